What follows belongs to an exercise in optimizing a design on an open flow for small area and a short achievable clock period; a production flow would make more cautious choices. The RTL was checked by simulation tests, not by an equivalence proof against the original design. The runs stand in the order in which they began. Some may have run side by side, so a run need not build on the results above it, and the first need not be the original design. Some runs may be left out. An edit can pass the tests and still lose a function that they never use. Power is estimated from default activity; no workload was simulated.

**flow/run.sh**
```bash
#!/bin/bash
# synth_recipe.tcl (not shown) runs the flow's synth.tcl, then flattens the netlist and writes it again
# the make line also repeats each setting of config.mk as NAME=value (left out here)
make -C /OpenROAD-flow-scripts/flow DESIGN_CONFIG=/design/flow/config.mk WORK_HOME=/design/flow/orfs CLKGATE_MAP_FILE= SYNTH_SCRIPT=/design/flow/synth_recipe.tcl finish
```
**flow/config.mk**
```make
export PLATFORM = sky130hd
export DESIGN_NAME = slifo_v2
export DESIGN_NICKNAME = slifo_v2
export VERILOG_FILES = /design/flow/design.v
export SDC_FILE = /design/flow/constraint.sdc
export NUM_CORES = 4
export LEC_CHECK = 0
export CAP_MARGIN = 20
export CORE_MARGIN = 2
export CORE_UTILIZATION = 40
export SLEW_MARGIN = 20
```
**flow/constraint.sdc**
```tcl
create_clock -name core_clock -period 3.7 [get_ports {clk}]
set_input_delay 0.7400 -clock core_clock [delete_from_list [all_inputs] [get_ports {clk}]]
set_output_delay 0.7400 -clock core_clock [all_outputs]
set_load 0.01 [all_outputs]
```
**flow/design.v**
```verilog
module slifo_v2 (clk, rst_n, wr, rd,
                    lifo_empty,
                    lifo_full,
                    low_th,
                    high_th,
                    lifo_low_th,
                    lifo_high_th,
                    lifo_ov,
                    lifo_ud,
                    lifo_valid,
                    data_in, data_out);
parameter DATA_WIDTH    = 32;
parameter POINTER_WIDTH = 5;
parameter DATA_NUM      = 2**POINTER_WIDTH;
input clk;
  input [POINTER_WIDTH:0] low_th;
  input [POINTER_WIDTH:0] high_th;
input rst_n;
input wr;
input rd;
input [DATA_WIDTH-1:0] data_in;
output  reg [DATA_WIDTH-1:0] data_out;
  output wire lifo_low_th;
  output wire lifo_high_th;
  output reg lifo_ov;
  output reg lifo_ud;
  output  lifo_empty;
  output  lifo_full;
  output reg lifo_valid;
reg [POINTER_WIDTH:0] pointer;
wire [POINTER_WIDTH:0] next_pointer, add_value;
reg [DATA_WIDTH-1:0] mem_array[DATA_NUM-1:0];
wire lifo_re, lifo_we, lifo_en;
  assign lifo_we = wr & ~lifo_full & ~rd;
  assign lifo_re = rd & ~lifo_empty & ~wr;
assign lifo_en = lifo_re ^ lifo_we;
assign add_value[POINTER_WIDTH:0] = lifo_re? {{POINTER_WIDTH{1'b1}}, 1'b0}: {POINTER_WIDTH{1'b0}};
assign next_pointer[POINTER_WIDTH:0] = 
        pointer[POINTER_WIDTH:0] +
        add_value[POINTER_WIDTH:0] + 1'b1;
always @ (posedge clk) begin
  if (~rst_n)
    pointer[POINTER_WIDTH:0] <= {(POINTER_WIDTH+1){1'b0}};
  else if (lifo_en)
    pointer[POINTER_WIDTH:0] <= next_pointer[POINTER_WIDTH:0];
end
assign lifo_full = pointer[POINTER_WIDTH];
assign lifo_empty= ~|pointer[POINTER_WIDTH:0];
always @ (posedge clk) begin
  if (lifo_we)
    mem_array[pointer[POINTER_WIDTH-1:0]] <=
    data_in[DATA_WIDTH-1:0];
end
  wire forward_dt = wr & rd;
  wire [DATA_WIDTH-1:0] pre_data_out = forward_dt?
  data_in[DATA_WIDTH-1:0]: mem_array[next_pointer[POINTER_WIDTH-1:0]];
  always @ (posedge clk) begin
    data_out[DATA_WIDTH-1:0] <= pre_data_out[DATA_WIDTH-1:0];
  end
    wire [POINTER_WIDTH:0] low_level = low_th[POINTER_WIDTH:0];
  assign lifo_low_th = (pointer[POINTER_WIDTH:0] < low_level[POINTER_WIDTH:0]);
    wire [POINTER_WIDTH:0] high_level = high_th[POINTER_WIDTH:0];
  assign lifo_high_th = (pointer[POINTER_WIDTH:0] >= high_level[POINTER_WIDTH:0]);
    wire set_ov = wr & lifo_full & ~rd;
  always @ (posedge clk) begin
    if (~rst_n) lifo_ov <= 1'b0;
    else if (rd) lifo_ov <= 1'b0;
    else if (set_ov) lifo_ov <= 1'b1;
  end
    wire set_ud = rd & lifo_empty & ~wr;
  always @ (posedge clk) begin
    if (~rst_n) lifo_ud <= 1'b0;
    else if (wr) lifo_ud <= 1'b0;
    else if (set_ud) lifo_ud <= 1'b1;
  end
    always @ (posedge clk) begin
      lifo_valid <= lifo_re | forward_dt;
    end
endmodule
```
==> run summary, run 1 <==
Outcome - finished clean
Area after DPL - 0.0455 sq mm
Sequential cell area - 0.0316 sq mm
Distinct cells, synth - 39
Worst reg2reg path startpoint - pointer[2]
Syn avg cell area - 19.8 sq um
First-pass GRT wire length - 152000 microns
Die Height - 325 microns
Antenna Nets Post-Route - 0
Gate power share - 28.4%
CP endpoint kind - output port
Initial DRT Pass Iterations - 7
Routed WL per cell - 27.5 microns
Clock latency (worst-skew pair) - 690 ps
Syn Inst Count - 2074
Largest stage delay, worst path - 550 ps
Setup Viol. Count Final - 0
Startpoint Class - input port
Placed cells - 3580
Routed vias/inst - 5.60
TritonCTS clock tree - built
Data arrival, critical path - 2880 ps
Multi-input logic area - 0.00918 sq mm
Core area - 0.102 sq mm
Initial antenna violation count - 4
Slew @ Worst Pin - 1050 ps
Largest fanout on the critical path - 1
Hold Startpoint - lifo_ov
Final non-filler cell area - 0.0489 sq mm
Final Max Slew Viols - 0
Tmin final - 3620 ps
Die X - 325 microns
WP data required - 2960 ps
Switch Pwr - 0.00983 W
Num Clock Sinks - 1065
Detailed placement HPWL - 58200 microns
Die area - 0.105 sq mm
Routability cong. - 0.778
Synth area leader - edfxtp_1
Max Freq - 276 MHz
Num CTS Buffers - 105
Leak pwr - 15.7 nW
Reg clk slew, reported paths - 60 ps
Top post-synthesis cells by area - edfxtp_1 75%, mux4_2 14%, nand2_1 3.0%, dfxtp_1 2.0%, o211ai_1 1.2%
TNS Setup - 0 ps
Final hold vios - 0
Clk pwr share - 30.9%
Initial DRC count - 2128
Post-synthesis sequential area ratio - 76.8%
Largest net degree at the start of global routing - 109
Fin util - 48.0%
Drc violations - 0
EDFF count, synth - 1024
Via count - 21200
Post-synth top flop - edfxtp_1
Maxcap violations - 0
Yosys reg bits - 1065
Layout fillers - 8380
P_int - 0.0241 W
Post-layout nets - 2390
Post-Route Skew - 26.2 ps
Post-synth top area share - 74.8%
Post-synth ARST share - 0%
Number of global-route vias before repair - 21700
Hold buffers post-CTS - 0
H-Tree Depth - 3
Clock Path Buffers - 3
Slew HR - 29.5%
Worst path cell trace - clkdlybuf4s50_1 -> inv_1 -> ha_1 -> a21o_1 -> a21o_1 -> a21o_1 -> a21o_1 -> a21oi_1 -> clkdlybuf4s50_1
Final Cycle Share - 97.8%
CP Class - input port to output port
# IOs - 87
Layout cells sized above 1 - 26.6%
Flop pwr share - 40.8%
Mapped Area - 0.0411 sq mm
Most common cell type on the critical path - a21o_1
Initial cell density of the core - 40.4%
Cell Pwr Density - 694 mW/mm^2
WL final - 104000 microns
Switching share of power - 29.0%
Area growth syn-to-layout - 19.0%
GRT overflow - 0
Peak supply drop - 0.000566 V
Critical path's slowest cell - clkdlybuf4s50_1
Total track usage - 19.8%
Yosys warning count - 1
IO Port Bufs - 86
Hold WS - 527 ps
Worst setup startpoint - low_th[1]
Row count - 117
Non-filler instance count after layout - 3784
HP Class - flip-flop to flip-flop
CTS root buf - clkbuf_16
kinds of logic after synthesis:
logic type / synth area share, %
DFF: 76.8
and+or+nand+nor: 4.84
muxes: 14.1
buffers and inverters: 1.63
AOI/OAI and AO/OA: 2.00
adders and majority gates: 0.505
xor gates and xnor gates: 0.128
flip-flops by register name, summed over array words and instances (netlist names):
signal / cells
data_out: 32
lifo_ov: 1
lifo_ud: 1
lifo_valid: 1
mem_array: 1024
pointer: 6
critical path, delay by kind of cell:
| kind | cells | cell delay (ps) |
|---|---|---|
| buffers and inverters | 3 | 1040 |
| AOI/OAI and AO/OA | 5 | 810 |
| adders and majority gates | 1 | 280 |
layout make-up:
type | instances | share of cell area [%]
Tap cell | 1368 | 3.50
Multi-Input combinational cell | 879 | 18.8
Sequential cell | 1065 | 64.5
Clock buffer | 139 | 5.86
Inverter | 13 | 0.105
Antenna cell | 1 | 0.00511
Clock inverter | 57 | 1.08
Timing Repair Buffer | 262 | 6.15
layout by cell type (no fill, tap or decap), types with 8 or more instances in the layout:
cell             synthesis  final
edfxtp_1              1024   1024
nand2_1                325    324
mux4_2                 256    256
clkbuf_16                0    107
buf_4                   12    106
clkdlybuf4s50_1          0     73
nand3_1                 68     68
buf_12                   0     65
o211ai_1                64     64
dfxtp_1                 41     40
nor2_1                  69     38
a31oi_1                 32     32
nor2_4                   0     31
clkbuf_1                41     25
clkinv_1                 0     19
clkinv_2                 0     17
ha_1                    15     15
inv_1                   12     12
buf_2                   30     12
a21o_1                  10     10
bufinv_16                0      8
cell usage after synthesis (2+ instances only):
master,instances
buf_6,13
xor2_1,2
dfxtp_1,41
nor2_1,69
nand2_1,325
o211ai_1,64
xnor2_1,4
mux4_2,256
a21oi_1,5
inv_1,12
ha_1,15
mux2i_1,4
clkbuf_1,41
nand3b_1,3
nor3b_1,2
buf_2,30
nand3_1,68
a21o_1,10
edfxtp_1,1024
nor2b_1,3
buf_4,12
nand2b_1,3
buf_1,21
a31oi_1,32
power groups by stage:
stage / registers, W / clock network (W) / logic, W
floorplan: 0.0140 / 0 / 0.00561
detailed placement: 0.0141 / 0 / 0.00958
finish: 0.0138 / 0.0105 / 0.00962
global placement: 0.0141 / 0 / 0.00954
CTS: 0.0138 / 0.0107 / 0.00969
global route: 0.0138 / 0.0112 / 0.0104
worst paths after layout:
check	endpoint	slack, ps	depth (start not counted)
setup / recovery	lifo_low_th	80	9
hold / removal	lifo_ov	530	2
setup reg to reg	data_out[16]	90	13
hold reg to reg	lifo_ov	530	2
stage by stage:
step | total power (W) | setup WS, ps
2_1_floorplan | 0.0196 | 249
3_3_place_gp | 0.0236 | -262
3_5_place_dp | 0.0237 | -224
4_1_cts | 0.0342 | 36.1
5_1_grt | 0.0354 | -5.77
6_report | 0.0339 | 80.8
layer usage:
layer  global-route usage, %  part of all wire (%)  up-vias
li1                        -                     -     8870
met1                    28.4                    43    11300
met2                    31.6                    47      839
met3                    3.74                   7.6      149
met4                    4.79                   2.2        4
met5                       0                 0.026        -
timing repair:
item	4_1_cts	5_1_grt
gates resized for setup	1	4
cloned	1	0
endpoints found under the setup margin	2	7
buffers inserted	2	4
pin swaps	0	1
==> run 2: changes to the inputs <==
==> flow/design.v (replaced) <==
module slifo_v2 (clk, rst_n, wr, rd, lifo_empty, lifo_full, low_th, high_th,
                 lifo_low_th, lifo_high_th, lifo_ov, lifo_ud, lifo_valid,
                 data_in, data_out);
  input         clk;
  input         rst_n;
  input         wr;
  input         rd;
  input  [5:0]  low_th;
  input  [5:0]  high_th;
  input  [31:0] data_in;
  output reg [31:0] data_out;
  output        lifo_empty;
  output        lifo_full;
  output        lifo_low_th;
  output        lifo_high_th;
  output reg    lifo_ov;
  output reg    lifo_ud;
  output reg    lifo_valid;
  reg  [5:0]  cnt;      
  reg  [4:0]  top;      
  reg  [31:0] mem [0:31];
  assign lifo_empty = (cnt == 6'd0);
  assign lifo_full  = cnt[5];
  wire push = wr & ~rd & ~cnt[5];
  wire pop  = rd & ~wr & ~lifo_empty;
  wire fwd  = wr & rd;
  always @(posedge clk) begin
    if (~rst_n) begin
      cnt <= 6'd0;
      top <= 5'd31;
    end else if (push) begin
      cnt <= cnt + 6'd1;
      top <= top + 5'd1;
    end else if (pop) begin
      cnt <= cnt - 6'd1;
      top <= top - 5'd1;
    end
  end
  wire [31:0] sel;
  genvar g;
  generate
    for (g = 0; g < 32; g = g + 1) begin : g_word
      assign sel[g] = (top == g);
      always @(posedge clk)
        if (push & sel[(g + 31) % 32])
          mem[g] <= data_in;
    end
  endgenerate
  reg [31:0] rdata;
  integer k;
  always @(*) begin
    rdata = 32'd0;
    for (k = 0; k < 32; k = k + 1)
      rdata = rdata | (mem[k] & {32{sel[k]}});
  end
  always @(posedge clk) begin
    data_out   <= fwd ? data_in : rdata;
    lifo_valid <= pop | fwd;
  end
  always @(posedge clk) begin
    if (~rst_n)                 lifo_ov <= 1'b0;
    else if (rd)                lifo_ov <= 1'b0;
    else if (wr & lifo_full)    lifo_ov <= 1'b1;
  end
  always @(posedge clk) begin
    if (~rst_n)                 lifo_ud <= 1'b0;
    else if (wr)                lifo_ud <= 1'b0;
    else if (rd & lifo_empty)   lifo_ud <= 1'b1;
  end
  assign lifo_low_th  = (cnt <  low_th);
  assign lifo_high_th = (cnt >= high_th);
endmodule
--- a/flow/config.mk
+++ b/flow/config.mk
@@ -7,5 +7,6 @@
 export LEC_CHECK = 0
 export CAP_MARGIN = 20
 export CORE_MARGIN = 2
-export CORE_UTILIZATION = 40
+export CORE_UTILIZATION = 60
+export SETUP_SLACK_MARGIN = 1.4
 export SLEW_MARGIN = 20
==> run 2 against run 1 <==
Effect of this change: die area is 34% lower; hold slack worse by 11 ps; flip-flop and latch count is 5 higher; largest cell class unchanged; setup slack better by 860 ps.
==> run summary, run 2 <==
Mapped Area - 0.0404 sq mm (was 0.0411 sq mm)
Drc violations - 0 (unchanged)
Final non-filler cell area - 0.0520 sq mm (was 0.0489 sq mm)
CP endpoint kind - output port (unchanged)
CTS root buf - clkbuf_16 (unchanged)
Fin util - 77.7% (was 48.0%)
Switch Pwr - 0.00936 W (was 0.00983 W)
IO Port Bufs - 86 (unchanged)
Die area - 0.0694 sq mm (was 0.105 sq mm)
Die X - 264 microns (was 325 microns)
Via count - 28700 (was 21200)
Syn avg cell area - 17.6 sq um (was 19.8 sq um)
Critical path's slowest cell - dfxtp_4 (was clkdlybuf4s50_1)
Clk pwr share - 33.0% (was 30.9%)
Distinct cells, synth - 76 (was 39)
Number of flip-flops in the largest register - 1024 (unchanged)
Initial DRC count - 5779 (was 2128)
# IOs - 87 (unchanged)
CP Class - flip-flop to output port (was input port to output port)
Largest stage delay, worst path - 350 ps (was 550 ps)
Setup Viol. Count Final - 0 (unchanged)
Data arrival, critical path - 2020 ps (was 2880 ps)
Yosys warning count - 2 (was 1)
Final hold vios - 0 (unchanged)
Hold buffers post-CTS - 0 (unchanged)
Largest fanout on the critical path - 2 (was 1)
Initial DRT Pass Iterations - 7 (unchanged)
EDFF count, synth - 1024 (unchanged)
TritonCTS clock tree - built (unchanged)
Clock latency (worst-skew pair) - 690 ps (about the same)
TNS Setup - 0 ps (unchanged)
First-pass GRT wire length - 212000 microns (was 152000 microns)
H-Tree Depth - 3 (unchanged)
Slew @ Worst Pin - 1140 ps (was 1050 ps)
Die Height - 264 microns (was 325 microns)
Leak pwr - 17.7 nW (was 15.7 nW)
Final Cycle Share - 74.6% (was 97.8%)
Max Freq - 363 MHz (was 276 MHz)
Commonest non-fill, non-tap cell in the layout - edfxtp_1 (unchanged)
Routability cong. - 0.889 (was 0.778)
Total track usage - 45.1% (was 19.8%)
Yosys reg bits - 1070 (was 1065)
Reg clk slew, reported paths - 60 ps (about the same)
Startpoint Class - flip-flop (was input port)
Maxcap violations - 0 (unchanged)
Post-synth top area share - 76.1% (was 74.8%)
Num Clock Sinks - 1070 (was 1065)
Initial antenna violation count - 10 (was 4)
Peak supply drop - 0.000551 V (was 0.000566 V)
Slew HR - 24.0% (was 29.5%)
Detailed placement HPWL - 87800 microns (was 58200 microns)
Routed WL per cell - 43.8 microns (was 27.5 microns)
Outcome - finished clean (unchanged)
Non-filler instance count after layout - 3757 (was 3784)
Initial cell density of the core - 60.4% (was 40.4%)
Core area - 0.0669 sq mm (was 0.102 sq mm)
Layout cells sized above 1 - 33.1% (was 26.6%)
Syn Inst Count - 2297 (was 2074)
Clock Path Buffers - 3 (unchanged)
Switching share of power - 29.1% (was 29.0%)
Unrepaired setup endpoints after global routing - true
Post-synth ARST share - 0% (unchanged)
Top-count cell post-synth - edfxtp_1 (unchanged)
Top post-synthesis cells by count - 1024 x edfxtp_1, 252 x a22oi_1, 87 x nand2_1, 75 x clkbuf_1, 60 x mux2_2 (was 1024 x edfxtp_1, 325 x nand2_1, 256 x mux4_2, 69 x nor2_1, 68 x nand3_1)
Synth area leader - edfxtp_1 (unchanged)
Gate power share - 23.5% (was 28.4%)
Most frequent cells in the layout - 1024 x edfxtp_1, 240 x buf_4, 204 x a22oi_1 (was 1024 x edfxtp_1, 324 x nand2_1, 256 x mux4_2)
WL final - 164000 microns (was 104000 microns)
Final Max Slew Viols - 0 (unchanged)
Area after DPL - 0.0438 sq mm (was 0.0455 sq mm)
Post-Route Skew - 21.2 ps (was 26.2 ps)
Most common cell type on the critical path - a21o_1 (unchanged)
Overall Power - 0.0321 W (was 0.0339 W)
Post-layout nets - 2858 (was 2390)
Num CTS Buffers - 104 (was 105)
Tmin final - 2760 ps (was 3620 ps)
Routed vias/inst - 7.64 (was 5.60)
Top post-synthesis cells by area - edfxtp_1 76%, a22oi_1 4.7%, dfxtp_1 2.3%, mux2_2 1.7%, mux2i_1 1.0% (was edfxtp_1 75%, mux4_2 14%, nand2_1 3.0%, dfxtp_1 2.0%, o211ai_1 1.2%)
WP data required - 2960 ps (about the same)
Post-synthesis sequential area ratio - 78.4% (was 76.8%)
GRT overflow - 0 (unchanged)
Placed cells - 3304 (was 3580)
Cell Pwr Density - 617 mW/mm^2 (was 694 mW/mm^2)
Worst path cell trace - inv_2 -> ha_4 -> nand2b_4 -> a21o_1 -> a21o_1 -> a21oi_1 -> o21ai_1 -> buf_2 (was clkdlybuf4s50_1 -> inv_1 -> ha_1 -> a21o_1 -> a21o_1 -> a21o_1 -> a21o_1 -> a21oi_1 -> clkdlybuf4s50_1)
Antenna Nets Post-Route - 0 (unchanged)
Row count - 95 (was 117)
P_int - 0.0228 W (was 0.0241 W)
Flop pwr share - 43.5% (was 40.8%)
HP Class - input port to flip-flop (was flip-flop to flip-flop)
Post-synth top flop - edfxtp_1 (unchanged)
Layout fillers - 3667 (was 8380)
Largest net degree at the start of global routing - 36 (was 109)
Area growth syn-to-layout - 28.7% (was 19.0%)
Number of global-route vias before repair - 25800 (was 21700)
-- run 2: changes by cell type in the layout (fill, tap and decap cells not counted), moves of 39 or more --
| cell | delta |
|---|---|
| buf_4 | +134 |
| o211ai_1 | -55 |
| buf_6 | +61 |
| mux2_2 | +60 |
| nand3_1 | -39 |
| mux4_2 | -254 |
| nand2_1 | -248 |
| a22oi_2 | +49 |
| a22oi_1 | +204 |
-- run 2: power groups by stage --
stage | clock (W) | sequential, W | combinational, W
3_5_place_dp | 0 | 0.0143 | 0.00511
2_1_floorplan | 0 | 0.0142 | 0.00254
6_report | 0.0106 | 0.0140 | 0.00754
5_1_grt | 0.0110 | 0.0140 | 0.00754
3_3_place_gp | 0 | 0.0143 | 0.00505
4_1_cts | 0.0105 | 0.0140 | 0.00635
-- run 2: final cells by class --
| type | count | area (sq um) | area share, % |
|---|---|---|---|
| antenna | 5 | 12.5 | 0.0241 |
| clock buffer | 133 | 2790 | 5.37 |
| clock inverter | 65 | 581 | 1.12 |
| inverter | 21 | 91.3 | 0.176 |
| multi-input combinational | 1061 | 9640 | 18.5 |
| sequential | 1070 | 31700 | 61.0 |
| tap | 873 | 1090 | 2.10 |
| timing repair buffer | 529 | 6100 | 11.7 |
-- run 2: metal layers --
layer | part of all wire (%) | global-route usage (%) | wire length (microns) | vias up
met5 | 0.036 | 0 | 60 | -
met4 | 7.9 | 24.8 | 13000 | 6
met3 | 18 | 15.4 | 29300 | 809
met2 | 42 | 65.2 | 68900 | 3049
met1 | 32 | 60.7 | 53200 | 14300
li1 | - | - | - | 10600
-- run 2: repair_timing --
action,CTS,global route
resized for setup,294,232
cloned,8,19
setup endpoints to repair,1038,600
pin swaps,76,123
buffers inserted,145,78
-- run 2: critical path: cells and delay by family (launching register included) --
family,cells,cell delay [ps]
AO/OA/AOI/OAI,4,480
flip-flops,1,350
adder cells (fa/ha/maj),1,220
buffers and inverters,2,180
AND/OR/NAND/NOR,1,130
-- run 2: path summary, 6_finish.rpt --
kind | end | slack [ps] | start | depth (start not counted)
max | lifo_high_th | 940 | cnt[0] | 8
min | lifo_ud | 520 | wr | 2
max reg2reg | data_out[2] | 1120 | top[2] | 6
min reg2reg | lifo_ov | 520 | lifo_ov | 2
-- run 2: stage by stage --
step	setup slack (ps)	hold slack [ps]
4_1_cts	922	520
3_3_place_gp	277	503
6_report	942	516
3_5_place_dp	297	517
5_1_grt	872	558
2_1_floorplan	892	486
-- run 2: logic make-up after synthesis --
| kind of cell | synth area share [%] |
|---|---|
| fa+ha+maj | 0.731 |
| mux | 2.91 |
| flops | 78.4 |
| simple gates | 4.78 |
| xor+xnor | 0.152 |
| buf+inv | 2.00 |
| compound gates | 11.1 |
==> run 3: changes to the inputs <==
--- a/flow/config.mk
+++ b/flow/config.mk
@@ -5,6 +5,7 @@
 export SDC_FILE = /design/flow/constraint.sdc
 export NUM_CORES = 4
 export LEC_CHECK = 0
+export ABC_CLOCK_PERIOD_IN_PS = 2200
 export CAP_MARGIN = 20
 export CORE_MARGIN = 2
 export CORE_UTILIZATION = 60
==> run 3 against run 2 <==
Effect of this change: still clean; hold slack stayed put; global-route usage did not move; critical path depth stayed put; maximum frequency stayed put; first-iteration DRC count unchanged; synthesized cell count unchanged; register-to-register slack barely moved; largest power group unchanged.
==> run summary, run 3 <==
First-pass GRT wire length - 212000 microns (unchanged)
WP data required - 2960 ps (about the same)
Sequential cell area - 0.0317 sq mm (unchanged)
Num Clock Sinks - 1070 (unchanged)
Clock Path Buffers - 3 (unchanged)
Yosys warning count - 2 (unchanged)
Top post-synthesis cells by area - edfxtp_1 76%, a22oi_1 4.7%, dfxtp_1 2.3%, mux2_2 1.7%, mux2i_1 1.0% (unchanged)
Syn Inst Count - 2297 (unchanged)
Post-synth ARST share - 0% (unchanged)
Routed vias/inst - 7.64 (unchanged)
Layout fillers - 3667 (unchanged)
Hold WS - 516 ps (unchanged)
Final Cycle Share - 74.6% (unchanged)
Setup Viol. Count Final - 0 (unchanged)
CP endpoint kind - output port (unchanged)
GRT overflow - 0 (unchanged)
# IOs - 87 (unchanged)
Largest fanout on the critical path - 2 (unchanged)
Initial DRC count - 5779 (unchanged)
CTS root buf - clkbuf_16 (unchanged)
Combinational family with the most area after synthesis - compound AO/OA/AOI/OAI gates (unchanged)
Post-layout nets - 2858 (unchanged)
Cell Pwr Density - 617 mW/mm^2 (unchanged)
Total track usage - 45.1% (unchanged)
Distinct cells, synth - 76 (unchanged)
Post-synthesis mux area share - 2.91% (unchanged)
Overall Power - 0.0321 W (unchanged)
Top post-synthesis cells by count - 1024 x edfxtp_1, 252 x a22oi_1, 87 x nand2_1, 75 x clkbuf_1, 60 x mux2_2 (unchanged)
Synth area leader - edfxtp_1 (unchanged)
Max Freq - 363 MHz (unchanged)
Hold Startpoint - wr (unchanged)
Post-Route Skew - 21.2 ps (unchanged)
Row count - 95 (unchanged)
Final Max Slew Viols - 0 (unchanged)
Slew @ Worst Pin - 1140 ps (unchanged)
Routability cong. - 0.889 (unchanged)
Yosys reg bits - 1070 (unchanged)
Metal2 WL - 68900 microns (unchanged)
Outcome - finished clean (unchanged)
Die area - 0.0694 sq mm (unchanged)
Num CTS Buffers - 104 (unchanged)
Post-synthesis sequential area ratio - 78.4% (unchanged)
Initial DRT Pass Iterations - 7 (unchanged)
DR top layer - met5 (unchanged)
Post-synth top area share - 76.1% (unchanged)
Number of global-route vias before repair - 25800 (unchanged)
Peak supply drop - 0.000551 V (unchanged)
Multi-input logic area - 0.00964 sq mm (unchanged)
Worst setup startpoint - cnt[0] (unchanged)
DR WL met3 - 29300 microns (unchanged)
Top-count cell post-synth - edfxtp_1 (unchanged)
Hold buffers post-CTS - 0 (unchanged)
Worst reg2reg path startpoint - top[2] (unchanged)
TNS Setup - 0 ps (unchanged)
Synth Area in Simple Gates - 4.78% (unchanged)
CP Class - flip-flop to output port (unchanged)
Drc violations - 0 (unchanged)
Die Height - 264 microns (unchanged)
HP Class - input port to flip-flop (unchanged)
Tmin final - 2760 ps (unchanged)
Post-synth top flop - edfxtp_1 (unchanged)
Data arrival, critical path - 2020 ps (about the same)
Reg clk slew, reported paths - 60 ps (about the same)
H-Tree Depth - 3 (unchanged)
Number of flip-flops in the largest register - 1024 (unchanged)
Clock latency (worst-skew pair) - 690 ps (about the same)
EDFF count, synth - 1024 (unchanged)
Initial cell density of the core - 60.4% (unchanged)
Die X - 264 microns (unchanged)
Syn avg cell area - 17.6 sq um (unchanged)
Detailed placement HPWL - 87800 microns (unchanged)
Area growth syn-to-layout - 28.7% (unchanged)
Leak pwr - 17.7 nW (unchanged)
IO Port Bufs - 86 (unchanged)
Maxcap violations - 0 (unchanged)
Flop-to-flop setup slack - 1120 ps (about the same)
TritonCTS clock tree - built (unchanged)
WL final - 164000 microns (unchanged)
Slew HR - 24.0% (unchanged)
Post-Synth Adder-Cell Area - 0.731% (unchanged)
Core area - 0.0669 sq mm (unchanged)
Unrepaired setup endpoints after global routing - true (unchanged)
Layout cells sized above 1 - 33.1% (unchanged)
Startpoint Class - flip-flop (unchanged)
Final hold vios - 0 (unchanged)
Synth Area in XOR/XNOR - 0.152% (unchanged)
Compound-Gate Fraction of Synth Area - 11.1% (unchanged)
Final non-filler cell area - 0.0520 sq mm (unchanged)
Mapped Area - 0.0404 sq mm (unchanged)
Antenna Nets Post-Route - 0 (unchanged)
Largest net degree at the start of global routing - 36 (unchanged)
M1 WL - 53200 microns (unchanged)
Initial antenna violation count - 10 (unchanged)
Area after DPL - 0.0438 sq mm (unchanged)
Via count - 28700 (unchanged)
Routed WL per cell - 43.8 microns (unchanged)
Most frequent cells in the layout - 1024 x edfxtp_1, 240 x buf_4, 204 x a22oi_1 (unchanged)
Commonest non-fill, non-tap cell in the layout - edfxtp_1 (unchanged)
run 3: path summary, 6_finish.rpt:
path,endpoint,depth (start not counted)
worst min register to register,lifo_ov,2
worst min-delay path,lifo_ud,2
worst max-delay path,lifo_high_th,8
worst max register to register,data_out[2],6
run 3: logic make-up after synthesis:
family | count (synthesis)
compound gates | 582
xor+xnor | 7
fa+ha+maj | 23
buf+inv | 168
flops | 1070
mux | 106
simple gates | 341
run 3: timing repair:
| action | CTS | global route |
|---|---|---|
| gates cloned | 8 | 19 |
| setup endpoints to repair | 1038 | 600 |
| buffers inserted | 145 | 78 |
| pin swaps | 76 | 123 |
| resized for setup | 294 | 232 |
run 3: power breakdown:
| group | internal (W) | total (W) | leakage [nW] | switching (W) |
|---|---|---|---|---|
| Sequential | 0.0137 | 0.0140 | 9.60 | 0.000279 |
| Clock | 0.00597 | 0.0106 | 1.65 | 0.00462 |
| Combinational | 0.00309 | 0.00754 | 6.42 | 0.00446 |
run 3: worst max-delay path, stage by stage (launching register included):
cell	delay, ps
dfxtp_4	350
inv_2	40
ha_4	220
nand2b_4	130
a21o_1	150
a21o_1	140
a21oi_1	120
o21ai_1	70
buf_2	140
run 3: layer usage:
layer	GRT usage (%)	vias to the layer above
met5	0	-
met4	24.8	6
met3	15.4	809
met2	65.2	3049
met1	60.7	14300
li1	-	10600
run 3: stage by stage:
step	worst slack, ps	instances	util, %
after floorplan	892	2297	-
after global placement	277	3304	65.5
after detailed placement	297	3304	65.5
after CTS	922	3655	74.4
after global routing	872	3752	77.7
final	942	3757	77.7
run 3: layout make-up:
class / count / share of cell area (%)
sequential: 1070 / 61.0
multi-input combinational: 1061 / 18.5
timing repair buffer: 529 / 11.7
clock buffer: 133 / 5.37
tap: 873 / 2.10
clock inverter: 65 / 1.12
inverter: 21 / 0.176
antenna: 5 / 0.0241
==> run 4: changes to the inputs <==
--- a/flow/design.v
+++ b/flow/design.v
@@ -9,7 +9,7 @@
   input  [5:0]  high_th;
   input  [31:0] data_in;
   output reg [31:0] data_out;
-  output        lifo_empty;
+  output reg    lifo_empty;
   output        lifo_full;
   output        lifo_low_th;
   output        lifo_high_th;
@@ -17,30 +17,37 @@
   output reg    lifo_ud;
   output reg    lifo_valid;
   reg  [5:0]  cnt;      
-  reg  [4:0]  top;      
+  reg  [3:0]  tlo;      
+  reg  [7:0]  thi;      
   reg  [31:0] mem [0:31];
-  assign lifo_empty = (cnt == 6'd0);
-  assign lifo_full  = cnt[5];
+  assign lifo_full = cnt[5];
   wire push = wr & ~rd & ~cnt[5];
   wire pop  = rd & ~wr & ~lifo_empty;
   wire fwd  = wr & rd;
+  wire [5:0] cnt_nx = push ? cnt + 6'd1 : pop ? cnt - 6'd1 : cnt;
   always @(posedge clk) begin
     if (~rst_n) begin
-      cnt <= 6'd0;
-      top <= 5'd31;
-    end else if (push) begin
-      cnt <= cnt + 6'd1;
-      top <= top + 5'd1;
-    end else if (pop) begin
-      cnt <= cnt - 6'd1;
-      top <= top - 5'd1;
+      cnt        <= 6'd0;
+      lifo_empty <= 1'b1;
+      tlo        <= 4'b1000;
+      thi        <= 8'b1000_0000;
+    end else begin
+      cnt        <= cnt_nx;
+      lifo_empty <= (cnt_nx == 6'd0);
+      if (push) begin
+        tlo <= {tlo[2:0], tlo[3]};
+        if (tlo[3]) thi <= {thi[6:0], thi[7]};
+      end else if (pop) begin
+        tlo <= {tlo[0], tlo[3:1]};
+        if (tlo[0]) thi <= {thi[0], thi[7:1]};
+      end
     end
   end
   wire [31:0] sel;
   genvar g;
   generate
     for (g = 0; g < 32; g = g + 1) begin : g_word
-      assign sel[g] = (top == g);
+      assign sel[g] = tlo[g % 4] & thi[g / 4];
       always @(posedge clk)
         if (push & sel[(g + 31) % 32])
           mem[g] <= data_in;
@@ -67,6 +74,20 @@
     else if (wr)                lifo_ud <= 1'b0;
     else if (rd & lifo_empty)   lifo_ud <= 1'b1;
   end
-  assign lifo_low_th  = (cnt <  low_th);
-  assign lifo_high_th = (cnt >= high_th);
+  function lt6;
+    input [5:0] c;
+    input [5:0] x;
+    reg [5:0] gt, eq;
+    reg gh, eh, gl;
+    begin
+      gt = x & ~c;
+      eq = ~(x ^ c);
+      gh = gt[5] | (eq[5] & gt[4]) | (eq[5] & eq[4] & gt[3]);
+      eh = eq[5] & eq[4] & eq[3];
+      gl = gt[2] | (eq[2] & gt[1]) | (eq[2] & eq[1] & gt[0]);
+      lt6 = gh | (eh & gl);
+    end
+  endfunction
+  assign lifo_low_th  = lt6(cnt, low_th);
+  assign lifo_high_th = ~lt6(cnt, high_th);
 endmodule
--- a/flow/config.mk
+++ b/flow/config.mk
@@ -5,9 +5,8 @@
 export SDC_FILE = /design/flow/constraint.sdc
 export NUM_CORES = 4
 export LEC_CHECK = 0
-export ABC_CLOCK_PERIOD_IN_PS = 2200
 export CAP_MARGIN = 20
 export CORE_MARGIN = 2
-export CORE_UTILIZATION = 60
+export CORE_UTILIZATION = 55
 export SETUP_SLACK_MARGIN = 1.4
 export SLEW_MARGIN = 20
==> run 4 against run 3 <==
Effect of this change: area after synthesis shrank 1.8%; hold slack lost 80 ps; die area grew 7.1%; first-iteration DRC count shrank 28%; clock skew grew 11 ps; clock power grew 4%; core utilization shrank 12 points; total power shrank 16%; critical endpoint unchanged.
==> run summary, run 4 <==
Die Height - 273 microns (was 264 microns)
CP Class - flip-flop to output port (unchanged)
Num Clock Sinks - 1078 (was 1070)
Routed vias/inst - 7.17 (was 7.64)
Post-Route Skew - 32.3 ps (was 21.2 ps)
Most frequent cells in the layout - 1024 x edfxtp_1, 319 x a22oi_1, 111 x clkbuf_16 (was 1024 x edfxtp_1, 240 x buf_4, 204 x a22oi_1)
Num CTS Buffers - 106 (was 104)
Routability cong. - 0.856 (was 0.889)
Max Freq - 349 MHz (was 363 MHz)
Syn avg cell area - 17.2 sq um (was 17.6 sq um)
Top post-synthesis cells by count - 1024 x edfxtp_1, 321 x a22oi_1, 107 x a21oi_1, 103 x clkbuf_1, 63 x nor2_1 (was 1024 x edfxtp_1, 252 x a22oi_1, 87 x nand2_1, 75 x clkbuf_1, 60 x mux2_2)
TritonCTS clock tree - built (unchanged)
GRT met2 Usage - 55.6% (was 65.2%)
Final hold vios - 0 (unchanged)
Largest net degree at the start of global routing - 73 (was 36)
Worst setup startpoint - cnt[1] (was cnt[0])
Top-count cell post-synth - edfxtp_1 (unchanged)
Unrepaired setup endpoints after global routing - true (unchanged)
Hold Startpoint - wr (unchanged)
Hold EP - lifo_ud (unchanged)
Area growth syn-to-layout - 17.8% (was 28.7%)
Peak supply drop - 0.000431 V (was 0.000551 V)
Detailed placement HPWL - 68800 microns (was 87800 microns)
Routed WL per cell - 38.3 microns (was 43.8 microns)
# IOs - 87 (unchanged)
Met1 usage in global routing - 50.9% (was 60.7%)
WL final - 135000 microns (was 164000 microns)
Initial cell density of the core - 55.5% (was 60.4%)
Antenna Nets Post-Route - 0 (unchanged)
Post-layout nets - 2544 (was 2858)
H-Tree Depth - 3 (unchanged)
Die X - 273 microns (was 264 microns)
Via count - 25300 (was 28700)
Met3 Usage GRT - 8.80% (was 15.4%)
First-pass GRT wire length - 187000 microns (was 212000 microns)
Reg2reg end - mem[3][16] (was data_out[2])
Layout cells sized above 1 - 15.6% (was 33.1%)
Initial DRT Pass Iterations - 9 (was 7)
Yosys reg bits - 1078 (was 1070)
Slew @ Worst Pin - 1110 ps (was 1140 ps)
Slew HR - 25.7% (was 24.0%)
Non-filler instance count after layout - 3528 (was 3757)
Initial DRC count - 4138 (was 5779)
Hold buffers post-CTS - 0 (unchanged)
CTS root buf - clkbuf_16 (unchanged)
Drc violations - 0 (unchanged)
Post-synthesis sequential area ratio - 80.2% (was 78.4%)
Syn Inst Count - 2309 (was 2297)
Die area - 0.0744 sq mm (was 0.0694 sq mm)
HP Class - input port to flip-flop (unchanged)
Row count - 98 (was 95)
Yosys warning count - 2 (unchanged)
EDFF count, synth - 1024 (unchanged)
Worst reg2reg path depth - 4 (was 6)
Final Cycle Share - 77.4% (was 74.6%)
Most Used Layer, Global Route - met2 (unchanged)
Mapped Area - 0.0397 sq mm (was 0.0404 sq mm)
Worst reg2reg path startpoint - tlo[2] (was top[2])
Clock latency (worst-skew pair) - 680 ps (was 690 ps)
Tmin final - 2860 ps (was 2760 ps)
Hold depth - 2 (unchanged)
Number of global-route vias before repair - 24300 (was 25800)
Placed cells - 3303 (was 3304)
TNS Setup - 0 ps (unchanged)
Cell Pwr Density - 576 mW/mm^2 (was 617 mW/mm^2)
CP endpoint kind - output port (unchanged)
Largest stage delay, worst path - 370 ps (was 350 ps)
Clock Path Buffers - 3 (unchanged)
Largest fanout on the critical path - 3 (was 2)
Distinct cells, synth - 62 (was 76)
Reg clk slew, reported paths - 70 ps (was 60 ps)
IO Port Bufs - 86 (unchanged)
Core area - 0.0715 sq mm (was 0.0669 sq mm)
WP data required - 2960 ps (about the same)
Data arrival, critical path - 2120 ps (was 2020 ps)
Synth area leader - edfxtp_1 (unchanged)
Commonest non-fill, non-tap cell in the layout - edfxtp_1 (unchanged)
Setup Viol. Count Final - 0 (unchanged)
Final Max Slew Viols - 0 (unchanged)
Worst path cell trace - inv_6 -> ha_4 -> and3b_1 -> o21a_1 -> o21ai_2 -> a21oi_2 -> nor2_1 -> buf_2 (was inv_2 -> ha_4 -> nand2b_4 -> a21o_1 -> a21o_1 -> a21oi_1 -> o21ai_1 -> buf_2)
Post-synth ARST share - 0% (unchanged)
Flop-to-flop setup slack - 1310 ps (was 1120 ps)
Post-synth top flop - edfxtp_1 (unchanged)
Outcome - finished clean (unchanged)
Initial antenna violation count - 5 (was 10)
GRT overflow - 0 (unchanged)
Post-synth top area share - 77.4% (was 76.1%)
Top post-synthesis cells by area - edfxtp_1 77%, a22oi_1 6.1%, dfxtp_1 2.7%, a222oi_1 1.5%, a21oi_1 1.3% (was edfxtp_1 76%, a22oi_1 4.7%, dfxtp_1 2.3%, mux2_2 1.7%, mux2i_1 1.0%)
Number of flip-flops in the largest register - 1024 (unchanged)
Maxcap violations - 0 (unchanged)
Critical path's slowest cell - dfxtp_4 (unchanged)
Total track usage - 35.9% (was 45.1%)
Startpoint Class - flip-flop (unchanged)
Leak pwr - 15.0 nW (was 17.7 nW)
run 4: cell count changes in the layout (fill, tap and decap cells not counted), moves of 53 or more:
cell      delta
buf_4      -138
a22oi_1    +115
a21oi_1     +80
mux2_2      -60
a222oi_1    +53
buf_6       -53
run 4: cell families after synthesis:
kind of cell	synth area share (%)
and+or+nand+nor	3.44
AOI/OAI and AO/OA	13.9
buffers and inverters	2.00
adders and majority gates	0.378
DFF	80.2
xor gates and xnor gates	0.0882
run 4: power by group:
part | total, W | switching (W) | internal (W)
logic | 0.00228 | 0.00151 | 0.000765
registers | 0.0137 | 0.000186 | 0.0135
clock network | 0.0110 | 0.00460 | 0.00637
run 4: worst max-delay path, delay by kind of cell, from the launching register on:
family / cells / cell delay (ps)
flops: 1 / 370
buf+inv: 2 / 180
compound gates: 3 / 440
simple gates: 2 / 240
fa+ha+maj: 1 / 220
run 4: layout make-up:
cell class	instances	area, sq um
flip-flops and latches	1078	31900
fillers	4854	24700
multi-input cells	1032	7420
clock buffers	145	2960
repair buffers	246	2660
well taps	950	1190
clock inverters	55	569
inverters	20	93.8
diodes	2	5.00
run 4: what timing repair did:
item,in CTS,in global routing
pin swaps,10,6
gates cloned,1,3
resized for setup,58,20
endpoints found under the setup margin,785,227
setup buffers,13,6
run 4: metrics by stage:
step	hold WS (ps)	instance area (sq um)	total power, W	util (%)	setup slack (ps)
detailed placement	540	42800	0.0161	59.8	233
floorplan	531	40000	0.0149	-	880
global route	446	46800	0.0275	65.4	781
CTS	514	46600	0.0269	65.2	821
global placement	504	42800	0.0161	59.8	237
finish	436	46800	0.0270	65.5	836
run 4: worst max-delay path by stage:
stage	endpoint	slack [ps]
2_1_floorplan	mem[14][0]	880
3_3_place_gp	lifo_high_th	240
3_5_place_dp	lifo_high_th	230
4_1_cts	lifo_high_th	820
5_1_grt	lifo_low_th	780
6_report	lifo_high_th	840
run 4: layer usage:
metal	vias to the layer above	wire length, microns
met5	-	12
met4	2	4330
met3	257	18600
met2	2031	62900
met1	13000	49300
li1	10000	-
==> run 5: changes to the inputs <==
--- a/flow/design.v
+++ b/flow/design.v
@@ -53,13 +53,17 @@
           mem[g] <= data_in;
     end
   endgenerate
-  reg [31:0] rdata;
-  integer k;
-  always @(*) begin
-    rdata = 32'd0;
-    for (k = 0; k < 32; k = k + 1)
-      rdata = rdata | (mem[k] & {32{sel[k]}});
-  end
+  wire [31:0] grp [0:10];
+  generate
+    for (g = 0; g < 10; g = g + 1) begin : g_grp
+      slifo_aoi3 u_aoi (.a(mem[3*g]), .b(mem[3*g+1]), .c(mem[3*g+2]),
+                        .sa(sel[3*g]), .sb(sel[3*g+1]), .sc(sel[3*g+2]), .y(grp[g]));
+    end
+  endgenerate
+  slifo_aoi3 u_aoi_last (.a(mem[30]), .b(mem[31]), .c(32'd0),
+                         .sa(sel[30]), .sb(sel[31]), .sc(1'b0), .y(grp[10]));
+  wire [31:0] rdata = ~(grp[0] & grp[1] & grp[2] & grp[3] & grp[4] & grp[5] &
+                        grp[6] & grp[7] & grp[8] & grp[9] & grp[10]);
   always @(posedge clk) begin
     data_out   <= fwd ? data_in : rdata;
     lifo_valid <= pop | fwd;
@@ -74,20 +78,25 @@
     else if (wr)                lifo_ud <= 1'b0;
     else if (rd & lifo_empty)   lifo_ud <= 1'b1;
   end
-  function lt6;
-    input [5:0] c;
-    input [5:0] x;
-    reg [5:0] gt, eq;
-    reg gh, eh, gl;
-    begin
-      gt = x & ~c;
-      eq = ~(x ^ c);
-      gh = gt[5] | (eq[5] & gt[4]) | (eq[5] & eq[4] & gt[3]);
-      eh = eq[5] & eq[4] & eq[3];
-      gl = gt[2] | (eq[2] & gt[1]) | (eq[2] & eq[1] & gt[0]);
-      lt6 = gh | (eh & gl);
-    end
-  endfunction
-  assign lifo_low_th  = lt6(cnt, low_th);
-  assign lifo_high_th = ~lt6(cnt, high_th);
+  slifo_lt u_lt_low  (.c(cnt), .x(low_th),  .lt(lifo_low_th));
+  wire hi_lt;
+  slifo_lt u_lt_high (.c(cnt), .x(high_th), .lt(hi_lt));
+  assign lifo_high_th = ~hi_lt;
 endmodule
+module slifo_aoi3 (a, b, c, sa, sb, sc, y);
+  input  [31:0] a, b, c;
+  input         sa, sb, sc;
+  output [31:0] y;
+  assign y = ~((a & {32{sa}}) | (b & {32{sb}}) | (c & {32{sc}}));
+endmodule
+module slifo_lt (c, x, lt);
+  input  [5:0] c;
+  input  [5:0] x;
+  output       lt;
+  wire [5:0] g = x & ~c;
+  wire [5:0] p = x | ~c;
+  wire gh = g[5] | (p[5] & g[4]) | (p[5] & p[4] & g[3]);
+  wire ph = p[5] & p[4] & p[3];
+  wire gl = g[2] | (p[2] & g[1]) | (p[2] & p[1] & g[0]);
+  assign lt = gh | (ph & gl);
+endmodule
--- a/flow/config.mk
+++ b/flow/config.mk
@@ -10,3 +10,4 @@
 export CORE_UTILIZATION = 55
 export SETUP_SLACK_MARGIN = 1.4
 export SLEW_MARGIN = 20
+export SYNTH_HIERARCHICAL = 1
==> run 5 against run 4 <==
Effect of this change: largest power group unchanged; setup slack gained 54 ps; flip-flop and latch count stayed put; hold slack better by 80 ps; synthesized cell count down 16%; critical path type unchanged; critical path depth decreased by 1; global-route usage down 10 points; combinational power shrank 34%; core utilization decreased by 1.2 points; via count shrank 16%; first-iteration DRC count fell by 6.8%; non-clock buffer count shrank 57.
==> run summary, run 5 <==
WP data required - 2960 ps (about the same)
Hold WS - 516 ps (was 436 ps)
Top post-synthesis cells by area - edfxtp_1 80%, a222oi_1 9.1%, dfxtp_1 2.8%, buf_6 2.0%, nand4_1 1.1% (was edfxtp_1 77%, a22oi_1 6.1%, dfxtp_1 2.7%, a222oi_1 1.5%, a21oi_1 1.3%)
Post-Route Skew - 30.0 ps (was 32.3 ps)
Initial DRT Pass Iterations - 8 (was 9)
Num CTS Buffers - 105 (was 106)
Syn Inst Count - 1944 (was 2309)
Sequential cell area - 0.0319 sq mm (about the same)
# IOs - 87 (unchanged)
Max Freq - 356 MHz (was 349 MHz)
Via count - 21400 (was 25300)
GRT met2 Usage - 41.1% (was 55.6%)
Yosys reg bits - 1078 (unchanged)
Drc violations - 0 (unchanged)
Worst reg2reg path depth - 7 (was 4)
H-Tree Depth - 3 (unchanged)
Worst path cell trace - buf_6 -> nor3b_4 -> a2111oi_4 -> o221ai_2 -> maj3_2 -> inv_2 -> buf_6 (was inv_6 -> ha_4 -> and3b_1 -> o21a_1 -> o21ai_2 -> a21oi_2 -> nor2_1 -> buf_2)
Initial antenna violation count - 0 (was 5)
Post-synth top flop - edfxtp_1 (unchanged)
Leak pwr - 14.2 nW (was 15.0 nW)
Slew @ Worst Pin - 705 ps (was 1110 ps)
EDFF count, synth - 1024 (unchanged)
Routed WL per cell - 30.9 microns (was 38.3 microns)
Number of global-route vias before repair - 20400 (was 24300)
CP endpoint kind - output port (unchanged)
Gate power share - 5.8% (was 8.4%)
Switching share of power - 21.3% (was 23.3%)
Detailed placement HPWL - 53000 microns (was 68800 microns)
Num Clock Sinks - 1078 (unchanged)
Syn avg cell area - 19.9 sq um (was 17.2 sq um)
Met1 usage in global routing - 36.6% (was 50.9%)
Reg clk slew, reported paths - 60 ps (was 70 ps)
Post-synth top area share - 79.6% (was 77.4%)
Tmin final - 2810 ps (was 2860 ps)
Area growth syn-to-layout - 16.0% (was 17.8%)
Placed cells - 2961 (was 3303)
Routed vias/inst - 6.68 (was 7.17)
Switch Pwr - 0.00552 W (was 0.00629 W)
Setup Viol. Count Final - 0 (unchanged)
CTS root buf - clkbuf_16 (unchanged)
Post-layout nets - 2221 (was 2544)
CP Class - flip-flop to output port (unchanged)
Die X - 269 microns (was 273 microns)
Maxcap violations - 0 (unchanged)
Final Max Slew Viols - 0 (unchanged)
Distinct cells, synth - 45 (was 62)
Total track usage - 25.8% (was 35.9%)
Yosys warning count - 9 (was 2)
Antenna Nets Post-Route - 0 (unchanged)
Core area - 0.0698 sq mm (was 0.0715 sq mm)
Most Used Layer, Global Route - met2 (unchanged)
TritonCTS clock tree - built (unchanged)
Clock latency (worst-skew pair) - 670 ps (was 680 ps)
HP Class - flip-flop to flip-flop (was input port to flip-flop)
Post-synth ARST share - 0% (unchanged)
Critical path's slowest cell - dfxtp_4 (unchanged)
Largest stage delay, worst path - 370 ps (about the same)
Number of flip-flops in the largest register - 1024 (unchanged)
Overall Power - 0.0259 W (was 0.0270 W)
Final Cycle Share - 75.9% (was 77.4%)
Unrepaired setup endpoints after global routing - true (unchanged)
Routability cong. - 0.817 (was 0.856)
Final hold vios - 0 (unchanged)
Flop pwr share - 52.7% (was 50.9%)
Most frequent cells in the layout - 1024 x edfxtp_1, 352 x a222oi_1, 109 x clkbuf_16 (was 1024 x edfxtp_1, 319 x a22oi_1, 111 x clkbuf_16)
Multi-input logic area - 0.00651 sq mm (was 0.00742 sq mm)
Non-filler instance count after layout - 3200 (was 3528)
Row count - 97 (was 98)
Hold depth - 2 (unchanged)
Largest net degree at the start of global routing - 52 (was 73)
First-pass GRT wire length - 135000 microns (was 187000 microns)
Outcome - finished clean (unchanged)
Commonest non-fill, non-tap cell in the layout - edfxtp_1 (unchanged)
Die area - 0.0724 sq mm (was 0.0744 sq mm)
Mapped Area - 0.0386 sq mm (was 0.0397 sq mm)
GRT overflow - 0 (unchanged)
P_int - 0.0204 W (was 0.0207 W)
Flop-to-flop setup slack - 1310 ps (about the same)
Largest fanout on the critical path - 4 (was 3)
Met3 Usage GRT - 4.26% (was 8.80%)
Top-count cell post-synth - edfxtp_1 (unchanged)
Startpoint Class - flip-flop (unchanged)
Cell Pwr Density - 579 mW/mm^2 (was 576 mW/mm^2)
Die Height - 269 microns (was 273 microns)
Initial cell density of the core - 55.4% (was 55.5%)
TNS Setup - 0 ps (unchanged)
Hold buffers post-CTS - 0 (unchanged)
N_diodes - 0 (was 2)
Layout cells sized above 1 - 17.6% (was 15.6%)
Top post-synthesis cells by count - 1024 x edfxtp_1, 352 x a222oi_1, 70 x nand4_1, 67 x buf_6, 54 x dfxtp_1 (was 1024 x edfxtp_1, 321 x a22oi_1, 107 x a21oi_1, 103 x clkbuf_1, 63 x nor2_1)
Peak supply drop - 0.000392 V (was 0.000431 V)
IO Port Bufs - 86 (unchanged)
Clk pwr share - 41.5% (was 40.6%)
Post-synthesis sequential area ratio - 82.4% (was 80.2%)
WL final - 98900 microns (was 135000 microns)
Initial DRC count - 3856 (was 4138)
Layout fillers - 4780 (was 4854)
Data arrival, critical path - 2070 ps (was 2120 ps)
Clock Path Buffers - 3 (unchanged)
Synth area leader - edfxtp_1 (unchanged)
Most common cell type on the critical path - buf_6
Slew HR - 53.0% (was 25.7%)
==> run 5: changes by cell type in the layout (fill, tap and decap cells not counted), moves of 48 or more <==
cell,change
nand4_1,+54
a21oi_1,-74
a22oi_1,-316
a222oi_1,+291
and3_4,+48
a22o_1,-58
==> run 5: area by class of cell <==
type / count / area share [%]
Sequential cell: 1078 / 71.1
Multi-Input combinational cell: 784 / 14.5
Tap cell: 940 / 2.62
Inverter: 13 / 0.109
Clock inverter: 63 / 1.44
Clock buffer: 133 / 6.37
Timing Repair Buffer: 189 / 3.86
==> run 5: worst paths after layout <==
kind                                      to  startpoint
worst max register to register  data_out[10]      thi[2]
worst min register to register       lifo_ud     lifo_ud
worst min-delay path                 lifo_ud     lifo_ud
worst max-delay path            lifo_high_th      cnt[0]
==> run 5: cell families (layout without fill, tap and decap cells) <==
logic type / after synthesis / count (layout) / share of synthesized area (%)
buffers and inverters: 145 / 398 / 2.83
XOR/XNOR: 1 / 1 / 0.0227
AO/OA/AOI/OAI: 425 / 425 / 10.4
adder cells (fa/ha/maj): 4 / 4 / 0.123
AND/OR/NAND/NOR: 290 / 317 / 4.21
flip-flops: 1078 / 1078 / 82.4
other: 1 / 37 / 0.00971
==> run 5: timing repair <==
action	in CTS	in global routing
setup buffers	3	13
cloned	0	27
resized for setup	81	65
pin swaps	31	67
endpoints found under the setup margin	48	630
==> run 5: modules after synthesis (local to each module, per instance) <==
module	flip-flops and latches	copies in the design
slifo_v2	1078	1
slifo_lt	0	2
slifo_aoi3	0	11
==> run 5: metrics by stage <==
| stage | instance area (sq um) | util, % | setup WS [ps] |
|---|---|---|---|
| after floorplan | 38900 | - | 1230 |
| after global placement | 40700 | 58.3 | 161 |
| after detailed placement | 40700 | 58.3 | 206 |
| after CTS | 44300 | 63.5 | 749 |
| after global routing | 44800 | 64.2 | 797 |
| final | 44800 | 64.2 | 891 |
==> run 5: power by group through the flow <==
stage	logic [W]	clock network (W)	registers [W]
floorplan	0.000673	0	0.0139
global placement	0.00140	0	0.0139
detailed placement	0.00142	0	0.0139
CTS	0.00144	0.0109	0.0137
global route	0.00160	0.0114	0.0137
finish	0.00150	0.0108	0.0137
==> run 5: worst max-delay path, delay by kind of cell (launching register included) <==
| kind | cells | cell delay, ps |
|---|---|---|
| DFF | 1 | 370 |
| and+or+nand+nor | 1 | 40 |
| AOI/OAI and AO/OA | 2 | 410 |
| buffers and inverters | 3 | 260 |
| adders and majority gates | 1 | 330 |
==> run 5: layer usage <==
layer | share of wire [%] | vias up
li1 | - | 9120
met1 | 39 | 10900
met2 | 47 | 1224
met3 | 10 | 150
met5 | 0 | -
met4 | 3.1 | 0
==> run 6: changes to the inputs <==
--- a/flow/config.mk
+++ b/flow/config.mk
@@ -8,6 +8,9 @@
 export CAP_MARGIN = 20
 export CORE_MARGIN = 2
 export CORE_UTILIZATION = 55
+export CTS_BUF_LIST = sky130_fd_sc_hd__clkbuf_8
+export CTS_CLUSTER_DIAMETER = 50
+export CTS_CLUSTER_SIZE = 12
 export SETUP_SLACK_MARGIN = 1.4
 export SLEW_MARGIN = 20
 export SYNTH_HIERARCHICAL = 1
==> run 6 against run 5 <==
Effect of this change: non-clock buffer count decreased by 9; clock-buffer cell count is 18 lower; flip-flop and latch count unchanged; maximum frequency down 4.7%; clock power decreased by 33%.
==> run summary, run 6 <==
HP Class - flip-flop to flip-flop (unchanged)
Post-layout nets - 2188 (was 2221)
Routed vias/inst - 6.59 (was 6.68)
Largest fanout on the critical path - 2 (was 4)
Final hold vios - 0 (unchanged)
Via count - 20800 (was 21400)
First-pass GRT wire length - 135000 microns (about the same)
Outcome - finished clean (unchanged)
Largest stage delay, worst path - 430 ps (was 370 ps)
Slew HR - 27.3% (was 53.0%)
Total track usage - 25.8% (about the same)
Antenna Nets Post-Route - 0 (unchanged)
Unrepaired setup endpoints after global routing - true (unchanged)
Drc violations - 0 (unchanged)
Synth area leader - edfxtp_1 (unchanged)
Maxcap violations - 0 (unchanged)
Die Height - 269 microns (unchanged)
CP endpoint kind - output port (unchanged)
Max Freq - 339 MHz (was 356 MHz)
Non-filler instance count after layout - 3154 (was 3200)
Area growth syn-to-layout - 11.3% (was 16.0%)
Row count - 97 (unchanged)
TritonCTS clock tree - built (unchanged)
Worst path cell trace - clkdlybuf4s50_1 -> nor2b_4 -> a2111oi_4 -> o221ai_1 -> maj3_2 -> buf_6 (was buf_6 -> nor3b_4 -> a2111oi_4 -> o221ai_2 -> maj3_2 -> inv_2 -> buf_6)
Post-synthesis sequential area ratio - 82.4% (unchanged)
Fin util - 61.6% (was 64.2%)
Num CTS Buffers - 108 (was 105)
Syn Inst Count - 1944 (unchanged)
Post-synth top area share - 79.6% (unchanged)
Post-synth top flop - edfxtp_1 (unchanged)
Top-count cell post-synth - edfxtp_1 (unchanged)
Initial antenna violation count - 1 (was 0)
WL final - 93000 microns (was 98900 microns)
Layout fillers - 4994 (was 4780)
TNS Setup - 0 ps (unchanged)
Cell Pwr Density - 519 mW/mm^2 (was 579 mW/mm^2)
Yosys reg bits - 1078 (unchanged)
H-Tree Depth - 3 (unchanged)
Commonest non-fill, non-tap cell in the layout - edfxtp_1 (unchanged)
Tmin final - 2950 ps (was 2810 ps)
Routability cong. - 0.817 (unchanged)
Detailed placement HPWL - 53000 microns (unchanged)
Reg clk slew, reported paths - 80 ps (was 60 ps)
Die area - 0.0724 sq mm (unchanged)
CP Class - input port to output port (was flip-flop to output port)
Syn avg cell area - 19.9 sq um (unchanged)
Hold WS - 518 ps (was 516 ps)
Clock Path Buffers - 3 (unchanged)
Post-synth ARST share - 0% (unchanged)
Number of flip-flops in the largest register - 1024 (unchanged)
Clock latency (worst-skew pair) - 740 ps (was 670 ps)
Final Max Slew Viols - 0 (unchanged)
GRT overflow - 0 (unchanged)
Final Cycle Share - 79.7% (was 75.9%)
Startpoint Class - input port (was flip-flop)
Core area - 0.0698 sq mm (unchanged)
Critical path's slowest cell - clkdlybuf4s50_1 (was dfxtp_4)
Top post-synthesis cells by area - edfxtp_1 80%, a222oi_1 9.1%, dfxtp_1 2.8%, buf_6 2.0%, nand4_1 1.1% (unchanged)
Yosys warning count - 9 (unchanged)
Initial cell density of the core - 55.4% (unchanged)
Initial DRC count - 3484 (was 3856)
Routed WL per cell - 29.5 microns (was 30.9 microns)
Post-placement setup slack - 206 ps (unchanged)
Die X - 269 microns (unchanged)
Hold buffers post-CTS - 0 (unchanged)
Slew @ Worst Pin - 1090 ps (was 705 ps)
Initial DRT Pass Iterations - 13 (was 8)
Distinct cells, synth - 45 (unchanged)
Top post-synthesis cells by count - 1024 x edfxtp_1, 352 x a222oi_1, 70 x nand4_1, 67 x buf_6, 54 x dfxtp_1 (unchanged)
Largest net degree at the start of global routing - 52 (unchanged)
# IOs - 87 (unchanged)
Num Clock Sinks - 1078 (unchanged)
Data arrival, critical path - 2210 ps (was 2070 ps)
EDFF count, synth - 1024 (unchanged)
Most frequent cells in the layout - 1024 x edfxtp_1, 352 x a222oi_1, 115 x clkbuf_8 (was 1024 x edfxtp_1, 352 x a222oi_1, 109 x clkbuf_16)
Peak supply drop - 0.000367 V (was 0.000392 V)
Placed cells - 2961 (unchanged)
WP data required - 2960 ps (about the same)
CTS root buf - clkbuf_8 (was clkbuf_16)
Mapped Area - 0.0386 sq mm (unchanged)
Final setup margin - 752 ps (was 891 ps)
Layout cells sized above 1 - 15.6% (was 17.6%)
Post-Route Skew - 34.1 ps (was 30.0 ps)
Leak pwr - 13.6 nW (was 14.2 nW)
IO Port Bufs - 86 (unchanged)
Setup Viol. Count Final - 0 (unchanged)
Number of global-route vias before repair - 20400 (about the same)
==> run 6: final cells by class <==
type                            instances  area [sq um]  share of cell area (%)
Sequential cell                      1078         31900                    74.1
Multi-Input combinational cell        757          6210                    14.5
Timing Repair Buffer                  180          1630                    3.80
Clock buffer                          115          1580                    3.68
Tap cell                              940          1180                    2.73
Clock inverter                         70           477                    1.11
Inverter                               13          48.8                   0.113
Antenna cell                            1          2.50                 0.00582
==> run 6: metal layers <==
metal / track usage (%) / vias to the layer above / part of all wire, %
met4: 8.27 / 0 / 2.7
met2: 41.5 / 1019 / 48
met5: 0 / - / 0
met1: 36.9 / 10700 / 40
li1: - / 8982 / -
met3: 3.78 / 118 / 8.9
==> run 6: kinds of logic (layout without fill, tap and decap cells) <==
kind of cell,count (synthesis),in the layout,share of synthesized area (%)
compound gates,425,425,10.4
xor+xnor,1,1,0.0227
fa+ha+maj,4,4,0.123
buf+inv,145,378,2.83
flops,1078,1078,82.4
other cells,1,38,0.00971
simple gates,290,290,4.21
==> run 6: timing repair <==
action	in CTS	in global routing
pin swaps	31	40
setup endpoints to repair	71	26
gates resized for setup	110	34
setup buffers	3	4
==> run 6: path summary, 6_finish.rpt <==
path | from | end | slack [ps] | cells past startpoint
worst min-delay path | lifo_ud | lifo_ud | 520 | 2
worst min register to register | lifo_ud | lifo_ud | 520 | 2
worst max register to register | thi[2] | data_out[10] | 1380 | 7
worst max-delay path | low_th[2] | lifo_low_th | 750 | 6
==> run 6: through the flow <==
step                power (W)  cell area, sq um
detailed placement     0.0153             40700
global placement       0.0153             40700
CTS                    0.0224             42900
floorplan              0.0146             38900
finish                 0.0223             43000
global route           0.0230             43000
==> run 6: Yosys stat by module, one instance, submodules excluded <==
module / cells / area [sq um]
slifo_aoi3: 41 / 403
slifo_lt: 14 / 93.8
slifo_v2: 1465 / 34000
==> run 6: power breakdown <==
group          total, W  leakage [nW]  internal [W]  switching (W)
clock network   0.00722          1.18       0.00329        0.00393
logic           0.00144          2.70      0.000493       0.000947
registers        0.0136          9.68        0.0135       0.000112
total            0.0223          13.6        0.0173        0.00499
==> run 6: critical path: cells and delay by family <==
kind	cells	cell delay [ps]
adders and majority gates	1	320
buffers and inverters	2	550
and+or+nand+nor	1	140
AOI/OAI and AO/OA	2	450
==> run 7: changes to the inputs <==
--- a/flow/design.v
+++ b/flow/design.v
@@ -17,6 +17,7 @@
   output reg    lifo_ud;
   output reg    lifo_valid;
   reg  [5:0]  cnt;      
+  reg  [5:0]  ncnt;     
   reg  [3:0]  tlo;      
   reg  [7:0]  thi;      
   reg  [31:0] mem [0:31];
@@ -28,11 +29,13 @@
   always @(posedge clk) begin
     if (~rst_n) begin
       cnt        <= 6'd0;
+      ncnt       <= 6'h3f;
       lifo_empty <= 1'b1;
       tlo        <= 4'b1000;
       thi        <= 8'b1000_0000;
     end else begin
       cnt        <= cnt_nx;
+      ncnt       <= ~cnt_nx;
       lifo_empty <= (cnt_nx == 6'd0);
       if (push) begin
         tlo <= {tlo[2:0], tlo[3]};
@@ -78,10 +81,8 @@
     else if (wr)                lifo_ud <= 1'b0;
     else if (rd & lifo_empty)   lifo_ud <= 1'b1;
   end
-  slifo_lt u_lt_low  (.c(cnt), .x(low_th),  .lt(lifo_low_th));
-  wire hi_lt;
-  slifo_lt u_lt_high (.c(cnt), .x(high_th), .lt(hi_lt));
-  assign lifo_high_th = ~hi_lt;
+  slifo_ge u_ge_low  (.c(cnt), .nx(~low_th), .nge(lifo_low_th));
+  slifo_gt u_gt_high (.nc(ncnt), .x(high_th), .ngt(lifo_high_th));
 endmodule
 module slifo_aoi3 (a, b, c, sa, sb, sc, y);
   input  [31:0] a, b, c;
@@ -89,14 +90,61 @@
   output [31:0] y;
   assign y = ~((a & {32{sa}}) | (b & {32{sb}}) | (c & {32{sc}}));
 endmodule
-module slifo_lt (c, x, lt);
-  input  [5:0] c;
-  input  [5:0] x;
-  output       lt;
-  wire [5:0] g = x & ~c;
-  wire [5:0] p = x | ~c;
-  wire gh = g[5] | (p[5] & g[4]) | (p[5] & p[4] & g[3]);
-  wire ph = p[5] & p[4] & p[3];
-  wire gl = g[2] | (p[2] & g[1]) | (p[2] & p[1] & g[0]);
-  assign lt = gh | (ph & gl);
+module slifo_ge (c, nx, nge);
+  input  [5:0] c, nx;
+  output       nge;
+  wire [5:0] ng, np;    
+  genvar i;
+  generate
+    for (i = 0; i < 6; i = i + 1) begin : g_bit
+      slifo_nand2 u_g (.a(c[i]), .b(nx[i]), .y(ng[i]));
+      slifo_nor2  u_p (.a(c[i]), .b(nx[i]), .y(np[i]));
+    end
+  endgenerate
+  wire g10, g32, g54, p54, p5432;
+  slifo_oai21  u_g10 (.a1(np[1]), .a2(np[0]), .b(ng[1]), .y(g10));
+  slifo_oai21  u_g32 (.a1(np[3]), .a2(ng[2]), .b(ng[3]), .y(g32));
+  slifo_oai21  u_g54 (.a1(np[5]), .a2(ng[4]), .b(ng[5]), .y(g54));
+  slifo_nor2   u_p54 (.a(np[5]), .b(np[4]), .y(p54));
+  slifo_nor4   u_p52 (.a(np[5]), .b(np[4]), .c(np[3]), .d(np[2]), .y(p5432));
+  slifo_a221oi u_out (.a1(p54), .a2(g32), .b1(p5432), .b2(g10), .c(g54), .y(nge));
 endmodule
+module slifo_gt (nc, x, ngt);
+  input  [5:0] nc, x;
+  output       ngt;
+  wire [5:0] ng, np;
+  genvar i;
+  generate
+    for (i = 0; i < 6; i = i + 1) begin : g_bit
+      slifo_nand2 u_g (.a(x[i]), .b(nc[i]), .y(ng[i]));
+      slifo_nor2  u_p (.a(x[i]), .b(nc[i]), .y(np[i]));
+    end
+  endgenerate
+  wire g10, g32, g54, p54, p5432;
+  slifo_oai21  u_g10 (.a1(np[1]), .a2(ng[0]), .b(ng[1]), .y(g10));
+  slifo_oai21  u_g32 (.a1(np[3]), .a2(ng[2]), .b(ng[3]), .y(g32));
+  slifo_oai21  u_g54 (.a1(np[5]), .a2(ng[4]), .b(ng[5]), .y(g54));
+  slifo_nor2   u_p54 (.a(np[5]), .b(np[4]), .y(p54));
+  slifo_nor4   u_p52 (.a(np[5]), .b(np[4]), .c(np[3]), .d(np[2]), .y(p5432));
+  slifo_a221oi u_out (.a1(p54), .a2(g32), .b1(p5432), .b2(g10), .c(g54), .y(ngt));
+endmodule
+module slifo_nand2 (a, b, y);
+  input a, b; output y;
+  assign y = ~(a & b);
+endmodule
+module slifo_nor2 (a, b, y);
+  input a, b; output y;
+  assign y = ~(a | b);
+endmodule
+module slifo_nor4 (a, b, c, d, y);
+  input a, b, c, d; output y;
+  assign y = ~(a | b | c | d);
+endmodule
+module slifo_oai21 (a1, a2, b, y);
+  input a1, a2, b; output y;
+  assign y = ~((a1 | a2) & b);
+endmodule
+module slifo_a221oi (a1, a2, b1, b2, c, y);
+  input a1, a2, b1, b2, c; output y;
+  assign y = ~((a1 & a2) | (b1 & b2) | c);
+endmodule
--- a/flow/config.mk
+++ b/flow/config.mk
@@ -8,9 +8,6 @@
 export CAP_MARGIN = 20
 export CORE_MARGIN = 2
 export CORE_UTILIZATION = 55
-export CTS_BUF_LIST = sky130_fd_sc_hd__clkbuf_8
-export CTS_CLUSTER_DIAMETER = 50
-export CTS_CLUSTER_SIZE = 12
 export SETUP_SLACK_MARGIN = 1.4
 export SLEW_MARGIN = 20
 export SYNTH_HIERARCHICAL = 1
==> run 7 against run 6 <==
Effect of this change: core utilization rose by 2.4 points; largest power group unchanged; non-clock buffer count rose by 47; die area rose by 0.27%; routed wire length rose by 3.0%; clock power rose by 45%; clock skew fell by 18 ps; maximum frequency rose by 23%; total power rose by 15%; via count rose by 2.5%; setup slack improved by 560 ps; flip-flop and latch count rose by 6.
==> run summary, run 7 <==
Outcome - finished clean (unchanged)
Maxcap violations - 0 (unchanged)
Drc violations - 0 (unchanged)
Yosys warning count - 9 (unchanged)
Post-synth top flop - edfxtp_1 (unchanged)
Hold buffers post-CTS - 0 (unchanged)
Post-Route Skew - 16.2 ps (was 34.1 ps)
H-Tree Depth - 3 (unchanged)
Largest fanout on the critical path - 2 (unchanged)
Cell Pwr Density - 575 mW/mm^2 (was 519 mW/mm^2)
Commonest non-fill, non-tap cell in the layout - edfxtp_1 (unchanged)
Final hold vios - 0 (unchanged)
Final Max Slew Viols - 0 (unchanged)
Initial DRC count - 3671 (was 3484)
Clock Path Buffers - 3 (unchanged)
Total track usage - 25.9% (was 25.8%)
HP Class - flip-flop to flip-flop (unchanged)
Post-synth top area share - 79.4% (was 79.6%)
Synth area leader - edfxtp_1 (unchanged)
Routed WL per cell - 29.7 microns (was 29.5 microns)
# IOs - 87 (unchanged)
Hold WS - 520 ps (was 518 ps)
Die X - 269 microns (about the same)
Syn avg cell area - 19.9 sq um (about the same)
Hold depth - 2 (unchanged)
TNS Setup - 0 ps (unchanged)
Top post-synthesis cells by count - 1024 x edfxtp_1, 352 x a222oi_1, 68 x buf_6, 67 x nand4_1, 60 x dfxtp_1 (was 1024 x edfxtp_1, 352 x a222oi_1, 70 x nand4_1, 67 x buf_6, 54 x dfxtp_1)
Post-synthesis sequential area ratio - 82.5% (was 82.4%)
Via count - 21300 (was 20800)
Setup Viol. Count Final - 0 (unchanged)
Final Cycle Share - 64.6% (was 79.7%)
Routability cong. - 0.841 (was 0.817)
Die area - 0.0726 sq mm (was 0.0724 sq mm)
First-pass GRT wire length - 139000 microns (was 135000 microns)
Slew HR - 37.8% (was 27.3%)
Unrepaired setup endpoints after global routing - true (unchanged)
EDFF count, synth - 1024 (unchanged)
Area growth syn-to-layout - 15.6% (was 11.3%)
Tmin final - 2390 ps (was 2950 ps)
Num CTS Buffers - 104 (was 108)
Routed vias/inst - 6.61 (was 6.59)
Fin util - 64.1% (was 61.6%)
Max Freq - 419 MHz (was 339 MHz)
CP endpoint kind - output port (unchanged)
Data arrival, critical path - 1650 ps (was 2210 ps)
Row count - 97 (unchanged)
Placed cells - 3014 (was 2961)
WP data required - 2960 ps (about the same)
Most frequent cells in the layout - 1024 x edfxtp_1, 352 x a222oi_1, 118 x buf_4 (was 1024 x edfxtp_1, 352 x a222oi_1, 115 x clkbuf_8)
Initial DRT Pass Iterations - 13 (unchanged)
Mapped Area - 0.0387 sq mm (was 0.0386 sq mm)
TritonCTS clock tree - built (unchanged)
Leak pwr - 14.5 nW (was 13.6 nW)
Layout cells sized above 1 - 17.5% (was 15.6%)
GRT overflow - 0 (unchanged)
Number of flip-flops in the largest register - 1024 (unchanged)
Non-filler instance count after layout - 3223 (was 3154)
Initial cell density of the core - 55.4% (about the same)
IO Port Bufs - 86 (unchanged)
Detailed placement HPWL - 56900 microns (was 53000 microns)
Num Clock Sinks - 1084 (was 1078)
Distinct cells, synth - 40 (was 45)
Top post-synthesis cells by area - edfxtp_1 79%, a222oi_1 9.1%, dfxtp_1 3.1%, buf_6 2.0%, nand4_1 1.1% (was edfxtp_1 80%, a222oi_1 9.1%, dfxtp_1 2.8%, buf_6 2.0%, nand4_1 1.1%)
Largest net degree at the start of global routing - 52 (unchanged)
Startpoint Class - input port (unchanged)
Peak supply drop - 0.000388 V (was 0.000367 V)
Syn Inst Count - 1950 (was 1944)
Worst reg2reg path depth - 6 (was 7)
Post-layout nets - 2242 (was 2188)
Slew @ Worst Pin - 930 ps (was 1090 ps)
Core area - 0.0699 sq mm (was 0.0698 sq mm)
CP Class - input port to output port (unchanged)
Die Height - 269 microns (about the same)
Initial antenna violation count - 0 (was 1)
WL final - 95800 microns (was 93000 microns)
Antenna Nets Post-Route - 0 (unchanged)
Post-synth ARST share - 0% (unchanged)
Top-count cell post-synth - edfxtp_1 (unchanged)
CTS root buf - clkbuf_16 (was clkbuf_8)
Reg clk slew, reported paths - 60 ps (was 80 ps)
Clock latency (worst-skew pair) - 650 ps (was 740 ps)
Number of global-route vias before repair - 20600 (was 20400)
Yosys reg bits - 1084 (was 1078)
[run 7: changes by cell type after synthesis, moves of 4 or more]
cell,before,now
o221ai_1,4,0
dfxtp_1,54,60
and3_1,38,33
mux2i_1,0,11
a211oi_1,0,7
nor2_1,39,53
a311oi_1,7,0
[run 7: per-layer routing]
layer / part of all wire [%] / GRT usage (%)
met1: 39 / 36.8
met2: 49 / 42.1
met3: 9.0 / 3.52
met4: 3.0 / 8.79
met5: 0 / 0
[run 7: cell families after synthesis]
family	synth area share [%]
and+or+nand+nor	4.01
buffers and inverters	2.85
xor gates and xnor gates	0.113
adders and majority gates	0.0646
DFF	82.5
other	0.00968
AOI/OAI and AO/OA	10.2
muxes	0.313
[run 7: final timing paths]
check | from | endpoint | slack [ps]
min | lifo_ov | lifo_ov | 520
max | low_th[3] | lifo_low_th | 1310
min reg2reg | lifo_ov | lifo_ov | 520
max reg2reg | thi[2] | data_out[26] | 1420
[run 7: cell type report]
cell class              count  area, sq um
diodes                      1         2.50
clock buffers             131         2890
clock inverters            65          508
fillers                  4875        25100
inverters                  15         56.3
multi-input cells         760         6060
flip-flops and latches   1084        32000
well taps                 940         1180
repair buffers            227         2100
[run 7: worst max-delay path: stages]
cell and delay, ps:
dlygate4sd2_1 240, inv_2 80, nor2_4 50, nor4_2 290, a221oi_2 90, buf_2 150
[run 7: stage by stage]
step	power (W)	area, sq um	worst slack (ps)
after floorplan	0.0147	38900	1240
after global placement	0.0155	41100	570
after detailed placement	0.0155	41100	547
after CTS	0.0259	44600	1270
after global routing	0.0265	44800	1260
final	0.0257	44800	1310
[run 7: what timing repair did]
item / 4_1_cts / 5_1_grt
resized for setup: 107 / 32
endpoints found under the setup margin: 200 / 75
pin swaps: 37 / 19
setup buffers: 1 / 8
gates cloned: 3 / 0
[run 7: Yosys stat by module (local to each module, per instance), a selection]
module | times used | cells inside
slifo_a221oi | 2 | 1
slifo_aoi3 | 11 | 41
slifo_nand2 | 11 | 1
slifo_nor2 | 13 | 1
slifo_nor4 | 2 | 1
slifo_oai21 | 6 | 1
slifo_v2 | 1 | 1465
[run 7: report_power, final]
group	switching (W)	leakage, nW	internal [W]	total [W]
combinational	0.000997	3.08	0.000548	0.00154
sequential	0.000123	9.73	0.0136	0.0137
clock	0.00439	1.68	0.00607	0.0105
==> run 8: changes to the inputs <==
--- a/flow/config.mk
+++ b/flow/config.mk
@@ -8,6 +8,9 @@
 export CAP_MARGIN = 20
 export CORE_MARGIN = 2
 export CORE_UTILIZATION = 55
+export CTS_BUF_LIST = sky130_fd_sc_hd__clkbuf_8
+export CTS_CLUSTER_DIAMETER = 50
+export CTS_CLUSTER_SIZE = 12
 export SETUP_SLACK_MARGIN = 1.4
 export SLEW_MARGIN = 20
 export SYNTH_HIERARCHICAL = 1
==> run 8 against run 7 <==
Effect of this change: still clean on timing, DRC and antenna; synthesized cell count is the same; core utilization shrank 2.2 points; sequential power is essentially flat; global-route usage shrank 0.30 points; non-clock buffer count shrank 3; setup slack lost 43 ps; cell count shrank 0.25%; cell area shrank 3.4%; first-iteration DRC count shrank 2.7%; register-to-register slack is essentially flat; clock power shrank 35%; largest power group unchanged.
==> run summary, run 8 <==
Mapped Area - 0.0387 sq mm (unchanged)
Distinct cells, synth - 40 (unchanged)
Drc violations - 0 (unchanged)
Yosys warning count - 9 (unchanged)
Leak pwr - 14.0 nW (was 14.5 nW)
IO Port Bufs - 86 (unchanged)
Top post-synthesis cells by count - 1024 x edfxtp_1, 352 x a222oi_1, 68 x buf_6, 67 x nand4_1, 60 x dfxtp_1 (unchanged)
Area after DPL - 0.0411 sq mm (unchanged)
Clock Path Buffers - 3 (unchanged)
Post-Synth Adder-Cell Area - 0.0646% (unchanged)
Switch Pwr - 0.00503 W (was 0.00551 W)
Cell Pwr Density - 509 mW/mm^2 (was 575 mW/mm^2)
Unrepaired setup endpoints after global routing - true (unchanged)
Number of flip-flops in the largest register - 1024 (unchanged)
Clock latency (worst-skew pair) - 710 ps (was 650 ps)
Die X - 269 microns (unchanged)
TritonCTS clock tree - built (unchanged)
Clk pwr share - 30.9% (was 40.6%)
Overall Power - 0.0220 W (was 0.0257 W)
Commonest non-fill, non-tap cell in the layout - edfxtp_1 (unchanged)
Tmin final - 2430 ps (was 2390 ps)
First-pass GRT wire length - 137000 microns (was 139000 microns)
Top post-synthesis cells by area - edfxtp_1 79%, a222oi_1 9.1%, dfxtp_1 3.1%, buf_6 2.0%, nand4_1 1.1% (unchanged)
Flop pwr share - 62.3% (was 53.4%)
Initial cell density of the core - 55.4% (unchanged)
Initial DRC count - 3571 (was 3671)
Maxcap violations - 0 (unchanged)
Largest stage delay, worst path - 400 ps (was 290 ps)
Gate power share - 6.8% (was 6.0%)
Final Cycle Share - 65.7% (was 64.6%)
Final Max Slew Viols - 0 (unchanged)
Post-synthesis mux area share - 0.313% (unchanged)
Antenna Nets Post-Route - 0 (unchanged)
Data arrival, critical path - 1690 ps (was 1650 ps)
Yosys reg bits - 1084 (unchanged)
Outcome - finished clean (unchanged)
Synth area leader - edfxtp_1 (unchanged)
Max Freq - 411 MHz (was 419 MHz)
Final hold vios - 0 (unchanged)
GRT overflow - 0 (unchanged)
Fin util - 61.9% (was 64.1%)
Peak supply drop - 0.000327 V (was 0.000388 V)
Post-Route Skew - 22.0 ps (was 16.2 ps)
Syn Inst Count - 1950 (unchanged)
Most frequent cells in the layout - 1024 x edfxtp_1, 352 x a222oi_1, 116 x clkbuf_8 (was 1024 x edfxtp_1, 352 x a222oi_1, 118 x buf_4)
Switching share of power - 22.8% (was 21.4%)
CTS root buf - clkbuf_8 (was clkbuf_16)
Initial antenna violation count - 2 (was 0)
Post-synth top flop - edfxtp_1 (unchanged)
Row count - 97 (unchanged)
Synth Area in Simple Gates - 4.01% (unchanged)
Compound-Gate Fraction of Synth Area - 10.2% (unchanged)
CP endpoint kind - output port (unchanged)
Routability cong. - 0.841 (unchanged)
Largest fanout on the critical path - 5 (was 2)
Post-synthesis sequential area ratio - 82.5% (unchanged)
Die Height - 269 microns (unchanged)
Total track usage - 25.7% (was 25.9%)
Num CTS Buffers - 107 (was 104)
P_int - 0.0170 W (was 0.0202 W)
Startpoint Class - flip-flop (was input port)
Routed WL per cell - 29.5 microns (was 29.7 microns)
Critical path's slowest cell - dfxtp_4 (was nor4_2)
# IOs - 87 (unchanged)
Area growth syn-to-layout - 11.6% (was 15.6%)
Layout cells sized above 1 - 16.5% (was 17.5%)
Post-synth top area share - 79.4% (unchanged)
Number of global-route vias before repair - 20500 (was 20600)
HP Class - flip-flop to flip-flop (unchanged)
Detailed placement HPWL - 56900 microns (unchanged)
Syn avg cell area - 19.9 sq um (unchanged)
Reg clk slew, reported paths - 70 ps (was 60 ps)
Hold buffers post-CTS - 0 (unchanged)
Initial DRT Pass Iterations - 10 (was 13)
Post-synth ARST share - 0% (unchanged)
EDFF count, synth - 1024 (unchanged)
Final non-filler cell area - 0.0432 sq mm (was 0.0448 sq mm)
Core area - 0.0699 sq mm (unchanged)
CP Class - flip-flop to output port (was input port to output port)
Num Clock Sinks - 1084 (unchanged)
H-Tree Depth - 3 (unchanged)
Hold WS - 520 ps (about the same)
Worst path cell trace - nor2_4 -> nor4_2 -> a221oi_2 -> buf_2 (was dlygate4sd2_1 -> inv_2 -> nor2_4 -> nor4_2 -> a221oi_2 -> buf_2)
WL final - 95000 microns (was 95800 microns)
Setup Viol. Count Final - 0 (unchanged)
Die area - 0.0726 sq mm (unchanged)
Synth Area in XOR/XNOR - 0.113% (unchanged)
Largest net degree at the start of global routing - 49 (was 52)
Via count - 21200 (was 21300)
Combinational family with the most area after synthesis - compound AO/OA/AOI/OAI gates (unchanged)
Routed vias/inst - 6.59 (was 6.61)
WP data required - 2960 ps (about the same)
Slew @ Worst Pin - 933 ps (was 930 ps)
Top-count cell post-synth - edfxtp_1 (unchanged)
Post-layout nets - 2240 (was 2242)
Slew HR - 37.6% (was 37.8%)
TNS Setup - 0 ps (unchanged)
-- run 8: cell count changes in the layout (fill, tap and decap cells not counted), moves of 16 or more --
cell / previous run / this run
clkinv_1: 30 / 5
clkbuf_16: 110 / 0
dlygate4sd2_1: 23 / 47
clkinv_2: 21 / 5
clkbuf_8: 7 / 116
inv_1: 11 / 69
clkdlybuf4s50_1: 54 / 34
-- run 8: worst paths after layout --
check | from | to | slack (ps) | cells past startpoint
setup / recovery | cnt[4] | lifo_low_th | 1270 | 4
hold / removal | lifo_ud | lifo_ud | 520 | 2
setup reg to reg | thi[6] | data_out[19] | 1420 | 6
hold reg to reg | lifo_ud | lifo_ud | 520 | 2
-- run 8: final cells by class --
cell class | count | area (sq um)
Antenna cell | 2 | 5.00
Sequential cell | 1084 | 32000
Clock inverter | 77 | 337
Timing Repair Buffer | 224 | 2050
Fill cell | 5070 | 26700
Clock buffer | 115 | 1580
Inverter | 15 | 56.3
Tap cell | 940 | 1180
Multi-Input combinational cell | 758 | 6040
-- run 8: cells by family (layout without fill, tap and decap cells) --
family	after synthesis	after routing
buffers and inverters	145	431
other	1	39
AO/OA/AOI/OAI	417	417
XOR/XNOR	5	5
adder cells (fa/ha/maj)	2	2
flip-flops	1084	1084
AND/OR/NAND/NOR	284	285
multiplexers	12	12
-- run 8: worst max-delay path: cells and delay by family, from the launching register on --
kind | cells | cell delay [ps]
buffers and inverters | 1 | 150
AND/OR/NAND/NOR | 2 | 350
flip-flops | 1 | 400
AO/OA/AOI/OAI | 1 | 90
-- run 8: per-stage QoR --
| step | setup slack (ps) | std cells |
|---|---|---|
| after floorplan | 1240 | 1986 |
| after global placement | 570 | 3014 |
| after detailed placement | 547 | 3014 |
| after CTS | 1180 | 3207 |
| after global routing | 1180 | 3215 |
| final | 1270 | 3215 |
-- run 8: what timing repair did --
action / 4_1_cts / 5_1_grt
resized for setup: 128 / 34
endpoints found under the setup margin: 71 / 192
pin swaps: 37 / 22
buffers inserted: 1 / 5
cloned: 0 / 1
-- run 8: routing by layer --
| layer | share of wire, % | track usage (%) |
|---|---|---|
| met2 | 49 | 41.8 |
| met3 | 8.3 | 3.77 |
| met1 | 39 | 36.0 |
| met5 | 0 | 0 |
| met4 | 3.2 | 8.57 |
-- run 8: power groups by stage --
stage	registers, W	logic [W]	clock network (W)
floorplan	0.0140	0.000704	0
global placement	0.0140	0.00149	0
finish	0.0137	0.00151	0.00680
CTS	0.0137	0.00148	0.00694
detailed placement	0.0140	0.00151	0
global route	0.0137	0.00160	0.00741
-- run 8: Yosys stat by module (local to each module, per instance), excerpt --
module        cells  times used  area (sq um)  flops+latches
slifo_v2       1465           1         34100           1084
slifo_aoi3       41          11           403              0
slifo_a221oi      1           2          15.0              0
slifo_nor4        1           2          12.5              0
slifo_oai21       1           6          5.00              0
slifo_nand2       1          11          3.75              0
slifo_nor2        1          13          3.75              0
==> run 9: changes to the inputs <==
==> flow/design.v (replaced) <==
module slifo_v2 (clk, rst_n, wr, rd, lifo_empty, lifo_full, low_th, high_th,
                 lifo_low_th, lifo_high_th, lifo_ov, lifo_ud, lifo_valid,
                 data_in, data_out);
  input         clk;
  input         rst_n;
  input         wr;
  input         rd;
  input  [5:0]  low_th;
  input  [5:0]  high_th;
  input  [31:0] data_in;
  output reg [31:0] data_out;
  output reg    lifo_empty;
  output        lifo_full;
  output        lifo_low_th;
  output        lifo_high_th;
  output reg    lifo_ov;
  output reg    lifo_ud;
  output reg    lifo_valid;
  reg  [5:0]  cnt;      
  reg  [5:0]  ncnt;     
  reg  [31:0] sel;      
  reg  [31:0] mem [0:31];
  assign lifo_full = cnt[5];
  wire push = wr & ~rd & ~cnt[5];
  wire pop  = rd & ~wr & ~lifo_empty;
  wire fwd  = wr & rd;
  wire [5:0] cnt_nx = push ? cnt + 6'd1 : pop ? cnt - 6'd1 : cnt;
  always @(posedge clk) begin
    if (~rst_n) begin
      cnt        <= 6'd0;
      ncnt       <= 6'h3f;
      lifo_empty <= 1'b1;
      sel        <= 32'h8000_0000;
    end else begin
      cnt        <= cnt_nx;
      ncnt       <= ~cnt_nx;
      lifo_empty <= (cnt_nx == 6'd0);
      if (push)
        sel <= {sel[30:0], sel[31]};
      else if (pop)
        sel <= {sel[0], sel[31:1]};
    end
  end
  genvar g;
  generate
    for (g = 0; g < 32; g = g + 1) begin : g_word
      always @(posedge clk)
        if (push & sel[(g + 31) % 32])
          mem[g] <= data_in;
    end
  endgenerate
  wire [31:0] grp [0:10];
  generate
    for (g = 0; g < 10; g = g + 1) begin : g_grp
      slifo_aoi3 u_aoi (.a(mem[3*g]), .b(mem[3*g+1]), .c(mem[3*g+2]),
                        .sa(sel[3*g]), .sb(sel[3*g+1]), .sc(sel[3*g+2]), .y(grp[g]));
    end
  endgenerate
  slifo_aoi2 u_aoi_last (.a(mem[30]), .b(mem[31]),
                         .sa(sel[30]), .sb(sel[31]), .y(grp[10]));
  wire [31:0] rdata = ~(grp[0] & grp[1] & grp[2] & grp[3] & grp[4] & grp[5] &
                        grp[6] & grp[7] & grp[8] & grp[9] & grp[10]);
  always @(posedge clk) begin
    data_out   <= fwd ? data_in : rdata;
    lifo_valid <= pop | fwd;
  end
  always @(posedge clk) begin
    if (~rst_n)                 lifo_ov <= 1'b0;
    else if (rd)                lifo_ov <= 1'b0;
    else if (wr & lifo_full)    lifo_ov <= 1'b1;
  end
  always @(posedge clk) begin
    if (~rst_n)                 lifo_ud <= 1'b0;
    else if (wr)                lifo_ud <= 1'b0;
    else if (rd & lifo_empty)   lifo_ud <= 1'b1;
  end
  slifo_cla6 #(.CIN(0)) u_low  (.pa(cnt),  .pb(~low_th), .co(lifo_low_th));
  slifo_cla6 #(.CIN(1)) u_high (.pa(ncnt), .pb(high_th), .co(lifo_high_th));
endmodule
module slifo_aoi3 (a, b, c, sa, sb, sc, y);
  input  [31:0] a, b, c;
  input         sa, sb, sc;
  output [31:0] y;
  assign y = ~((a & {32{sa}}) | (b & {32{sb}}) | (c & {32{sc}}));
endmodule
module slifo_aoi2 (a, b, sa, sb, y);
  input  [31:0] a, b;
  input         sa, sb;
  output [31:0] y;
  assign y = ~((a & {32{sa}}) | (b & {32{sb}}));
endmodule
module slifo_cla6 (pa, pb, co);
  parameter CIN = 0;
  input  [5:0] pa, pb;
  output       co;
  wire [5:0] g, p;
  genvar i;
  generate
    for (i = 0; i < 6; i = i + 1) begin : g_bit
      slifo_nor2  u_g (.a(pa[i]), .b(pb[i]), .y(g[i]));
      slifo_nand2 u_p (.a(pa[i]), .b(pb[i]), .y(p[i]));
    end
  endgenerate
  wire c1 = CIN ? p[0] : g[0];
  wire ng10, ng32, ng54, np54, np5432;
  slifo_aoi21 u_g10 (.a1(p[1]), .a2(c1),   .b(g[1]), .y(ng10));
  slifo_aoi21 u_g32 (.a1(p[3]), .a2(g[2]), .b(g[3]), .y(ng32));
  slifo_aoi21 u_g54 (.a1(p[5]), .a2(g[4]), .b(g[5]), .y(ng54));
  slifo_nand2 u_p54 (.a(p[5]), .b(p[4]), .y(np54));
  slifo_nand4 u_p52 (.a(p[5]), .b(p[4]), .c(p[3]), .d(p[2]), .y(np5432));
  slifo_o221ai u_co (.a1(np54), .a2(ng32), .b1(np5432), .b2(ng10), .c(ng54), .y(co));
endmodule
module slifo_nand2 (a, b, y);
  input a, b; output y;
  assign y = ~(a & b);
endmodule
module slifo_nor2 (a, b, y);
  input a, b; output y;
  assign y = ~(a | b);
endmodule
module slifo_nand4 (a, b, c, d, y);
  input a, b, c, d; output y;
  assign y = ~(a & b & c & d);
endmodule
module slifo_aoi21 (a1, a2, b, y);
  input a1, a2, b; output y;
  assign y = ~((a1 & a2) | b);
endmodule
module slifo_o221ai (a1, a2, b1, b2, c, y);
  input a1, a2, b1, b2, c; output y;
  assign y = ~((a1 | a2) & (b1 | b2) & c);
endmodule
--- a/flow/config.mk
+++ b/flow/config.mk
@@ -8,9 +8,8 @@
 export CAP_MARGIN = 20
 export CORE_MARGIN = 2
 export CORE_UTILIZATION = 55
-export CTS_BUF_LIST = sky130_fd_sc_hd__clkbuf_8
-export CTS_CLUSTER_DIAMETER = 50
-export CTS_CLUSTER_SIZE = 12
-export SETUP_SLACK_MARGIN = 1.4
+export CTS_CLUSTER_DIAMETER = 100
+export CTS_CLUSTER_SIZE = 26
+export SETUP_SLACK_MARGIN = 1.5
 export SLEW_MARGIN = 20
 export SYNTH_HIERARCHICAL = 1
==> run 9 against run 8 <==
Effect of this change: critical endpoint is now data_out[7]; core utilization decreased by 1.2 points; area after synthesis increased by 0.59%; via count increased by 1.9%; sequential share of layout area increased by 2.3 points.
==> run summary, run 9 <==
Initial antenna violation count - 3 (was 2)
WL final - 111000 microns (was 95000 microns)
Number of flip-flops in the largest register - 1024 (unchanged)
Maxcap violations - 0 (unchanged)
First-pass GRT wire length - 152000 microns (was 137000 microns)
Unrepaired setup endpoints after global routing - true (unchanged)
Startpoint Class - flip-flop (unchanged)
Synth area leader - edfxtp_1 (unchanged)
Initial DRC count - 4581 (was 3571)
Cell Pwr Density - 491 mW/mm^2 (was 509 mW/mm^2)
CP Class - flip-flop to flip-flop (was flip-flop to output port)
TNS Setup - 0 ps (unchanged)
WP data required - 4220 ps (was 2960 ps)
Slew @ Worst Pin - 1230 ps (was 933 ps)
Commonest non-fill, non-tap cell in the layout - edfxtp_1 (unchanged)
Compound-Gate Fraction of Synth Area - 10.5% (was 10.2%)
Via count - 21600 (was 21200)
Most Used Layer, Global Route - met1 (was met2)
Final Cycle Share - 68.7% (was 65.7%)
Number of global-route vias before repair - 19800 (was 20500)
IO Port Bufs - 86 (unchanged)
Slew HR - 17.8% (was 37.6%)
Post-synth top area share - 78.9% (was 79.4%)
Max Freq - 394 MHz (was 411 MHz)
Post-synthesis mux area share - 0.0835% (was 0.313%)
Setup Viol. Count Final - 0 (unchanged)
Distinct cells, synth - 43 (was 40)
Area growth syn-to-layout - 9.19% (was 11.6%)
Post-synth ARST share - 0% (unchanged)
# IOs - 87 (unchanged)
Top-count cell post-synth - edfxtp_1 (unchanged)
TritonCTS clock tree - built (unchanged)
Row count - 97 (unchanged)
Die Height - 270 microns (was 269 microns)
Leak pwr - 13.3 nW (was 14.0 nW)
Peak supply drop - 0.000418 V (was 0.000327 V)
Mapped Area - 0.0390 sq mm (was 0.0387 sq mm)
H-Tree Depth - 2 (was 3)
Met3 Usage GRT - 5.91% (was 3.77%)
Post-synthesis sequential area ratio - 83.0% (was 82.5%)
Clock latency (worst-skew pair) - 630 ps (was 710 ps)
Combinational family with the most area after synthesis - compound AO/OA/AOI/OAI gates (unchanged)
CP endpoint kind - flip-flop (was output port)
HP Class - flip-flop to flip-flop (unchanged)
Top post-synthesis cells by area - edfxtp_1 79%, a222oi_1 8.2%, dfxtp_1 4.1%, buf_6 1.8%, nand4_1 1.2% (was edfxtp_1 79%, a222oi_1 9.1%, dfxtp_1 3.1%, buf_6 2.0%, nand4_1 1.1%)
Die area - 0.0730 sq mm (was 0.0726 sq mm)
Clock Path Buffers - 3 (unchanged)
Initial cell density of the core - 55.6% (was 55.4%)
Antenna Nets Post-Route - 0 (unchanged)
GRT overflow - 0 (unchanged)
Core area - 0.0701 sq mm (was 0.0699 sq mm)
Initial DRT Pass Iterations - 13 (was 10)
Post-synth top flop - edfxtp_1 (unchanged)
Most frequent cells in the layout - 1024 x edfxtp_1, 320 x a222oi_1, 74 x nand4_1 (was 1024 x edfxtp_1, 352 x a222oi_1, 116 x clkbuf_8)
Layout fillers - 5133 (was 5070)
CTS root buf - clkbuf_16 (was clkbuf_8)
Yosys warning count - 9 (unchanged)
Post-Route Skew - 23.3 ps (was 22.0 ps)
Detailed placement HPWL - 63100 microns (was 56900 microns)
EDFF count, synth - 1024 (unchanged)
Die X - 270 microns (was 269 microns)
Post-layout nets - 2112 (was 2240)
Final hold vios - 0 (unchanged)
Data arrival, critical path - 3060 ps (was 1690 ps)
Synth Area in XOR/XNOR - 0.112% (was 0.113%)
Num CTS Buffers - 48 (was 107)
Largest net degree at the start of global routing - 40 (was 49)
Total track usage - 29.7% (was 25.7%)
Routability cong. - 0.856 (was 0.841)
Area after DPL - 0.0402 sq mm (was 0.0411 sq mm)
N_diodes - 0 (was 2)
Num Clock Sinks - 1104 (was 1084)
Met1 usage in global routing - 46.1% (was 36.0%)
GRT met2 Usage - 43.4% (was 41.8%)
Final non-filler cell area - 0.0426 sq mm (was 0.0432 sq mm)
Outcome - finished clean (unchanged)
Reg clk slew, reported paths - 100 ps (was 70 ps)
Largest fanout on the critical path - 8 (was 5)
Syn avg cell area - 20.0 sq um (was 19.9 sq um)
Post-Synth Adder-Cell Area - 0.0642% (was 0.0646%)
Syn Inst Count - 1952 (was 1950)
Drc violations - 0 (unchanged)
Routed vias/inst - 7.10 (was 6.59)
Routed WL per cell - 36.4 microns (was 29.5 microns)
Tmin final - 2540 ps (was 2430 ps)
Layout cells sized above 1 - 14.9% (was 16.5%)
Final Max Slew Viols - 0 (unchanged)
Yosys reg bits - 1104 (was 1084)
Top post-synthesis cells by count - 1024 x edfxtp_1, 320 x a222oi_1, 80 x dfxtp_1, 74 x nand4_1, 72 x nor2_1 (was 1024 x edfxtp_1, 352 x a222oi_1, 68 x buf_6, 67 x nand4_1, 60 x dfxtp_1)
Synth Area in Simple Gates - 3.65% (was 4.01%)
## run 9: cell count changes after synthesis, sizes merged, moves of 7 or more
cell    delta
a211oi     -7
a221oi    +29
a222oi    -32
a22oi     +30
and3      -33
buf        -7
dfxtp     +20
mux2i     -10
nand4      +7
nor2      +19
## run 9: layout make-up
| cell class | instances | area [sq um] | area share, % |
|---|---|---|---|
| inverter | 14 | 52.6 | 0.123 |
| sequential | 1104 | 32500 | 76.3 |
| timing repair buffer | 178 | 1540 | 3.61 |
| clock buffer | 86 | 1380 | 3.23 |
| clock inverter | 1 | 16.3 | 0.0382 |
| tap | 940 | 1180 | 2.76 |
| multi-input combinational | 716 | 5930 | 13.9 |
## run 9: what timing repair did
item / CTS / global route
buffers inserted: 33 / 35
hold buffers: 0 / 0
cloned: 1 / 1
endpoints found under the setup margin: 1029 / 30
resized for setup: 143 / 30
hold endpoints to repair: 0 / 0
pin swaps: 112 / 70
## run 9: final timing paths
check                             start           to  slack (ps)  cells after the start
worst min register to register  lifo_ud      lifo_ud         520                      2
worst max-delay path             sel[9]  data_out[7]        1160                      6
worst min-delay path            lifo_ud      lifo_ud         520                      2
worst max register to register   sel[9]  data_out[7]        1160                      6
## run 9: logic make-up after synthesis
| kind of cell | after synthesis |
|---|---|
| xor gates and xnor gates | 5 |
| buffers and inverters | 132 |
| AOI/OAI and AO/OA | 438 |
| DFF | 1104 |
| adders and majority gates | 2 |
| and+or+nand+nor | 268 |
| muxes | 3 |
## run 9: power by group
part | leakage [nW] | internal (W) | switching (W) | total (W)
logic | 2.71 | 0.000234 | 0.000653 | 0.000887
registers | 9.89 | 0.0137 | 0.0000807 | 0.0138
clock network | 0.660 | 0.00256 | 0.00366 | 0.00622
total | 13.3 | 0.0165 | 0.00440 | 0.0209
## run 9: Yosys stat by module (local to each module, per instance), a selection
module | area [sq um] | flip-flops and latches | times used | cells inside
slifo_nand4 | 6.26 | 0 | 2 | 1
slifo_nand2 | 3.75 | 0 | 13 | 1
slifo_aoi3 | 403 | 0 | 10 | 41
slifo_aoi2 | 289 | 0 | 1 | 38
slifo_v2 | 34500 | 1104 | 1 | 1470
slifo_aoi21 | 8.76 | 0 | 6 | 1
slifo_o221ai | 15.0 | 0 | 2 | 1
slifo_nor2 | 3.75 | 0 | 11 | 1
## run 9: worst max-delay path, stage by stage, from the launching register on
cell and delay [ps]:
dfxtp_4 400, buf_6 140, buf_4 120, a222oi_1 910, nand4_1 460, nor3_2 290
a21oi_1 100
## run 9: per-layer routing
| metal | part of all wire, % | routed length (microns) |
|---|---|---|
| met4 | 2.9 | 3200 |
| met1 | 41 | 45000 |
| met2 | 45 | 49200 |
| met5 | 0 | 0 |
| met3 | 12 | 13200 |
## run 9: metrics by stage
stage               hold WS [ps]  setup WS [ps]  power (W)  instances  util, %
finish                       521           1160     0.0209       3039     60.7
global route                 535           1150     0.0214       3039     60.7
CTS                          522           1330     0.0209       3003     60.1
detailed placement           510            702     0.0149       2882     57.4
global placement             503            755     0.0149       2882     57.4
floorplan                    525           1490     0.0143       1952        -
==> run 10: changes to the inputs <==
--- a/flow/config.mk
+++ b/flow/config.mk
@@ -10,6 +10,6 @@
 export CORE_UTILIZATION = 55
 export CTS_CLUSTER_DIAMETER = 100
 export CTS_CLUSTER_SIZE = 26
-export SETUP_SLACK_MARGIN = 1.5
+export SETUP_SLACK_MARGIN = 1.2
 export SLEW_MARGIN = 20
 export SYNTH_HIERARCHICAL = 1
==> run 10 against run 9 <==
Effect of this change: still clean; global-route usage decreased by 0.96 points; critical path depth unchanged; core utilization decreased by 0.055 points; combinational power decreased by 12%; area after synthesis unchanged; register-to-register slack improved by 160 ps; sequential power about the same; flip-flop and latch count unchanged; clock power decreased by 0.8%; critical path type is now input port to output port.
==> run summary, run 10 <==
Outcome - finished clean (unchanged)
Num CTS Buffers - 48 (unchanged)
Slew HR - 23.6% (was 17.8%)
Slew @ Worst Pin - 1150 ps (was 1230 ps)
H-Tree Depth - 2 (unchanged)
Largest fanout on the critical path - 2 (was 8)
Antenna Nets Post-Route - 0 (unchanged)
CP Class - input port to output port (was flip-flop to flip-flop)
Max Freq - 400 MHz (was 394 MHz)
Unrepaired setup endpoints after global routing - true (unchanged)
Initial antenna violation count - 0 (was 3)
Post-layout nets - 2129 (was 2112)
Cell Pwr Density - 488 mW/mm^2 (was 491 mW/mm^2)
Die X - 270 microns (unchanged)
Fin util - 60.6% (was 60.7%)
Post-synth top flop - edfxtp_1 (unchanged)
Setup Viol. Count Final - 0 (unchanged)
Routability cong. - 0.815 (was 0.856)
TritonCTS clock tree - built (unchanged)
Leak pwr - 13.2 nW (was 13.3 nW)
GRT overflow - 0 (unchanged)
# IOs - 87 (unchanged)
Tmin final - 2500 ps (was 2540 ps)
Post-Route Skew - 24.1 ps (was 23.3 ps)
WL final - 106000 microns (was 111000 microns)
Final setup margin - 1200 ps (was 1160 ps)
Mapped Area - 0.0390 sq mm (unchanged)
Syn avg cell area - 20.0 sq um (unchanged)
Post-synth ARST share - 0% (unchanged)
Distinct cells, synth - 43 (unchanged)
Num Clock Sinks - 1104 (unchanged)
Number of global-route vias before repair - 20900 (was 19800)
Synth area leader - edfxtp_1 (unchanged)
Non-filler instance count after layout - 3061 (was 3039)
IO Port Bufs - 86 (unchanged)
Number of flip-flops in the largest register - 1024 (unchanged)
Initial DRT Pass Iterations - 9 (was 13)
Top post-synthesis cells by count - 1024 x edfxtp_1, 320 x a222oi_1, 80 x dfxtp_1, 74 x nand4_1, 72 x nor2_1 (unchanged)
Area growth syn-to-layout - 9.10% (was 9.19%)
Layout cells sized above 1 - 12.6% (was 14.9%)
Core area - 0.0701 sq mm (unchanged)
Row count - 97 (unchanged)
Hold buffers post-CTS - 0 (unchanged)
Top post-synthesis cells by area - edfxtp_1 79%, a222oi_1 8.2%, dfxtp_1 4.1%, buf_6 1.8%, nand4_1 1.2% (unchanged)
Largest net degree at the start of global routing - 36 (was 40)
Total track usage - 28.7% (was 29.7%)
Final Max Slew Viols - 0 (unchanged)
Yosys warning count - 9 (unchanged)
HP Class - flip-flop to flip-flop (unchanged)
TNS Setup - 0 ps (unchanged)
Via count - 21500 (was 21600)
Clock latency (worst-skew pair) - 640 ps (was 630 ps)
Detailed placement HPWL - 60600 microns (was 63100 microns)
Top-count cell post-synth - edfxtp_1 (unchanged)
Syn Inst Count - 1952 (unchanged)
WP data required - 2960 ps (was 4220 ps)
Initial DRC count - 4273 (was 4581)
Post-CTS Setup Inserts - 0 (was 33)
Placed cells - 2969 (was 2882)
Final Cycle Share - 67.6% (was 68.7%)
First-pass GRT wire length - 151000 microns (was 152000 microns)
CP endpoint kind - output port (was flip-flop)
EDFF count, synth - 1024 (unchanged)
Routed WL per cell - 34.5 microns (was 36.4 microns)
Die area - 0.0730 sq mm (unchanged)
Data arrival, critical path - 1760 ps (was 3060 ps)
Peak supply drop - 0.000375 V (was 0.000418 V)
Post-synth top area share - 78.9% (unchanged)
CTS root buf - clkbuf_16 (unchanged)
Die Height - 270 microns (unchanged)
Startpoint Class - input port (was flip-flop)
Yosys reg bits - 1104 (unchanged)
Post-synthesis sequential area ratio - 83.0% (unchanged)
Post-placement setup slack - 684 ps (was 702 ps)
Reg clk slew, reported paths - 100 ps (about the same)
Final hold vios - 0 (unchanged)
Drc violations - 0 (unchanged)
Maxcap violations - 0 (unchanged)
Clock Path Buffers - 3 (unchanged)
Most frequent cells in the layout - 1024 x edfxtp_1, 320 x a222oi_1, 94 x buf_4 (was 1024 x edfxtp_1, 320 x a222oi_1, 74 x nand4_1)
Initial cell density of the core - 55.6% (unchanged)
Routed vias/inst - 7.02 (was 7.10)
Commonest non-fill, non-tap cell in the layout - edfxtp_1 (unchanged)
[run 10: cell counts after synthesis]
No cell type changed its count.
[run 10: worst paths after layout]
| kind | from | endpoint | slack (ps) | cells past startpoint |
|---|---|---|---|---|
| worst min register to register | lifo_ud | lifo_ud | 520 | 2 |
| worst max register to register | sel[15] | data_out[15] | 1320 | 5 |
| worst min-delay path | lifo_ud | lifo_ud | 520 | 2 |
| worst max-delay path | low_th[3] | lifo_low_th | 1200 | 6 |
[run 10: timing repair]
action / CTS / global route
setup endpoints to repair: 3 / 3
pin swaps: 2 / 3
resized for setup: 11 / 13
[run 10: kinds of logic after synthesis]
kind of cell | after synthesis | share of synthesized area [%]
simple gates | 268 | 3.65
compound gates | 438 | 10.5
fa+ha+maj | 2 | 0.0642
buf+inv | 132 | 2.60
xor+xnor | 5 | 0.112
mux | 3 | 0.0835
flops | 1104 | 83.0
[run 10: worst max-delay path: stages]
cell,delay [ps]
clkdlybuf4s50_1,450
inv_1,70
nand2_2,80
nand4_1,120
o221ai_2,140
buf_2,160
[run 10: area by class of cell]
type / instances / area, sq um
repair buffers: 195 / 1800
clock inverters: 4 / 36.3
flip-flops and latches: 1104 / 32400
well taps: 940 / 1180
clock buffers: 86 / 1370
fillers: 5138 / 27600
diodes: 2 / 5.00
inverters: 14 / 52.6
multi-input cells: 716 / 5670
[run 10: routing by layer]
layer / wire (microns) / global-route usage (%) / part of all wire, %
met4: 2740 / 7.55 / 2.6
met2: 49100 / 45.0 / 47
met3: 10700 / 4.19 / 10
met5: 0 / 0 / 0
met1: 42900 / 42.9 / 41
[run 10: through the flow]
stage	hold WS, ps	total power, W	area, sq um
2_1_floorplan	525	0.0143	39000
3_3_place_gp	500	0.0148	41100
3_5_place_dp	508	0.0149	41100
4_1_cts	524	0.0209	42500
5_1_grt	546	0.0213	42500
6_report	522	0.0207	42500
[run 10: per-module statistics from Yosys, one instance, submodules excluded, a selection]
module | flip-flops and latches | times used | cells inside | cell area, sq um
slifo_aoi21 | 0 | 6 | 1 | 8.76
slifo_nand2 | 0 | 13 | 1 | 3.75
slifo_aoi3 | 0 | 10 | 41 | 403
slifo_nor2 | 0 | 11 | 1 | 3.75
slifo_nand4 | 0 | 2 | 1 | 6.26
slifo_o221ai | 0 | 2 | 1 | 15.0
slifo_aoi2 | 0 | 1 | 38 | 289
slifo_v2 | 1104 | 1 | 1470 | 34500
[run 10: report_power, final]
| part | total, W | switching [W] | leakage [nW] | internal [W] |
|---|---|---|---|---|
| clock network | 0.00617 | 0.00362 | 0.663 | 0.00255 |
| logic | 0.000779 | 0.000501 | 2.63 | 0.000278 |
| registers | 0.0138 | 0.0000916 | 9.89 | 0.0137 |
==> run 11: changes to the inputs <==
--- a/flow/design.v
+++ b/flow/design.v
@@ -18,6 +18,7 @@
   output reg    lifo_valid;
   reg  [5:0]  cnt;      
   reg  [5:0]  ncnt;     
+  reg  [5:0]  cntp1;    
   reg  [31:0] sel;      
   reg  [31:0] mem [0:31];
   assign lifo_full = cnt[5];
@@ -29,11 +30,13 @@
     if (~rst_n) begin
       cnt        <= 6'd0;
       ncnt       <= 6'h3f;
+      cntp1      <= 6'd1;
       lifo_empty <= 1'b1;
       sel        <= 32'h8000_0000;
     end else begin
       cnt        <= cnt_nx;
       ncnt       <= ~cnt_nx;
+      cntp1      <= cnt_nx + 6'd1;
       lifo_empty <= (cnt_nx == 6'd0);
       if (push)
         sel <= {sel[30:0], sel[31]};
@@ -74,7 +77,7 @@
     else if (wr)                lifo_ud <= 1'b0;
     else if (rd & lifo_empty)   lifo_ud <= 1'b1;
   end
-  slifo_cla6 #(.CIN(0)) u_low  (.pa(cnt),  .pb(~low_th), .co(lifo_low_th));
+  slifo_cla6 #(.CIN(1)) u_low  (.pa(~low_th), .pb(cntp1), .co(lifo_low_th));
   slifo_cla6 #(.CIN(1)) u_high (.pa(ncnt), .pb(high_th), .co(lifo_high_th));
 endmodule
 module slifo_aoi3 (a, b, c, sa, sb, sc, y);
--- a/flow/config.mk
+++ b/flow/config.mk
@@ -7,9 +7,10 @@
 export LEC_CHECK = 0
 export CAP_MARGIN = 20
 export CORE_MARGIN = 2
-export CORE_UTILIZATION = 55
+export CORE_UTILIZATION = 65
 export CTS_CLUSTER_DIAMETER = 100
 export CTS_CLUSTER_SIZE = 26
-export SETUP_SLACK_MARGIN = 1.2
+export PLACE_DENSITY = 0.78
+export SETUP_SLACK_MARGIN = 1.5
 export SLEW_MARGIN = 20
 export SYNTH_HIERARCHICAL = 1
==> run 11 against run 10 <==
Effect of this change: setup slack improved by 160 ps; hold slack got worse by 38 ps; via count up 3.3%; non-clock buffer count is 35 lower; combinational power rose by 18%; routed wire length down 3.1%; register-to-register slack better by 30 ps; still clean; clock skew down 0.73 ps; highest routed layer is now met5; clock-buffer cell count fell by 2.
==> run summary, run 11 <==
P_int - 0.0166 W (was 0.0165 W)
Post-placement setup slack - 560 ps (was 684 ps)
Syn Inst Count - 1965 (was 1952)
Layout cells sized above 1 - 15.2% (was 12.6%)
N_diodes - 0 (was 2)
Post-synthesis sequential area ratio - 82.9% (was 83.0%)
Num CTS Buffers - 48 (unchanged)
Max Freq - 426 MHz (was 400 MHz)
Distinct cells, synth - 44 (was 43)
HP Class - input port to flip-flop (was flip-flop to flip-flop)
Data arrival, critical path - 2820 ps (was 1760 ps)
Post-synth top area share - 78.6% (was 78.9%)
Layout fillers - 3395 (was 5138)
Leak pwr - 13.4 nW (was 13.2 nW)
TNS Setup - 0 ps (unchanged)
Unrepaired setup endpoints after global routing - true (unchanged)
Final Max Slew Viols - 0 (unchanged)
Top post-synthesis cells by area - edfxtp_1 79%, a222oi_1 8.2%, dfxtp_1 4.3%, buf_6 1.8%, nand4_1 1.2% (was edfxtp_1 79%, a222oi_1 8.2%, dfxtp_1 4.1%, buf_6 1.8%, nand4_1 1.2%)
Slew HR - 33.5% (was 23.6%)
Most frequent cells in the layout - 1024 x edfxtp_1, 320 x a222oi_1, 75 x nand4_1 (was 1024 x edfxtp_1, 320 x a222oi_1, 94 x buf_4)
Top post-synthesis cells by count - 1024 x edfxtp_1, 320 x a222oi_1, 85 x dfxtp_1, 75 x nand4_1, 69 x nor2_1 (was 1024 x edfxtp_1, 320 x a222oi_1, 80 x dfxtp_1, 74 x nand4_1, 72 x nor2_1)
Mapped Area - 0.0391 sq mm (was 0.0390 sq mm)
CP Class - flip-flop to flip-flop (was input port to output port)
H-Tree Depth - 2 (unchanged)
Yosys reg bits - 1109 (was 1104)
Initial DRC count - 5568 (was 4273)
Post-synth ARST share - 0% (unchanged)
Routability cong. - 0.927 (was 0.815)
Syn avg cell area - 19.9 sq um (was 20.0 sq um)
Detailed placement HPWL - 58100 microns (was 60600 microns)
Routed vias/inst - 7.65 (was 7.02)
Largest stage delay, worst path - 730 ps (was 450 ps)
Final setup margin - 1350 ps (was 1200 ps)
Post-layout nets - 2144 (was 2129)
TritonCTS clock tree - built (unchanged)
Core area - 0.0592 sq mm (was 0.0701 sq mm)
First-pass GRT wire length - 144000 microns (was 151000 microns)
Reg clk slew, reported paths - 100 ps (about the same)
# IOs - 87 (unchanged)
Final hold vios - 0 (unchanged)
Die area - 0.0622 sq mm (was 0.0730 sq mm)
Post-synth top flop - edfxtp_1 (unchanged)
Hold WS - 484 ps (was 522 ps)
Startpoint Class - flip-flop (was input port)
Switching share of power - 20.7% (was 20.3%)
Flop pwr share - 66.2% (was 66.5%)
WP data required - 4170 ps (was 2960 ps)
Placed cells - 2739 (was 2969)
Outcome - finished clean (unchanged)
Clock Path Buffers - 3 (unchanged)
Clk pwr share - 29.4% (was 29.7%)
Commonest non-fill, non-tap cell in the layout - edfxtp_1 (unchanged)
Initial DRT Pass Iterations - 11 (was 9)
Setup Viol. Count Final - 0 (unchanged)
Top-count cell post-synth - edfxtp_1 (unchanged)
Routed WL per cell - 35.2 microns (was 34.5 microns)
EDFF count, synth - 1024 (unchanged)
CTS root buf - clkbuf_16 (unchanged)
Area growth syn-to-layout - 9.17% (was 9.10%)
Cell Pwr Density - 489 mW/mm^2 (was 488 mW/mm^2)
GRT overflow - 0 (unchanged)
Initial antenna violation count - 4 (was 0)
Drc violations - 0 (unchanged)
Row count - 89 (was 97)
Die X - 249 microns (was 270 microns)
Tmin final - 2350 ps (was 2500 ps)
WL final - 102000 microns (was 106000 microns)
Antenna Nets Post-Route - 0 (unchanged)
Largest net degree at the start of global routing - 43 (was 36)
IO Port Bufs - 86 (unchanged)
Via count - 22200 (was 21500)
Clock latency (worst-skew pair) - 650 ps (was 640 ps)
Fin util - 72.1% (was 60.6%)
Initial cell density of the core - 66.0% (was 55.6%)
Number of flip-flops in the largest register - 1024 (unchanged)
Num Clock Sinks - 1109 (was 1104)
Number of global-route vias before repair - 20500 (was 20900)
Maxcap violations - 0 (unchanged)
Slew @ Worst Pin - 997 ps (was 1150 ps)
Die Height - 249 microns (was 270 microns)
Synth area leader - edfxtp_1 (unchanged)
Gate power share - 4.4% (was 3.8%)
Largest fanout on the critical path - 19 (was 2)
Non-filler instance count after layout - 2902 (was 3061)
Critical path's slowest cell - a222oi_1 (was clkdlybuf4s50_1)
Total track usage - 32.4% (was 28.7%)
Hold buffers post-CTS - 0 (unchanged)
Peak supply drop - 0.000413 V (was 0.000375 V)
Final Cycle Share - 63.4% (was 67.6%)
CP endpoint kind - flip-flop (was output port)
Worst path cell trace - buf_6 -> a222oi_1 -> nand4_1 -> o32a_1 (was clkdlybuf4s50_1 -> inv_1 -> nand2_2 -> nand4_1 -> o221ai_2 -> buf_2)
Switch Pwr - 0.00433 W (was 0.00421 W)
Yosys warning count - 9 (unchanged)
Post-Route Skew - 23.4 ps (was 24.1 ps)
-- run 11: changes by cell type in the layout (fill, tap and decap cells not counted), moves of 14 or more --
| cell | previous run | this run |
|---|---|---|
| and2_2 | 32 | 16 |
| dfxtp_4 | 3 | 22 |
| dlygate4sd2_1 | 0 | 40 |
| buf_2 | 13 | 28 |
| nor3_1 | 30 | 16 |
| and2_4 | 0 | 51 |
| clkdlybuf4s50_1 | 72 | 7 |
| buf_4 | 94 | 40 |
-- run 11: routing by layer --
metal | global-route usage (%) | up-vias | part of all wire [%]
li1 | - | 8885 | -
met1 | 48.4 | 11100 | 35
met2 | 49.5 | 2030 | 46
met3 | 6.77 | 197 | 16
met4 | 8.76 | 6 | 3.2
met5 | 0 | - | 0.043
-- run 11: cell families after synthesis --
| logic type | Yosys count | synth area share [%] |
|---|---|---|
| DFF | 1109 | 82.9 |
| AOI/OAI and AO/OA | 438 | 10.5 |
| and+or+nand+nor | 272 | 3.66 |
| buffers and inverters | 136 | 2.63 |
| xor gates and xnor gates | 6 | 0.173 |
| adders and majority gates | 4 | 0.128 |
-- run 11: final timing paths --
kind         cells after the start  slack [ps]    start            to
max                              4        1350  sel[27]  data_out[12]
min                              2         480       rd       lifo_ov
max reg2reg                      4        1350  sel[27]  data_out[12]
min reg2reg                      2         520  lifo_ov       lifo_ov
-- run 11: power by group through the flow --
stage	logic [W]	registers [W]	clock network [W]
global route	0.000957	0.0138	0.00652
global placement	0.000848	0.0141	0
CTS	0.000878	0.0138	0.00612
detailed placement	0.000875	0.0141	0
floorplan	0.000310	0.0141	0
finish	0.000920	0.0138	0.00613
-- run 11: area by class of cell --
| type | count | area [sq um] | area share (%) |
|---|---|---|---|
| clock buffer | 84 | 1360 | 3.18 |
| clock inverter | 3 | 28.8 | 0.0674 |
| inverter | 18 | 67.6 | 0.158 |
| multi-input combinational | 755 | 6180 | 14.5 |
| sequential | 1109 | 32600 | 76.2 |
| tap | 773 | 967 | 2.26 |
| timing repair buffer | 160 | 1550 | 3.63 |
-- run 11: metrics by stage --
stage	power [W]	instance area (sq um)
final	0.0209	42700
after global routing	0.0213	42700
after CTS	0.0208	42400
after detailed placement	0.0150	40200
after global placement	0.0150	40200
after floorplan	0.0144	39200
-- run 11: repair_timing --
item,in CTS,in global routing
setup buffers,29,11
gates resized for setup,135,62
hold endpoints to repair,0,0
setup endpoints to repair,1132,28
pin swaps,50,52
gates cloned,35,1
-- run 11: critical path: cells and delay by family, from the launching register on --
family | cells | cell delay [ps]
AO/OA/AOI/OAI | 2 | 1260
flip-flops | 1 | 380
AND/OR/NAND/NOR | 1 | 370
buffers and inverters | 1 | 170
-- run 11: per-module statistics from Yosys (local to each module, per instance), a selection --
module | cells inside | copies in the design | cell area (sq um)
slifo_aoi21 | 1 | 6 | 8.76
slifo_aoi3 | 41 | 10 | 403
slifo_v2 | 1483 | 1 | 34600
slifo_nand2 | 1 | 14 | 3.75
slifo_nor2 | 1 | 10 | 3.75
slifo_nand4 | 1 | 2 | 6.26
slifo_o221ai | 1 | 2 | 15.0
slifo_aoi2 | 38 | 1 | 289
==> run 12: changes to the inputs <==
--- a/flow/design.v
+++ b/flow/design.v
@@ -22,10 +22,13 @@
   reg  [31:0] sel;      
   reg  [31:0] mem [0:31];
   assign lifo_full = cnt[5];
-  wire push = wr & ~rd & ~cnt[5];
+  wire pw   = wr & ~rd;               
+  wire push = pw & ~cnt[5];
   wire pop  = rd & ~wr & ~lifo_empty;
   wire fwd  = wr & rd;
-  wire [5:0] cnt_nx = push ? cnt + 6'd1 : pop ? cnt - 6'd1 : cnt;
+  wire [5:0] cnt_inc = cnt + 6'd1;
+  wire [5:0] cnt_dec = cnt - 6'd1;
+  wire [5:0] cnt_inc2 = cnt + 6'd2;
   always @(posedge clk) begin
     if (~rst_n) begin
       cnt        <= 6'd0;
@@ -33,22 +36,31 @@
       cntp1      <= 6'd1;
       lifo_empty <= 1'b1;
       sel        <= 32'h8000_0000;
-    end else begin
-      cnt        <= cnt_nx;
-      ncnt       <= ~cnt_nx;
-      cntp1      <= cnt_nx + 6'd1;
-      lifo_empty <= (cnt_nx == 6'd0);
-      if (push)
-        sel <= {sel[30:0], sel[31]};
-      else if (pop)
-        sel <= {sel[0], sel[31:1]};
+    end else if (push) begin
+      cnt        <= cnt_inc;
+      ncnt       <= ~cnt_inc;
+      cntp1      <= cnt_inc2;
+      lifo_empty <= 1'b0;
+      sel        <= {sel[30:0], sel[31]};
+    end else if (pop) begin
+      cnt        <= cnt_dec;
+      ncnt       <= ~cnt_dec;
+      cntp1      <= cnt;
+      lifo_empty <= (cnt == 6'd1);
+      sel        <= {sel[0], sel[31:1]};
     end
   end
   genvar g;
   generate
     for (g = 0; g < 32; g = g + 1) begin : g_word
+      wire we;
+      if (g == 0) begin : g_w0
+        assign we = pw & sel[31] & ~cnt[5];
+      end else begin : g_wn
+        assign we = pw & sel[g - 1];
+      end
       always @(posedge clk)
-        if (push & sel[(g + 31) % 32])
+        if (we)
           mem[g] <= data_in;
     end
   endgenerate
==> run 12 against run 11 <==
Effect of this change: largest cell class unchanged; register-to-register slack gained 150 ps; critical endpoint is now lifo_low_th; combinational power grew 100%; highest routed layer unchanged; still clean on timing, DRC and antenna; cell count increased by 2.7%; area after synthesis increased by 0.61%; critical path type is now flip-flop to output port.
==> run summary, run 12 <==
Outcome - finished clean (unchanged)
Mapped Area - 0.0394 sq mm (was 0.0391 sq mm)
Antenna Nets Post-Route - 0 (unchanged)
Routed vias/inst - 7.50 (was 7.65)
EDFF count, synth - 1024 (unchanged)
H-Tree Depth - 2 (unchanged)
WP data required - 2960 ps (was 4170 ps)
Drc violations - 0 (unchanged)
Initial DRT Pass Iterations - 11 (unchanged)
TNS Setup - 0 ps (unchanged)
Top-count cell post-synth - edfxtp_1 (unchanged)
Tmin final - 2290 ps (was 2350 ps)
Initial cell density of the core - 65.5% (was 66.0%)
Clock latency (worst-skew pair) - 630 ps (was 650 ps)
Synth area leader - edfxtp_1 (unchanged)
Metal2 WL - 46900 microns (was 47100 microns)
M1 WL - 34400 microns (was 35500 microns)
Number of global-route vias before repair - 21700 (was 20500)
Final non-filler cell area - 0.0428 sq mm (was 0.0427 sq mm)
Post-synthesis sequential area ratio - 82.4% (was 82.9%)
HP Class - flip-flop to flip-flop (was input port to flip-flop)
Routed WL per cell - 33.5 microns (was 35.2 microns)
Initial antenna violation count - 1 (was 4)
N_diodes - 0 (unchanged)
Post-synth top flop - edfxtp_1 (unchanged)
Startpoint Class - flip-flop (unchanged)
Core area - 0.0601 sq mm (was 0.0592 sq mm)
Worst setup startpoint - cntp1[5] (was sel[27])
Worst reg2reg path startpoint - sel[6] (was sel[27])
Slew @ Worst Pin - 1120 ps (was 997 ps)
Largest net degree at the start of global routing - 37 (was 43)
Total track usage - 31.8% (was 32.4%)
Num CTS Buffers - 48 (unchanged)
Final Max Slew Viols - 0 (unchanged)
Post-layout nets - 2213 (was 2144)
Distinct cells, synth - 48 (was 44)
Yosys warning count - 9 (unchanged)
Hold buffers post-CTS - 0 (unchanged)
First-pass GRT wire length - 145000 microns (was 144000 microns)
CP Class - flip-flop to output port (was flip-flop to flip-flop)
Number of flip-flops in the largest register - 1024 (unchanged)
CTS root buf - clkbuf_16 (unchanged)
# IOs - 87 (unchanged)
Commonest non-fill, non-tap cell in the layout - edfxtp_1 (unchanged)
Top post-synthesis cells by area - edfxtp_1 78%, a222oi_1 8.2%, dfxtp_1 4.3%, buf_6 1.8%, nand4_1 1.1% (was edfxtp_1 79%, a222oi_1 8.2%, dfxtp_1 4.3%, buf_6 1.8%, nand4_1 1.2%)
Post-placement setup slack - 552 ps (was 560 ps)
Sequential cell area - 0.0325 sq mm (was 0.0326 sq mm)
Post-Route Skew - 20.0 ps (was 23.4 ps)
IO Port Bufs - 86 (unchanged)
Via count - 22400 (was 22200)
Layout fillers - 3580 (was 3395)
Post-synth top area share - 78.1% (was 78.6%)
Detailed placement HPWL - 60600 microns (was 58100 microns)
Final Cycle Share - 61.8% (was 63.4%)
Fin util - 71.2% (was 72.1%)
Area growth syn-to-layout - 8.76% (was 9.17%)
Routability cong. - 0.851 (was 0.927)
Final hold vios - 0 (unchanged)
Data arrival, critical path - 1550 ps (was 2820 ps)
CP endpoint kind - output port (was flip-flop)
Syn Inst Count - 2027 (was 1965)
Initial DRC count - 5020 (was 5568)
Leak pwr - 13.4 nW (about the same)
WL final - 99800 microns (was 102000 microns)
Top post-synthesis cells by count - 1024 x edfxtp_1, 321 x a222oi_1, 85 x dfxtp_1, 79 x nor2_1, 71 x nand4_1 (was 1024 x edfxtp_1, 320 x a222oi_1, 85 x dfxtp_1, 75 x nand4_1, 69 x nor2_1)
DR top layer - met5 (unchanged)
Syn avg cell area - 19.4 sq um (was 19.9 sq um)
Setup Viol. Count Final - 0 (unchanged)
TritonCTS clock tree - built (unchanged)
Maxcap violations - 0 (unchanged)
Die X - 250 microns (was 249 microns)
Multi-input logic area - 0.00597 sq mm (was 0.00618 sq mm)
Reg clk slew, reported paths - 100 ps (about the same)
Slew HR - 25.0% (was 33.5%)
Clock Path Buffers - 3 (unchanged)
Num Clock Sinks - 1109 (unchanged)
DR WL met3 - 14200 microns (was 16300 microns)
Layout cells sized above 1 - 12.6% (was 15.2%)
Final setup margin - 1410 ps (was 1350 ps)
Largest fanout on the critical path - 3 (was 19)
Max Freq - 437 MHz (was 426 MHz)
Unrepaired setup endpoints after global routing - true (unchanged)
Peak supply drop - 0.000429 V (was 0.000413 V)
Row count - 90 (was 89)
Hold WS - 485 ps (was 484 ps)
GRT overflow - 0 (unchanged)
Die area - 0.0625 sq mm (was 0.0622 sq mm)
Cell Pwr Density - 517 mW/mm^2 (was 489 mW/mm^2)
Hold Startpoint - ncnt[3] (was rd)
Post-synth ARST share - 0% (unchanged)
Most frequent cells in the layout - 1024 x edfxtp_1, 321 x a222oi_1, 90 x buf_4 (was 1024 x edfxtp_1, 320 x a222oi_1, 75 x nand4_1)
Die Height - 250 microns (was 249 microns)
Yosys reg bits - 1109 (unchanged)
Area after DPL - 0.0414 sq mm (was 0.0402 sq mm)
-- run 12: changes by cell type after synthesis, moves of 3 or more --
cell / change
nor3_1: +29
a221oi_1: -27
o22ai_1: +27
a21oi_1: +10
nor2_1: +10
inv_1: -8
buf_2: +6
nand3_1: +6
a21o_1: +4
a22oi_1: +4
nand4_1: -4
buf_1: +3
o32a_1: -3
-- run 12: critical path, stage by stage, from the launching register on --
cell and delay, ps:
dfxtp_1 420, nand2_2 100, a21oi_2 160, o221ai_2 100
buf_2 150
-- run 12: logic make-up after synthesis --
| family | after synthesis | synth area share (%) |
|---|---|---|
| buffers and inverters | 137 | 2.67 |
| xor gates and xnor gates | 1 | 0.0223 |
| adders and majority gates | 6 | 0.191 |
| and+or+nand+nor | 310 | 4.00 |
| DFF | 1109 | 82.4 |
| muxes | 1 | 0.0254 |
| AOI/OAI and AO/OA | 463 | 10.6 |
-- run 12: path summary, 6_finish.rpt --
| path | to | cells after the start | slack [ps] |
|---|---|---|---|
| worst min register to register | ncnt[3] | 1 | 490 |
| worst max register to register | data_out[12] | 6 | 1500 |
| worst max-delay path | lifo_low_th | 4 | 1410 |
| worst min-delay path | ncnt[3] | 1 | 490 |
-- run 12: modules after synthesis, one instance, submodules excluded, excerpt --
| module | flip-flops and latches | copies in the design | cells inside |
|---|---|---|---|
| slifo_nand4 | 0 | 2 | 1 |
| slifo_aoi21 | 0 | 6 | 1 |
| slifo_o221ai | 0 | 2 | 1 |
| slifo_v2 | 1109 | 1 | 1545 |
| slifo_aoi3 | 0 | 10 | 41 |
| slifo_nor2 | 0 | 10 | 1 |
| slifo_aoi2 | 0 | 1 | 38 |
| slifo_nand2 | 0 | 14 | 1 |
-- run 12: what timing repair did --
item | CTS | global route
setup endpoints to repair | 729 | 826
resized for setup | 119 | 15
pin swaps | 18 | 10
hold endpoints to repair | 0 | 0
setup buffers | 3 | 0
-- run 12: where the power goes --
group / switching [W] / internal, W / total, W / leakage (nW)
Combinational: 0.00124 / 0.000596 / 0.00184 / 2.78
Clock: 0.00353 / 0.00254 / 0.00607 / 0.655
Sequential: 0.000245 / 0.0140 / 0.0142 / 9.97
-- run 12: through the flow --
step                      total power, W  cells
final                             0.0222   2979
after global routing              0.0227   2979
after CTS                         0.0221   2979
after detailed placement          0.0163   2888
after global placement            0.0163   2888
after floorplan                   0.0154   2027
-- run 12: cell type report --
| cell class | instances | share of cell area (%) |
|---|---|---|
| Sequential cell | 1109 | 75.9 |
| Multi-Input combinational cell | 781 | 14.0 |
| Timing Repair Buffer | 209 | 4.55 |
| Clock buffer | 87 | 3.20 |
| Tap cell | 782 | 2.29 |
| Inverter | 10 | 0.0877 |
| Clock inverter | 1 | 0.0263 |
-- run 12: layer usage --
metal  track usage [%]  up-vias
met2              49.8     1995
met3              6.20      267
met4              12.7        2
li1                  -     9082
met5                 0        -
met1              45.1    11000
==> run 13: changes to the inputs <==
==> flow/flow/run.sh (new file) <==
#!/bin/bash
# The standard layout (standard.sh, all steps), with two placement
# hooks: the storage flip-flops are pre-placed as bit slices before global
# placement and released for legalization after it. ORFS writes each step's
# full log under orfs/logs/; the make output goes to standard.log.
set -euo pipefail
here=$(cd "$(dirname "${BASH_SOURCE[0]}")" && pwd)
export PRE_GLOBAL_PLACE_SKIP_IO_TCL="$here/preplace.tcl"
export POST_GLOBAL_PLACE_TCL="$here/release.tcl"
bash standard.sh > standard.log 2>&1
==> flow/flow/preplace.tcl (new file) <==
# Pre-place the storage flip-flops as bit slices: bit b's 32 words sit together
# in one block of an 8 x 4 grid over the core, two columns of 16 words, so each
# bit's write data and read mux stay local. The flops are fixed during global
# placement and released afterwards (see release.tcl), so detailed placement
# legalizes them with everything else.
set block [ord::get_db_block]
set core [$block getCoreArea]
set cx0 [$core xMin]; set cy0 [$core yMin]
set cw [expr {[$core xMax] - $cx0}]; set ch [expr {[$core yMax] - $cy0}]
set site_w 460; set row_h 2720
set rows [$block getRows]
set row0 [lindex $rows 0]
set ry0 [[$row0 getBBox] yMin]
set nbx 8; set nby 4
set bw [expr {$cw / $nbx}]; set bh [expr {$ch / $nby}]
set n 0
foreach inst [$block getInsts] {
  set name [$inst getName]
  if {![regexp {^mem\\?\[(\d+)\\?\]\\?\[(\d+)\\?\]} $name -> w b]} { continue }
  set w [expr {int($w)}]; set b [expr {int($b)}]
  set bx [expr {$b % $nbx}]; set by [expr {$b / $nbx}]
  set fw [[$inst getMaster] getWidth]
  set col [expr {$w / 16}]; set r [expr {$w % 16}]
  # block origin, snapped to the site and row grid
  set x [expr {$cx0 + $bx * $bw + $col * $fw + 2 * $site_w}]
  set x [expr {$cx0 + (($x - $cx0) / $site_w) * $site_w}]
  set y [expr {$cy0 + $by * $bh + 2 * $row_h}]
  set y [expr {$ry0 + (($y - $ry0) / $row_h + $r) * $row_h}]
  # orientation of the row at y
  set orient R0
  foreach row $rows {
    if {[[$row getBBox] yMin] == $y} { set orient [$row getOrient]; break }
  }
  $inst setOrient $orient
  $inst setLocation $x $y
  $inst setPlacementStatus FIRM
  incr n
}
puts "preplace: placed $n storage flops"
==> flow/flow/release.tcl (new file) <==
# Release the pre-placed storage flops so later steps may legalize and move them.
set n 0
foreach inst [[ord::get_db_block] getInsts] {
  if {[$inst getPlacementStatus] == "FIRM"} { $inst setPlacementStatus PLACED; incr n }
}
puts "release: released $n storage flops"
==> flow/standard.sh (new file) <==
#!/bin/bash
# synth_recipe.tcl (not shown) runs the flow's synth.tcl, then flattens the netlist and writes it again
# the make line also repeats each setting of config.mk as NAME=value (left out here)
make -C /OpenROAD-flow-scripts/flow DESIGN_CONFIG=/design/flow/config.mk WORK_HOME=/design/flow/orfs CLKGATE_MAP_FILE= SYNTH_SCRIPT=/design/flow/synth_recipe.tcl "${@:-finish}"
removed: flow/run.sh
==> run 13 against run 12 <==
Effect of this change: still clean; routed wire length rose by 22%; sequential power barely moved; cell area fell by 0.30%; global-route usage rose by 6.6 points; flip-flop and latch count did not move; via count rose by 6.4%; clock skew rose by 13 ps; maximum frequency fell by 6.0%; largest cell class unchanged.
==> run summary, run 13 <==
# IOs - 87 (unchanged)
Compound-Gate Fraction of Synth Area - 10.6% (unchanged)
CTS root buf - clkbuf_16 (unchanged)
CP endpoint kind - flip-flop (was output port)
EDFF count, synth - 1024 (unchanged)
Maxcap violations - 0 (unchanged)
Die X - 250 microns (unchanged)
Top-count cell post-synth - edfxtp_1 (unchanged)
Post-layout nets - 2183 (was 2213)
Number of global-route vias before repair - 20900 (was 21700)
DR WL met3 - 32200 microns (was 14200 microns)
Mapped Area - 0.0394 sq mm (unchanged)
Number of flip-flops in the largest register - 1024 (unchanged)
Post-synth ARST share - 0% (unchanged)
Drc violations - 0 (unchanged)
Synth area leader - edfxtp_1 (unchanged)
Tmin final - 2430 ps (was 2290 ps)
Post-synth top flop - edfxtp_1 (unchanged)
Layout cells sized above 1 - 11.8% (was 12.6%)
Yosys warning count - 9 (unchanged)
Max Freq - 411 MHz (was 437 MHz)
Metal2 WL - 42300 microns (was 46900 microns)
Row count - 90 (unchanged)
Cell Pwr Density - 523 mW/mm^2 (was 517 mW/mm^2)
Combinational family with the most area after synthesis - compound AO/OA/AOI/OAI gates (unchanged)
Top post-synthesis cells by count - 1024 x edfxtp_1, 321 x a222oi_1, 85 x dfxtp_1, 79 x nor2_1, 71 x nand4_1 (unchanged)
Area after DPL - 0.0412 sq mm (was 0.0414 sq mm)
Total track usage - 38.4% (was 31.8%)
Post-synthesis sequential area ratio - 82.4% (unchanged)
Hold WS - 513 ps (was 485 ps)
Worst setup startpoint - sel[25] (was cntp1[5])
Post-Route Skew - 32.7 ps (was 20.0 ps)
Slew HR - 10.0% (was 25.0%)
Initial cell density of the core - 65.5% (unchanged)
Setup Viol. Count Final - 0 (unchanged)
Placed cells - 2859 (was 2888)
Slew @ Worst Pin - 1350 ps (was 1120 ps)
Unrepaired setup endpoints after global routing - true (unchanged)
Non-filler instance count after layout - 2950 (was 2979)
Detailed placement HPWL - 63900 microns (was 60600 microns)
DR top layer - met5 (unchanged)
H-Tree Depth - 2 (unchanged)
WP data required - 3970 ps (was 2960 ps)
First-pass GRT wire length - 160000 microns (was 145000 microns)
Routed vias/inst - 8.06 (was 7.50)
Worst reg2reg path startpoint - sel[25] (was sel[6])
Clock latency (worst-skew pair) - 660 ps (was 630 ps)
Layout fillers - 3534 (was 3580)
Die Height - 250 microns (unchanged)
Final Cycle Share - 65.8% (was 61.8%)
Leak pwr - 13.2 nW (was 13.4 nW)
Final non-filler cell area - 0.0427 sq mm (was 0.0428 sq mm)
Antenna Nets Post-Route - 0 (unchanged)
Most frequent cells in the layout - 1024 x edfxtp_1, 321 x a222oi_1, 74 x nor2_1 (was 1024 x edfxtp_1, 321 x a222oi_1, 90 x buf_4)
Post-Synth Adder-Cell Area - 0.191% (unchanged)
HP Class - flip-flop to flip-flop (unchanged)
Core area - 0.0601 sq mm (unchanged)
GRT overflow - 0 (unchanged)
Outcome - finished clean (unchanged)
Area growth syn-to-layout - 8.43% (was 8.76%)
M1 WL - 42400 microns (was 34400 microns)
TNS Setup - 0 ps (unchanged)
Peak supply drop - 0.000437 V (was 0.000429 V)
Post-synthesis mux area share - 0.0254% (unchanged)
Reg clk slew, reported paths - 100 ps (about the same)
Distinct cells, synth - 48 (unchanged)
Syn Inst Count - 2027 (unchanged)
Post-synth top area share - 78.1% (unchanged)
Commonest non-fill, non-tap cell in the layout - edfxtp_1 (unchanged)
TritonCTS clock tree - built (unchanged)
Syn avg cell area - 19.4 sq um (unchanged)
Initial DRT Pass Iterations - 11 (unchanged)
Data arrival, critical path - 2710 ps (was 1550 ps)
Clock Path Buffers - 3 (unchanged)
Initial antenna violation count - 2 (was 1)
Num Clock Sinks - 1109 (unchanged)
Multi-input logic area - 0.00599 sq mm (was 0.00597 sq mm)
Final Max Slew Viols - 0 (unchanged)
Routed WL per cell - 41.2 microns (was 33.5 microns)
Largest net degree at the start of global routing - 44 (was 37)
Via count - 23800 (was 22400)
WL final - 121000 microns (was 99800 microns)
Sequential cell area - 0.0326 sq mm (was 0.0325 sq mm)
Top post-synthesis cells by area - edfxtp_1 78%, a222oi_1 8.2%, dfxtp_1 4.3%, buf_6 1.8%, nand4_1 1.1% (unchanged)
IO Port Bufs - 86 (unchanged)
Synth Area in Simple Gates - 4.00% (unchanged)
Startpoint Class - flip-flop (unchanged)
CP Class - flip-flop to flip-flop (was flip-flop to output port)
Hold Startpoint - lifo_ud (was ncnt[3])
Yosys reg bits - 1109 (unchanged)
Initial DRC count - 6979 (was 5020)
Die area - 0.0625 sq mm (unchanged)
Largest fanout on the critical path - 29 (was 3)
Final hold vios - 0 (unchanged)
Synth Area in XOR/XNOR - 0.0223% (unchanged)
Num CTS Buffers - 48 (unchanged)
run 13: cell families (layout without fill, tap and decap cells):
family,count (synthesis),count (layout)
muxes,1,1
xor gates and xnor gates,1,1
buffers and inverters,137,277
AOI/OAI and AO/OA,463,463
DFF,1109,1109
and+or+nand+nor,310,310
adders and majority gates,6,6
other,0,1
run 13: power breakdown:
group	leakage (nW)	switching, W	internal [W]	total, W
Clock	0.661	0.00355	0.00254	0.00609
Sequential	9.98	0.000517	0.0140	0.0145
Combinational	2.58	0.00115	0.000575	0.00173
Total	13.2	0.00522	0.0171	0.0223
run 13: repair_timing:
item,in CTS,in global routing
hold buffers,0,0
buffers inserted,0,2
pin swaps,11,5
resized for setup,96,27
endpoints found under the hold margin,0,0
endpoints found under the setup margin,539,27
run 13: layer usage:
layer  up-vias  global-route usage [%]
met2      3094                    43.5
li1       9029                       -
met3       309                    20.4
met4         2                    12.6
met1     11300                    62.2
met5         -                   0.618
run 13: path summary, 6_finish.rpt:
check | to | slack, ps | cells after the start
worst max-delay path | mem[26][17] | 1270 | 2
worst min-delay path | lifo_ud | 510 | 2
worst max register to register | mem[26][17] | 1270 | 2
worst min register to register | lifo_ud | 510 | 2
run 13: area by class of cell:
| cell class | instances | area share [%] |
|---|---|---|
| repair buffers | 179 | 4.03 |
| diodes | 1 | 0.00586 |
| flip-flops and latches | 1109 | 76.3 |
| clock inverters | 3 | 0.0674 |
| well taps | 782 | 2.29 |
| clock buffers | 85 | 3.19 |
| inverters | 10 | 0.0967 |
| multi-input cells | 781 | 14.0 |
run 13: worst max-delay path: stages (launching register included):
cell     delay [ps]
dfxtp_2        1240
and2_2          340
buf_4           430
run 13: modules after synthesis (local to each module, per instance), a selection:
module | copies in the design | flops+latches | cells inside
slifo_aoi2 | 1 | 0 | 38
slifo_aoi21 | 6 | 0 | 1
slifo_nand2 | 14 | 0 | 1
slifo_nand4 | 2 | 0 | 1
slifo_nor2 | 10 | 0 | 1
slifo_o221ai | 2 | 0 | 1
slifo_v2 | 1 | 1109 | 1545
run 13: through the flow:
| step | power (W) | worst slack [ps] | utilization, % |
|---|---|---|---|
| floorplan | 0.0154 | 1460 | - |
| global placement | 0.0163 | 666 | 68.5 |
| detailed placement | 0.0164 | 660 | 68.5 |
| CTS | 0.0222 | 1310 | 70.8 |
| global route | 0.0228 | 1380 | 71.0 |
| finish | 0.0223 | 1270 | 71.0 |
==> run 14: changes to the inputs <==
==> flow/run.sh (new file) <==
#!/bin/bash
# synth_recipe.tcl (not shown) runs the flow's synth.tcl, then flattens the netlist and writes it again
# the make line also repeats each setting of config.mk as NAME=value (left out here)
make -C /OpenROAD-flow-scripts/flow DESIGN_CONFIG=/design/flow/config.mk WORK_HOME=/design/flow/orfs CLKGATE_MAP_FILE= SYNTH_SCRIPT=/design/flow/synth_recipe.tcl finish
--- a/flow/config.mk
+++ b/flow/config.mk
@@ -11,6 +11,6 @@
 export CTS_CLUSTER_DIAMETER = 100
 export CTS_CLUSTER_SIZE = 26
 export PLACE_DENSITY = 0.78
-export SETUP_SLACK_MARGIN = 1.5
+export SETUP_SLACK_MARGIN = 1.8
 export SLEW_MARGIN = 20
 export SYNTH_HIERARCHICAL = 1
removed: flow/flow/run.sh
removed: flow/flow/preplace.tcl
removed: flow/flow/release.tcl
removed: flow/standard.sh
==> run 14 against run 13 <==
Effect of this change: sequential share of layout area down 1.4 points; sequential power about the same; clock skew down 10 ps; hold slack worse by 88 ps; highest routed layer is now met4; via count down 2.2%; still clean; clock power up 1%; clock-buffer cell count up 2; area after synthesis unchanged; non-clock buffer count up 28; first-iteration DRC count down 21%; register-to-register slack better by 410 ps.
==> run summary, run 14 <==
Die X - 250 microns (unchanged)
Mapped Area - 0.0394 sq mm (unchanged)
Most frequent cells in the layout - 1024 x edfxtp_1, 321 x a222oi_1, 75 x nor2_1 (was 1024 x edfxtp_1, 321 x a222oi_1, 74 x nor2_1)
Post-layout nets - 2242 (was 2183)
Detailed placement HPWL - 54300 microns (was 63900 microns)
Max Freq - 441 MHz (was 411 MHz)
Switching share of power - 23.4% (about the same)
Switch Pwr - 0.00527 W (was 0.00522 W)
Worst setup startpoint - low_th[1] (was sel[25])
Yosys warning count - 9 (unchanged)
Row count - 90 (unchanged)
# IOs - 87 (unchanged)
Synth Area in Simple Gates - 4.00% (unchanged)
WP data required - 2960 ps (was 3970 ps)
Unrepaired setup endpoints after global routing - true (unchanged)
WL final - 110000 microns (was 121000 microns)
Flop pwr share - 63.6% (was 65.0%)
Area growth syn-to-layout - 10.5% (was 8.43%)
Initial antenna violation count - 0 (was 2)
Num Clock Sinks - 1109 (unchanged)
Layout fillers - 3427 (was 3534)
Cell Pwr Density - 517 mW/mm^2 (was 523 mW/mm^2)
Initial cell density of the core - 65.5% (unchanged)
Fin util - 72.4% (was 71.0%)
Post-Route Skew - 22.7 ps (was 32.7 ps)
Drc violations - 0 (unchanged)
Routability cong. - 0.851
Synth Area in XOR/XNOR - 0.0223% (unchanged)
Peak supply drop - 0.000391 V (was 0.000437 V)
Largest fanout on the critical path - 2 (was 29)
H-Tree Depth - 2 (unchanged)
Post-synth top flop - edfxtp_1 (unchanged)
Top post-synthesis cells by area - edfxtp_1 78%, a222oi_1 8.2%, dfxtp_1 4.3%, buf_6 1.8%, nand4_1 1.1% (unchanged)
IO Port Bufs - 86 (unchanged)
Routed WL per cell - 36.6 microns (was 41.2 microns)
Post-synth top area share - 78.1% (unchanged)
Via count - 23300 (was 23800)
P_int - 0.0172 W (was 0.0171 W)
TritonCTS clock tree - built (unchanged)
Final Cycle Share - 61.3% (was 65.8%)
Clock Path Buffers - 3 (unchanged)
Num CTS Buffers - 48 (unchanged)
Die area - 0.0625 sq mm (unchanged)
HP Class - input port to flip-flop (was flip-flop to flip-flop)
Final setup margin - 1430 ps (was 1270 ps)
Placed cells - 2826 (was 2859)
Distinct cells, synth - 48 (unchanged)
Combinational family with the most area after synthesis - compound AO/OA/AOI/OAI gates (unchanged)
Setup Viol. Count Final - 0 (unchanged)
Total track usage - 33.7% (was 38.4%)
Layout cells sized above 1 - 18.5% (was 11.8%)
Area after DPL - 0.0408 sq mm (was 0.0412 sq mm)
CP Class - input port to output port (was flip-flop to flip-flop)
Slew HR - 23.6% (was 10.0%)
Data arrival, critical path - 1530 ps (was 2710 ps)
Post-placement setup slack - 559 ps (was 660 ps)
Post-synthesis mux area share - 0.0254% (unchanged)
Post-synthesis sequential area ratio - 82.4% (unchanged)
Routed vias/inst - 7.72 (was 8.06)
Clock latency (worst-skew pair) - 640 ps (was 660 ps)
Clk pwr share - 27.4% (was 27.2%)
Gate power share - 9.1% (was 7.7%)
Startpoint Class - input port (was flip-flop)
Compound-Gate Fraction of Synth Area - 10.6% (unchanged)
Top-count cell post-synth - edfxtp_1 (unchanged)
Largest net degree at the start of global routing - 65 (was 44)
Die Height - 250 microns (unchanged)
Leak pwr - 13.6 nW (was 13.2 nW)
Number of global-route vias before repair - 22300 (was 20900)
GRT overflow - 0 (unchanged)
Final non-filler cell area - 0.0435 sq mm (was 0.0427 sq mm)
CTS root buf - clkbuf_16 (unchanged)
Syn Inst Count - 2027 (unchanged)
First-pass GRT wire length - 150000 microns (was 160000 microns)
EDFF count, synth - 1024 (unchanged)
Reg clk slew, reported paths - 100 ps (about the same)
Initial DRC count - 5483 (was 6979)
Hold Startpoint - wr (was lifo_ud)
Antenna Nets Post-Route - 0 (unchanged)
Slew @ Worst Pin - 1140 ps (was 1350 ps)
Synth area leader - edfxtp_1 (unchanged)
Multi-input logic area - 0.00645 sq mm (was 0.00599 sq mm)
Maxcap violations - 0 (unchanged)
Syn avg cell area - 19.4 sq um (unchanged)
Post-synth ARST share - 0% (unchanged)
Tmin final - 2270 ps (was 2430 ps)
CP endpoint kind - output port (was flip-flop)
Worst reg2reg path startpoint - sel[8] (was sel[25])
Sequential cell area - 0.0326 sq mm (about the same)
Final hold vios - 0 (unchanged)
Core area - 0.0601 sq mm (unchanged)
Outcome - finished clean (unchanged)
Non-filler instance count after layout - 3011 (was 2950)
Post-Synth Adder-Cell Area - 0.191% (unchanged)
Number of flip-flops in the largest register - 1024 (unchanged)
TNS Setup - 0 ps (unchanged)
Commonest non-fill, non-tap cell in the layout - edfxtp_1 (unchanged)
Initial DRT Pass Iterations - 13 (was 11)
Yosys reg bits - 1109 (unchanged)
Top post-synthesis cells by count - 1024 x edfxtp_1, 321 x a222oi_1, 85 x dfxtp_1, 79 x nor2_1, 71 x nand4_1 (unchanged)
Final Max Slew Viols - 0 (unchanged)
==> run 14: modules after synthesis, one instance, submodules excluded, excerpt <==
module / copies in the design / cells inside / flops+latches / area (sq um)
slifo_v2: 1 / 1545 / 1109 / 34900
slifo_nand4: 2 / 1 / 0 / 6.26
slifo_aoi2: 1 / 38 / 0 / 289
slifo_o221ai: 2 / 1 / 0 / 15.0
slifo_nand2: 14 / 1 / 0 / 3.75
slifo_aoi3: 10 / 41 / 0 / 403
slifo_aoi21: 6 / 1 / 0 / 8.76
slifo_nor2: 10 / 1 / 0 / 3.75
==> run 14: timing repair <==
item	4_1_cts	5_1_grt
resized for setup	302	39
hold buffers	0	0
cloned	31	2
setup endpoints to repair	1141	1010
setup buffers	34	27
pin swaps	54	61
==> run 14: stage by stage <==
stage                     hold slack (ps)  total power, W
final                                 425          0.0225
after global routing                  430          0.0230
after CTS                             503          0.0222
after detailed placement              482          0.0163
after global placement                472          0.0162
after floorplan                       450          0.0154
==> run 14: path summary, 6_finish.rpt <==
kind / to / cells after the start / slack [ps]
max: lifo_low_th / 6 / 1430
min: lifo_ud / 2 / 430
max reg2reg: data_out[5] / 4 / 1680
min reg2reg: ncnt[2] / 1 / 500
==> run 14: critical path, cell delays in order <==
cell           delay, ps
dlygate4sd2_1        240
inv_2                 50
nand2_1               60
a21oi_2              170
o221ai_2             120
buf_2                150
==> run 14: area by class of cell <==
class / count / share of cell area, %
Timing Repair Buffer: 207 / 4.68
Antenna cell: 1 / 0.00575
Multi-Input combinational cell: 812 / 14.8
Inverter: 10 / 0.0892
Tap cell: 782 / 2.25
Clock inverter: 3 / 0.0661
Sequential cell: 1109 / 74.9
Clock buffer: 87 / 3.15
==> run 14: power by group through the flow <==
stage / sequential (W) / clock, W / combinational (W)
floorplan: 0.0144 / 0 / 0.00102
global placement: 0.0146 / 0 / 0.00160
detailed placement: 0.0146 / 0 / 0.00165
CTS: 0.0143 / 0.00613 / 0.00178
global route: 0.0143 / 0.00655 / 0.00211
finish: 0.0143 / 0.00616 / 0.00205
==> run 14: logic make-up (layout without fill, tap and decap cells) <==
| group | after synthesis | after routing |
|---|---|---|
| AO/OA/AOI/OAI | 463 | 463 |
| XOR/XNOR | 1 | 1 |
| adder cells (fa/ha/maj) | 6 | 6 |
| buffers and inverters | 137 | 307 |
| flip-flops | 1109 | 1109 |
| multiplexers | 1 | 1 |
| other | 0 | 1 |
| AND/OR/NAND/NOR | 310 | 341 |
==> run 14: layer usage <==
layer | vias up | share of wire, % | global-route usage [%]
met1 | 11300 | 31 | 43.9
met3 | 462 | 16 | 8.86
met4 | 0 | 6.6 | 17.8
met2 | 2281 | 46 | 52.9
met5 | - | 0 | 0
li1 | 9185 | - | -
==> run 15: changes to the inputs <==
--- a/flow/design.v
+++ b/flow/design.v
@@ -32,22 +32,25 @@
   always @(posedge clk) begin
     if (~rst_n) begin
       cnt        <= 6'd0;
-      ncnt       <= 6'h3f;
-      cntp1      <= 6'd1;
       lifo_empty <= 1'b1;
       sel        <= 32'h8000_0000;
     end else if (push) begin
       cnt        <= cnt_inc;
-      ncnt       <= ~cnt_inc;
-      cntp1      <= cnt_inc2;
       lifo_empty <= 1'b0;
       sel        <= {sel[30:0], sel[31]};
     end else if (pop) begin
       cnt        <= cnt_dec;
-      ncnt       <= ~cnt_dec;
-      cntp1      <= cnt;
       lifo_empty <= (cnt == 6'd1);
       sel        <= {sel[0], sel[31:1]};
+    end
+  end
+  always @(posedge clk) begin
+    if (~rst_n) begin
+      ncnt  <= 6'h3f;
+      cntp1 <= 6'd1;
+    end else begin
+      ncnt  <= push ? ~cnt_inc : pop ? ~cnt_dec : ~cnt;
+      cntp1 <= push ? cnt_inc2 : pop ? cnt : cnt_inc;
     end
   end
   genvar g;
--- a/flow/config.mk
+++ b/flow/config.mk
@@ -11,6 +11,6 @@
 export CTS_CLUSTER_DIAMETER = 100
 export CTS_CLUSTER_SIZE = 26
 export PLACE_DENSITY = 0.78
-export SETUP_SLACK_MARGIN = 1.8
+export SETUP_SLACK_MARGIN = 1.5
 export SLEW_MARGIN = 20
 export SYNTH_HIERARCHICAL = 1
==> run 15 against run 14 <==
Effect of this change: total power fell by 1.4%; sequential power barely moved; via count fell by 3.7%; register-to-register slack got worse by 180 ps; flip-flop and latch count did not move; cell count fell by 0.63%; setup slack improved by 29 ps; critical path type unchanged.
==> run summary, run 15 <==
Initial DRT Pass Iterations - 10 (was 13)
Layout fillers - 3533 (was 3427)
CP Class - input port to output port (unchanged)
Detailed placement HPWL - 58100 microns (was 54300 microns)
Row count - 90 (unchanged)
HP Class - flip-flop to flip-flop (was input port to flip-flop)
Top post-synthesis cells by count - 1024 x edfxtp_1, 320 x a222oi_1, 86 x nand2_1, 85 x dfxtp_1, 74 x nor2_1 (was 1024 x edfxtp_1, 321 x a222oi_1, 85 x dfxtp_1, 79 x nor2_1, 71 x nand4_1)
M1 WL - 34600 microns (was 34200 microns)
Post-placement setup slack - 734 ps (was 559 ps)
Via count - 22400 (was 23300)
Die area - 0.0628 sq mm (was 0.0625 sq mm)
CP endpoint kind - output port (unchanged)
Largest stage delay, worst path - 250 ps (was 240 ps)
Yosys warning count - 9 (unchanged)
Number of flip-flops in the largest register - 1024 (unchanged)
Leak pwr - 13.3 nW (was 13.6 nW)
Num Clock Sinks - 1109 (unchanged)
TNS Setup - 0 ps (unchanged)
Cell Pwr Density - 518 mW/mm^2 (was 517 mW/mm^2)
Worst reg2reg path depth - 3 (was 4)
Largest fanout on the critical path - 2 (unchanged)
Die X - 251 microns (was 250 microns)
Slew @ Worst Pin - 1180 ps (was 1140 ps)
Post-synthesis mux area share - 0.0253% (was 0.0254%)
Yosys reg bits - 1109 (unchanged)
Clock latency (worst-skew pair) - 640 ps (about the same)
WL final - 100000 microns (was 110000 microns)
DR WL met3 - 15000 microns (was 17900 microns)
Initial antenna violation count - 0 (unchanged)
Combinational family with the most area after synthesis - compound AO/OA/AOI/OAI gates (unchanged)
Switch Pwr - 0.00503 W (was 0.00527 W)
Synth area leader - edfxtp_1 (unchanged)
WP data required - 2960 ps (about the same)
Critical path's slowest cell - dlygate4sd2_1 (unchanged)
IO Port Bufs - 86 (unchanged)
Maxcap violations - 0 (unchanged)
Die Height - 251 microns (was 250 microns)
Post-synth ARST share - 0% (unchanged)
Drc violations - 0 (unchanged)
Hold depth - 2 (unchanged)
Routed WL per cell - 33.4 microns (was 36.6 microns)
Synth Area in Simple Gates - 4.31% (was 4.00%)
Non-filler instance count after layout - 2992 (was 3011)
Post-layout nets - 2222 (was 2242)
Metal2 WL - 46800 microns (was 50800 microns)
Levels on crit path - 6 (unchanged)
Initial cell density of the core - 65.6% (was 65.5%)
H-Tree Depth - 2 (unchanged)
Mapped Area - 0.0395 sq mm (was 0.0394 sq mm)
Reg clk slew, reported paths - 100 ps (about the same)
EDFF count, synth - 1024 (unchanged)
Antenna Nets Post-Route - 0 (unchanged)
CTS root buf - clkbuf_16 (unchanged)
Tmin final - 2240 ps (was 2270 ps)
Outcome - finished clean (unchanged)
Unrepaired setup endpoints after global routing - true (unchanged)
Synth Area in XOR/XNOR - 0.0887% (was 0.0223%)
Routed vias/inst - 7.49 (was 7.72)
Final Cycle Share - 60.6% (was 61.3%)
# IOs - 87 (unchanged)
Post-Synth Adder-Cell Area - 0.158% (was 0.191%)
Core area - 0.0602 sq mm (was 0.0601 sq mm)
First-pass GRT wire length - 145000 microns (was 150000 microns)
Syn Inst Count - 2057 (was 2027)
Final Max Slew Viols - 0 (unchanged)
Switching share of power - 22.7% (was 23.4%)
Routability cong. - 0.849 (was 0.851)
Clock Path Buffers - 3 (unchanged)
Total track usage - 31.8% (was 33.7%)
Multi-input logic area - 0.00610 sq mm (was 0.00645 sq mm)
Flop pwr share - 64.4% (was 63.6%)
Crit-path leading delay family - buffers and inverters (unchanged)
Commonest non-fill, non-tap cell in the layout - edfxtp_1 (unchanged)
P_int - 0.0172 W (about the same)
Post-synth top area share - 77.8% (was 78.1%)
Top post-synthesis cells by area - edfxtp_1 78%, a222oi_1 8.1%, dfxtp_1 4.3%, buf_6 1.8%, nand4_1 1.1% (was edfxtp_1 78%, a222oi_1 8.2%, dfxtp_1 4.3%, buf_6 1.8%, nand4_1 1.1%)
Clk pwr share - 27.7% (was 27.4%)
Post-Route Skew - 35.0 ps (was 22.7 ps)
Slew HR - 21.3% (was 23.6%)
Gate power share - 7.8% (was 9.1%)
DR top layer - met4 (unchanged)
Layout cells sized above 1 - 12.6% (was 18.5%)
Max Freq - 446 MHz (was 441 MHz)
Sequential cell area - 0.0325 sq mm (was 0.0326 sq mm)
Final setup margin - 1460 ps (was 1430 ps)
Startpoint Class - input port (unchanged)
Largest net degree at the start of global routing - 63 (was 65)
TritonCTS clock tree - built (unchanged)
Peak supply drop - 0.000552 V (was 0.000391 V)
Data arrival, critical path - 1500 ps (was 1530 ps)
Worst path cell trace - dlygate4sd2_1 -> inv_2 -> nor2_2 -> a21oi_2 -> o221ai_2 -> buf_2 (was dlygate4sd2_1 -> inv_2 -> nand2_1 -> a21oi_2 -> o221ai_2 -> buf_2)
Placed cells - 2899 (was 2826)
Compound-Gate Fraction of Synth Area - 10.6% (about the same)
Initial DRC count - 5468 (was 5483)
Worst path bufs/invs - 3 (unchanged)
Num CTS Buffers - 48 (unchanged)
Top-count cell post-synth - edfxtp_1 (unchanged)
Area growth syn-to-layout - 8.28% (was 10.5%)
GRT overflow - 0 (unchanged)
Setup Viol. Count Final - 0 (unchanged)
Syn avg cell area - 19.2 sq um (was 19.4 sq um)
Hold WS - 525 ps (was 425 ps)
Post-synthesis sequential area ratio - 82.1% (was 82.4%)
Number of global-route vias before repair - 22000 (was 22300)
Final hold vios - 0 (unchanged)
Post-synth top flop - edfxtp_1 (unchanged)
Distinct cells, synth - 46 (was 48)
Most frequent cells in the layout - 1024 x edfxtp_1, 320 x a222oi_1, 81 x buf_4 (was 1024 x edfxtp_1, 321 x a222oi_1, 75 x nor2_1)
## run 15: cell count changes after synthesis, sizes merged, moves of 5 or more
cell	delta
nand2	+59
nor3	-31
a311oi	+28
o22ai	-27
inv	+5
nor2	-5
## run 15: tightest hold or removal path, stage by stage, from the launching register on
cell     delay [ps]
dfxtp_1         330
a21oi_1         110
nor3b_1          50
## run 15: cell type report
| cell class | count | share of cell area (%) |
|---|---|---|
| antenna | 1 | 0.00585 |
| clock buffer | 88 | 3.26 |
| clock inverter | 2 | 0.0643 |
| inverter | 14 | 0.123 |
| multi-input combinational | 804 | 14.3 |
| sequential | 1109 | 75.9 |
| tap | 782 | 2.29 |
| timing repair buffer | 192 | 4.07 |
## run 15: path summary, 6_finish.rpt
path / start / endpoint / slack [ps]
max: low_th[2] / lifo_low_th / 1460
min: lifo_ud / lifo_ud / 520
max reg2reg: sel[20] / mem[21][6] / 1500
min reg2reg: lifo_ud / lifo_ud / 520
## run 15: per-layer routing
| metal | vias to the layer above | global-route usage (%) |
|---|---|---|
| li1 | 9116 | - |
| met1 | 11100 | 44.6 |
| met2 | 1957 | 50.0 |
| met3 | 240 | 7.08 |
| met4 | 0 | 11.7 |
| met5 | - | 0 |
## run 15: modules after synthesis, one instance, submodules excluded, excerpt
module        cells inside  flops+latches  copies in the design  area [sq um]
slifo_aoi2              38              0                     1           289
slifo_aoi21              1              0                     6          8.76
slifo_aoi3              41              0                    10           403
slifo_nand2              1              0                    14          3.75
slifo_nand4              1              0                     2          6.26
slifo_nor2               1              0                    10          3.75
slifo_o221ai             1              0                     2          15.0
slifo_v2              1575           1109                     1         35000
## run 15: timing repair
item / CTS / global route
hold buffers: 0 / 0
gates cloned: 0 / 0
pin swaps: 17 / 13
resized for setup: 89 / 27
buffers inserted: 1 / 0
endpoints found under the setup margin: 199 / 42
## run 15: metrics by stage
stage               utilization (%)  instance area [sq um]  total power, W
floorplan                         -                  39600          0.0154
global placement               68.7                  41400          0.0162
detailed placement             68.7                  41400          0.0163
CTS                            71.1                  42800          0.0222
global route                   71.0                  42800          0.0227
finish                         71.0                  42800          0.0222
## run 15: cells by family after synthesis
| family | count (synthesis) |
|---|---|
| AOI/OAI and AO/OA | 452 |
| xor gates and xnor gates | 4 |
| adders and majority gates | 5 |
| buffers and inverters | 144 |
| DFF | 1109 |
| muxes | 1 |
| and+or+nand+nor | 342 |
## run 15: power groups by stage
stage / clock network [W] / registers (W) / logic, W
6_report: 0.00615 / 0.0143 / 0.00173
5_1_grt: 0.00659 / 0.0143 / 0.00183
3_5_place_dp: 0 / 0.0146 / 0.00172
3_3_place_gp: 0 / 0.0145 / 0.00167
4_1_cts: 0.00619 / 0.0143 / 0.00169
2_1_floorplan: 0 / 0.0144 / 0.000967
==> run 16: changes to the inputs <==
==> flow/flow/run.sh (new file) <==
#!/bin/bash
# The standard layout (standard.sh, all steps) with two changes read
# from env.sh: the port buffers are buf_1 cells, and clock tree synthesis adds
# no dummy loads. ORFS writes each step's full log under orfs/logs/; the make
# output goes to standard.log.
set -euo pipefail
here=$(cd "$(dirname "${BASH_SOURCE[0]}")" && pwd)
source "$here/env.sh"
bash standard.sh > standard.log 2>&1
==> flow/flow/env.sh (new file) <==
export BUFFER_PORTS_ARGS="-buffer_cell sky130_fd_sc_hd__buf_1"
export CTS_ARGS="-sink_clustering_enable -repair_clock_nets -sink_clustering_size 26 -sink_clustering_max_diameter 100 -dont_use_dummy_load"
==> flow/standard.sh (new file) <==
#!/bin/bash
# synth_recipe.tcl (not shown) runs the flow's synth.tcl, then flattens the netlist and writes it again
# the make line also repeats each setting of config.mk as NAME=value (left out here)
make -C /OpenROAD-flow-scripts/flow DESIGN_CONFIG=/design/flow/config.mk WORK_HOME=/design/flow/orfs CLKGATE_MAP_FILE= SYNTH_SCRIPT=/design/flow/synth_recipe.tcl "${@:-finish}"
removed: flow/run.sh
==> run 16 against run 15 <==
Effect of this change: combinational power down 3%; setup slack lost 52 ps; cell count down 1.5%; maximum frequency is 2.3% lower; register-to-register slack worse by 90 ps; core utilization shrank 0.85 points; synthesized cell count stayed put; total power decreased by 2.0%; first-iteration DRC count is 15% lower; sequential share of layout area increased by 0.94 points; critical endpoint is now data_out[8].
==> run summary, run 16 <==
Hold WS - 486 ps (was 525 ps)
Crit path to - data_out[8] (was lifo_low_th)
Data arrival, critical path - 2760 ps (was 1500 ps)
Final setup margin - 1410 ps (was 1460 ps)
Die Height - 251 microns (unchanged)
Worst reg2reg path depth - 5 (was 3)
Hold buffers post-CTS - 0 (unchanged)
Post-synth ARST share - 0% (unchanged)
Layout cells sized above 1 - 11.5% (was 12.6%)
Number of flip-flops in the largest register - 1024 (unchanged)
Antenna Nets Post-Route - 0 (unchanged)
Routed vias/inst - 7.41 (was 7.49)
Drc violations - 0 (unchanged)
# IOs - 87 (unchanged)
Fin util - 70.2% (was 71.0%)
HP Class - input port to flip-flop (was flip-flop to flip-flop)
Worst path cell trace - buf_4 -> a222oi_1 -> nand3_1 -> nor3_1 -> a21oi_1 (was dlygate4sd2_1 -> inv_2 -> nor2_2 -> a21oi_2 -> o221ai_2 -> buf_2)
Via count - 21800 (was 22400)
Flop-to-flop setup slack - 1410 ps (was 1500 ps)
Slew HR - 27.9% (was 21.3%)
Total track usage - 30.5% (was 31.8%)
Post-Route Skew - 43.2 ps (was 35.0 ps)
Startpoint Class - flip-flop (was input port)
Initial DRT Pass Iterations - 14 (was 10)
CP Class - flip-flop to flip-flop (was input port to output port)
Post-placement setup slack - 690 ps (was 734 ps)
Num CTS Buffers - 48 (unchanged)
First-pass GRT wire length - 140000 microns (was 145000 microns)
WL final - 95600 microns (was 100000 microns)
Peak supply drop - 0.000460 V (was 0.000552 V)
Syn avg cell area - 19.2 sq um (unchanged)
Commonest non-fill, non-tap cell in the layout - edfxtp_1 (unchanged)
Reg2reg end - data_out[8] (was mem[21][6])
Maxcap violations - 0 (unchanged)
Row count - 90 (unchanged)
Synth area leader - edfxtp_1 (unchanged)
Unrepaired setup endpoints after global routing - true (unchanged)
Clock Path Buffers - 3 (unchanged)
Routed WL per cell - 32.4 microns (was 33.4 microns)
Worst path bufs/invs - 1 (was 3)
Syn Inst Count - 2057 (unchanged)
Hold depth - 2 (unchanged)
Clock latency (worst-skew pair) - 630 ps (was 640 ps)
Initial cell density of the core - 65.6% (unchanged)
Cell Pwr Density - 514 mW/mm^2 (was 518 mW/mm^2)
Tmin final - 2290 ps (was 2240 ps)
Post-CTS Setup Inserts - 0 (was 1)
Detailed placement HPWL - 57700 microns (was 58100 microns)
TritonCTS clock tree - built (unchanged)
Initial antenna violation count - 2 (was 0)
Leak pwr - 13.0 nW (was 13.3 nW)
Critical path's slowest cell - a222oi_1 (was dlygate4sd2_1)
Core area - 0.0602 sq mm (unchanged)
IO Port Bufs - 86 (unchanged)
Most frequent cells in the layout - 1024 x edfxtp_1, 320 x a222oi_1, 79 x nand2_1 (was 1024 x edfxtp_1, 320 x a222oi_1, 81 x buf_4)
Distinct cells, synth - 46 (unchanged)
H-Tree Depth - 2 (unchanged)
Initial DRC count - 4639 (was 5468)
Setup Viol. Count Final - 0 (unchanged)
Post-synth top area share - 77.8% (unchanged)
GRT overflow - 0 (unchanged)
Final Cycle Share - 62.0% (was 60.6%)
Crit-path leading delay family - compound AO/OA/AOI/OAI gates (was buffers and inverters)
Max Freq - 436 MHz (was 446 MHz)
Final Max Slew Viols - 0 (unchanged)
Number of global-route vias before repair - 21500 (was 22000)
Area growth syn-to-layout - 6.99% (was 8.28%)
TNS Setup - 0 ps (unchanged)
Layout fillers - 3583 (was 3533)
Post-synthesis sequential area ratio - 82.1% (unchanged)
Post-layout nets - 2219 (was 2222)
Yosys reg bits - 1109 (unchanged)
EDFF count, synth - 1024 (unchanged)
Largest stage delay, worst path - 570 ps (was 250 ps)
Final hold vios - 0 (unchanged)
Largest net degree at the start of global routing - 61 (was 63)
Largest fanout on the critical path - 17 (was 2)
Outcome - finished clean (unchanged)
Die area - 0.0628 sq mm (unchanged)
WP data required - 4160 ps (was 2960 ps)
Num Clock Sinks - 1109 (unchanged)
Reg clk slew, reported paths - 100 ps (about the same)
Slew @ Worst Pin - 1080 ps (was 1180 ps)
Worst setup startpoint - sel[25] (was low_th[2])
Worst reg2reg path startpoint - sel[25] (was sel[20])
Post-synth top flop - edfxtp_1 (unchanged)
Top post-synthesis cells by count - 1024 x edfxtp_1, 320 x a222oi_1, 86 x nand2_1, 85 x dfxtp_1, 74 x nor2_1 (unchanged)
CP endpoint kind - flip-flop (was output port)
Levels on crit path - 5 (was 6)
Top-count cell post-synth - edfxtp_1 (unchanged)
Yosys warning count - 9 (unchanged)
Top post-synthesis cells by area - edfxtp_1 78%, a222oi_1 8.1%, dfxtp_1 4.3%, buf_6 1.8%, nand4_1 1.1% (unchanged)
Die X - 251 microns (unchanged)
CTS root buf - clkbuf_16 (unchanged)
Routability cong. - 0.898 (was 0.849)
Mapped Area - 0.0395 sq mm (unchanged)
-- run 16: cell families (layout without fill, tap and decap cells) --
logic type	after synthesis	count (layout)	synth area share [%]
buffers and inverters	144	251	2.72
adders and majority gates	5	5	0.158
xor gates and xnor gates	4	4	0.0887
and+or+nand+nor	342	342	4.31
other	0	2	0
muxes	1	1	0.0253
DFF	1109	1109	82.1
AOI/OAI and AO/OA	452	452	10.6
-- run 16: area by class of cell --
cell class | instances | area [sq um] | share of cell area (%)
antenna | 2 | 5.00 | 0.0118
multi-input combinational | 804 | 6090 | 14.4
inverter | 14 | 52.6 | 0.124
timing repair buffer | 189 | 1450 | 3.42
tap | 782 | 978 | 2.31
sequential | 1109 | 32500 | 76.9
clock buffer | 48 | 1200 | 2.84
-- run 16: worst min path at each step --
stage             from        to
6_report            wr   lifo_ud
3_5_place_dp   lifo_ov   lifo_ov
3_3_place_gp   lifo_ov   lifo_ov
2_1_floorplan   cnt[1]  cntp1[1]
4_1_cts          rst_n   ncnt[0]
5_1_grt          rst_n   ncnt[0]
-- run 16: metal layers --
metal	share of wire (%)	vias up	GRT usage, %
li1	-	9060	-
met1	35	10900	41.8
met2	49	1703	49.5
met3	14	185	6.96
met4	3.2	4	9.85
met5	0.028	-	0
-- run 16: per-module statistics from Yosys, one instance, submodules excluded, excerpt --
module	flops+latches	copies in the design	area, sq um	cells inside
slifo_nand2	0	14	3.75	1
slifo_nand4	0	2	6.26	1
slifo_aoi3	0	10	403	41
slifo_o221ai	0	2	15.0	1
slifo_nor2	0	10	3.75	1
slifo_aoi2	0	1	289	38
-- run 16: power breakdown --
part / leakage [nW] / switching (W) / internal (W)
Combinational: 2.46 / 0.00114 / 0.000531
Clock: 0.592 / 0.00343 / 0.00233
Sequential: 9.97 / 0.000304 / 0.0140
Total: 13.0 / 0.00487 / 0.0169
-- run 16: what timing repair did --
action,CTS,global route
resized for setup,33,17
pin swaps,11,14
gates cloned,0,0
hold endpoints to repair,0,0
endpoints found under the setup margin,411,349
-- run 16: through the flow --
stage               cells  cell area [sq um]  total power, W
floorplan            2057              39600          0.0154
global placement     2898              41000          0.0161
detailed placement   2898              41000          0.0162
CTS                  2946              42200          0.0217
global route         2946              42300          0.0222
finish               2948              42300          0.0217
==> run 17: changes to the inputs <==
==> flow/run.sh (new file) <==
#!/bin/bash
# synth_recipe.tcl (not shown) runs the flow's synth.tcl, then flattens the netlist and writes it again
# the make line also repeats each setting of config.mk as NAME=value (left out here)
make -C /OpenROAD-flow-scripts/flow DESIGN_CONFIG=/design/flow/config.mk WORK_HOME=/design/flow/orfs CLKGATE_MAP_FILE= SYNTH_SCRIPT=/design/flow/synth_recipe.tcl finish
--- a/flow/config.mk
+++ b/flow/config.mk
@@ -9,7 +9,7 @@
 export CORE_MARGIN = 2
 export CORE_UTILIZATION = 65
 export CTS_CLUSTER_DIAMETER = 100
-export CTS_CLUSTER_SIZE = 26
+export CTS_CLUSTER_SIZE = 30
 export PLACE_DENSITY = 0.78
 export SETUP_SLACK_MARGIN = 1.5
 export SLEW_MARGIN = 20
removed: flow/flow/run.sh
removed: flow/flow/env.sh
removed: flow/standard.sh
==> run 17 against run 16 <==
Effect of this change: still clean on timing, DRC and antenna; setup slack improved by 55 ps; non-clock buffer count increased by 2; clock skew decreased by 21 ps; routed wire length increased by 4.4%; global-route usage increased by 1.2 points; cell count increased by 1.0%; sequential share of layout area decreased by 0.54 points; critical path depth increased by 1; register-to-register slack improved by 110 ps; cell area increased by 0.71%; critical endpoint is now lifo_low_th.
==> run summary, run 17 <==
Slew HR - 28.8% (was 27.9%)
WL final - 99900 microns (was 95600 microns)
Total track usage - 31.7% (was 30.5%)
Post-layout nets - 2215 (was 2219)
Leak pwr - 13.2 nW (was 13.0 nW)
Num Clock Sinks - 1109 (unchanged)
Core area - 0.0602 sq mm (unchanged)
Startpoint Class - input port (was flip-flop)
# IOs - 87 (unchanged)
EDFF count, synth - 1024 (unchanged)
Die Height - 251 microns (unchanged)
TNS Setup - 0 ps (unchanged)
Number of global-route vias before repair - 21900 (was 21500)
Reg clk slew, reported paths - 110 ps (was 100 ps)
HP Class - flip-flop to flip-flop (was input port to flip-flop)
Yosys reg bits - 1109 (unchanged)
Setup Viol. Count Final - 0 (unchanged)
CTS root buf - clkbuf_16 (unchanged)
Final Cycle Share - 60.5% (was 62.0%)
Flop pwr share - 65.7% (was 65.8%)
Syn Inst Count - 2057 (unchanged)
CP endpoint kind - output port (was flip-flop)
WP data required - 2960 ps (was 4160 ps)
Clk pwr share - 26.3% (was 26.5%)
Post-synth top flop - edfxtp_1 (unchanged)
Largest fanout on the critical path - 2 (was 17)
Mapped Area - 0.0395 sq mm (unchanged)
Initial antenna violation count - 0 (was 2)
Post-synthesis sequential area ratio - 82.1% (unchanged)
Top-count cell post-synth - edfxtp_1 (unchanged)
Largest net degree at the start of global routing - 63 (was 61)
H-Tree Depth - 2 (unchanged)
Outcome - finished clean (unchanged)
Final Max Slew Viols - 0 (unchanged)
Routability cong. - 0.849 (was 0.898)
Yosys warning count - 9 (unchanged)
Syn avg cell area - 19.2 sq um (unchanged)
TritonCTS clock tree - built (unchanged)
Distinct cells, synth - 46 (unchanged)
Row count - 90 (unchanged)
Switching share of power - 22.7% (was 22.4%)
Data arrival, critical path - 1500 ps (was 2760 ps)
Most frequent cells in the layout - 1024 x edfxtp_1, 320 x a222oi_1, 81 x buf_4 (was 1024 x edfxtp_1, 320 x a222oi_1, 79 x nand2_1)
Post-placement setup slack - 734 ps (was 690 ps)
Final hold vios - 0 (unchanged)
Commonest non-fill, non-tap cell in the layout - edfxtp_1 (unchanged)
Unrepaired setup endpoints after global routing - true (unchanged)
Overall Power - 0.0217 W (about the same)
Layout fillers - 3577 (was 3583)
Clock Path Buffers - 3 (unchanged)
Initial cell density of the core - 65.6% (unchanged)
CP Class - input port to output port (was flip-flop to flip-flop)
P_int - 0.0168 W (was 0.0169 W)
GRT overflow - 0 (unchanged)
Routed WL per cell - 33.5 microns (was 32.4 microns)
Synth area leader - edfxtp_1 (unchanged)
Detailed placement HPWL - 58100 microns (was 57700 microns)
Clock latency (worst-skew pair) - 630 ps (about the same)
Tmin final - 2240 ps (was 2290 ps)
Initial DRT Pass Iterations - 12 (was 14)
Routed vias/inst - 7.51 (was 7.41)
Post-synth top area share - 77.8% (unchanged)
Post-synth ARST share - 0% (unchanged)
Maxcap violations - 0 (unchanged)
Drc violations - 0 (unchanged)
Max Freq - 447 MHz (was 436 MHz)
Peak supply drop - 0.000359 V (was 0.000460 V)
Top post-synthesis cells by area - edfxtp_1 78%, a222oi_1 8.1%, dfxtp_1 4.3%, buf_6 1.8%, nand4_1 1.1% (unchanged)
Layout cells sized above 1 - 12.5% (was 11.5%)
Switch Pwr - 0.00493 W (was 0.00487 W)
IO Port Bufs - 86 (unchanged)
Initial DRC count - 5400 (was 4639)
Post-Route Skew - 22.6 ps (was 43.2 ps)
Number of flip-flops in the largest register - 1024 (unchanged)
Cell Pwr Density - 511 mW/mm^2 (was 514 mW/mm^2)
Die area - 0.0628 sq mm (unchanged)
Top post-synthesis cells by count - 1024 x edfxtp_1, 320 x a222oi_1, 86 x nand2_1, 85 x dfxtp_1, 74 x nor2_1 (unchanged)
Via count - 22400 (was 21800)
Area growth syn-to-layout - 7.75% (was 6.99%)
First-pass GRT wire length - 144000 microns (was 140000 microns)
Slew @ Worst Pin - 1070 ps (was 1080 ps)
Final setup margin - 1460 ps (was 1410 ps)
Num CTS Buffers - 42 (was 48)
Gate power share - 8.0% (was 7.7%)
Post-CTS Setup Inserts - 0 (unchanged)
Antenna Nets Post-Route - 0 (unchanged)
Die X - 251 microns (unchanged)
run 17: cell counts after synthesis:
Identical to the previous run, type by type.
run 17: area by class of cell:
cell class                 count  area, sq um  share of cell area, %
tap                          782          978                   2.30
sequential                  1109        32500                   76.3
clock buffer                  76         1200                   2.82
multi-input combinational    804         6100                   14.3
timing repair buffer         191         1730                   4.06
clock inverter                 1         8.76                 0.0206
antenna                        1         2.50                0.00588
inverter                      14         52.6                  0.123
run 17: final timing paths:
path / startpoint / to / slack [ps] / depth (start not counted)
setup / recovery: low_th[2] / lifo_low_th / 1460 / 6
hold / removal: lifo_ud / lifo_ud / 530 / 2
setup reg to reg: sel[0] / data_out[25] / 1520 / 4
hold reg to reg: lifo_ud / lifo_ud / 530 / 2
run 17: through the flow:
stage | instances | util (%) | hold slack (ps) | area [sq um]
CTS | 2976 | 70.7 | 528 | 42600
global placement | 2899 | 68.7 | 504 | 41400
global route | 2977 | 70.7 | 572 | 42600
detailed placement | 2899 | 68.7 | 517 | 41400
finish | 2978 | 70.7 | 532 | 42600
floorplan | 2057 | - | 487 | 39600
run 17: metal layers:
layer / track usage (%) / vias up / share of wire (%)
li1: - / 9093 / -
met3: 7.44 / 233 / 15
met5: 0 / - / 0
met2: 50.1 / 1888 / 47
met4: 10.5 / 0 / 3.5
met1: 44.6 / 11100 / 35
run 17: worst max-delay path, stage by stage:
cell	delay, ps
dlygate4sd2_1	250
inv_2	60
nor2_2	30
a21oi_2	150
o221ai_2	110
buf_2	150
run 17: Yosys stat by module (local to each module, per instance), excerpt:
module	cells	flip-flops and latches	times used
slifo_nand2	1	0	14
slifo_aoi3	41	0	10
slifo_o221ai	1	0	2
slifo_aoi2	38	0	1
slifo_nor2	1	0	10
slifo_aoi21	1	0	6
slifo_nand4	1	0	2
slifo_v2	1575	1109	1
run 17: cell families after synthesis:
family	Yosys count	share of synthesized area [%]
buffers and inverters	144	2.72
xor gates and xnor gates	4	0.0887
and+or+nand+nor	342	4.31
DFF	1109	82.1
muxes	1	0.0253
adders and majority gates	5	0.158
AOI/OAI and AO/OA	452	10.6
run 17: power groups by stage:
stage	Sequential (W)	Clock (W)	Combinational (W)
3_3_place_gp	0.0145	0	0.00167
2_1_floorplan	0.0144	0	0.000967
6_report	0.0143	0.00571	0.00173
5_1_grt	0.0143	0.00615	0.00182
3_5_place_dp	0.0146	0	0.00172
4_1_cts	0.0143	0.00574	0.00170
run 17: repair_timing:
item	4_1_cts	5_1_grt
hold buffers	0	0
endpoints found under the setup margin	251	73
gates resized for setup	89	33
pin swaps	17	14
==> run 18: changes to the inputs <==
--- a/flow/config.mk
+++ b/flow/config.mk
@@ -9,8 +9,8 @@
 export CORE_MARGIN = 2
 export CORE_UTILIZATION = 65
 export CTS_CLUSTER_DIAMETER = 100
-export CTS_CLUSTER_SIZE = 30
+export CTS_CLUSTER_SIZE = 26
 export PLACE_DENSITY = 0.78
-export SETUP_SLACK_MARGIN = 1.5
+export SETUP_SLACK_MARGIN = 1.7
 export SLEW_MARGIN = 20
 export SYNTH_HIERARCHICAL = 1
==> run 18 against run 17 <==
Effect of this change: still clean on timing, DRC and antenna; non-clock buffer count fell by 17; global-route usage is 0.58 points lower; highest routed layer unchanged; setup slack got worse by 18 ps; register-to-register slack about the same; combinational power grew 9%; clock-buffer cell count rose by 11; total power up 2.5%; clock power up 7.4%; sequential share of layout area is 0.98 points lower; cell area up 1.5%; cell count rose by 0.84%.
==> run summary, run 18 <==
Outcome - finished clean (unchanged)
Core area - 0.0602 sq mm (unchanged)
Peak supply drop - 0.000440 V (was 0.000359 V)
Post-layout nets - 2234 (was 2215)
Initial antenna violation count - 2 (was 0)
Mapped Area - 0.0395 sq mm (unchanged)
Number of global-route vias before repair - 21100 (was 21900)
Clock latency (worst-skew pair) - 650 ps (was 630 ps)
Leak pwr - 13.4 nW (was 13.2 nW)
TNS Setup - 0 ps (unchanged)
Syn avg cell area - 19.2 sq um (unchanged)
Setup Viol. Count Final - 0 (unchanged)
Top post-synthesis cells by area - edfxtp_1 78%, a222oi_1 8.1%, dfxtp_1 4.3%, buf_6 1.8%, nand4_1 1.1% (unchanged)
Sequential cell area - 0.0325 sq mm (about the same)
Layout cells sized above 1 - 13.9% (was 12.5%)
Fin util - 71.7% (was 70.7%)
Layout fillers - 3485 (was 3577)
Largest fanout on the critical path - 2 (unchanged)
Unrepaired setup endpoints after global routing - true (unchanged)
Top-count cell post-synth - edfxtp_1 (unchanged)
Overall Power - 0.0223 W (was 0.0217 W)
Cell Pwr Density - 516 mW/mm^2 (was 511 mW/mm^2)
Routability cong. - 0.865 (was 0.849)
Via count - 22600 (was 22400)
Multi-input logic area - 0.00655 sq mm (was 0.00610 sq mm)
Post-synth top flop - edfxtp_1 (unchanged)
Number of flip-flops in the largest register - 1024 (unchanged)
Final Max Slew Viols - 0 (unchanged)
HP Class - input port to flip-flop (was flip-flop to flip-flop)
Antenna Nets Post-Route - 0 (unchanged)
Clock Path Buffers - 3 (unchanged)
Reg clk slew, reported paths - 110 ps (about the same)
Largest net degree at the start of global routing - 63 (unchanged)
Final Cycle Share - 61.0% (was 60.5%)
IO Port Bufs - 86 (unchanged)
# IOs - 87 (unchanged)
Area after DPL - 0.0409 sq mm (was 0.0414 sq mm)
CP endpoint kind - output port (unchanged)
Initial DRC count - 4909 (was 5400)
GRT overflow - 0 (unchanged)
Drc violations - 0 (unchanged)
Top post-synthesis cells by count - 1024 x edfxtp_1, 320 x a222oi_1, 86 x nand2_1, 85 x dfxtp_1, 74 x nor2_1 (unchanged)
Final hold vios - 0 (unchanged)
Die Height - 251 microns (unchanged)
Post-synth ARST share - 0% (unchanged)
Data arrival, critical path - 1520 ps (was 1500 ps)
TritonCTS clock tree - built (unchanged)
Detailed placement HPWL - 55000 microns (was 58100 microns)
Post-synth top area share - 77.8% (unchanged)
CP Class - input port to output port (unchanged)
Final non-filler cell area - 0.0432 sq mm (was 0.0426 sq mm)
H-Tree Depth - 2 (unchanged)
Num CTS Buffers - 48 (was 42)
Initial cell density of the core - 65.6% (unchanged)
Yosys warning count - 9 (unchanged)
First-pass GRT wire length - 143000 microns (was 144000 microns)
Tmin final - 2260 ps (was 2240 ps)
Most frequent cells in the layout - 1024 x edfxtp_1, 320 x a222oi_1, 79 x nand2_1 (was 1024 x edfxtp_1, 320 x a222oi_1, 81 x buf_4)
Post-Route Skew - 32.8 ps (was 22.6 ps)
Routed vias/inst - 7.52 (was 7.51)
WP data required - 2960 ps (about the same)
Die X - 251 microns (unchanged)
Startpoint Class - input port (unchanged)
Slew @ Worst Pin - 1120 ps (was 1070 ps)
Syn Inst Count - 2057 (unchanged)
Post-synthesis sequential area ratio - 82.1% (unchanged)
Distinct cells, synth - 46 (unchanged)
Yosys reg bits - 1109 (unchanged)
Row count - 90 (unchanged)
Total track usage - 31.2% (was 31.7%)
Slew HR - 25.1% (was 28.8%)
N_diodes - 0 (was 1)
Initial DRT Pass Iterations - 10 (was 12)
Commonest non-fill, non-tap cell in the layout - edfxtp_1 (unchanged)
Synth area leader - edfxtp_1 (unchanged)
Routed WL per cell - 32.8 microns (was 33.5 microns)
EDFF count, synth - 1024 (unchanged)
Maxcap violations - 0 (unchanged)
Die area - 0.0628 sq mm (unchanged)
Hold buffers post-CTS - 0 (unchanged)
Max Freq - 443 MHz (was 447 MHz)
Area growth syn-to-layout - 9.32% (was 7.75%)
WL final - 98600 microns (was 99900 microns)
Num Clock Sinks - 1109 (unchanged)
CTS root buf - clkbuf_16 (unchanged)
## run 18: cell counts after synthesis
Identical to the previous run, type by type.
## run 18: final cells by class
class                           count  share of cell area (%)
Sequential cell                  1109                    75.4
Multi-Input combinational cell    834                    15.2
Timing Repair Buffer              174                    3.87
Clock buffer                       87                    3.17
Tap cell                          782                    2.27
Inverter                           14                   0.122
Clock inverter                      3                  0.0666
## run 18: power breakdown
part | total, W | internal, W | switching [W]
clock network | 0.00613 | 0.00255 | 0.00358
logic | 0.00189 | 0.000620 | 0.00127
registers | 0.0143 | 0.0140 | 0.000273
## run 18: critical path, cell delays in order
cell	delay [ps]
dlygate4sd2_1	220
inv_2	60
nor2_4	100
a21oi_4	60
o221ai_2	180
buf_2	160
## run 18: modules after synthesis (local to each module, per instance), excerpt
module	area, sq um	copies in the design	flip-flops and latches	cells
slifo_aoi3	403	10	0	41
slifo_v2	35000	1	1109	1575
slifo_aoi2	289	1	0	38
slifo_nor2	3.75	10	0	1
slifo_aoi21	8.76	6	0	1
slifo_nand4	6.26	2	0	1
slifo_o221ai	15.0	2	0	1
slifo_nand2	3.75	14	0	1
## run 18: logic make-up after synthesis
group           share of synthesized area [%]
fa+ha+maj                               0.158
compound gates                           10.6
mux                                    0.0253
simple gates                             4.31
xor+xnor                               0.0887
buf+inv                                  2.72
flops                                    82.1
## run 18: through the flow
step                hold slack (ps)  setup WS, ps  cells
floorplan                       487          1710   2057
global placement                470           776   2860
detailed placement              494           699   2860
CTS                             502          1410   2991
global route                    510          1380   3003
finish                          478          1440   3003
## run 18: final timing paths
kind | cells after the start | slack (ps) | start | endpoint
worst max-delay path | 6 | 1440 | low_th[2] | lifo_low_th
worst min-delay path | 2 | 480 | rd | lifo_ov
worst max register to register | 6 | 1530 | sel[0] | data_out[22]
worst min register to register | 2 | 530 | lifo_ov | lifo_ov
## run 18: timing repair
action | 4_1_cts | 5_1_grt
setup buffers | 10 | 10
endpoints found under the setup margin | 1133 | 389
pin swaps | 61 | 81
gates resized for setup | 178 | 71
cloned | 31 | 2
## run 18: per-layer routing
| metal | track usage, % | wire length (microns) | vias to the layer above |
|---|---|---|---|
| li1 | - | - | 9163 |
| met1 | 45.7 | 35300 | 11200 |
| met2 | 48.5 | 46400 | 2005 |
| met3 | 6.09 | 13900 | 196 |
| met4 | 9.53 | 3070 | 0 |
| met5 | 0 | 0 | - |
==> run 19: changes to the inputs <==
==> flow/flow/run.sh (new file) <==
#!/bin/bash
# The standard layout (standard.sh, all steps) with two changes read
# from env.sh: the port buffers are buf_1 cells, and clock tree synthesis adds
# no dummy loads. ORFS writes each step's full log under orfs/logs/; the make
# output goes to standard.log.
set -euo pipefail
here=$(cd "$(dirname "${BASH_SOURCE[0]}")" && pwd)
source "$here/env.sh"
bash standard.sh > standard.log 2>&1
==> flow/flow/env.sh (new file) <==
export BUFFER_PORTS_ARGS="-buffer_cell sky130_fd_sc_hd__buf_1"
export CTS_ARGS="-sink_clustering_enable -repair_clock_nets -sink_clustering_size 26 -sink_clustering_max_diameter 100 -dont_use_dummy_load"
==> flow/standard.sh (new file) <==
#!/bin/bash
# synth_recipe.tcl (not shown) runs the flow's synth.tcl, then flattens the netlist and writes it again
# the make line also repeats each setting of config.mk as NAME=value (left out here)
make -C /OpenROAD-flow-scripts/flow DESIGN_CONFIG=/design/flow/config.mk WORK_HOME=/design/flow/orfs CLKGATE_MAP_FILE= SYNTH_SCRIPT=/design/flow/synth_recipe.tcl "${@:-finish}"
--- a/flow/config.mk
+++ b/flow/config.mk
@@ -11,6 +11,6 @@
 export CTS_CLUSTER_DIAMETER = 100
 export CTS_CLUSTER_SIZE = 26
 export PLACE_DENSITY = 0.78
-export SETUP_SLACK_MARGIN = 1.7
+export SETUP_SLACK_MARGIN = 1.35
 export SLEW_MARGIN = 20
 export SYNTH_HIERARCHICAL = 1
removed: flow/run.sh
==> run 19 against run 18 <==
Effect of this change: core utilization decreased by 2.4 points; flip-flop and latch count unchanged; critical path depth decreased by 2; combinational power decreased by 14%; setup slack got worse by 110 ps; first-iteration DRC count decreased by 12%; area after synthesis unchanged; sequential power about the same; global-route usage decreased by 3.5 points; clock skew decreased by 1.1 ps; hold slack improved by 0.81 ps; critical endpoint is now mem[29][13]; largest cell class unchanged.
==> run summary, run 19 <==
CP endpoint kind - flip-flop (was output port)
Post-CTS Setup Inserts - 0 (was 10)
Distinct cells, synth - 46 (unchanged)
Top post-synthesis cells by count - 1024 x edfxtp_1, 320 x a222oi_1, 86 x nand2_1, 85 x dfxtp_1, 74 x nor2_1 (unchanged)
Placed cells - 2868 (was 2860)
Most frequent cells in the layout - 1024 x edfxtp_1, 320 x a222oi_1, 85 x nand2_1 (was 1024 x edfxtp_1, 320 x a222oi_1, 79 x nand2_1)
Drc violations - 0 (unchanged)
Routability cong. - 0.853 (was 0.865)
Top post-synthesis cells by area - edfxtp_1 78%, a222oi_1 8.1%, dfxtp_1 4.3%, buf_6 1.8%, nand4_1 1.1% (unchanged)
Area growth syn-to-layout - 5.63% (was 9.32%)
Post-synthesis sequential area ratio - 82.1% (unchanged)
P_int - 0.0168 W (was 0.0172 W)
Total track usage - 27.7% (was 31.2%)
Row count - 90 (unchanged)
Layout fillers - 3645 (was 3485)
WL final - 87300 microns (was 98600 microns)
Final setup margin - 1330 ps (was 1440 ps)
Syn avg cell area - 19.2 sq um (unchanged)
Final Cycle Share - 64.0% (was 61.0%)
WP data required - 3950 ps (was 2960 ps)
Initial cell density of the core - 65.6% (unchanged)
Final hold vios - 0 (unchanged)
Setup Viol. Count Final - 0 (unchanged)
Data arrival, critical path - 2620 ps (was 1520 ps)
GRT overflow - 0 (unchanged)
Post-synth top area share - 77.8% (unchanged)
Slew HR - 26.6% (was 25.1%)
# IOs - 87 (unchanged)
EDFF count, synth - 1024 (unchanged)
Clk pwr share - 26.5% (was 27.5%)
Switch Pwr - 0.00482 W (was 0.00513 W)
Startpoint Class - input port (unchanged)
Leak pwr - 12.8 nW (was 13.4 nW)
Antenna Nets Post-Route - 0 (unchanged)
Layout cells sized above 1 - 9.56% (was 13.9%)
Clock Path Buffers - 3 (unchanged)
Via count - 21300 (was 22600)
Detailed placement HPWL - 54300 microns (was 55000 microns)
Clock latency (worst-skew pair) - 620 ps (was 650 ps)
Num CTS Buffers - 48 (unchanged)
Largest net degree at the start of global routing - 62 (was 63)
Commonest non-fill, non-tap cell in the layout - edfxtp_1 (unchanged)
First-pass GRT wire length - 129000 microns (was 143000 microns)
Syn Inst Count - 2057 (unchanged)
Final Max Slew Viols - 0 (unchanged)
Num Clock Sinks - 1109 (unchanged)
Peak supply drop - 0.000502 V (was 0.000440 V)
Tmin final - 2370 ps (was 2260 ps)
Die X - 251 microns (unchanged)
Flop pwr share - 66.0% (was 64.0%)
Cell Pwr Density - 518 mW/mm^2 (was 516 mW/mm^2)
Routed vias/inst - 7.29 (was 7.52)
Met1 usage in global routing - 41.4% (was 45.7%)
H-Tree Depth - 2 (unchanged)
N_diodes - 0 (unchanged)
CP Class - input port to flip-flop (was input port to output port)
Initial antenna violation count - 3 (was 2)
Post-layout nets - 2189 (was 2234)
Unrepaired setup endpoints after global routing - true (unchanged)
Flop-to-flop setup slack - 1350 ps (was 1530 ps)
HP Class - input port to flip-flop (unchanged)
Die area - 0.0628 sq mm (unchanged)
Top-count cell post-synth - edfxtp_1 (unchanged)
Post-Route Skew - 31.7 ps (was 32.8 ps)
Routed WL per cell - 30.0 microns (was 32.8 microns)
Final non-filler cell area - 0.0417 sq mm (was 0.0432 sq mm)
Die Height - 251 microns (unchanged)
Post-placement setup slack - 721 ps (was 699 ps)
Non-filler instance count after layout - 2916 (was 3003)
Switching share of power - 22.3% (was 23.0%)
IO Port Bufs - 86 (unchanged)
Initial DRC count - 4317 (was 4909)
Hold buffers post-CTS - 0 (unchanged)
Yosys reg bits - 1109 (unchanged)
Area after DPL - 0.0405 sq mm (was 0.0409 sq mm)
Reg clk slew, reported paths - 100 ps (was 110 ps)
Mapped Area - 0.0395 sq mm (unchanged)
Most Used Layer, Global Route - met2 (unchanged)
GRT met2 Usage - 44.4% (was 48.5%)
Largest fanout on the critical path - 32 (was 2)
Post-synth top flop - edfxtp_1 (unchanged)
Met3 Usage GRT - 4.12% (was 6.09%)
TNS Setup - 0 ps (unchanged)
Outcome - finished clean (unchanged)
Overall Power - 0.0216 W (was 0.0223 W)
Number of flip-flops in the largest register - 1024 (unchanged)
Slew @ Worst Pin - 1100 ps (was 1120 ps)
Yosys warning count - 9 (unchanged)
Initial DRT Pass Iterations - 11 (was 10)
Number of global-route vias before repair - 20500 (was 21100)
Synth area leader - edfxtp_1 (unchanged)
Post-synth ARST share - 0% (unchanged)
Core area - 0.0602 sq mm (unchanged)
Max Freq - 422 MHz (was 443 MHz)
Maxcap violations - 0 (unchanged)
TritonCTS clock tree - built (unchanged)
Gate power share - 7.5% (was 8.5%)
CTS root buf - clkbuf_16 (unchanged)
[run 19: cell counts after synthesis]
Identical to the previous run, type by type.
[run 19: path summary, 6_finish.rpt]
| path | start | to | cells past startpoint |
|---|---|---|---|
| setup / recovery | wr | mem[29][13] | 4 |
| hold / removal | rst_n | ncnt[3] | 3 |
| setup reg to reg | sel[14] | data_out[23] | 5 |
| hold reg to reg | sel[7] | sel[6] | 2 |
[run 19: modules after synthesis, one instance, submodules excluded, excerpt]
| module | cells inside | flip-flops and latches | cell area (sq um) |
|---|---|---|---|
| slifo_aoi3 | 41 | 0 | 403 |
| slifo_nand4 | 1 | 0 | 6.26 |
| slifo_nand2 | 1 | 0 | 3.75 |
| slifo_aoi2 | 38 | 0 | 289 |
| slifo_v2 | 1575 | 1109 | 35000 |
| slifo_aoi21 | 1 | 0 | 8.76 |
[run 19: what timing repair did]
| action | 4_1_cts | 5_1_grt |
|---|---|---|
| endpoints found under the setup margin | 13 | 453 |
| pin swaps | 4 | 8 |
| resized for setup | 8 | 12 |
[run 19: area by class of cell]
type                    instances  area (sq um)  area share [%]
clock buffers                  48          1200            2.88
inverters                      14          52.6           0.126
multi-input cells             804          6070            14.5
flip-flops and latches       1109         32500            77.8
well taps                     782           978            2.34
repair buffers                159           963            2.31
[run 19: kinds of logic (layout without fill, tap and decap cells)]
kind of cell | count (synthesis) | in the layout | synth area share (%)
AO/OA/AOI/OAI | 452 | 452 | 10.6
XOR/XNOR | 4 | 4 | 0.0887
adder cells (fa/ha/maj) | 5 | 5 | 0.158
buffers and inverters | 144 | 221 | 2.72
flip-flops | 1109 | 1109 | 82.1
multiplexers | 1 | 1 | 0.0253
AND/OR/NAND/NOR | 342 | 342 | 4.31
[run 19: through the flow]
step | hold WS, ps | utilization, %
floorplan | 487 | -
global placement | 467 | 67.2
detailed placement | 473 | 67.2
CTS | 441 | 69.2
global route | 481 | 69.3
finish | 479 | 69.3
[run 19: worst max-delay path: stages]
cell and delay (ps):
buf_1 420, nor2b_1 220, buf_4 360, and2_2 800
[run 19: per-layer routing]
metal  wire, microns  share of wire [%]
met3           10200                 12
met2           42100                 48
met5               9              0.010
met4            1590                1.8
met1           33400                 38
[run 19: power groups by stage]
stage          logic (W)  clock network [W]  registers (W)
2_1_floorplan   0.000966                  0         0.0144
3_3_place_gp     0.00153                  0         0.0145
3_5_place_dp     0.00158                  0         0.0145
4_1_cts          0.00159            0.00580         0.0143
5_1_grt          0.00173            0.00618         0.0143
6_report         0.00163            0.00574         0.0143
==> run 20: changes to the inputs <==
==> flow/run.sh (new file) <==
#!/bin/bash
# synth_recipe.tcl (not shown) runs the flow's synth.tcl, then flattens the netlist and writes it again
# the make line also repeats each setting of config.mk as NAME=value (left out here)
make -C /OpenROAD-flow-scripts/flow DESIGN_CONFIG=/design/flow/config.mk WORK_HOME=/design/flow/orfs CLKGATE_MAP_FILE= SYNTH_SCRIPT=/design/flow/synth_recipe.tcl finish
removed: flow/flow/run.sh
removed: flow/flow/env.sh
removed: flow/standard.sh
==> run 20 against run 19 <==
Effect of this change: still clean; non-clock buffer count grew 28; first-iteration DRC count grew 13%; clock-buffer cell count grew 39; clock power grew 7.1%; setup slack gained 25 ps; sequential share of layout area shrank 2.1 points; critical path depth grew 1; cell count grew 2.4%; core utilization grew 1.9 points; total power grew 2.6%.
==> run summary, run 20 <==
# IOs - 87 (unchanged)
Initial DRT Pass Iterations - 10 (was 11)
Via count - 22200 (was 21300)
H-Tree Depth - 2 (unchanged)
Detailed placement HPWL - 58900 microns (was 54300 microns)
WL final - 96700 microns (was 87300 microns)
Cell Pwr Density - 517 mW/mm^2 (was 518 mW/mm^2)
Initial DRC count - 4870 (was 4317)
Layout cells sized above 1 - 11.1% (was 9.56%)
Largest stage delay, worst path - 590 ps (was 800 ps)
Clock Path Buffers - 3 (unchanged)
Maxcap violations - 0 (unchanged)
IO Port Bufs - 86 (unchanged)
Die area - 0.0628 sq mm (unchanged)
Initial antenna violation count - 2 (was 3)
TNS Setup - 0 ps (unchanged)
Synth area leader - edfxtp_1 (unchanged)
Hold buffers post-CTS - 0 (unchanged)
CP endpoint kind - flip-flop (unchanged)
Routed vias/inst - 7.44 (was 7.29)
Row count - 90 (unchanged)
Hold Startpoint - lifo_ov (was rst_n)
Leak pwr - 13.3 nW (was 12.8 nW)
CP Class - flip-flop to flip-flop (was input port to flip-flop)
Crit-path leading delay family - simple AND/OR/NAND/NOR gates (unchanged)
Post-synth top area share - 77.8% (unchanged)
Commonest non-fill, non-tap cell in the layout - edfxtp_1 (unchanged)
Data arrival, critical path - 2860 ps (was 2620 ps)
Post-synth top flop - edfxtp_1 (unchanged)
Tmin final - 2350 ps (was 2370 ps)
Initial cell density of the core - 65.6% (unchanged)
Yosys warning count - 9 (unchanged)
Most frequent cells in the layout - 1024 x edfxtp_1, 320 x a222oi_1, 81 x nand2_1 (was 1024 x edfxtp_1, 320 x a222oi_1, 85 x nand2_1)
Largest net degree at the start of global routing - 63 (was 62)
Num Clock Sinks - 1109 (unchanged)
Num CTS Buffers - 48 (unchanged)
CTS root buf - clkbuf_16 (unchanged)
Post-synth ARST share - 0% (unchanged)
Switch Pwr - 0.00505 W (was 0.00482 W)
Flop pwr share - 64.2% (was 66.0%)
Largest fanout on the critical path - 21 (was 32)
HP Class - flip-flop to flip-flop (was input port to flip-flop)
Die Height - 251 microns (unchanged)
Top post-synthesis cells by area - edfxtp_1 78%, a222oi_1 8.1%, dfxtp_1 4.3%, buf_6 1.8%, nand4_1 1.1% (unchanged)
Area growth syn-to-layout - 8.53% (was 5.63%)
Post-Route Skew - 29.1 ps (was 31.7 ps)
Routability cong. - 0.914 (was 0.853)
Peak supply drop - 0.000383 V (was 0.000502 V)
Slew HR - 43.9% (was 26.6%)
Clock latency (worst-skew pair) - 650 ps (was 620 ps)
Core area - 0.0602 sq mm (unchanged)
Setup Viol. Count Final - 0 (unchanged)
Routed WL per cell - 32.4 microns (was 30.0 microns)
Outcome - finished clean (unchanged)
Worst path bufs/invs - 1 (was 2)
Drc violations - 0 (unchanged)
Post-layout nets - 2217 (was 2189)
Gate power share - 8.0% (was 7.5%)
Critical path's slowest cell - dfxtp_1 (was and2_2)
Yosys reg bits - 1109 (unchanged)
First-pass GRT wire length - 141000 microns (was 129000 microns)
Final Cycle Share - 63.4% (was 64.0%)
Number of global-route vias before repair - 21400 (was 20500)
WP data required - 4210 ps (was 3950 ps)
Final Max Slew Viols - 0 (unchanged)
Worst path cell trace - buf_4 -> a222oi_1 -> nand3_1 -> nor3_1 -> a21oi_1 (was buf_1 -> nor2b_1 -> buf_4 -> and2_2)
Total track usage - 30.8% (was 27.7%)
Worst setup startpoint - sel[27] (was wr)
Clk pwr share - 27.7% (was 26.5%)
Mapped Area - 0.0395 sq mm (unchanged)
Die X - 251 microns (unchanged)
Syn avg cell area - 19.2 sq um (unchanged)
EDFF count, synth - 1024 (unchanged)
Reg clk slew, reported paths - 100 ps (about the same)
Startpoint Class - flip-flop (was input port)
N_diodes - 0 (unchanged)
Antenna Nets Post-Route - 0 (unchanged)
Post-synthesis sequential area ratio - 82.1% (unchanged)
Max Freq - 426 MHz (was 422 MHz)
P_int - 0.0171 W (was 0.0168 W)
TritonCTS clock tree - built (unchanged)
Number of flip-flops in the largest register - 1024 (unchanged)
Worst reg2reg path startpoint - sel[27] (was sel[14])
Top-count cell post-synth - edfxtp_1 (unchanged)
Top post-synthesis cells by count - 1024 x edfxtp_1, 320 x a222oi_1, 86 x nand2_1, 85 x dfxtp_1, 74 x nor2_1 (unchanged)
Unrepaired setup endpoints after global routing - true (unchanged)
Distinct cells, synth - 46 (unchanged)
GRT overflow - 0 (unchanged)
Final hold vios - 0 (unchanged)
Syn Inst Count - 2057 (unchanged)
Hold WS - 525 ps (was 479 ps)
Switching share of power - 22.8% (was 22.3%)
Slew @ Worst Pin - 840 ps (was 1100 ps)
-- run 20: cell counts after synthesis --
No cell type changed its count.
-- run 20: layout make-up --
type / instances / area (sq um)
sequential: 1109 / 32500
timing repair buffer: 187 / 1910
multi-input combinational: 804 / 6070
inverter: 14 / 56.3
fill: 3493 / 17400
clock inverter: 3 / 28.8
clock buffer: 87 / 1370
tap: 782 / 978
-- run 20: Yosys stat by module (local to each module, per instance), excerpt --
module | flip-flops and latches | area, sq um | cells | times used
slifo_aoi2 | 0 | 289 | 38 | 1
slifo_aoi21 | 0 | 8.76 | 1 | 6
slifo_aoi3 | 0 | 403 | 41 | 10
slifo_nand2 | 0 | 3.75 | 1 | 14
slifo_nor2 | 0 | 3.75 | 1 | 10
slifo_o221ai | 0 | 15.0 | 1 | 2
slifo_v2 | 1109 | 35000 | 1575 | 1
-- run 20: worst register-to-register path, cell delays in order (launching register included) --
cell      delay, ps
dfxtp_1         590
buf_4           400
a222oi_1        370
nand3_1         290
nor3_1          450
a21oi_1         120
-- run 20: worst paths after layout --
path	end	slack [ps]	depth (start not counted)
worst max-delay path	data_out[1]	1350	5
worst min-delay path	lifo_ov	530	2
worst max register to register	data_out[1]	1350	5
worst min register to register	lifo_ov	530	2
-- run 20: kinds of logic after synthesis --
| family | after synthesis | synth area share [%] |
|---|---|---|
| buf+inv | 144 | 2.72 |
| flops | 1109 | 82.1 |
| compound gates | 452 | 10.6 |
| mux | 1 | 0.0253 |
| fa+ha+maj | 5 | 0.158 |
| xor+xnor | 4 | 0.0887 |
| simple gates | 342 | 4.31 |
-- run 20: power groups by stage --
| stage | logic [W] | clock network, W | registers, W |
|---|---|---|---|
| 6_report | 0.00179 | 0.00615 | 0.0143 |
| 5_1_grt | 0.00188 | 0.00656 | 0.0143 |
| 4_1_cts | 0.00175 | 0.00617 | 0.0142 |
| 3_5_place_dp | 0.00175 | 0 | 0.0145 |
| 3_3_place_gp | 0.00169 | 0 | 0.0145 |
| 2_1_floorplan | 0.000966 | 0 | 0.0144 |
-- run 20: repair_timing --
item | CTS | global route
resized for setup | 48 | 12
pin swaps | 12 | 3
buffers inserted | 0 | 0
endpoints found under the setup margin | 214 | 51
-- run 20: metrics by stage --
step	utilization [%]	std cells	total power, W	area [sq um]	worst slack, ps
final	71.2	2986	0.0222	42900	1350
after global routing	71.2	2986	0.0227	42900	1350
after CTS	71.2	2986	0.0222	42900	1240
after detailed placement	68.9	2896	0.0163	41500	609
after global placement	68.9	2896	0.0162	41500	646
after floorplan	-	2057	0.0154	39500	1360
-- run 20: routing by layer --
metal | track usage [%] | vias to the layer above | part of all wire, %
li1 | - | 9113 | -
met1 | 43.7 | 11100 | 35
met2 | 49.2 | 1838 | 48
met3 | 5.78 | 209 | 13
met4 | 9.97 | 4 | 3.3
met5 | 0 | - | 0.024
==> run 21: changes to the inputs <==
==> flow/flow/run.sh (new file) <==
#!/bin/bash
# The standard layout (standard.sh, all steps) with two changes read
# from env.sh: the port buffers are buf_1 cells, and clock tree synthesis adds
# no dummy loads. ORFS writes each step's full log under orfs/logs/; the make
# output goes to standard.log.
set -euo pipefail
here=$(cd "$(dirname "${BASH_SOURCE[0]}")" && pwd)
source "$here/env.sh"
bash standard.sh > standard.log 2>&1
==> flow/flow/env.sh (new file) <==
export BUFFER_PORTS_ARGS="-buffer_cell sky130_fd_sc_hd__buf_1"
export CTS_ARGS="-sink_clustering_enable -repair_clock_nets -sink_clustering_size 26 -sink_clustering_max_diameter 100 -dont_use_dummy_load"
==> flow/standard.sh (new file) <==
#!/bin/bash
# synth_recipe.tcl (not shown) runs the flow's synth.tcl, then flattens the netlist and writes it again
# the make line also repeats each setting of config.mk as NAME=value (left out here)
make -C /OpenROAD-flow-scripts/flow DESIGN_CONFIG=/design/flow/config.mk WORK_HOME=/design/flow/orfs CLKGATE_MAP_FILE= SYNTH_SCRIPT=/design/flow/synth_recipe.tcl "${@:-finish}"
--- a/flow/config.mk
+++ b/flow/config.mk
@@ -11,6 +11,6 @@
 export CTS_CLUSTER_DIAMETER = 100
 export CTS_CLUSTER_SIZE = 26
 export PLACE_DENSITY = 0.78
-export SETUP_SLACK_MARGIN = 1.35
+export SETUP_SLACK_MARGIN = 1.6
 export SLEW_MARGIN = 20
 export SYNTH_HIERARCHICAL = 1
removed: flow/run.sh
==> run 21 against run 20 <==
Effect of this change: still clean; routed wire length fell by 0.81%; total power shrank 2.1%; sequential power hardly changed; flip-flop and latch count stayed put; register-to-register slack improved by 200 ps; setup slack better by 150 ps; area after synthesis stayed put; die area unchanged; first-iteration DRC count is 2.8% lower; sequential share of layout area rose by 1.0 points; hold slack got worse by 51 ps; combinational power fell by 6%; largest cell class unchanged.
==> run summary, run 21 <==
Outcome - finished clean (unchanged)
Number of flip-flops in the largest register - 1024 (unchanged)
Largest net degree at the start of global routing - 61 (was 63)
Yosys reg bits - 1109 (unchanged)
First-pass GRT wire length - 140000 microns (was 141000 microns)
Die X - 251 microns (unchanged)
Num Clock Sinks - 1109 (unchanged)
TNS Setup - 0 ps (unchanged)
# IOs - 87 (unchanged)
Die area - 0.0628 sq mm (unchanged)
Post-layout nets - 2221 (was 2217)
Unrepaired setup endpoints after global routing - true (unchanged)
Via count - 22000 (was 22200)
Total track usage - 30.5% (was 30.8%)
Initial antenna violation count - 0 (was 2)
Layout cells sized above 1 - 12.1% (was 11.1%)
Clock Path Buffers - 3 (unchanged)
Initial DRC count - 4735 (was 4870)
Num CTS Buffers - 48 (unchanged)
Most frequent cells in the layout - 1024 x edfxtp_1, 320 x a222oi_1, 78 x nand2_1, 78 x buf_1, 71 x nor2_1 (was 1024 x edfxtp_1, 320 x a222oi_1, 81 x nand2_1)
Antenna Nets Post-Route - 0 (unchanged)
Drc violations - 0 (unchanged)
Routability cong. - 0.898 (was 0.914)
Final non-filler cell area - 0.0424 sq mm (was 0.0429 sq mm)
Syn avg cell area - 19.2 sq um (unchanged)
Multi-input logic area - 0.00614 sq mm (was 0.00607 sq mm)
Setup Viol. Count Final - 0 (unchanged)
WP data required - 2960 ps (was 4210 ps)
Post-synth top area share - 77.8% (unchanged)
Die Height - 251 microns (unchanged)
Final hold vios - 0 (unchanged)
Mapped Area - 0.0395 sq mm (unchanged)
Distinct cells, synth - 46 (unchanged)
HP Class - input port to flip-flop (was flip-flop to flip-flop)
Row count - 90 (unchanged)
CTS root buf - clkbuf_16 (unchanged)
Core area - 0.0602 sq mm (unchanged)
Post-synthesis sequential area ratio - 82.1% (unchanged)
Tmin final - 2190 ps (was 2350 ps)
Post-synth ARST share - 0% (unchanged)
Slew @ Worst Pin - 1080 ps (was 840 ps)
Syn Inst Count - 2057 (unchanged)
Sequential cell area - 0.0325 sq mm (about the same)
GRT overflow - 0 (unchanged)
Maxcap violations - 0 (unchanged)
Reg clk slew, reported paths - 100 ps (about the same)
Peak supply drop - 0.000459 V (was 0.000383 V)
Layout fillers - 3559 (was 3493)
WL final - 95900 microns (was 96700 microns)
Clock latency (worst-skew pair) - 630 ps (was 650 ps)
Yosys warning count - 9 (unchanged)
Routed WL per cell - 32.5 microns (was 32.4 microns)
Commonest non-fill, non-tap cell in the layout - edfxtp_1 (unchanged)
Startpoint Class - flip-flop (unchanged)
Final Cycle Share - 59.3% (was 63.4%)
Post-Route Skew - 40.4 ps (was 29.1 ps)
Area growth syn-to-layout - 7.27% (was 8.53%)
Top post-synthesis cells by count - 1024 x edfxtp_1, 320 x a222oi_1, 86 x nand2_1, 85 x dfxtp_1, 74 x nor2_1 (unchanged)
Top-count cell post-synth - edfxtp_1 (unchanged)
CP endpoint kind - output port (was flip-flop)
Initial cell density of the core - 65.6% (unchanged)
Largest fanout on the critical path - 2 (was 21)
Max Freq - 456 MHz (was 426 MHz)
Synth area leader - edfxtp_1 (unchanged)
TritonCTS clock tree - built (unchanged)
Leak pwr - 13.1 nW (was 13.3 nW)
Number of global-route vias before repair - 21500 (was 21400)
IO Port Bufs - 86 (unchanged)
Slew HR - 27.9% (was 43.9%)
Hold buffers post-CTS - 0 (unchanged)
Area after DPL - 0.0410 sq mm (was 0.0415 sq mm)
Post-synth top flop - edfxtp_1 (unchanged)
Cell Pwr Density - 513 mW/mm^2 (was 517 mW/mm^2)
Detailed placement HPWL - 57700 microns (was 58900 microns)
CP Class - flip-flop to output port (was flip-flop to flip-flop)
EDFF count, synth - 1024 (unchanged)
Final Max Slew Viols - 0 (unchanged)
Data arrival, critical path - 1450 ps (was 2860 ps)
H-Tree Depth - 2 (unchanged)
Routed vias/inst - 7.47 (was 7.44)
Top post-synthesis cells by area - edfxtp_1 78%, a222oi_1 8.1%, dfxtp_1 4.3%, buf_6 1.8%, nand4_1 1.1% (unchanged)
Initial DRT Pass Iterations - 10 (unchanged)
## run 21: cell types whose count changed in the layout (fill, tap and decap cells not counted), sizes merged
cell | before | now
buf | 121 | 190
clkbuf | 87 | 49
clkdlybuf4s50 | 49 | 0
clkinvlp | 1 | 0
diode | 0 | 2
dlygate4sd2 | 14 | 0
dlymetal6s2s | 3 | 0
inv | 16 | 14
## run 21: path summary, 6_finish.rpt
kind	to	startpoint	cells past startpoint	slack, ps
setup / recovery	lifo_high_th	ncnt[1]	4	1510
hold / removal	lifo_ud	wr	2	470
setup reg to reg	data_out[17]	sel[17]	5	1550
hold reg to reg	lifo_ov	lifo_ov	2	540
## run 21: layer usage
layer	part of all wire [%]	track usage, %
met1	35	41.9
met2	48	49.5
met3	13	6.93
met4	3.5	9.82
met5	0	0
## run 21: worst max-delay path, stage by stage (launching register included)
cell	delay (ps)
dfxtp_2	350
nand2_2	70
a21oi_4	160
o221ai_2	100
buf_2	150
## run 21: modules after synthesis (local to each module, per instance), a selection
| module | flip-flops and latches | cells inside | copies in the design | area, sq um |
|---|---|---|---|---|
| slifo_nand4 | 0 | 1 | 2 | 6.26 |
| slifo_aoi2 | 0 | 38 | 1 | 289 |
| slifo_nor2 | 0 | 1 | 10 | 3.75 |
| slifo_v2 | 1109 | 1575 | 1 | 35000 |
| slifo_nand2 | 0 | 1 | 14 | 3.75 |
| slifo_aoi21 | 0 | 1 | 6 | 8.76 |
## run 21: logic make-up (layout without fill, tap and decap cells)
group                      Yosys count  in the layout  synth area share (%)
DFF                               1109           1109                  82.1
AOI/OAI and AO/OA                  452            452                  10.6
and+or+nand+nor                    342            342                  4.31
buffers and inverters              144            253                  2.72
adders and majority gates            5              5                 0.158
xor gates and xnor gates             4              4                0.0887
muxes                                1              1                0.0253
other                                0              2                     0
## run 21: layout make-up
class,count,area share (%)
diodes,2,0.0118
clock buffers,48,2.83
inverters,14,0.124
multi-input cells,804,14.5
flip-flops and latches,1109,76.7
well taps,782,2.31
repair buffers,191,3.52
## run 21: per-stage QoR
stage,total power (W),utilization [%],setup WS [ps],std cells,hold WS [ps]
3_5_place_dp,0.0162,68.0,690,2898,519
2_1_floorplan,0.0154,-,1480,2057,487
6_report,0.0217,70.4,1510,2950,475
4_1_cts,0.0217,70.2,1440,2946,448
3_3_place_gp,0.0161,68.0,725,2898,501
5_1_grt,0.0223,70.3,1420,2948,479
## run 21: where the power goes
part	switching (W)	total (W)	internal, W
Combinational	0.00115	0.00169	0.000540
Clock	0.00341	0.00574	0.00233
Sequential	0.000301	0.0143	0.0140
Total	0.00487	0.0217	0.0169
## run 21: timing repair
item / CTS / global route
setup endpoints to repair: 619 / 88
pin swaps: 20 / 21
gates resized for setup: 55 / 31
buffers inserted: 0 / 2
==> run 22: changes to the inputs <==
==> flow/run.sh (new file) <==
#!/bin/bash
# synth_recipe.tcl (not shown) runs the flow's synth.tcl, then flattens the netlist and writes it again
# the make line also repeats each setting of config.mk as NAME=value (left out here)
make -C /OpenROAD-flow-scripts/flow DESIGN_CONFIG=/design/flow/config.mk WORK_HOME=/design/flow/orfs CLKGATE_MAP_FILE= SYNTH_SCRIPT=/design/flow/synth_recipe.tcl finish
removed: flow/flow/run.sh
removed: flow/flow/env.sh
removed: flow/standard.sh
==> run 22 against run 21 <==
Effect of this change: total power is 2.4% higher; via count rose by 2.9%; cell area up 1.6%; maximum frequency is 3.1% lower; core utilization is 1.2 points higher; area after synthesis unchanged; first-iteration DRC count grew 15%; clock power rose by 7.8%; clock-buffer cell count is 40 higher; register-to-register slack better by 20 ps; largest cell class unchanged.
==> run summary, run 22 <==
Outcome - finished clean (unchanged)
Routed WL per cell - 33.9 microns (was 32.5 microns)
Post-synthesis sequential area ratio - 82.1% (unchanged)
Initial antenna violation count - 0 (unchanged)
Unrepaired setup endpoints after global routing - true (unchanged)
Total track usage - 31.9% (was 30.5%)
Multi-input logic area - 0.00611 sq mm (was 0.00614 sq mm)
Yosys reg bits - 1109 (unchanged)
Via count - 22700 (was 22000)
Layout cells sized above 1 - 13.6% (was 12.1%)
Mapped Area - 0.0395 sq mm (unchanged)
GRT overflow - 0 (unchanged)
EDFF count, synth - 1024 (unchanged)
H-Tree Depth - 2 (unchanged)
Num CTS Buffers - 48 (unchanged)
Largest net degree at the start of global routing - 63 (was 61)
TNS Setup - 0 ps (unchanged)
# IOs - 87 (unchanged)
Routed vias/inst - 7.54 (was 7.47)
Syn avg cell area - 19.2 sq um (unchanged)
Drc violations - 0 (unchanged)
Syn Inst Count - 2057 (unchanged)
Initial DRT Pass Iterations - 13 (was 10)
Top post-synthesis cells by area - edfxtp_1 78%, a222oi_1 8.1%, dfxtp_1 4.3%, buf_6 1.8%, nand4_1 1.1% (unchanged)
Area growth syn-to-layout - 9.04% (was 7.27%)
Detailed placement HPWL - 58100 microns (was 57700 microns)
Startpoint Class - input port (was flip-flop)
Final Max Slew Viols - 0 (unchanged)
Post-synth top flop - edfxtp_1 (unchanged)
CP endpoint kind - output port (unchanged)
Final Cycle Share - 61.2% (was 59.3%)
Cell Pwr Density - 517 mW/mm^2 (was 513 mW/mm^2)
Tmin final - 2260 ps (was 2190 ps)
Largest fanout on the critical path - 2 (unchanged)
Leak pwr - 13.5 nW (was 13.1 nW)
Yosys warning count - 9 (unchanged)
Die Height - 251 microns (unchanged)
CTS root buf - clkbuf_16 (unchanged)
Die X - 251 microns (unchanged)
HP Class - flip-flop to flip-flop (was input port to flip-flop)
Synth area leader - edfxtp_1 (unchanged)
Post-synth top area share - 77.8% (unchanged)
WP data required - 2960 ps (about the same)
First-pass GRT wire length - 145000 microns (was 140000 microns)
Maxcap violations - 0 (unchanged)
TritonCTS clock tree - built (unchanged)
Data arrival, critical path - 1520 ps (was 1450 ps)
Core area - 0.0602 sq mm (unchanged)
Commonest non-fill, non-tap cell in the layout - edfxtp_1 (unchanged)
Most frequent cells in the layout - 1024 x edfxtp_1, 320 x a222oi_1, 83 x buf_4 (was 1024 x edfxtp_1, 320 x a222oi_1, 78 x nand2_1, 78 x buf_1, 71 x nor2_1)
Post-Route Skew - 33.4 ps (was 40.4 ps)
Top-count cell post-synth - edfxtp_1 (unchanged)
Die area - 0.0628 sq mm (unchanged)
Sequential cell area - 0.0325 sq mm (about the same)
Max Freq - 442 MHz (was 456 MHz)
Worst path cell trace - dlygate4sd2_1 -> inv_2 -> nand2_2 -> a21oi_2 -> o221ai_2 -> buf_2 (was nand2_2 -> a21oi_4 -> o221ai_2 -> buf_2)
Hold buffers post-CTS - 0 (unchanged)
Post-layout nets - 2242 (was 2221)
Slew @ Worst Pin - 1090 ps (was 1080 ps)
Layout fillers - 3478 (was 3559)
Number of global-route vias before repair - 22000 (was 21500)
Top post-synthesis cells by count - 1024 x edfxtp_1, 320 x a222oi_1, 86 x nand2_1, 85 x dfxtp_1, 74 x nor2_1 (unchanged)
Num Clock Sinks - 1109 (unchanged)
N_diodes - 0 (was 2)
Clock latency (worst-skew pair) - 650 ps (was 630 ps)
Distinct cells, synth - 46 (unchanged)
Reg clk slew, reported paths - 100 ps (about the same)
Row count - 90 (unchanged)
Clock Path Buffers - 3 (unchanged)
CP Class - input port to output port (was flip-flop to output port)
Setup Viol. Count Final - 0 (unchanged)
Antenna Nets Post-Route - 0 (unchanged)
IO Port Bufs - 86 (unchanged)
WL final - 102000 microns (was 95900 microns)
Area after DPL - 0.0414 sq mm (was 0.0410 sq mm)
Final non-filler cell area - 0.0431 sq mm (was 0.0424 sq mm)
Initial DRC count - 5468 (was 4735)
Critical path's slowest cell - dlygate4sd2_1 (was dfxtp_2)
Largest stage delay, worst path - 240 ps (was 350 ps)
Routability cong. - 0.849 (was 0.898)
Slew HR - 27.2% (was 27.9%)
Peak supply drop - 0.000552 V (was 0.000459 V)
Post-synth ARST share - 0% (unchanged)
Number of flip-flops in the largest register - 1024 (unchanged)
Initial cell density of the core - 65.6% (unchanged)
Final hold vios - 0 (unchanged)
[run 22: cell types whose count changed in the layout (fill, tap and decap cells not counted), sizes merged]
cell,change
clkdlybuf4s50,+11
clkinv,+1
inv,+1
buf,-42
dlygate4sd2,+47
clkdlybuf4s15,+3
clkbuf,+42
diode,-2
[run 22: metal layers]
layer / vias up / share of wire (%) / GRT usage [%]
met5: - / 0 / 0
met4: 0 / 3.9 / 11.4
met3: 267 / 15 / 6.75
met1: 11200 / 34 / 45.0
li1: 9155 / - / -
met2: 2050 / 47 / 50.2
[run 22: path summary, 6_finish.rpt]
kind / startpoint / endpoint / slack (ps) / cells past startpoint
worst max register to register: sel[21] / data_out[10] / 1570 / 5
worst min register to register: lifo_ud / lifo_ud / 530 / 2
worst min-delay path: lifo_ud / lifo_ud / 530 / 2
worst max-delay path: low_th[3] / lifo_low_th / 1440 / 6
[run 22: cells by family (layout without fill, tap and decap cells)]
family                   Yosys count  count (layout)  synth area share, %
multiplexers                       1               1               0.0253
XOR/XNOR                           4               4               0.0887
adder cells (fa/ha/maj)            5               5                0.158
AND/OR/NAND/NOR                  342             342                 4.31
AO/OA/AOI/OAI                    452             452                 10.6
flip-flops                      1109            1109                 82.1
buffers and inverters            144             316                 2.72
[run 22: area by class of cell]
| cell class | count | share of cell area, % |
|---|---|---|
| multi-input combinational | 804 | 14.2 |
| tap | 782 | 2.27 |
| clock inverter | 2 | 0.0639 |
| clock buffer | 88 | 3.24 |
| inverter | 14 | 0.122 |
| sequential | 1109 | 75.5 |
| timing repair buffer | 212 | 4.67 |
[run 22: where the power goes]
group	leakage (nW)	switching, W	internal, W
clock network	0.674	0.00360	0.00259
logic	2.83	0.00121	0.000586
registers	9.97	0.000278	0.0140
[run 22: Yosys stat by module (local to each module, per instance), excerpt]
module	flops+latches	cells inside
slifo_v2	1109	1575
slifo_aoi3	0	41
slifo_aoi2	0	38
slifo_o221ai	0	1
slifo_aoi21	0	1
slifo_nand4	0	1
slifo_nand2	0	1
slifo_nor2	0	1
[run 22: repair_timing]
| item | 4_1_cts | 5_1_grt |
|---|---|---|
| gates cloned | 0 | 3 |
| pin swaps | 22 | 14 |
| resized for setup | 103 | 42 |
| setup buffers | 1 | 17 |
| setup endpoints to repair | 525 | 344 |
[run 22: per-stage QoR]
stage	hold WS (ps)	util [%]	total power, W	std cells	worst slack, ps
after floorplan	487	-	0.0154	2057	1480
after global placement	504	68.7	0.0162	2899	774
after detailed placement	517	68.7	0.0163	2899	734
after CTS	526	71.1	0.0222	2990	1440
after global routing	570	71.5	0.0228	3011	1420
final	526	71.5	0.0223	3011	1440
[run 22: critical path: cells and delay by family]
| family | cells | cell delay (ps) |
|---|---|---|
| AOI/OAI and AO/OA | 2 | 270 |
| and+or+nand+nor | 1 | 60 |
| buffers and inverters | 3 | 460 |

re-timing with driven ports:
No port has a modelled driver above. Below, the same layouts with a new extraction and two added sets of constraints. Step 1 sets driving cells, clkbuf_16 on the clock port and buf_2 on the other inputs (assumed; they add their load-dependent delay and slew). Step 2 moves the port delays by t, midway between the first and last clock arrival at a register: inputs arrive t later, outputs are due t later. That takes back most of the time a late clock gives input paths. Slacks: ideal ports / drivers / drivers and shift; pairs: ideal ports / drivers.
run	shift t [ns]	slack for setup (ns)	clock arrival spread, ns	cell pins on the clock port's net
run 1	0.734	0.081 / 0.052 / -0.321	0.038 / 0.038	1
run 2	0.740	0.942 / 0.874 / 0.845	0.031 / 0.031	1
run 3	0.740	0.942 / 0.874 / 0.845	0.031 / 0.031	1
run 4	0.738	0.836 / 0.768 / 0.765	0.033 / 0.033	1
run 5	0.722	0.891 / 0.825 / 0.690	0.033 / 0.033	1
run 6	0.786	0.752 / 0.705 / 0.730	0.040 / 0.039	1
run 7	0.712	1.311 / 1.249 / 0.730	0.020 / 0.020	1
run 8	0.766	1.268 / 1.204 / 0.984	0.025 / 0.025	1
run 9	0.689	1.160 / 1.160 / 0.968	0.025 / 0.025	1
run 10	0.696	1.197 / 1.170 / 0.669	0.026 / 0.026	1
run 11	0.697	1.354 / 1.354 / 0.964	0.025 / 0.025	1
run 12	0.683	1.412 / 1.349 / 0.970	0.020 / 0.021	1
run 13	0.706	1.267 / 1.267 / 0.940	0.035 / 0.034	1
run 14	0.689	1.431 / 1.395 / 1.209	0.027 / 0.027	1
run 15	0.688	1.459 / 1.426 / 0.860	0.036 / 0.036	1
run 16	0.671	1.407 / 1.407 / 0.966	0.052 / 0.052	1
run 17	0.680	1.462 / 1.418 / 0.854	0.023 / 0.023	1
run 18	0.695	1.444 / 1.387 / 1.158	0.039 / 0.038	1
run 19	0.670	1.330 / 1.345 / 0.695	0.037 / 0.037	1
run 20	0.697	1.355 / 1.325 / 0.723	0.037 / 0.037	1
run 21	0.673	1.506 / 1.441 / 1.022	0.047 / 0.048	1
run 22	0.697	1.437 / 1.411 / 0.932	0.035 / 0.035	1
With both steps, setup timing fails in run 1, where it was met with ideal ports. For run 19, which loses most, drivers alone change the setup slack by +0.015 ns; drivers and shift together by -0.635 ns.
